This design comes from an exercise in tuning for small area, a short achievable clock period and few clock cycles on the open sky130 flow, not from production work. Function was checked by simulation only, so behaviour that the tests miss may differ from the original. Runs are listed by start time; runs that overlapped did not see each other's results, and the first one shown may already differ from the original design. Not every run is shown, and edits may drop behaviour that the tests do not exercise. Power figures rest on the tool's default switching activity, not on a simulated workload.

### flow/design.v
module pe #(parameter DATAWIDTH = 16) (
    input wire clk,
    input wire rst_n,
    input wire valid_in,
    input wire [DATAWIDTH-1:0] a_in,
    input wire [DATAWIDTH-1:0] b_in,
    output reg valid_out,
    output reg [DATAWIDTH-1:0] a_out,
    output reg [DATAWIDTH-1:0] b_out,
    output reg [2*DATAWIDTH-1:0] c_out
);
    always @(posedge clk or negedge rst_n) begin
        if (!rst_n) begin
            a_out <= 0;
            b_out <= 0;
            c_out <= 0;
            valid_out <=0;
        end 
        else if (valid_in) begin
            a_out <= a_in;
            b_out <= b_in;
            c_out <= c_out + a_in*b_in;
            valid_out <= 1;
        end
        else if(!valid_in) valid_out <=0;  
    end
endmodule
module pipe_reg #(parameter DATAWIDTH = 16) (
    input wire clk,
    input wire rst_n,
    input wire valid_in,
    input wire [DATAWIDTH-1:0] in,
    output reg [DATAWIDTH-1:0] out
);
    always_ff @(posedge clk or negedge rst_n) begin
        if (!rst_n)
            out <= 0;
        else if (valid_in)
            out <= in;
    end
endmodule 
module counter #(
    parameter N_SIZE = 5  
)(
    input  wire clk,
    input  wire rst_n,
    input wire valid_out_enable,  
    output wire [$clog2(N_SIZE)-1:0] count
);
    reg [$clog2(N_SIZE)-1:0] count_reg;
    always @(posedge clk or negedge rst_n ) begin
        if (!rst_n)
            count_reg <= '0;
        else if (!(valid_out_enable))
            count_reg <= '0;
        else if (valid_out_enable) begin
            if (count_reg == N_SIZE - 1)
                count_reg <= '0;   
            else
                count_reg <= count_reg + 1;
        end
    end
    assign count = count_reg;
endmodule
module mux #(
    parameter DATAWIDTH = 16,  
    parameter N_INPUTS = 8,       
    parameter SELWIDTH = 3        
) (
    input wire [N_INPUTS*DATAWIDTH - 1 : 0 ] in_array,  
    input wire [SELWIDTH-1:0] sel,                                
    output wire [DATAWIDTH - 1 : 0 ] out 
);
    assign out = in_array[sel*DATAWIDTH +: DATAWIDTH];
endmodule
module systolic_array #(
    parameter DATAWIDTH = 16,
    parameter N_SIZE = 5
)(
    input wire clk,
    input wire rst_n,
    input wire valid_in,
    input wire [N_SIZE*DATAWIDTH-1:0] matrix_a_in,
    input wire [N_SIZE*DATAWIDTH-1:0] matrix_b_in,
    output wire valid_out,
    output wire [N_SIZE*2*DATAWIDTH-1:0] matrix_c_out
);
    wire [DATAWIDTH-1:0] a_pipelined_data [N_SIZE*(N_SIZE+1)-1:0];
    wire [DATAWIDTH-1:0] b_pipelined_data [(N_SIZE+1)*N_SIZE-1:0];
    genvar i, j;
    generate
        for (i = 0; i < N_SIZE; i++) begin : input_pipeline_gen
            for (j = 0; j < i; j++) begin : a_pipe_reg_inst
                pipe_reg #(DATAWIDTH) pipe_reg_a_inst (
                    .clk(clk),
                    .rst_n(rst_n),
                    .valid_in(1'b1),
                    .in(a_pipelined_data[i*(N_SIZE+1)+j]),
                    .out(a_pipelined_data[i*(N_SIZE+1)+j+1])
                );
            end
            for (j = 0; j < i; j++) begin : b_pipe_reg_inst
                pipe_reg #(DATAWIDTH) pipe_reg_b_inst (
                    .clk(clk),
                    .rst_n(rst_n),
                    .valid_in(1'b1),
                    .in(b_pipelined_data[j*N_SIZE+i]),
                    .out(b_pipelined_data[(j+1)*N_SIZE+i])
                );
            end
        end
    endgenerate
    genvar idx;
    generate
        for (idx = 0; idx < N_SIZE; idx++) begin : connect_inputs_to_pipeline_start
            assign a_pipelined_data[idx*(N_SIZE+1)] = matrix_a_in[idx*DATAWIDTH +: DATAWIDTH];
            assign b_pipelined_data[idx] = matrix_b_in[idx*DATAWIDTH +: DATAWIDTH];
        end
    endgenerate
    wire [DATAWIDTH-1:0] a_in_pe [N_SIZE*N_SIZE-1:0];
    wire [DATAWIDTH-1:0] b_in_pe [N_SIZE*N_SIZE-1:0];
    wire valid_in_pe [N_SIZE*N_SIZE-1:0];
    wire [DATAWIDTH-1:0] a_out_pe [N_SIZE*N_SIZE-1:0];
    wire [DATAWIDTH-1:0] b_out_pe [N_SIZE*N_SIZE-1:0];
    wire [2*DATAWIDTH-1:0] c_out_pe [N_SIZE*N_SIZE-1:0];
    wire valid_out_pe [N_SIZE*N_SIZE-1:0];
    genvar raw, col; 
    generate
        for (raw = 0; raw < N_SIZE; raw++) begin : pe_row_gen
            for (col = 0; col < N_SIZE; col++) begin : pe_col_gen
                pe #(DATAWIDTH) pe_inst (
                    .clk(clk),
                    .rst_n(rst_n),
                    .valid_in(valid_in_pe[raw*N_SIZE+col]),
                    .a_in(a_in_pe[raw*N_SIZE+col]),
                    .b_in(b_in_pe[raw*N_SIZE+col]),
                    .valid_out(valid_out_pe[raw*N_SIZE+col]),
                    .a_out(a_out_pe[raw*N_SIZE+col]),
                    .b_out(b_out_pe[raw*N_SIZE+col]),
                    .c_out(c_out_pe[raw*N_SIZE+col])
                );
            end
        end
    endgenerate
    genvar row_idx, col_idx;
    generate
        for (row_idx = 0; row_idx < N_SIZE; row_idx++) begin : pe_input_connections_row
            for (col_idx = 0; col_idx < N_SIZE; col_idx++) begin : pe_input_connections_col
                if (col_idx == 0) begin : a_from_pipe
                    assign a_in_pe[row_idx*N_SIZE+col_idx] = a_pipelined_data[row_idx*(N_SIZE+1)+row_idx];
                end else begin : a_from_left
                    assign a_in_pe[row_idx*N_SIZE+col_idx] = a_out_pe[row_idx*N_SIZE+col_idx-1];
                end
                if (row_idx == 0) begin : b_from_pipe
                    assign b_in_pe[row_idx*N_SIZE+col_idx] = b_pipelined_data[col_idx*N_SIZE+col_idx];
                end else begin : b_from_above
                    assign b_in_pe[row_idx*N_SIZE+col_idx] = b_out_pe[(row_idx-1)*N_SIZE+col_idx];
                end
                if (row_idx == 0 && col_idx == 0) begin : v_first
                    assign valid_in_pe[row_idx*N_SIZE+col_idx] = valid_in;
                end else if (row_idx == 0) begin : v_row0
                    assign valid_in_pe[row_idx*N_SIZE+col_idx] = valid_out_pe[row_idx*N_SIZE+col_idx-1];
                end else if (col_idx == 0) begin : v_col0
                    assign valid_in_pe[row_idx*N_SIZE+col_idx] = valid_out_pe[(row_idx-1)*N_SIZE+col_idx];
                end else begin : v_inner
                    assign valid_in_pe[row_idx*N_SIZE+col_idx] =
                        valid_out_pe[(row_idx-1)*N_SIZE+col_idx] && valid_out_pe[row_idx*N_SIZE+col_idx-1];
                end
            end
        end
    endgenerate
    wire [N_SIZE*2*DATAWIDTH-1:0] c_pe_column_data [N_SIZE-1:0];
    genvar r_reorder, c_reorder;
    generate
        for (c_reorder = 0; c_reorder < N_SIZE; c_reorder++) begin : reorder_col
            for (r_reorder = 0; r_reorder < N_SIZE; r_reorder++) begin : reorder_row
                assign c_pe_column_data[c_reorder][r_reorder*2*DATAWIDTH +: 2*DATAWIDTH] = c_out_pe[r_reorder*N_SIZE+c_reorder];
            end
        end
    endgenerate
    wire [$clog2(N_SIZE) - 1 : 0] output_row_select;
    counter #(
        .N_SIZE(N_SIZE)
    ) output_row_counter (
        .clk(clk),
        .rst_n(rst_n),
        .valid_out_enable(valid_out),
        .count(output_row_select)
    );
    genvar mux_col_idx;
    generate
        for (mux_col_idx = 0; mux_col_idx < N_SIZE; mux_col_idx++) begin : c_output_mux_gen
            mux #(
                .N_INPUTS(N_SIZE),
                .DATAWIDTH(2*DATAWIDTH),
                .SELWIDTH($clog2(N_SIZE))
            ) c_output_mux_col(
                .in_array(c_pe_column_data[mux_col_idx]),
                .sel(output_row_select),
                .out(matrix_c_out[mux_col_idx*2*DATAWIDTH +: 2*DATAWIDTH])
            );
        end
    endgenerate
    assign valid_out = valid_out_pe[N_SIZE*N_SIZE - 1];
endmodule
### flow/run.sh
#!/bin/bash
# synth_recipe.tcl (not shown) runs the flow's synth.tcl, then flattens the netlist and writes it again
# the make line also repeats each setting of config.mk as NAME=value (left out here)
make -C /OpenROAD-flow-scripts/flow DESIGN_CONFIG=/design/flow/config.mk WORK_HOME=/design/flow/orfs CLKGATE_MAP_FILE= SYNTH_SCRIPT=/design/flow/synth_recipe.tcl finish
### flow/config.mk
export PLATFORM = sky130hd
export DESIGN_NAME = systolic_array
export DESIGN_NICKNAME = systolic_array
export VERILOG_FILES = /design/flow/design.v
export SDC_FILE = /design/flow/constraint.sdc
export NUM_CORES = 4
export LEC_CHECK = 0
export CAP_MARGIN = 20
export CORE_MARGIN = 2
export CORE_UTILIZATION = 40
export SLEW_MARGIN = 20
### flow/constraint.sdc
create_clock -name core_clock -period 10.0 [get_ports {clk}]
set_input_delay 2.0000 -clock core_clock [delete_from_list [all_inputs] [get_ports {clk}]]
set_output_delay 2.0000 -clock core_clock [all_outputs]
set_load 0.01 [all_outputs]
==> results of run 1 <==
==> synth_stat cells, drive strengths merged, types with 24 or more instances <==
cell type,number
inv,8440
fa,5625
nand2,4090
and2,3018
ha,2477
dfrtp,1772
clkbuf,1208
mux2,920
o21ai,889
a21oi,666
xnor2,460
nor2,453
a21o,326
mux2i,322
xor2,196
o22ai,175
nand3,137
nand2b,106
nor3,94
o21a,88
and3,73
nor2b,73
o21bai,68
a31oi,67
buf,56
a211oi,51
nand4,48
or3,45
o31ai,38
o211ai,33
or2,27
a31o,26
nand3b,24
o2111ai,24
==> worst max-delay path, cell delays in order <==
cell             delay, ps
clkdlybuf4s50_1       1070
buf_4                  320
nand2_1                 90
fa_1                   530
fa_1                   460
fa_1                   420
inv_1                   80
fa_1                   440
fa_1                   540
inv_1                   50
fa_1                   470
inv_1                   40
ha_1                   350
o2111ai_1              170
o211ai_1               490
a31oi_1                240
o21ai_0                350
o21ai_0                230
o21ai_0                220
a21oi_1                120
xor2_1                 150
mux2i_1                 90
==> metrics by stage <==
stage               cell area (µm²)  hold WS (ps)  worst slack [ps]  std cells  utilization [%]
finish                       322000           338              1880      42200             43.1
global placement             314000           332               955      41700             41.9
floorplan                    300000           331              2180      32400                -
global route                 322000           342              1490      42200             43.1
detailed placement           314000           335               993      41700             41.9
CTS                          322000           327              1990      42200             43.1
==> layout by cell type (no fill, tap or decap), types with 33 or more instances in the layout <==
| cell | n |
|---|---|
| inv_1 | 8439 |
| fa_1 | 5625 |
| nand2_1 | 4090 |
| and2_1 | 3018 |
| ha_1 | 2477 |
| dfrtp_1 | 1761 |
| mux2_2 | 920 |
| o21ai_0 | 868 |
| a21oi_1 | 665 |
| xnor2_1 | 460 |
| nor2_1 | 452 |
| buf_4 | 328 |
| a21o_1 | 326 |
| mux2i_1 | 321 |
| clkdlybuf4s50_1 | 321 |
| clkbuf_16 | 236 |
| xor2_1 | 196 |
| o22ai_1 | 173 |
| nand3_1 | 137 |
| nand2b_1 | 105 |
| nor3_1 | 94 |
| o21a_1 | 88 |
| and3_1 | 73 |
| nor2b_1 | 73 |
| o21bai_1 | 68 |
| a31oi_1 | 66 |
| a211oi_1 | 49 |
| nand4_1 | 48 |
| or3_1 | 45 |
| bufinv_16 | 40 |
| o31ai_1 | 38 |
| clkinv_2 | 34 |
| o211ai_1 | 33 |
==> logic make-up (layout without fill, tap and decap cells) <==
kind of cell / after synthesis / count (layout) / share of synthesized area [%]
DFF: 1772 / 1772 / 14.8
adders and majority gates: 8102 / 8102 / 47.8
and+or+nand+nor: 8263 / 8263 / 13.4
buffers and inverters: 9705 / 9544 / 12.1
muxes: 1242 / 1242 / 4.53
other: 0 / 8 / 0
xor gates and xnor gates: 656 / 656 / 1.91
AOI/OAI and AO/OA: 2652 / 2652 / 5.41
==> how the worst max path moves through the flow <==
| stage | to | depth (start not counted) |
|---|---|---|
| global route | pe_row_gen[0].pe_col_gen[0].pe_inst.c_out[30]$_DFFE_PN0P_ | 21 |
| finish | pe_row_gen[0].pe_col_gen[0].pe_inst.c_out[30]$_DFFE_PN0P_ | 22 |
| floorplan | pe_row_gen[0].pe_col_gen[0].pe_inst.c_out[28]$_DFFE_PN0P_ | 26 |
| CTS | pe_row_gen[0].pe_col_gen[0].pe_inst.c_out[30]$_DFFE_PN0P_ | 23 |
| global placement | pe_row_gen[0].pe_col_gen[0].pe_inst.c_out[30]$_DFFE_PN0P_ | 23 |
| detailed placement | pe_row_gen[0].pe_col_gen[0].pe_inst.c_out[30]$_DFFE_PN0P_ | 23 |
==> metal layers <==
layer	vias to the layer above	part of all wire (%)	track usage, %
met5	-	0.057	0.225
met4	18	6.9	12.9
met3	1762	6.9	4.79
met2	6085	48	40.1
met1	112000	38	28.1
li1	95300	-	-
==> area by class of cell <==
| cell class | instances | area (µm²) |
|---|---|---|
| clock inverter | 157 | 2130 |
| tap | 9920 | 12400 |
| clock buffer | 278 | 6320 |
| sequential | 1772 | 44400 |
| multi-input combinational | 20900 | 219000 |
| inverter | 8441 | 31700 |
| antenna | 8 | 20.0 |
| fill | 73200 | 426000 |
| timing repair buffer | 668 | 6050 |
==> implementation parameters, run 1 <==
Parameter                              Value

Yosys
  Most instantiated flip-flop cell in the synthesis netlist    dfrtp_1
  FFs w/ async S/R, synth    100%
  Post-synth net total    40700
  Cell taking the most area after synthesis    fa_1
  Area of the mapped netlist    300000 µm²
  Average instance area after synthesis    9.27 µm²
  Post-synthesis cell count    32400
  Flops & latches, synth    1772
  Sequential fraction of the synthesis area    14.8%
  Unique cell type count in the Yosys netlist    91
  Cell types with the largest area share after synthesis    fa_1 38%, dfrtp_1 15%, inv_1 11%
  Yosys top cell area share    37.5%
  Count of flip-flops with a built-in enable after synthesis    0
  YS warnings    4

Clock tree
  Setup Fix Bufs, Post-CTS    0
  Number of clock sinks    1772
  Clock tree from TritonCTS    done
  CTS H-tree depth    4
  CTS-repair resized insts    0
  Clock edge transition at the registers on the reported setup and hold paths    70 ps
  Buffer levels on the longest clock path    4
  Clk Tree Root Cell    clkbuf_16
  Insertion delay of the later-clocked pin in the worst-skew pair    1040 ps
  Cts bufs inserted    233
  Hold-fix buffer count after cts    0

Critical path
  Worst Path Class, Setup    in -> reg
  Critical Path RT    10820 ps
  Register-to-register path setup slack    2060 ps
  Max FO, Critical Path    9
  Critical path launch point    matrix_b_in[1]
  Capturing element type of the critical path    flip-flop
  Destination of the worst register-to-register timing path    pe_row_gen[4].pe_col_gen[3].pe_inst.c_out[31]$_DFFE_PN0P_
  Worst reg2reg path startpoint    pe_row_gen[4].pe_col_gen[2].pe_inst.a_out[10]$_DFFE_PN0P_
  Kind of start point of the critical path    input pin
  Data arrival, critical path    8940 ps
  R2R cell count    22

Die
  Initial cell density of the core    40.1%
  Height of the chip    870 µm
  Chip Width    870 µm
  Core ar.    749000 µm²
  Total number of placement rows    318
  Die ar.    757000 µm²
  IO Count    324

Global route
  Total congestion overflow    0
  Antenna violations before repair    45
  Global-route wire length before repair    1390000 µm
  Global-route usage over all layers    23.6%
  Number of global-route vias before repair    235000
  Maximum number of pins on one net before global-route repair    153

Route
  Total via count after detailed routing    215000
  Detailed Route WL    880000 µm
  Routed length per instance    20.9 µm
  Total DRC errors in the routed layout    0
  Number of vias per cell    5.09
  Count of nets left with antenna violations after detail routing    0
  Detailed-router iteration count before antenna repair    8
  Initial DRC Count    12300

Timing
  Worst relative slew slack    8.16%
  Post-route fraction of the period consumed by the critical path    81.2%
  Worst Max-Slew Pin Slew    1380 ps
  Post-layout minimum cycle time    8120 ps
  Final Hold Fails    0
  Peak Freq    123 MHz
  Sum Neg Setup Slack    0 ps
  Number of pins exceeding their max-slew limit in the final report    0
  Finish-stage setup viols    0
  RSZ-0062 raised after global routing    false
  Setup clock skew after layout    82.0 ps

Layout
  Register with the highest flop count    pe_row_gen.pe_col_gen.pe_inst.c_out
  Fraction of layout instances using a drive strength above 1    5.54%
  Area Growth Syn to Fin    7.42%
  Total number of nets in the final design    40300
  Largest registers in the final layout    pe_row_gen.pe_col_gen.pe_inst.c_out (800), pe_row_gen.pe_col_gen.pe_inst.a_out (320), pe_row_gen.pe_col_gen.pe_inst.b_out (320)
  Largest register FFs    800

Min path
  Path type of the worst min-delay path    reg -> reg
  Instance count along the most critical hold path    0

Flow run
  Number of max-capacitance violations reported    0

Place
  Count of buffers from port buffering    323
  Routability Congestion    0.948
  Estimated wirelength of the detail-placed design    700000 µm

Status
  Result of the run  no timing/DRC/antenna violations
Testbench counts, summed over its fixed seeds: cycles 1,460.
Power of run 1 is not shown: default switching activity piles up to over one toggle a cycle in this logic, so the estimate is an artifact.
==> run 2, diff against run 1 <==
==> flow/design.v (replaced) <==
module pe (
    input  wire        clk,
    input  wire        rst_n,
    input  wire [24:0] e_in,
    input  wire [15:0] b_in,
    output reg  [31:0] cs,
    output wire [31:0] cc
);
    reg [24:0] e;
    reg [15:0] b;
    always @(posedge clk) begin
        e <= e_in;
        b <= b_in;
    end
    reg  [31:0] cc_r;
    wire [31:0] cs_n, cc_n;
    wire t0 = e[2] ^ cs[0] ^ (((e[0] & b[0])) ^ e[2]);
    wire t1 = (e[2] & cs[0]) | ((((e[0] & b[0])) ^ e[2]) & (e[2] ^ cs[0]));
    wire t2 = cs[1] ^ cc[1] ^ (((e[0] & b[1]) | (e[1] & b[0])) ^ e[2]);
    wire t3 = (cs[1] & cc[1]) | ((((e[0] & b[1]) | (e[1] & b[0])) ^ e[2]) & (cs[1] ^ cc[1]));
    wire t4 = e[5] ^ cs[2] ^ cc[2];
    wire t5 = (e[5] & cs[2]) | (cc[2] & (e[5] ^ cs[2]));
    wire t6 = cs[3] ^ cc[3] ^ (((e[0] & b[3]) | (e[1] & b[2])) ^ e[2]);
    wire t7 = (cs[3] & cc[3]) | ((((e[0] & b[3]) | (e[1] & b[2])) ^ e[2]) & (cs[3] ^ cc[3]));
    wire t8 = e[8] ^ cs[4] ^ cc[4];
    wire t9 = (e[8] & cs[4]) | (cc[4] & (e[8] ^ cs[4]));
    wire t10 = (((e[0] & b[4]) | (e[1] & b[3])) ^ e[2]) ^ (((e[3] & b[2]) | (e[4] & b[1])) ^ e[5]) ^ (((e[6] & b[0])) ^ e[8]);
    wire t11 = ((((e[0] & b[4]) | (e[1] & b[3])) ^ e[2]) & (((e[3] & b[2]) | (e[4] & b[1])) ^ e[5])) | ((((e[6] & b[0])) ^ e[8]) & ((((e[0] & b[4]) | (e[1] & b[3])) ^ e[2]) ^ (((e[3] & b[2]) | (e[4] & b[1])) ^ e[5])));
    wire t12 = cs[5] ^ cc[5] ^ (((e[0] & b[5]) | (e[1] & b[4])) ^ e[2]);
    wire t13 = (cs[5] & cc[5]) | ((((e[0] & b[5]) | (e[1] & b[4])) ^ e[2]) & (cs[5] ^ cc[5]));
    wire t14 = e[11] ^ cs[6] ^ cc[6];
    wire t15 = (e[11] & cs[6]) | (cc[6] & (e[11] ^ cs[6]));
    wire t16 = (((e[0] & b[6]) | (e[1] & b[5])) ^ e[2]) ^ (((e[3] & b[4]) | (e[4] & b[3])) ^ e[5]) ^ (((e[6] & b[2]) | (e[7] & b[1])) ^ e[8]);
    wire t17 = ((((e[0] & b[6]) | (e[1] & b[5])) ^ e[2]) & (((e[3] & b[4]) | (e[4] & b[3])) ^ e[5])) | ((((e[6] & b[2]) | (e[7] & b[1])) ^ e[8]) & ((((e[0] & b[6]) | (e[1] & b[5])) ^ e[2]) ^ (((e[3] & b[4]) | (e[4] & b[3])) ^ e[5])));
    wire t18 = cs[7] ^ cc[7] ^ (((e[0] & b[7]) | (e[1] & b[6])) ^ e[2]);
    wire t19 = (cs[7] & cc[7]) | ((((e[0] & b[7]) | (e[1] & b[6])) ^ e[2]) & (cs[7] ^ cc[7]));
    wire t20 = (((e[3] & b[5]) | (e[4] & b[4])) ^ e[5]) ^ (((e[6] & b[3]) | (e[7] & b[2])) ^ e[8]) ^ (((e[9] & b[1]) | (e[10] & b[0])) ^ e[11]);
    wire t21 = ((((e[3] & b[5]) | (e[4] & b[4])) ^ e[5]) & (((e[6] & b[3]) | (e[7] & b[2])) ^ e[8])) | ((((e[9] & b[1]) | (e[10] & b[0])) ^ e[11]) & ((((e[3] & b[5]) | (e[4] & b[4])) ^ e[5]) ^ (((e[6] & b[3]) | (e[7] & b[2])) ^ e[8])));
    wire t22 = e[14] ^ cs[8] ^ cc[8];
    wire t23 = (e[14] & cs[8]) | (cc[8] & (e[14] ^ cs[8]));
    wire t24 = (((e[0] & b[8]) | (e[1] & b[7])) ^ e[2]) ^ (((e[3] & b[6]) | (e[4] & b[5])) ^ e[5]) ^ (((e[6] & b[4]) | (e[7] & b[3])) ^ e[8]);
    wire t25 = ((((e[0] & b[8]) | (e[1] & b[7])) ^ e[2]) & (((e[3] & b[6]) | (e[4] & b[5])) ^ e[5])) | ((((e[6] & b[4]) | (e[7] & b[3])) ^ e[8]) & ((((e[0] & b[8]) | (e[1] & b[7])) ^ e[2]) ^ (((e[3] & b[6]) | (e[4] & b[5])) ^ e[5])));
    wire t26 = cs[9] ^ cc[9] ^ (((e[0] & b[9]) | (e[1] & b[8])) ^ e[2]);
    wire t27 = (cs[9] & cc[9]) | ((((e[0] & b[9]) | (e[1] & b[8])) ^ e[2]) & (cs[9] ^ cc[9]));
    wire t28 = (((e[3] & b[7]) | (e[4] & b[6])) ^ e[5]) ^ (((e[6] & b[5]) | (e[7] & b[4])) ^ e[8]) ^ (((e[9] & b[3]) | (e[10] & b[2])) ^ e[11]);
    wire t29 = ((((e[3] & b[7]) | (e[4] & b[6])) ^ e[5]) & (((e[6] & b[5]) | (e[7] & b[4])) ^ e[8])) | ((((e[9] & b[3]) | (e[10] & b[2])) ^ e[11]) & ((((e[3] & b[7]) | (e[4] & b[6])) ^ e[5]) ^ (((e[6] & b[5]) | (e[7] & b[4])) ^ e[8])));
    wire t30 = e[17] ^ cs[10] ^ cc[10];
    wire t31 = (e[17] & cs[10]) | (cc[10] & (e[17] ^ cs[10]));
    wire t32 = (((e[0] & b[10]) | (e[1] & b[9])) ^ e[2]) ^ (((e[3] & b[8]) | (e[4] & b[7])) ^ e[5]) ^ (((e[6] & b[6]) | (e[7] & b[5])) ^ e[8]);
    wire t33 = ((((e[0] & b[10]) | (e[1] & b[9])) ^ e[2]) & (((e[3] & b[8]) | (e[4] & b[7])) ^ e[5])) | ((((e[6] & b[6]) | (e[7] & b[5])) ^ e[8]) & ((((e[0] & b[10]) | (e[1] & b[9])) ^ e[2]) ^ (((e[3] & b[8]) | (e[4] & b[7])) ^ e[5])));
    wire t34 = (((e[9] & b[4]) | (e[10] & b[3])) ^ e[11]) ^ (((e[12] & b[2]) | (e[13] & b[1])) ^ e[14]) ^ (((e[15] & b[0])) ^ e[17]);
    wire t35 = ((((e[9] & b[4]) | (e[10] & b[3])) ^ e[11]) & (((e[12] & b[2]) | (e[13] & b[1])) ^ e[14])) | ((((e[15] & b[0])) ^ e[17]) & ((((e[9] & b[4]) | (e[10] & b[3])) ^ e[11]) ^ (((e[12] & b[2]) | (e[13] & b[1])) ^ e[14])));
    wire t36 = cs[11] ^ cc[11] ^ (((e[0] & b[11]) | (e[1] & b[10])) ^ e[2]);
    wire t37 = (cs[11] & cc[11]) | ((((e[0] & b[11]) | (e[1] & b[10])) ^ e[2]) & (cs[11] ^ cc[11]));
    wire t38 = (((e[3] & b[9]) | (e[4] & b[8])) ^ e[5]) ^ (((e[6] & b[7]) | (e[7] & b[6])) ^ e[8]) ^ (((e[9] & b[5]) | (e[10] & b[4])) ^ e[11]);
    wire t39 = ((((e[3] & b[9]) | (e[4] & b[8])) ^ e[5]) & (((e[6] & b[7]) | (e[7] & b[6])) ^ e[8])) | ((((e[9] & b[5]) | (e[10] & b[4])) ^ e[11]) & ((((e[3] & b[9]) | (e[4] & b[8])) ^ e[5]) ^ (((e[6] & b[7]) | (e[7] & b[6])) ^ e[8])));
    wire t40 = e[20] ^ cs[12] ^ cc[12];
    wire t41 = (e[20] & cs[12]) | (cc[12] & (e[20] ^ cs[12]));
    wire t42 = (((e[0] & b[12]) | (e[1] & b[11])) ^ e[2]) ^ (((e[3] & b[10]) | (e[4] & b[9])) ^ e[5]) ^ (((e[6] & b[8]) | (e[7] & b[7])) ^ e[8]);
    wire t43 = ((((e[0] & b[12]) | (e[1] & b[11])) ^ e[2]) & (((e[3] & b[10]) | (e[4] & b[9])) ^ e[5])) | ((((e[6] & b[8]) | (e[7] & b[7])) ^ e[8]) & ((((e[0] & b[12]) | (e[1] & b[11])) ^ e[2]) ^ (((e[3] & b[10]) | (e[4] & b[9])) ^ e[5])));
    wire t44 = (((e[9] & b[6]) | (e[10] & b[5])) ^ e[11]) ^ (((e[12] & b[4]) | (e[13] & b[3])) ^ e[14]) ^ (((e[15] & b[2]) | (e[16] & b[1])) ^ e[17]);
    wire t45 = ((((e[9] & b[6]) | (e[10] & b[5])) ^ e[11]) & (((e[12] & b[4]) | (e[13] & b[3])) ^ e[14])) | ((((e[15] & b[2]) | (e[16] & b[1])) ^ e[17]) & ((((e[9] & b[6]) | (e[10] & b[5])) ^ e[11]) ^ (((e[12] & b[4]) | (e[13] & b[3])) ^ e[14])));
    wire t46 = cs[13] ^ cc[13] ^ (((e[0] & b[13]) | (e[1] & b[12])) ^ e[2]);
    wire t47 = (cs[13] & cc[13]) | ((((e[0] & b[13]) | (e[1] & b[12])) ^ e[2]) & (cs[13] ^ cc[13]));
    wire t48 = (((e[3] & b[11]) | (e[4] & b[10])) ^ e[5]) ^ (((e[6] & b[9]) | (e[7] & b[8])) ^ e[8]) ^ (((e[9] & b[7]) | (e[10] & b[6])) ^ e[11]);
    wire t49 = ((((e[3] & b[11]) | (e[4] & b[10])) ^ e[5]) & (((e[6] & b[9]) | (e[7] & b[8])) ^ e[8])) | ((((e[9] & b[7]) | (e[10] & b[6])) ^ e[11]) & ((((e[3] & b[11]) | (e[4] & b[10])) ^ e[5]) ^ (((e[6] & b[9]) | (e[7] & b[8])) ^ e[8])));
    wire t50 = (((e[12] & b[5]) | (e[13] & b[4])) ^ e[14]) ^ (((e[15] & b[3]) | (e[16] & b[2])) ^ e[17]) ^ (((e[18] & b[1]) | (e[19] & b[0])) ^ e[20]);
    wire t51 = ((((e[12] & b[5]) | (e[13] & b[4])) ^ e[14]) & (((e[15] & b[3]) | (e[16] & b[2])) ^ e[17])) | ((((e[18] & b[1]) | (e[19] & b[0])) ^ e[20]) & ((((e[12] & b[5]) | (e[13] & b[4])) ^ e[14]) ^ (((e[15] & b[3]) | (e[16] & b[2])) ^ e[17])));
    wire t52 = e[23] ^ cs[14] ^ cc[14];
    wire t53 = (e[23] & cs[14]) | (cc[14] & (e[23] ^ cs[14]));
    wire t54 = (((e[0] & b[14]) | (e[1] & b[13])) ^ e[2]) ^ (((e[3] & b[12]) | (e[4] & b[11])) ^ e[5]) ^ (((e[6] & b[10]) | (e[7] & b[9])) ^ e[8]);
    wire t55 = ((((e[0] & b[14]) | (e[1] & b[13])) ^ e[2]) & (((e[3] & b[12]) | (e[4] & b[11])) ^ e[5])) | ((((e[6] & b[10]) | (e[7] & b[9])) ^ e[8]) & ((((e[0] & b[14]) | (e[1] & b[13])) ^ e[2]) ^ (((e[3] & b[12]) | (e[4] & b[11])) ^ e[5])));
    wire t56 = (((e[9] & b[8]) | (e[10] & b[7])) ^ e[11]) ^ (((e[12] & b[6]) | (e[13] & b[5])) ^ e[14]) ^ (((e[15] & b[4]) | (e[16] & b[3])) ^ e[17]);
    wire t57 = ((((e[9] & b[8]) | (e[10] & b[7])) ^ e[11]) & (((e[12] & b[6]) | (e[13] & b[5])) ^ e[14])) | ((((e[15] & b[4]) | (e[16] & b[3])) ^ e[17]) & ((((e[9] & b[8]) | (e[10] & b[7])) ^ e[11]) ^ (((e[12] & b[6]) | (e[13] & b[5])) ^ e[14])));
    wire t58 = cs[15] ^ cc[15] ^ (((e[0] & b[15]) | (e[1] & b[14])) ^ e[2]);
    wire t59 = (cs[15] & cc[15]) | ((((e[0] & b[15]) | (e[1] & b[14])) ^ e[2]) & (cs[15] ^ cc[15]));
    wire t60 = (((e[3] & b[13]) | (e[4] & b[12])) ^ e[5]) ^ (((e[6] & b[11]) | (e[7] & b[10])) ^ e[8]) ^ (((e[9] & b[9]) | (e[10] & b[8])) ^ e[11]);
    wire t61 = ((((e[3] & b[13]) | (e[4] & b[12])) ^ e[5]) & (((e[6] & b[11]) | (e[7] & b[10])) ^ e[8])) | ((((e[9] & b[9]) | (e[10] & b[8])) ^ e[11]) & ((((e[3] & b[13]) | (e[4] & b[12])) ^ e[5]) ^ (((e[6] & b[11]) | (e[7] & b[10])) ^ e[8])));
    wire t62 = (((e[12] & b[7]) | (e[13] & b[6])) ^ e[14]) ^ (((e[15] & b[5]) | (e[16] & b[4])) ^ e[17]) ^ (((e[18] & b[3]) | (e[19] & b[2])) ^ e[20]);
    wire t63 = ((((e[12] & b[7]) | (e[13] & b[6])) ^ e[14]) & (((e[15] & b[5]) | (e[16] & b[4])) ^ e[17])) | ((((e[18] & b[3]) | (e[19] & b[2])) ^ e[20]) & ((((e[12] & b[7]) | (e[13] & b[6])) ^ e[14]) ^ (((e[15] & b[5]) | (e[16] & b[4])) ^ e[17])));
    wire t64 = cs[16] ^ cc[16] ^ (e[24] & b[0]);
    wire t65 = (cs[16] & cc[16]) | ((e[24] & b[0]) & (cs[16] ^ cc[16]));
    wire t66 = (((e[1] & b[15])) ^ e[2]) ^ (((e[3] & b[14]) | (e[4] & b[13])) ^ e[5]) ^ (((e[6] & b[12]) | (e[7] & b[11])) ^ e[8]);
    wire t67 = ((((e[1] & b[15])) ^ e[2]) & (((e[3] & b[14]) | (e[4] & b[13])) ^ e[5])) | ((((e[6] & b[12]) | (e[7] & b[11])) ^ e[8]) & ((((e[1] & b[15])) ^ e[2]) ^ (((e[3] & b[14]) | (e[4] & b[13])) ^ e[5])));
    wire t68 = (((e[9] & b[10]) | (e[10] & b[9])) ^ e[11]) ^ (((e[12] & b[8]) | (e[13] & b[7])) ^ e[14]) ^ (((e[15] & b[6]) | (e[16] & b[5])) ^ e[17]);
    wire t69 = ((((e[9] & b[10]) | (e[10] & b[9])) ^ e[11]) & (((e[12] & b[8]) | (e[13] & b[7])) ^ e[14])) | ((((e[15] & b[6]) | (e[16] & b[5])) ^ e[17]) & ((((e[9] & b[10]) | (e[10] & b[9])) ^ e[11]) ^ (((e[12] & b[8]) | (e[13] & b[7])) ^ e[14])));
    wire t70 = ~(cs[17] ^ cc[17]);
    wire t71 = cs[17] | cc[17];
    wire t72 = ~e[2] ^ (e[24] & b[1]) ^ (((e[3] & b[15]) | (e[4] & b[14])) ^ e[5]);
    wire t73 = (~e[2] & (e[24] & b[1])) | ((((e[3] & b[15]) | (e[4] & b[14])) ^ e[5]) & (~e[2] ^ (e[24] & b[1])));
    wire t74 = (((e[6] & b[13]) | (e[7] & b[12])) ^ e[8]) ^ (((e[9] & b[11]) | (e[10] & b[10])) ^ e[11]) ^ (((e[12] & b[9]) | (e[13] & b[8])) ^ e[14]);
    wire t75 = ((((e[6] & b[13]) | (e[7] & b[12])) ^ e[8]) & (((e[9] & b[11]) | (e[10] & b[10])) ^ e[11])) | ((((e[12] & b[9]) | (e[13] & b[8])) ^ e[14]) & ((((e[6] & b[13]) | (e[7] & b[12])) ^ e[8]) ^ (((e[9] & b[11]) | (e[10] & b[10])) ^ e[11])));
    wire t76 = (((e[15] & b[7]) | (e[16] & b[6])) ^ e[17]) ^ (((e[18] & b[5]) | (e[19] & b[4])) ^ e[20]) ^ (((e[21] & b[3]) | (e[22] & b[2])) ^ e[23]);
    wire t77 = ((((e[15] & b[7]) | (e[16] & b[6])) ^ e[17]) & (((e[18] & b[5]) | (e[19] & b[4])) ^ e[20])) | ((((e[21] & b[3]) | (e[22] & b[2])) ^ e[23]) & ((((e[15] & b[7]) | (e[16] & b[6])) ^ e[17]) ^ (((e[18] & b[5]) | (e[19] & b[4])) ^ e[20])));
    wire t78 = ~(cs[18] ^ cc[18]);
    wire t79 = cs[18] | cc[18];
    wire t80 = (e[24] & b[2]) ^ (((e[4] & b[15])) ^ e[5]) ^ (((e[6] & b[14]) | (e[7] & b[13])) ^ e[8]);
    wire t81 = ((e[24] & b[2]) & (((e[4] & b[15])) ^ e[5])) | ((((e[6] & b[14]) | (e[7] & b[13])) ^ e[8]) & ((e[24] & b[2]) ^ (((e[4] & b[15])) ^ e[5])));
    wire t82 = (((e[9] & b[12]) | (e[10] & b[11])) ^ e[11]) ^ (((e[12] & b[10]) | (e[13] & b[9])) ^ e[14]) ^ (((e[15] & b[8]) | (e[16] & b[7])) ^ e[17]);
    wire t83 = ((((e[9] & b[12]) | (e[10] & b[11])) ^ e[11]) & (((e[12] & b[10]) | (e[13] & b[9])) ^ e[14])) | ((((e[15] & b[8]) | (e[16] & b[7])) ^ e[17]) & ((((e[9] & b[12]) | (e[10] & b[11])) ^ e[11]) ^ (((e[12] & b[10]) | (e[13] & b[9])) ^ e[14])));
    wire t84 = cs[19] ^ cc[19] ^ ~e[5];
    wire t85 = (cs[19] & cc[19]) | (~e[5] & (cs[19] ^ cc[19]));
    wire t86 = (e[24] & b[3]) ^ (((e[6] & b[15]) | (e[7] & b[14])) ^ e[8]) ^ (((e[9] & b[13]) | (e[10] & b[12])) ^ e[11]);
    wire t87 = ((e[24] & b[3]) & (((e[6] & b[15]) | (e[7] & b[14])) ^ e[8])) | ((((e[9] & b[13]) | (e[10] & b[12])) ^ e[11]) & ((e[24] & b[3]) ^ (((e[6] & b[15]) | (e[7] & b[14])) ^ e[8])));
    wire t88 = (((e[12] & b[11]) | (e[13] & b[10])) ^ e[14]) ^ (((e[15] & b[9]) | (e[16] & b[8])) ^ e[17]) ^ (((e[18] & b[7]) | (e[19] & b[6])) ^ e[20]);
    wire t89 = ((((e[12] & b[11]) | (e[13] & b[10])) ^ e[14]) & (((e[15] & b[9]) | (e[16] & b[8])) ^ e[17])) | ((((e[18] & b[7]) | (e[19] & b[6])) ^ e[20]) & ((((e[12] & b[11]) | (e[13] & b[10])) ^ e[14]) ^ (((e[15] & b[9]) | (e[16] & b[8])) ^ e[17])));
    wire t90 = ~(cs[20] ^ cc[20]);
    wire t91 = cs[20] | cc[20];
    wire t92 = (e[24] & b[4]) ^ (((e[7] & b[15])) ^ e[8]) ^ (((e[9] & b[14]) | (e[10] & b[13])) ^ e[11]);
    wire t93 = ((e[24] & b[4]) & (((e[7] & b[15])) ^ e[8])) | ((((e[9] & b[14]) | (e[10] & b[13])) ^ e[11]) & ((e[24] & b[4]) ^ (((e[7] & b[15])) ^ e[8])));
    wire t94 = (((e[12] & b[12]) | (e[13] & b[11])) ^ e[14]) ^ (((e[15] & b[10]) | (e[16] & b[9])) ^ e[17]) ^ (((e[18] & b[8]) | (e[19] & b[7])) ^ e[20]);
    wire t95 = ((((e[12] & b[12]) | (e[13] & b[11])) ^ e[14]) & (((e[15] & b[10]) | (e[16] & b[9])) ^ e[17])) | ((((e[18] & b[8]) | (e[19] & b[7])) ^ e[20]) & ((((e[12] & b[12]) | (e[13] & b[11])) ^ e[14]) ^ (((e[15] & b[10]) | (e[16] & b[9])) ^ e[17])));
    wire t96 = cs[21] ^ cc[21] ^ ~e[8];
    wire t97 = (cs[21] & cc[21]) | (~e[8] & (cs[21] ^ cc[21]));
    wire t98 = (e[24] & b[5]) ^ (((e[9] & b[15]) | (e[10] & b[14])) ^ e[11]) ^ (((e[12] & b[13]) | (e[13] & b[12])) ^ e[14]);
    wire t99 = ((e[24] & b[5]) & (((e[9] & b[15]) | (e[10] & b[14])) ^ e[11])) | ((((e[12] & b[13]) | (e[13] & b[12])) ^ e[14]) & ((e[24] & b[5]) ^ (((e[9] & b[15]) | (e[10] & b[14])) ^ e[11])));
    wire t100 = (((e[15] & b[11]) | (e[16] & b[10])) ^ e[17]) ^ (((e[18] & b[9]) | (e[19] & b[8])) ^ e[20]) ^ (((e[21] & b[7]) | (e[22] & b[6])) ^ e[23]);
    wire t101 = ((((e[15] & b[11]) | (e[16] & b[10])) ^ e[17]) & (((e[18] & b[9]) | (e[19] & b[8])) ^ e[20])) | ((((e[21] & b[7]) | (e[22] & b[6])) ^ e[23]) & ((((e[15] & b[11]) | (e[16] & b[10])) ^ e[17]) ^ (((e[18] & b[9]) | (e[19] & b[8])) ^ e[20])));
    wire t102 = ~(cs[22] ^ cc[22]);
    wire t103 = cs[22] | cc[22];
    wire t104 = (e[24] & b[6]) ^ (((e[10] & b[15])) ^ e[11]) ^ (((e[12] & b[14]) | (e[13] & b[13])) ^ e[14]);
    wire t105 = ((e[24] & b[6]) & (((e[10] & b[15])) ^ e[11])) | ((((e[12] & b[14]) | (e[13] & b[13])) ^ e[14]) & ((e[24] & b[6]) ^ (((e[10] & b[15])) ^ e[11])));
    wire t106 = (((e[15] & b[12]) | (e[16] & b[11])) ^ e[17]) ^ (((e[18] & b[10]) | (e[19] & b[9])) ^ e[20]) ^ (((e[21] & b[8]) | (e[22] & b[7])) ^ e[23]);
    wire t107 = ((((e[15] & b[12]) | (e[16] & b[11])) ^ e[17]) & (((e[18] & b[10]) | (e[19] & b[9])) ^ e[20])) | ((((e[21] & b[8]) | (e[22] & b[7])) ^ e[23]) & ((((e[15] & b[12]) | (e[16] & b[11])) ^ e[17]) ^ (((e[18] & b[10]) | (e[19] & b[9])) ^ e[20])));
    wire t108 = cs[23] ^ cc[23] ^ ~e[11];
    wire t109 = (cs[23] & cc[23]) | (~e[11] & (cs[23] ^ cc[23]));
    wire t110 = (e[24] & b[7]) ^ (((e[12] & b[15]) | (e[13] & b[14])) ^ e[14]) ^ (((e[15] & b[13]) | (e[16] & b[12])) ^ e[17]);
    wire t111 = ((e[24] & b[7]) & (((e[12] & b[15]) | (e[13] & b[14])) ^ e[14])) | ((((e[15] & b[13]) | (e[16] & b[12])) ^ e[17]) & ((e[24] & b[7]) ^ (((e[12] & b[15]) | (e[13] & b[14])) ^ e[14])));
    wire t112 = ~(cs[24] ^ cc[24]);
    wire t113 = cs[24] | cc[24];
    wire t114 = (e[24] & b[8]) ^ (((e[13] & b[15])) ^ e[14]) ^ (((e[15] & b[14]) | (e[16] & b[13])) ^ e[17]);
    wire t115 = ((e[24] & b[8]) & (((e[13] & b[15])) ^ e[14])) | ((((e[15] & b[14]) | (e[16] & b[13])) ^ e[17]) & ((e[24] & b[8]) ^ (((e[13] & b[15])) ^ e[14])));
    wire t116 = cs[25] ^ cc[25] ^ ~e[14];
    wire t117 = (cs[25] & cc[25]) | (~e[14] & (cs[25] ^ cc[25]));
    wire t118 = (e[24] & b[9]) ^ (((e[15] & b[15]) | (e[16] & b[14])) ^ e[17]) ^ (((e[18] & b[13]) | (e[19] & b[12])) ^ e[20]);
    wire t119 = ((e[24] & b[9]) & (((e[15] & b[15]) | (e[16] & b[14])) ^ e[17])) | ((((e[18] & b[13]) | (e[19] & b[12])) ^ e[20]) & ((e[24] & b[9]) ^ (((e[15] & b[15]) | (e[16] & b[14])) ^ e[17])));
    wire t120 = ~(cs[26] ^ cc[26]);
    wire t121 = cs[26] | cc[26];
    wire t122 = (e[24] & b[10]) ^ (((e[16] & b[15])) ^ e[17]) ^ (((e[18] & b[14]) | (e[19] & b[13])) ^ e[20]);
    wire t123 = ((e[24] & b[10]) & (((e[16] & b[15])) ^ e[17])) | ((((e[18] & b[14]) | (e[19] & b[13])) ^ e[20]) & ((e[24] & b[10]) ^ (((e[16] & b[15])) ^ e[17])));
    wire t124 = cs[27] ^ cc[27] ^ ~e[17];
    wire t125 = (cs[27] & cc[27]) | (~e[17] & (cs[27] ^ cc[27]));
    wire t126 = (e[24] & b[11]) ^ (((e[18] & b[15]) | (e[19] & b[14])) ^ e[20]) ^ (((e[21] & b[13]) | (e[22] & b[12])) ^ e[23]);
    wire t127 = ((e[24] & b[11]) & (((e[18] & b[15]) | (e[19] & b[14])) ^ e[20])) | ((((e[21] & b[13]) | (e[22] & b[12])) ^ e[23]) & ((e[24] & b[11]) ^ (((e[18] & b[15]) | (e[19] & b[14])) ^ e[20])));
    wire t128 = ~(cs[28] ^ cc[28]);
    wire t129 = cs[28] | cc[28];
    wire t130 = (e[24] & b[12]) ^ (((e[19] & b[15])) ^ e[20]) ^ (((e[21] & b[14]) | (e[22] & b[13])) ^ e[23]);
    wire t131 = ((e[24] & b[12]) & (((e[19] & b[15])) ^ e[20])) | ((((e[21] & b[14]) | (e[22] & b[13])) ^ e[23]) & ((e[24] & b[12]) ^ (((e[19] & b[15])) ^ e[20])));
    wire t132 = cs[29] ^ cc[29] ^ ~e[20];
    wire t133 = (cs[29] & cc[29]) | (~e[20] & (cs[29] ^ cc[29]));
    wire t134 = ~(cs[30] ^ cc[30]);
    wire t135 = cs[30] | cc[30];
    wire t136 = cs[31] ^ cc[31] ^ ~e[23];
    wire t137 = (((e[0] & b[2]) | (e[1] & b[1])) ^ e[2]) ^ (((e[3] & b[0])) ^ e[5]) ^ t4;
    wire t138 = ((((e[0] & b[2]) | (e[1] & b[1])) ^ e[2]) & (((e[3] & b[0])) ^ e[5])) | (t4 & ((((e[0] & b[2]) | (e[1] & b[1])) ^ e[2]) ^ (((e[3] & b[0])) ^ e[5])));
    wire t139 = (((e[3] & b[1]) | (e[4] & b[0])) ^ e[5]) ^ t5 ^ t6;
    wire t140 = ((((e[3] & b[1]) | (e[4] & b[0])) ^ e[5]) & t5) | (t6 & ((((e[3] & b[1]) | (e[4] & b[0])) ^ e[5]) ^ t5));
    wire t141 = t8 ^ t7 ^ t10;
    wire t142 = (t8 & t7) | (t10 & (t8 ^ t7));
    wire t143 = (((e[3] & b[3]) | (e[4] & b[2])) ^ e[5]) ^ (((e[6] & b[1]) | (e[7] & b[0])) ^ e[8]) ^ t9;
    wire t144 = ((((e[3] & b[3]) | (e[4] & b[2])) ^ e[5]) & (((e[6] & b[1]) | (e[7] & b[0])) ^ e[8])) | (t9 & ((((e[3] & b[3]) | (e[4] & b[2])) ^ e[5]) ^ (((e[6] & b[1]) | (e[7] & b[0])) ^ e[8])));
    wire t145 = (((e[9] & b[0])) ^ e[11]) ^ t14 ^ t13;
    wire t146 = ((((e[9] & b[0])) ^ e[11]) & t14) | (t13 & ((((e[9] & b[0])) ^ e[11]) ^ t14));
    wire t147 = t15 ^ t17 ^ t18;
    wire t148 = (t15 & t17) | (t18 & (t15 ^ t17));
    wire t149 = (((e[9] & b[2]) | (e[10] & b[1])) ^ e[11]) ^ (((e[12] & b[0])) ^ e[14]) ^ t22;
    wire t150 = ((((e[9] & b[2]) | (e[10] & b[1])) ^ e[11]) & (((e[12] & b[0])) ^ e[14])) | (t22 & ((((e[9] & b[2]) | (e[10] & b[1])) ^ e[11]) ^ (((e[12] & b[0])) ^ e[14])));
    wire t151 = t19 ^ t21 ^ t24;
    wire t152 = (t19 & t21) | (t24 & (t19 ^ t21));
    wire t153 = (((e[12] & b[1]) | (e[13] & b[0])) ^ e[14]) ^ t23 ^ t25;
    wire t154 = ((((e[12] & b[1]) | (e[13] & b[0])) ^ e[14]) & t23) | (t25 & ((((e[12] & b[1]) | (e[13] & b[0])) ^ e[14]) ^ t23));
    wire t155 = t30 ^ t27 ^ t29;
    wire t156 = (t30 & t27) | (t29 & (t30 ^ t27));
    wire t157 = (((e[12] & b[3]) | (e[13] & b[2])) ^ e[14]) ^ (((e[15] & b[1]) | (e[16] & b[0])) ^ e[17]) ^ t31;
    wire t158 = ((((e[12] & b[3]) | (e[13] & b[2])) ^ e[14]) & (((e[15] & b[1]) | (e[16] & b[0])) ^ e[17])) | (t31 & ((((e[12] & b[3]) | (e[13] & b[2])) ^ e[14]) ^ (((e[15] & b[1]) | (e[16] & b[0])) ^ e[17])));
    wire t159 = t33 ^ t35 ^ t36;
    wire t160 = (t33 & t35) | (t36 & (t33 ^ t35));
    wire t161 = (((e[18] & b[0])) ^ e[20]) ^ t40 ^ t37;
    wire t162 = ((((e[18] & b[0])) ^ e[20]) & t40) | (t37 & ((((e[18] & b[0])) ^ e[20]) ^ t40));
    wire t163 = t39 ^ t42 ^ t44;
    wire t164 = (t39 & t42) | (t44 & (t39 ^ t42));
    wire t165 = t41 ^ t43 ^ t45;
    wire t166 = (t41 & t43) | (t45 & (t41 ^ t43));
    wire t167 = t46 ^ t48 ^ t50;
    wire t168 = (t46 & t48) | (t50 & (t46 ^ t48));
    wire t169 = (((e[18] & b[2]) | (e[19] & b[1])) ^ e[20]) ^ (((e[21] & b[0])) ^ e[23]) ^ t52;
    wire t170 = ((((e[18] & b[2]) | (e[19] & b[1])) ^ e[20]) & (((e[21] & b[0])) ^ e[23])) | (t52 & ((((e[18] & b[2]) | (e[19] & b[1])) ^ e[20]) ^ (((e[21] & b[0])) ^ e[23])));
    wire t171 = t47 ^ t49 ^ t51;
    wire t172 = (t47 & t49) | (t51 & (t47 ^ t49));
    wire t173 = (((e[21] & b[1]) | (e[22] & b[0])) ^ e[23]) ^ t53 ^ t55;
    wire t174 = ((((e[21] & b[1]) | (e[22] & b[0])) ^ e[23]) & t53) | (t55 & ((((e[21] & b[1]) | (e[22] & b[0])) ^ e[23]) ^ t53));
    wire t175 = t57 ^ t58 ^ t60;
    wire t176 = (t57 & t58) | (t60 & (t57 ^ t58));
    wire t177 = (((e[18] & b[4]) | (e[19] & b[3])) ^ e[20]) ^ (((e[21] & b[2]) | (e[22] & b[1])) ^ e[23]) ^ t64;
    wire t178 = ((((e[18] & b[4]) | (e[19] & b[3])) ^ e[20]) & (((e[21] & b[2]) | (e[22] & b[1])) ^ e[23])) | (t64 & ((((e[18] & b[4]) | (e[19] & b[3])) ^ e[20]) ^ (((e[21] & b[2]) | (e[22] & b[1])) ^ e[23])));
    wire t179 = t59 ^ t61 ^ t63;
    wire t180 = (t59 & t61) | (t63 & (t59 ^ t61));
    wire t181 = t70 ^ t65 ^ t67;
    wire t182 = (t70 & t65) | (t67 & (t70 ^ t65));
    wire t183 = t69 ^ t72 ^ t74;
    wire t184 = (t69 & t72) | (t74 & (t69 ^ t72));
    wire t185 = t71 ^ t78 ^ (((e[18] & b[6]) | (e[19] & b[5])) ^ e[20]);
    wire t186 = (t71 & t78) | ((((e[18] & b[6]) | (e[19] & b[5])) ^ e[20]) & (t71 ^ t78));
    wire t187 = (((e[21] & b[4]) | (e[22] & b[3])) ^ e[23]) ^ t73 ^ t75;
    wire t188 = ((((e[21] & b[4]) | (e[22] & b[3])) ^ e[23]) & t73) | (t75 & ((((e[21] & b[4]) | (e[22] & b[3])) ^ e[23]) ^ t73));
    wire t189 = t77 ^ t80 ^ t82;
    wire t190 = (t77 & t80) | (t82 & (t77 ^ t80));
    wire t191 = t79 ^ (((e[21] & b[5]) | (e[22] & b[4])) ^ e[23]) ^ t84;
    wire t192 = (t79 & (((e[21] & b[5]) | (e[22] & b[4])) ^ e[23])) | (t84 & (t79 ^ (((e[21] & b[5]) | (e[22] & b[4])) ^ e[23])));
    wire t193 = t81 ^ t83 ^ t86;
    wire t194 = (t81 & t83) | (t86 & (t81 ^ t83));
    wire t195 = t90 ^ (((e[21] & b[6]) | (e[22] & b[5])) ^ e[23]) ^ t85;
    wire t196 = (t90 & (((e[21] & b[6]) | (e[22] & b[5])) ^ e[23])) | (t85 & (t90 ^ (((e[21] & b[6]) | (e[22] & b[5])) ^ e[23])));
    wire t197 = t87 ^ t89 ^ t92;
    wire t198 = (t87 & t89) | (t92 & (t87 ^ t89));
    wire t199 = t91 ^ t96 ^ t93;
    wire t200 = (t91 & t96) | (t93 & (t91 ^ t96));
    wire t201 = t95 ^ t98 ^ t100;
    wire t202 = (t95 & t98) | (t100 & (t95 ^ t98));
    wire t203 = t102 ^ t97 ^ t99;
    wire t204 = (t102 & t97) | (t99 & (t102 ^ t97));
    wire t205 = t101 ^ t104 ^ t106;
    wire t206 = (t101 & t104) | (t106 & (t101 ^ t104));
    wire t207 = t103 ^ (((e[18] & b[11]) | (e[19] & b[10])) ^ e[20]) ^ (((e[21] & b[9]) | (e[22] & b[8])) ^ e[23]);
    wire t208 = (t103 & (((e[18] & b[11]) | (e[19] & b[10])) ^ e[20])) | ((((e[21] & b[9]) | (e[22] & b[8])) ^ e[23]) & (t103 ^ (((e[18] & b[11]) | (e[19] & b[10])) ^ e[20])));
    wire t209 = t108 ^ t105 ^ t107;
    wire t210 = (t108 & t105) | (t107 & (t108 ^ t105));
    wire t211 = t112 ^ (((e[18] & b[12]) | (e[19] & b[11])) ^ e[20]) ^ (((e[21] & b[10]) | (e[22] & b[9])) ^ e[23]);
    wire t212 = (t112 & (((e[18] & b[12]) | (e[19] & b[11])) ^ e[20])) | ((((e[21] & b[10]) | (e[22] & b[9])) ^ e[23]) & (t112 ^ (((e[18] & b[12]) | (e[19] & b[11])) ^ e[20])));
    wire t213 = t109 ^ t111 ^ t114;
    wire t214 = (t109 & t111) | (t114 & (t109 ^ t111));
    wire t215 = t113 ^ (((e[21] & b[11]) | (e[22] & b[10])) ^ e[23]) ^ t116;
    wire t216 = (t113 & (((e[21] & b[11]) | (e[22] & b[10])) ^ e[23])) | (t116 & (t113 ^ (((e[21] & b[11]) | (e[22] & b[10])) ^ e[23])));
    wire t217 = t120 ^ (((e[21] & b[12]) | (e[22] & b[11])) ^ e[23]) ^ t117;
    wire t218 = (t120 & (((e[21] & b[12]) | (e[22] & b[11])) ^ e[23])) | (t117 & (t120 ^ (((e[21] & b[12]) | (e[22] & b[11])) ^ e[23])));
    wire t219 = t121 ^ t124 ^ t123;
    wire t220 = (t121 & t124) | (t123 & (t121 ^ t124));
    wire t221 = t128 ^ t125 ^ t127;
    wire t222 = (t128 & t125) | (t127 & (t128 ^ t125));
    wire t223 = (e[24] & b[13]) ^ t129 ^ (((e[21] & b[15]) | (e[22] & b[14])) ^ e[23]);
    wire t224 = ((e[24] & b[13]) & t129) | ((((e[21] & b[15]) | (e[22] & b[14])) ^ e[23]) & ((e[24] & b[13]) ^ t129));
    wire t225 = (e[24] & b[14]) ^ t134 ^ (((e[22] & b[15])) ^ e[23]);
    wire t226 = ((e[24] & b[14]) & t134) | ((((e[22] & b[15])) ^ e[23]) & ((e[24] & b[14]) ^ t134));
    wire t227 = (e[24] & b[15]) ^ t135 ^ t136;
    wire t228 = t11 ^ t12 ^ t143;
    wire t229 = (t11 & t12) | (t143 & (t11 ^ t12));
    wire t230 = t144 ^ t16 ^ t145;
    wire t231 = (t144 & t16) | (t145 & (t144 ^ t16));
    wire t232 = t20 ^ t146 ^ t147;
    wire t233 = (t20 & t146) | (t147 & (t20 ^ t146));
    wire t234 = t149 ^ t148 ^ t151;
    wire t235 = (t149 & t148) | (t151 & (t149 ^ t148));
    wire t236 = t26 ^ t28 ^ t150;
    wire t237 = (t26 & t28) | (t150 & (t26 ^ t28));
    wire t238 = t32 ^ t34 ^ t154;
    wire t239 = (t32 & t34) | (t154 & (t32 ^ t34));
    wire t240 = t38 ^ t157 ^ t156;
    wire t241 = (t38 & t157) | (t156 & (t38 ^ t157));
    wire t242 = t158 ^ t161 ^ t160;
    wire t243 = (t158 & t161) | (t160 & (t158 ^ t161));
    wire t244 = t162 ^ t165 ^ t164;
    wire t245 = (t162 & t165) | (t164 & (t162 ^ t165));
    wire t246 = t54 ^ t56 ^ t169;
    wire t247 = (t54 & t56) | (t169 & (t54 ^ t56));
    wire t248 = t166 ^ t171 ^ t168;
    wire t249 = (t166 & t171) | (t168 & (t166 ^ t171));
    wire t250 = t62 ^ t170 ^ t172;
    wire t251 = (t62 & t170) | (t172 & (t62 ^ t170));
    wire t252 = t173 ^ t175;
    wire t253 = t173 & t175;
    wire t254 = t66 ^ t68 ^ t177;
    wire t255 = (t66 & t68) | (t177 & (t66 ^ t68));
    wire t256 = t174 ^ t179 ^ t176;
    wire t257 = (t174 & t179) | (t176 & (t174 ^ t179));
    wire t258 = t76 ^ t178 ^ t180;
    wire t259 = (t76 & t178) | (t180 & (t76 ^ t178));
    wire t260 = t181 ^ t183;
    wire t261 = t181 & t183;
    wire t262 = t185 ^ t182 ^ t187;
    wire t263 = (t185 & t182) | (t187 & (t185 ^ t182));
    wire t264 = t184 ^ t189;
    wire t265 = t184 & t189;
    wire t266 = t186 ^ t88 ^ t191;
    wire t267 = (t186 & t88) | (t191 & (t186 ^ t88));
    wire t268 = t188 ^ t190 ^ t193;
    wire t269 = (t188 & t190) | (t193 & (t188 ^ t190));
    wire t270 = t94 ^ t192 ^ t195;
    wire t271 = (t94 & t192) | (t195 & (t94 ^ t192));
    wire t272 = t194 ^ t197;
    wire t273 = t194 & t197;
    wire t274 = t196 ^ t199 ^ t198;
    wire t275 = (t196 & t199) | (t198 & (t196 ^ t199));
    wire t276 = t200 ^ t203 ^ t202;
    wire t277 = (t200 & t203) | (t202 & (t200 ^ t203));
    wire t278 = t207 ^ t110 ^ t204;
    wire t279 = (t207 & t110) | (t204 & (t207 ^ t110));
    wire t280 = t208 ^ t211 ^ t210;
    wire t281 = (t208 & t211) | (t210 & (t208 ^ t211));
    wire t282 = t212 ^ t115 ^ t118;
    wire t283 = (t212 & t115) | (t118 & (t212 ^ t115));
    wire t284 = t119 ^ t122 ^ t216;
    wire t285 = (t119 & t122) | (t216 & (t119 ^ t122));
    wire t286 = t126 ^ t218 ^ t219;
    wire t287 = (t126 & t218) | (t219 & (t126 ^ t218));
    wire t288 = t130 ^ t220 ^ t221;
    wire t289 = (t130 & t220) | (t221 & (t130 ^ t220));
    wire t290 = t132 ^ t131 ^ t223;
    wire t291 = (t132 & t131) | (t223 & (t132 ^ t131));
    wire t292 = t133 ^ t224 ^ t225;
    wire t293 = (t133 & t224) | (t225 & (t133 ^ t224));
    wire t294 = t153 ^ t152 ^ t236;
    wire t295 = (t153 & t152) | (t236 & (t153 ^ t152));
    wire t296 = t155 ^ t237 ^ t238;
    wire t297 = (t155 & t237) | (t238 & (t155 ^ t237));
    wire t298 = t159 ^ t239 ^ t240;
    wire t299 = (t159 & t239) | (t240 & (t159 ^ t239));
    wire t300 = t163 ^ t241 ^ t242;
    wire t301 = (t163 & t241) | (t242 & (t163 ^ t241));
    wire t302 = t167 ^ t243 ^ t244;
    wire t303 = (t167 & t243) | (t244 & (t167 ^ t243));
    wire t304 = t246 ^ t245 ^ t248;
    wire t305 = (t246 & t245) | (t248 & (t246 ^ t245));
    wire t306 = t247 ^ t252 ^ t250;
    wire t307 = (t247 & t252) | (t250 & (t247 ^ t252));
    wire t308 = t254 ^ t251 ^ t253;
    wire t309 = (t254 & t251) | (t253 & (t254 ^ t251));
    wire t310 = t255 ^ t260 ^ t258;
    wire t311 = (t255 & t260) | (t258 & (t255 ^ t260));
    wire t312 = t259 ^ t261 ^ t264;
    wire t313 = (t259 & t261) | (t264 & (t259 ^ t261));
    wire t314 = t266 ^ t265 ^ t263;
    wire t315 = (t266 & t265) | (t263 & (t266 ^ t265));
    wire t316 = t267 ^ t270 ^ t272;
    wire t317 = (t267 & t270) | (t272 & (t267 ^ t270));
    wire t318 = t201 ^ t271 ^ t273;
    wire t319 = (t201 & t271) | (t273 & (t201 ^ t271));
    wire t320 = t205 ^ t275 ^ t276;
    wire t321 = (t205 & t275) | (t276 & (t205 ^ t275));
    wire t322 = t209 ^ t206 ^ t278;
    wire t323 = (t209 & t206) | (t278 & (t209 ^ t206));
    wire t324 = t213 ^ t279 ^ t280;
    wire t325 = (t213 & t279) | (t280 & (t213 ^ t279));
    wire t326 = t215 ^ t214 ^ t282;
    wire t327 = (t215 & t214) | (t282 & (t215 ^ t214));
    wire t328 = t217 ^ t283 ^ t284;
    wire t329 = (t217 & t283) | (t284 & (t217 ^ t283));
    wire t330 = t222 ^ t290 ^ t289;
    wire t331 = (t222 & t290) | (t289 & (t222 ^ t290));
    wire t332 = t226 ^ t227 ^ t293;
    wire t333 = t249 ^ t306 ^ t305;
    wire t334 = (t249 & t306) | (t305 & (t249 ^ t306));
    wire t335 = t256 ^ t307 ^ t308;
    wire t336 = (t256 & t307) | (t308 & (t256 ^ t307));
    wire t337 = t257 ^ t309 ^ t310;
    wire t338 = (t257 & t309) | (t310 & (t257 ^ t309));
    wire t339 = t262 ^ t311 ^ t312;
    wire t340 = (t262 & t311) | (t312 & (t262 ^ t311));
    wire t341 = t268 ^ t313 ^ t314;
    wire t342 = (t268 & t313) | (t314 & (t268 ^ t313));
    wire t343 = t269 ^ t315 ^ t316;
    wire t344 = (t269 & t315) | (t316 & (t269 ^ t315));
    wire t345 = t274 ^ t317 ^ t318;
    wire t346 = (t274 & t317) | (t318 & (t274 ^ t317));
    wire t347 = t319 ^ t320;
    wire t348 = t319 & t320;
    wire t349 = t277 ^ t322 ^ t321;
    wire t350 = (t277 & t322) | (t321 & (t277 ^ t322));
    wire t351 = t323 ^ t324;
    wire t352 = t323 & t324;
    wire t353 = t281 ^ t326 ^ t325;
    wire t354 = (t281 & t326) | (t325 & (t281 ^ t326));
    wire t355 = t327 ^ t328;
    wire t356 = t327 & t328;
    wire t357 = t285 ^ t286 ^ t329;
    wire t358 = (t285 & t286) | (t329 & (t285 ^ t286));
    wire t359 = t287 ^ t288;
    wire t360 = t287 & t288;
    wire t361 = t291 ^ t292 ^ t331;
    wire t362 = (t291 & t292) | (t331 & (t291 ^ t292));
    assign cs_n[0] = t0;
    assign cs_n[1] = t1;
    assign cs_n[2] = t3;
    assign cs_n[3] = t138;
    assign cs_n[4] = t140;
    assign cs_n[5] = t142;
    assign cs_n[6] = t229;
    assign cs_n[7] = t231;
    assign cs_n[8] = t233;
    assign cs_n[9] = t235;
    assign cs_n[10] = t295;
    assign cs_n[11] = t297;
    assign cs_n[12] = t299;
    assign cs_n[13] = t301;
    assign cs_n[14] = t303;
    assign cs_n[15] = t333;
    assign cs_n[16] = t334;
    assign cs_n[17] = t336;
    assign cs_n[18] = t338;
    assign cs_n[19] = t340;
    assign cs_n[20] = t342;
    assign cs_n[21] = t344;
    assign cs_n[22] = t346;
    assign cs_n[23] = t348;
    assign cs_n[24] = t350;
    assign cs_n[25] = t352;
    assign cs_n[26] = t354;
    assign cs_n[27] = t356;
    assign cs_n[28] = t358;
    assign cs_n[29] = t360;
    assign cs_n[30] = t361;
    assign cs_n[31] = t362;
    assign cc_n[0] = 1'b0;
    assign cc_n[1] = t2;
    assign cc_n[2] = t137;
    assign cc_n[3] = t139;
    assign cc_n[4] = t141;
    assign cc_n[5] = t228;
    assign cc_n[6] = t230;
    assign cc_n[7] = t232;
    assign cc_n[8] = t234;
    assign cc_n[9] = t294;
    assign cc_n[10] = t296;
    assign cc_n[11] = t298;
    assign cc_n[12] = t300;
    assign cc_n[13] = t302;
    assign cc_n[14] = t304;
    assign cc_n[15] = 1'b0;
    assign cc_n[16] = t335;
    assign cc_n[17] = t337;
    assign cc_n[18] = t339;
    assign cc_n[19] = t341;
    assign cc_n[20] = t343;
    assign cc_n[21] = t345;
    assign cc_n[22] = t347;
    assign cc_n[23] = t349;
    assign cc_n[24] = t351;
    assign cc_n[25] = t353;
    assign cc_n[26] = t355;
    assign cc_n[27] = t357;
    assign cc_n[28] = t359;
    assign cc_n[29] = t330;
    assign cc_n[30] = 1'b0;
    assign cc_n[31] = t332;
    always @(posedge clk or negedge rst_n) begin
        if (!rst_n) begin
            cs <= 32'd0;
            cc_r[1] <= 1'b0;
            cc_r[2] <= 1'b0;
            cc_r[3] <= 1'b0;
            cc_r[4] <= 1'b0;
            cc_r[5] <= 1'b0;
            cc_r[6] <= 1'b0;
            cc_r[7] <= 1'b0;
            cc_r[8] <= 1'b0;
            cc_r[9] <= 1'b0;
            cc_r[10] <= 1'b0;
            cc_r[11] <= 1'b0;
            cc_r[12] <= 1'b0;
            cc_r[13] <= 1'b0;
            cc_r[14] <= 1'b0;
            cc_r[16] <= 1'b0;
            cc_r[17] <= 1'b0;
            cc_r[18] <= 1'b0;
            cc_r[19] <= 1'b0;
            cc_r[20] <= 1'b0;
            cc_r[21] <= 1'b0;
            cc_r[22] <= 1'b0;
            cc_r[23] <= 1'b0;
            cc_r[24] <= 1'b0;
            cc_r[25] <= 1'b0;
            cc_r[26] <= 1'b0;
            cc_r[27] <= 1'b0;
            cc_r[28] <= 1'b0;
            cc_r[29] <= 1'b0;
            cc_r[31] <= 1'b0;
        end else begin
            cs <= cs_n;
            cc_r[1] <= cc_n[1];
            cc_r[2] <= cc_n[2];
            cc_r[3] <= cc_n[3];
            cc_r[4] <= cc_n[4];
            cc_r[5] <= cc_n[5];
            cc_r[6] <= cc_n[6];
            cc_r[7] <= cc_n[7];
            cc_r[8] <= cc_n[8];
            cc_r[9] <= cc_n[9];
            cc_r[10] <= cc_n[10];
            cc_r[11] <= cc_n[11];
            cc_r[12] <= cc_n[12];
            cc_r[13] <= cc_n[13];
            cc_r[14] <= cc_n[14];
            cc_r[16] <= cc_n[16];
            cc_r[17] <= cc_n[17];
            cc_r[18] <= cc_n[18];
            cc_r[19] <= cc_n[19];
            cc_r[20] <= cc_n[20];
            cc_r[21] <= cc_n[21];
            cc_r[22] <= cc_n[22];
            cc_r[23] <= cc_n[23];
            cc_r[24] <= cc_n[24];
            cc_r[25] <= cc_n[25];
            cc_r[26] <= cc_n[26];
            cc_r[27] <= cc_n[27];
            cc_r[28] <= cc_n[28];
            cc_r[29] <= cc_n[29];
            cc_r[31] <= cc_n[31];
        end
    end
    assign cc[1] = cc_r[1];
    assign cc[2] = cc_r[2];
    assign cc[3] = cc_r[3];
    assign cc[4] = cc_r[4];
    assign cc[5] = cc_r[5];
    assign cc[6] = cc_r[6];
    assign cc[7] = cc_r[7];
    assign cc[8] = cc_r[8];
    assign cc[9] = cc_r[9];
    assign cc[10] = cc_r[10];
    assign cc[11] = cc_r[11];
    assign cc[12] = cc_r[12];
    assign cc[13] = cc_r[13];
    assign cc[14] = cc_r[14];
    assign cc[16] = cc_r[16];
    assign cc[17] = cc_r[17];
    assign cc[18] = cc_r[18];
    assign cc[19] = cc_r[19];
    assign cc[20] = cc_r[20];
    assign cc[21] = cc_r[21];
    assign cc[22] = cc_r[22];
    assign cc[23] = cc_r[23];
    assign cc[24] = cc_r[24];
    assign cc[25] = cc_r[25];
    assign cc[26] = cc_r[26];
    assign cc[27] = cc_r[27];
    assign cc[28] = cc_r[28];
    assign cc[29] = cc_r[29];
    assign cc[31] = cc_r[31];
    assign cc[0] = 1'b0;
    assign cc[15] = 1'b0;
    assign cc[30] = 1'b0;
endmodule
module counter (
    input  wire clk,
    input  wire rst_n,
    input  wire valid_in,
    output reg  [4:0] sel
);
    reg [2:0] kcnt;
    reg       d1;
    always @(posedge clk or negedge rst_n) begin
        if (!rst_n) begin
            kcnt <= 3'd0;
            d1   <= 1'b0;
            sel  <= 5'd0;
        end else begin
            if (valid_in)
                kcnt <= (kcnt == 3'd4) ? 3'd0 : kcnt + 3'd1;
            d1  <= valid_in && (kcnt == 3'd4);
            sel <= {sel[3:0], d1};
        end
    end
endmodule
module mux (
    input  wire [159:0] in_array,
    input  wire [4:0]   sel,
    output wire [31:0]  out
);
    assign out = ({32{sel[0]}} & in_array[0 +: 32])
               | ({32{sel[1]}} & in_array[32 +: 32])
               | ({32{sel[2]}} & in_array[64 +: 32])
               | ({32{sel[3]}} & in_array[96 +: 32])
               | ({32{sel[4]}} & in_array[128 +: 32]);
endmodule
module systolic_array #(
    parameter DATAWIDTH = 16,
    parameter N_SIZE = 5
)(
    input  wire clk,
    input  wire rst_n,
    input  wire valid_in,
    input  wire [N_SIZE*DATAWIDTH-1:0] matrix_a_in,
    input  wire [N_SIZE*DATAWIDTH-1:0] matrix_b_in,
    output reg  valid_out,
    output reg  [N_SIZE*2*DATAWIDTH-1:0] matrix_c_out
);
    localparam EW = 25;
    wire [N_SIZE*EW-1:0] a_enc;
    genvar i, j;
    generate
        for (i = 0; i < N_SIZE; i = i + 1) begin : enc
            wire [15:0] x = matrix_a_in[i*DATAWIDTH +: DATAWIDTH];
            wire [16:0] xp = {x, 1'b0};
            for (j = 0; j < 8; j = j + 1) begin : g
                wire b2 = xp[2*j+2], b1 = xp[2*j+1], b0 = xp[2*j];
                assign a_enc[i*EW + 3*j + 0] = valid_in & (b1 ^ b0);
                assign a_enc[i*EW + 3*j + 1] = valid_in & ((b2 & ~b1 & ~b0) | (~b2 & b1 & b0));
                assign a_enc[i*EW + 3*j + 2] = valid_in & b2 & ~(b1 & b0);
            end
            assign a_enc[i*EW + 24] = valid_in & x[15];
        end
    endgenerate
    reg [EW-1:0] a3_d1, a4_d1, a4_d2;
    always @(posedge clk or negedge rst_n) begin
        if (!rst_n) begin
            a3_d1 <= '0;
            a4_d1 <= '0;
            a4_d2 <= '0;
        end else begin
            a3_d1 <= a_enc[3*EW +: EW];
            a4_d1 <= a_enc[4*EW +: EW];
            a4_d2 <= a4_d1;
        end
    end
    reg [N_SIZE*DATAWIDTH-1:0] b_d1, b_d2;
    always @(posedge clk) begin
        b_d1 <= matrix_b_in;
        b_d2 <= b_d1;
    end
    wire [31:0] cs [0:N_SIZE*N_SIZE-1];
    wire [31:0] cc [0:N_SIZE*N_SIZE-1];
    generate
        for (i = 0; i < N_SIZE; i = i + 1) begin : row
            wire [EW-1:0] ar = (i == 4) ? a4_d2 : (i == 3) ? a3_d1 : a_enc[i*EW +: EW];
            wire [N_SIZE*DATAWIDTH-1:0] br = (i == 4) ? b_d2 : (i == 3) ? b_d1 : matrix_b_in;
            for (j = 0; j < N_SIZE; j = j + 1) begin : col
                pe u_pe (
                    .clk(clk), .rst_n(rst_n),
                    .e_in(ar), .b_in(br[j*DATAWIDTH +: DATAWIDTH]),
                    .cs(cs[i*N_SIZE+j]), .cc(cc[i*N_SIZE+j])
                );
            end
        end
    endgenerate
    wire [N_SIZE-1:0] sel;
    counter u_ctl (
        .clk(clk), .rst_n(rst_n), .valid_in(valid_in),
        .sel(sel)
    );
    generate
        for (j = 0; j < N_SIZE; j = j + 1) begin : ocol
            wire [31:0] s_sel, c_sel;
            mux u_ms (
                .in_array({cs[4*N_SIZE+j], cs[3*N_SIZE+j], cs[2*N_SIZE+j], cs[1*N_SIZE+j], cs[j]}),
                .sel(sel), .out(s_sel)
            );
            mux u_mc (
                .in_array({cc[4*N_SIZE+j], cc[3*N_SIZE+j], cc[2*N_SIZE+j], cc[1*N_SIZE+j], cc[j]}),
                .sel(sel), .out(c_sel)
            );
            always @(posedge clk)
                matrix_c_out[j*32 +: 32] <= s_sel + c_sel;
        end
    endgenerate
    always @(posedge clk or negedge rst_n) begin
        if (!rst_n)
            valid_out <= 1'b0;
        else
            valid_out <= |sel;
    end
endmodule
==> flow/flow/run.sh (new file) <==
#!/bin/bash
set -euo pipefail
bash standard.sh SETUP_SLACK_MARGIN=6.5 finish > standard_flow.log 2>&1
==> flow/standard.sh (new file) <==
#!/bin/bash
# synth_recipe.tcl (not shown) runs the flow's synth.tcl, then flattens the netlist and writes it again
# the make line also repeats each setting of config.mk as NAME=value (left out here)
make -C /OpenROAD-flow-scripts/flow DESIGN_CONFIG=/design/flow/config.mk WORK_HOME=/design/flow/orfs CLKGATE_MAP_FILE= SYNTH_SCRIPT=/design/flow/synth_recipe.tcl "${@:-finish}"
--- a/flow/config.mk
+++ b/flow/config.mk
@@ -7,5 +7,7 @@
 export LEC_CHECK = 0
+export ABC_CLOCK_PERIOD_IN_PS = 3000
 export CAP_MARGIN = 20
 export CORE_MARGIN = 2
-export CORE_UTILIZATION = 40
+export CORE_UTILIZATION = 50
 export SLEW_MARGIN = 20
+export TNS_END_PERCENT = 0
removed: flow/run.sh
==> run 2 against run 1 <==
  * Utilization rose by 12 points
  * Global-route usage rose by 21 points
  * Largest cell class unchanged
  * Clock skew rose by 20 ps
  * Sequential share of layout area rose by 6.1 points
==> implementation parameters, run 2 <==
Parameter                              Value

Layout
  Total number of nets in the final design    27000 (-33%)
  Filler cell count    41000 (-44%)
  Area Growth Syn to Fin    10.3%
  Multi-input combinational cell area    159000 µm² (-28%)
  Largest register FFs    800 (unchanged)
  Sequential cell area in the final layout    51400 µm² (+16%)
  Largest registers in the final layout    row.col.u_pe.cs (800), row.col.u_pe.cc_r (725), row.col.u_pe.b (232)
  Fraction of layout instances using a drive strength above 1    7.17% (+1.6 points)
  Leading cell types in the layout, fill and taps excluded    4735 x inv_1, 4052 x fa_1, 3398 x xnor2_1
  Leading cell type in the layout, fill and taps excluded    inv_1
  Register with the highest flop count    row.col.u_pe.cs

Global route
  Antenna violations before repair    123 (+170%)
  Global-route usage over all layers    44.2% (+21 points)
  Global-route wire length before repair    1470000 µm (+5.8%)
  Number of global-route vias before repair    191000 (-19%)
  Maximum number of pins on one net before global-route repair    164 (+7.2%)
  Total congestion overflow    0 (unchanged)

Route
  Total DRC errors in the routed layout    0 (unchanged)
  Detailed-router iteration count before antenna repair    12 (+4)
  Routed length per instance    36.5 µm (+75%)
  Detailed Route WL    1050000 µm (+20%)
  Initial DRC Count    26900 (+120%)
  Number of vias per cell    6.43 (+26%)
  Total via count after detailed routing    186000 (-14%)
  Count of nets left with antenna violations after detail routing    0 (unchanged)

Clock tree
  Cts bufs inserted    287 (+23%)
  CTS H-tree depth    5 (+1)
  Clock tree from TritonCTS    done
  Number of clock sinks    2135 (+20%)
  Insertion delay of the later-clocked pin in the worst-skew pair    1070 ps (+30 ps)
  Buffer levels on the longest clock path    4 (unchanged)
  Clk Tree Root Cell    clkbuf_16
  Clock edge transition at the registers on the reported setup and hold paths    60 ps (about the same)
  Hold-fix buffer count after cts    0 (unchanged)

Critical path
  Register-to-register path setup slack    5640 ps (+3580 ps)
  Data arrival, critical path    5260 ps (-3680 ps)
  Capturing element type of the critical path    flip-flop
  Kind of start point of the critical path    flip-flop
  Max FO, Critical Path    7 (-2)
  Critical Path RT    10910 ps (+90 ps)
  Worst Path Class, Setup    reg -> reg

Yosys
  Count of flip-flops with a built-in enable after synthesis    0 (unchanged)
  Ranking of synthesized cells by instance count    4740 x inv_1, 4055 x fa_1, 3400 x xnor2_1, 3305 x a22oi_1, 1844 x clkbuf_1
  Post-synthesis cell count    22900 (-29%)
  Post-synthesis simple-gate area fraction    2.95% (-10 points)
  FFs w/ async S/R, synth    75.4% (-25 points)
  Most instantiated flip-flop cell in the synthesis netlist    dfrtp_1
  Cell taking the most area after synthesis    fa_1
  Dominant combinational cell family by area after synthesis    adder cells
  Share of the synthesized area in compound gates (AO/OA/AOI/OAI)    13.0% (+7.6 points)
  Post-synth net total    27700 (-32%)
  Yosys top cell area share    34.5% (-3.0 points)
  Share of the synthesized netlist area taken by xor and xnor gates    13.7% (+12 points)
  Sequential fraction of the synthesis area    21.6% (+6.8 points)
  Flops & latches, synth    2135 (+20%)
  Most repeated cell in the gate-level netlist after synthesis    inv_1
  Arithmetic-cell share of the synthesized area counting full adders, half adders and majority gates    37.6% (-10 points)
  Post-synthesis mux area share    0.124% (-4.4 points)
  Cell types with the largest area share after synthesis    fa_1 35%, dfrtp_1 17%, xnor2_1 13%
  Average instance area after synthesis    10.3 µm² (+11%)
  Area of the mapped netlist    235000 µm² (-22%)
  Unique cell type count in the Yosys netlist    66 (-27%)
  YS warnings    3 (-1)

Flow run
  Number of max-capacitance violations reported    0 (unchanged)

Power and ir drop
  Total power after layout    90.2 mW
  Clock power frac    12.4%
  Switching power    44.4 mW
  Sequential group share of total power    20.2%
  Worst IR Drop VDD    265 µV
  Logic pwr share    67.4%
  Switching fraction of total power    49.2%
  Internal power component    45.9 mW
  P per Cell Area    348 nW/µm²
  Static Leakage    114 nW

Place
  Routability Congestion    0.977 (+3.1%)
  Estimated wirelength of the detail-placed design    677000 µm (-3.3%)
  Count of buffers from port buffering    323 (unchanged)

Die
  Height of the chip    690 µm (-21%)
  Die ar.    476000 µm² (-37%)
  IO Count    324 (unchanged)
  Core ar.    468000 µm² (-38%)
  Initial cell density of the core    50.3% (+10 points)
  Total number of placement rows    251 (-21%)
  Chip Width    690 µm (-21%)

Timing
  Worst relative slew slack    7.89% (-0.28 points)
  RSZ-0062 raised after global routing    true
  Worst hold slack    334 ps (-4.08 ps)
  Post-layout minimum cycle time    4360 ps (-3760 ps)
  Number of pins exceeding their max-slew limit in the final report    0 (unchanged)
  Worst Max-Slew Pin Slew    1380 ps (+4.13 ps)
  Setup clock skew after layout    102 ps (+20.3 ps)
  Peak Freq    229 MHz (+86%)
  Finish-stage setup viols    0 (unchanged)
  Post-route fraction of the period consumed by the critical path    43.6% (-38 points)
  Final Hold Fails    0 (unchanged)
  Sum Neg Setup Slack    0 ps (unchanged)

Min path
  Path type of the worst min-delay path    reg -> reg

Status
  Result of the run  no timing/DRC/antenna violations
run 2: path summary, 6_finish.rpt:
check                           cells after the start                   start                                  end
worst max-delay path                               12  u_ctl.sel[4]$_DFF_PN0_             matrix_c_out[57]$_DFF_P_
worst min-delay path                                0     a4_d2[20]$_DFF_PN0_     row[4].col[0].u_pe.e[20]$_DFF_P_
worst max register to register                     12  u_ctl.sel[4]$_DFF_PN0_             matrix_c_out[57]$_DFF_P_
worst min register to register                      0     a4_d2[20]$_DFF_PN0_     row[4].col[0].u_pe.e[20]$_DFF_P_
max in group asynchronous                           4                   rst_n  row[3].col[2].u_pe.cs[18]$_DFF_PN0_
min in group asynchronous                           1                   rst_n                  a4_d1[16]$_DFF_PN0_
run 2: final cells by class:
type	instances	area share (%)
diodes	265	0.256
clock buffers	405	3.20
clock inverters	117	0.569
inverters	4770	7.03
multi-input cells	13900	61.3
flip-flops and latches	2135	19.8
well taps	6198	2.99
repair buffers	1067	4.80
run 2: worst max-delay path, stage by stage, from the launching register on:
cell and delay (ps):
dfrtp_4 520, buf_4 200, buf_4 220, a222oi_1 1100
nand2_1 260, ha_1 370, or3_4 420, o21a_1 210
a21oi_4 210, o31ai_1 130, a21oi_1 280, buf_4 170
xnor2_1 140
run 2: logic make-up (layout without fill, tap and decap cells):
kind of cell | count (synthesis) | count (layout)
xor+xnor | 3691 | 3691
compound gates | 4032 | 4032
simple gates | 1519 | 1519
mux | 26 | 26
flops | 2135 | 2135
fa+ha+maj | 4632 | 4632
other cells | 0 | 265
buf+inv | 6903 | 6359
run 2: power by group through the flow:
stage | sequential (mW) | clock [mW] | combinational [mW]
global route | 18.4 | 11.5 | 70.4
global placement | 18.4 | 0 | 56.8
floorplan | 15.8 | 0 | 42.5
CTS | 18.1 | 11.2 | 60.4
finish | 18.2 | 11.2 | 60.8
detailed placement | 18.3 | 0 | 58.8
run 2: routing by layer:
layer  vias to the layer above  routed length (µm)  global-route usage, %
met5                         -                1040                   1.53
met3                      4083              172000                   21.4
met2                     15600              424000                   60.2
met1                     95400              358000                   53.4
met4                        82               97200                   33.7
li1                      70400                   -                      -
run 2: per-stage QoR:
stage / cell area, µm² / instances / util [%] / setup WS (ps)
2_1_floorplan: 236000 / 22900 / - / 6210
3_3_place_gp: 243000 / 27800 / 51.9 / 4820
3_5_place_dp: 243000 / 27800 / 51.9 / 4770
4_1_cts: 258000 / 28500 / 55.1 / 5840
5_1_grt: 259000 / 28700 / 55.4 / 5700
6_report: 259000 / 28900 / 55.4 / 5640
run 2: what timing repair did:
action	CTS	global route
setup buffers	188	60
gates resized for setup	423	102
cloned	16	1
pin swaps	66	54
setup endpoints to repair	1428	1245
endpoints found under the hold margin	0	0
Testbench counts for the RTL of run 2, summed over its fixed seeds: cycles 1,140.
==> run 3, diff against run 2 <==
==> flow/flow/run.sh (replaced) <==
#!/bin/bash
set -euo pipefail
WORK=$(cd "$(dirname "$0")/.." && pwd)
cd "$WORK"
RES="$WORK/orfs/results/${FLOW_PLATFORM:-sky130hd}/systolic_array/base"
bash standard.sh "$RES/1_2_yosys.v" > synth_flow.log 2>&1
cp "$RES/1_2_yosys.v" "$WORK/1_2_yosys.standard.v"
python3 flow/polarity.py "$WORK/1_2_yosys.standard.v" "$RES/1_2_yosys.v" > polarity.log 2>&1
bash standard.sh SETUP_SLACK_MARGIN=6.5 finish > standard_flow.log 2>&1
==> flow/flow/polarity.py (new file) <==
#!/usr/bin/env python3
"""Remove inverters from a flat Yosys gate netlist by choosing the polarity of
self-dual and complementary cells.

A full adder is self-dual: FA(~a, ~b, ~c) = (~sum, ~cout). So an FA may be
"flipped": its inputs take the complements of their signals and its outputs
then carry complemented values. An xnor2 may likewise become an xor2 (same
area) to complement its output. This script picks flips greedily so as to
need as few inverters as possible, then writes the netlist back with one
inverter per signal whose complement is still needed.

Registers and ports are untouched (same instance names, cells and nets).

usage: polarity.py IN.v OUT.v
"""
import re
import sys
from collections import defaultdict

OUT_PINS = {"X", "Y", "Q", "Q_N", "SUM", "COUT", "HI", "LO", "GCLK"}
INV = {"sky130_fd_sc_hd__inv_1", "sky130_fd_sc_hd__inv_2", "sky130_fd_sc_hd__clkinv_1"}
FA = {"sky130_fd_sc_hd__fa_1"}
SWAP = {"sky130_fd_sc_hd__xnor2_1": "sky130_fd_sc_hd__xor2_1",
        "sky130_fd_sc_hd__xor2_1": "sky130_fd_sc_hd__xnor2_1"}

USE_SWAP = True
ANNEAL = 300
cell_re = re.compile(r"^\s*(sky130_fd_sc_hd__\w+)\s+(\S+)\s*\((.*?)\);", re.S | re.M)
pin_re = re.compile(r"\.(\w+)\(([^()]*)\)")


def esc(net):
    return net + " " if net.startswith("\\") else net


def main():
    src, dst = sys.argv[1], sys.argv[2]
    text = open(src).read()
    mstart = text.index("module ")
    mend = text.rindex("endmodule")
    body = text[mstart:mend]

    cells = []      # [type, name, {pin: net}, span]
    for m in cell_re.finditer(body):
        pins = {p: n.strip() for p, n in pin_re.findall(m.group(3))}
        cells.append([m.group(1), m.group(2), pins, m.span()])

    # port nets (never renamed, drivers fixed)
    hdr = body[: body.index(";")]
    ports = set()
    for m in re.finditer(r"^\s*(input|output)\s+(\[\d+:\d+\]\s*)?(\S+);", body, re.M):
        ports.add(m.group(3))

    def base(net):
        return net.split("[")[0].strip()

    # assigns would complicate the net model: refuse them
    assigns = re.findall(r"^\s*assign\s+(.*?);", body, re.M)

    driver = {}     # net -> cell index
    for i, (t, n, pins, _) in enumerate(cells):
        for p, net in pins.items():
            if p in OUT_PINS:
                driver[net] = i

    inv_cells = [i for i, c in enumerate(cells) if c[0] in INV]
    inv_in = {cells[i][2]["Y"]: cells[i][2]["A"] for i in inv_cells}

    def root(net):
        par = 0
        seen = 0
        while net in inv_in:
            net = inv_in[net]
            par ^= 1
            seen += 1
            if seen > 50:
                raise SystemExit("inverter loop")
        return net, par

    # sinks: (cell index or None for port/assign, pin, root, parity)
    sinks = defaultdict(list)   # root -> list of [cell, pin, parity]
    for i, (t, n, pins, _) in enumerate(cells):
        if t in INV:
            continue
        for p, net in pins.items():
            if p in OUT_PINS:
                continue
            if net.startswith("1'b") or net == "":
                continue
            r, par = root(net)
            sinks[r].append([i, p, par])
    # nets used by assigns or ports are fixed-polarity sinks
    fixed_sink_nets = []
    for a in assigns:
        for net in re.findall(r"[\\\w$.\[\]]+(?:\s*\[\d+\])?", a):
            pass
    for m in re.finditer(r"^\s*assign\s+(.*?)\s*=\s*(.*?);", body, re.M):
        rhs = m.group(2).strip()
        if rhs.startswith("{") or "'" in rhs:
            continue
        r, par = root(rhs)
        sinks[r].append([None, rhs, par])
    for net in list(inv_in.keys()) + [c[2].get(p) for c in cells for p in c[2] if p in OUT_PINS]:
        if net is None:
            continue
        if base(net) in ports:
            r, par = root(net)
            if (r, par) != (net, 0):
                sinks[r].append([None, net, par])

    flippable = {}  # cell index -> kind
    for i, c in enumerate(cells):
        if any(base(c[2][p]) in ports for p in c[2] if p in OUT_PINS):
            continue
        if c[0] in FA:
            flippable[i] = "fa"
        elif c[0] in SWAP and USE_SWAP:
            flippable[i] = "swap"
    flip = defaultdict(int)

    # for each cell, the roots of its outputs and of its inputs
    out_roots = defaultdict(list)
    in_roots = defaultdict(set)
    for r, lst in sinks.items():
        for s in lst:
            if s[0] is not None:
                in_roots[s[0]].add(r)
    for i, c in enumerate(cells):
        for p, net in c[2].items():
            if p in OUT_PINS and c[0] not in INV:
                out_roots[i].append(net)

    def drv_flip(r):
        d = driver.get(r)
        return flip[d] if d is not None else 0

    def need(r):
        fd = drv_flip(r)
        for ci, p, par in sinks.get(r, ()):
            fs = flip[ci] if (ci is not None and flippable.get(ci) == "fa") else 0
            if par ^ fs ^ fd:
                return 1
        return 0

    def local_cost(i):
        rs = set(out_roots[i]) | (in_roots[i] if flippable[i] == "fa" else set())
        return sum(need(r) for r in rs)

    before = sum(need(r) for r in sinks)
    for it in range(20):
        changed = 0
        for i in flippable:
            c0 = local_cost(i)
            flip[i] ^= 1
            c1 = local_cost(i)
            if c1 < c0:
                changed += 1
            else:
                flip[i] ^= 1
        if not changed:
            break
    # simulated annealing on top of the greedy result
    import random, math
    rng = random.Random(1)
    fl = list(flippable)
    cur = sum(need(r) for r in sinks)
    best = cur
    best_flip = {i: flip[i] for i in fl}
    n_iter = ANNEAL * len(fl)
    for step in range(n_iter):
        T = 0.6 * (1 - step / n_iter) + 0.01
        i = fl[rng.randrange(len(fl))]
        c0 = local_cost(i)
        flip[i] ^= 1
        c1 = local_cost(i)
        d = c1 - c0
        if d <= 0 or rng.random() < math.exp(-d / T):
            cur += d
            if cur < best:
                best = cur
                best_flip = {j: flip[j] for j in fl}
        else:
            flip[i] ^= 1
    for j in fl:
        flip[j] = best_flip[j]
    after = sum(need(r) for r in sinks)
    print(f"inverters: {len(inv_cells)} cells, {before} needed before flips, {after} after;"
          f" flipped {sum(flip[i] for i in flippable)} of {len(flippable)}", file=sys.stderr)

    # rewrite
    newnet = {}
    extra = []
    k = 0
    for r in sinks:
        if need(r):
            nm = f"_pinv{k}_"
            k += 1
            newnet[r] = nm
            fd = drv_flip(r)
            phys = r
            extra.append(f"  wire {nm};\n  sky130_fd_sc_hd__inv_1 pinv{k}_ (\n    .A({esc(phys)}),\n    .Y({nm})\n  );\n")
    # new connections per cell pin
    conn = defaultdict(dict)
    for r, lst in sinks.items():
        fd = drv_flip(r)
        for ci, p, par in lst:
            fs = flip[ci] if (ci is not None and flippable.get(ci) == "fa") else 0
            net = newnet[r] if (par ^ fs ^ fd) else r
            if ci is None:
                conn[None][p] = net
            else:
                conn[ci][p] = net
    out = []
    pos = 0
    for i, (t, n, pins, span) in enumerate(cells):
        out.append(body[pos:span[0]])
        pos = span[1]
        if t in INV:
            continue
        swapped = flippable.get(i) == "swap" and flip[i]
        tt = SWAP[t] if swapped else t
        pl = []
        for p, net in pins.items():
            if p not in OUT_PINS and i in conn and p in conn[i]:
                net = conn[i][p]
            if swapped and p in ("X", "Y"):
                p = "X" if p == "Y" else "Y"
            pl.append(f"    .{p}({esc(net)})")
        out.append(f"{tt} {n} (\n" + ",\n".join(pl) + "\n  );")
    out.append(body[pos:])
    nb = "".join(out)
    # ports / assigns that read a complemented signal
    tail = []
    for key, net in conn[None].items():
        if net != key and not key.startswith("assign"):
            r = root(key)[0]
            # key is a port net or assign rhs that used to be an inverter output;
            # drive it from a fresh inverter of the root's physical net
            pass
    # port nets that were inverter outputs: keep an inverter driving them
    for y, a in inv_in.items():
        if base(y) in ports:
            r, par = root(y)
            fd = drv_flip(r)
            if par ^ fd:
                tail.append(f"  sky130_fd_sc_hd__inv_1 pport{len(tail)}_ (\n    .A({esc(r)}),\n    .Y({esc(y)})\n  );\n")
            else:
                tail.append(f"  sky130_fd_sc_hd__buf_1 pport{len(tail)}_ (\n    .A({esc(r)}),\n    .X({esc(y)})\n  );\n")
    # assign rhs that were inverter outputs
    def fix_assign(m):
        lhs, rhs = m.group(1), m.group(2).strip()
        if rhs in inv_in:
            r, par = root(rhs)
            fd = drv_flip(r)
            if par ^ fd:
                return f"assign {lhs} = {newnet[r]};"
            return f"assign {lhs} = {r};"
        return m.group(0)
    nb = re.sub(r"assign\s+(.*?)\s*=\s*(.*?);", fix_assign, nb)
    nb = nb + "".join(extra) + "".join(tail)
    open(dst, "w").write(text[:mstart] + nb + text[mend:])


if __name__ == "__main__":
    main()
==> run 3 against run 2 <==
  * Wire length down 5.7%
  * Register-to-register slack improved by 80 ps
  * Synthesized cell count down 16%
  * Die area shrank 6.0%
  * Combinational power decreased by 9.0%
  * Sequential power hardly changed
  * Final cell count is 14% lower
  * Setup slack better by 78 ps
  * Count of clock-buffer cells in the layout down 20
  * Global-route usage is 0.29 points higher
  * Design area is 6.0% lower
  * Synthesized area down 6.0%
  * Critical endpoint is now matrix_c_out[127]$_DFF_P_
==> implementation parameters, run 3 <==
Parameter                              Value

Status
  Result of the run  no timing/DRC/antenna violations

Die
  Die ar.    448000 µm² (-6.0%)
  IO Count    324 (unchanged)
  Core ar.    441000 µm² (-5.7%)
  Height of the chip    669 µm (-3.0%)
  Initial cell density of the core    50.1% (-0.15 points)
  Total number of placement rows    244 (-2.8%)
  Chip Width    669 µm (-3.0%)

Critical path
  Crit-path max cell delay    1130 ps (+30 ps)
  Register-to-register path setup slack    5720 ps (+80 ps)
  R2R cell count    11 (-1)
  Capturing element type of the critical path    flip-flop
  Cell with the largest stage delay on the worst path    a222oi_1
  Kind of start point of the critical path    flip-flop
  Data arrival, critical path    5130 ps (-130 ps)
  Critical Path RT    10850 ps (-60 ps)
  Max FO, Critical Path    54 (+47)
  Worst Path Class, Setup    reg -> reg
  Chain of cells forming the critical path    buf_16 > buf_12 > a222oi_1 > nand2_1 > ha_1 > and3_1 > a221o_2 > a41oi_4 > o21ai_2 > nor4_1 > nor4bb_1

Timing
  Peak Freq    234 MHz (+1.8%)
  Final setup margin    5720 ps (+77.8 ps)
  Finish-stage setup viols    0 (unchanged)
  Post-route fraction of the period consumed by the critical path    42.8% (-0.78 points)
  Number of pins exceeding their max-slew limit in the final report    0 (unchanged)
  Worst relative slew slack    3.18% (-4.7 points)
  Worst Max-Slew Pin Slew    1450 ps (+65.7 ps)
  RSZ-0062 raised after global routing    true
  Setup clock skew after layout    47.2 ps (-55.1 ps)
  Post-layout minimum cycle time    4280 ps (-77.8 ps)
  Final Hold Fails    0 (unchanged)
  Sum Neg Setup Slack    0 ps (unchanged)
  Worst hold slack    324 ps (-9.36 ps)

Place
  Pre-CTS setup slack    4560 ps (-217 ps)
  Count of buffers from port buffering    323 (unchanged)
  Routability Congestion    0.991 (+1.4%)
  Total placed cells including tap cells    23800 (-14%)
  Estimated wirelength of the detail-placed design    635000 µm (-6.2%)
  Post-placement cell area    229000 µm² (-5.9%)

Route
  Total via count after detailed routing    170000 (-8.3%)
  Initial DRC Count    24700 (-8.1%)
  Routed length per instance    40.2 µm (+10%)
  Total DRC errors in the routed layout    0 (unchanged)
  Detailed-router iteration count before antenna repair    13 (+1)
  Detailed Route WL    992000 µm (-5.7%)
  Number of vias per cell    6.90 (+7.2%)
  Count of nets left with antenna violations after detail routing    0 (unchanged)

Layout
  Leading cell types in the layout, fill and taps excluded    4053 x fa_1, 3303 x a22oi_1, 2254 x xor2_1
  Core Util, Final    55.3% (-0.16 points)
  Leading cell type in the layout, fill and taps excluded    fa_1
  Number of non-filler instances in the completed layout    24700 (-14%)
  Largest registers in the final layout    row.col.u_pe.cs (800), row.col.u_pe.cc_r (725), row.col.u_pe.b (232)
  Final design instance area without fill    244000 µm² (-6.0%)
  Largest register FFs    800 (unchanged)
  Fraction of layout instances using a drive strength above 1    8.54% (+1.4 points)
  Area Growth Syn to Fin    10.3% (about the same)
  Total number of nets in the final design    23200 (-14%)
  Register with the highest flop count    row.col.u_pe.cs

Clock tree
  Cts bufs inserted    280 (-2.4%)
  Clock edge transition at the registers on the reported setup and hold paths    60 ps (about the same)
  Number of clock sinks    2135 (unchanged)
  Clk Tree Root Cell    clkbuf_16
  Insertion delay of the later-clocked pin in the worst-skew pair    1010 ps (-60 ps)
  Buffer levels on the longest clock path    4 (unchanged)
  Clock tree from TritonCTS    done
  CTS H-tree depth    5 (unchanged)

Power and ir drop
  Static Leakage    98.6 nW (-13%)
  P per Cell Area    346 nW/µm² (-0.68%)
  Total power after layout    84.2 mW (-6.6%)
  Worst IR Drop VDD    226 µV (-15%)

Yosys
  Post-synth net total    24000 (-14%)
  Area of the mapped netlist    221000 µm² (-6.0%)
  YS warnings    3 (unchanged)
  Post-synthesis cell count    19200 (-16%)
  Average instance area after synthesis    11.5 µm² (+12%)

Min path
  Path type of the worst min-delay path    reg -> reg
  Instance count along the most critical hold path    0 (unchanged)

Global route
  Maximum number of pins on one net before global-route repair    133 (-19%)
  Global-route usage over all layers    44.5% (+0.29 points)
  Antenna violations before repair    107 (-13%)
  Total congestion overflow    0 (unchanged)
  Global-route wire length before repair    1400000 µm (-4.9%)
  Number of global-route vias before repair    181000 (-5.4%)

Flow run
  Number of max-capacitance violations reported    0 (unchanged)
## run 3: cell types whose count changed in the layout (fill, tap and decap cells not counted), moves of 10 or more
cell,previous run,this run
xnor2_1,3398,1429
dfxtp_4,147,131
xor2_1,290,2254
buf_16,32,21
buf_8,48,58
clkdlybuf4s50_1,319,293
buf_12,143,128
dfxtp_2,64,87
inv_1,4735,969
dlygate4sd2_1,2,28
diode_2,265,200
clkbuf_1,61,48
buf_6,124,107
## run 3: timing repair
| action | in CTS | in global routing |
|---|---|---|
| buffers inserted | 152 | 36 |
| endpoints found under the setup margin | 1540 | 1390 |
| endpoints found under the hold margin | 0 | 0 |
| pin swaps | 65 | 48 |
| gates resized for setup | 470 | 76 |
| hold buffers | 0 | 0 |
| cloned | 6 | 4 |
## run 3: area by class of cell
| class | count | area [µm²] |
|---|---|---|
| clock buffer | 385 | 8080 |
| multi-input combinational | 13900 | 159000 |
| timing repair buffer | 1038 | 11600 |
| tap | 5904 | 7390 |
| inverter | 1004 | 4000 |
| fill | 37600 | 197000 |
| sequential | 2135 | 51400 |
| clock inverter | 126 | 1680 |
| antenna | 200 | 500 |
## run 3: power breakdown
part,internal [mW],leakage (nW),switching (mW)
combinational,25.2,69.9,30.1
clock,6.50,4.79,4.57
sequential,13.9,23.9,4.00
## run 3: worst paths after layout
path,from,endpoint
min reg2reg,a4_d1[8]$_DFF_PN0_,a4_d2[8]$_DFF_PN0_
min,a4_d1[8]$_DFF_PN0_,a4_d2[8]$_DFF_PN0_
max reg2reg,u_ctl.sel[1]$_DFF_PN0_,matrix_c_out[127]$_DFF_P_
min in group asynchronous,rst_n,row[4].col[2].u_pe.cs[28]$_DFF_PN0_
max in group asynchronous,rst_n,row[2].col[1].u_pe.cc_r[4]$_DFF_PN0_
max,u_ctl.sel[1]$_DFF_PN0_,matrix_c_out[127]$_DFF_P_
## run 3: critical path: cells and delay by family (launching register included)
family	cells	cell delay, ps
AO/OA/AOI/OAI	4	1930
adder cells (fa/ha/maj)	1	410
buffers and inverters	2	430
AND/OR/NAND/NOR	4	670
flip-flops	1	610
## run 3: metal layers
layer | global-route usage, % | wire, µm | part of all wire (%)
met2 | 62.6 | 409000 | 41
met5 | 0.451 | 992 | 0.10
met1 | 52.0 | 326000 | 33
met4 | 39.0 | 111000 | 11
met3 | 18.8 | 145000 | 15
==> run 4, diff against run 3 <==
--- a/flow/design.v
+++ b/flow/design.v
@@ -3,4 +3,4 @@
     input  wire        rst_n,
-    input  wire [24:0] e_in,
-    input  wire [15:0] b_in,
+    input  wire [24:0] e,
+    input  wire [15:0] b,
     output reg  [31:0] cs,
@@ -8,8 +8,2 @@
 );
-    reg [24:0] e;
-    reg [15:0] b;
-    always @(posedge clk) begin
-        e <= e_in;
-        b <= b_in;
-    end
     reg  [31:0] cc_r;
@@ -541,2 +535,18 @@
 endmodule
+module booth_enc (
+    input  wire [15:0] x,
+    output wire [24:0] e
+);
+    wire [16:0] xp = {x, 1'b0};
+    genvar g;
+    generate
+        for (g = 0; g < 8; g = g + 1) begin : d
+            wire b2 = xp[2*g+2], b1 = xp[2*g+1], b0 = xp[2*g];
+            assign e[3*g + 0] = b1 ^ b0;
+            assign e[3*g + 1] = (b2 & ~b1 & ~b0) | (~b2 & b1 & b0);
+            assign e[3*g + 2] = b2 & ~(b1 & b0);
+        end
+    endgenerate
+    assign e[24] = x[15];
+endmodule
 module counter (
@@ -563,4 +573,4 @@
 module mux (
-    input  wire [159:0] in_array,
-    input  wire [4:0]   sel,
+    input  wire [127:0] in_array,
+    input  wire [3:0]   sel,
     output wire [31:0]  out
@@ -570,4 +580,3 @@
                | ({32{sel[2]}} & in_array[64 +: 32])
-               | ({32{sel[3]}} & in_array[96 +: 32])
-               | ({32{sel[4]}} & in_array[128 +: 32]);
+               | ({32{sel[3]}} & in_array[96 +: 32]);
 endmodule
@@ -586,33 +595,35 @@
     localparam EW = 25;
-    wire [N_SIZE*EW-1:0] a_enc;
     genvar i, j;
+    wire [N_SIZE*DATAWIDTH-1:0] a_g = valid_in ? matrix_a_in : '0;
+    wire [N_SIZE*EW-1:0] a_e, b_e;
     generate
         for (i = 0; i < N_SIZE; i = i + 1) begin : enc
-            wire [15:0] x = matrix_a_in[i*DATAWIDTH +: DATAWIDTH];
-            wire [16:0] xp = {x, 1'b0};
-            for (j = 0; j < 8; j = j + 1) begin : g
-                wire b2 = xp[2*j+2], b1 = xp[2*j+1], b0 = xp[2*j];
-                assign a_enc[i*EW + 3*j + 0] = valid_in & (b1 ^ b0);
-                assign a_enc[i*EW + 3*j + 1] = valid_in & ((b2 & ~b1 & ~b0) | (~b2 & b1 & b0));
-                assign a_enc[i*EW + 3*j + 2] = valid_in & b2 & ~(b1 & b0);
-            end
-            assign a_enc[i*EW + 24] = valid_in & x[15];
+            booth_enc u_ea (.x(a_g[i*DATAWIDTH +: DATAWIDTH]), .e(a_e[i*EW +: EW]));
+            booth_enc u_eb (.x(matrix_b_in[i*DATAWIDTH +: DATAWIDTH]), .e(b_e[i*EW +: EW]));
         end
     endgenerate
-    reg [EW-1:0] a3_d1, a4_d1, a4_d2;
+    reg [N_SIZE*DATAWIDTH-1:0] a_r, b_r;
+    reg [N_SIZE*EW-1:0]        a_er, b_er;
+    always @(posedge clk) begin
+        a_r  <= a_g;
+        a_er <= a_e;
+        b_r  <= matrix_b_in;
+        b_er <= b_e;
+    end
+    reg [DATAWIDTH-1:0]        a4_r;
+    reg [EW-1:0]               a4_er;
+    reg [N_SIZE*DATAWIDTH-1:0] b4_r;
+    reg [N_SIZE*EW-1:0]        b4_er;
     always @(posedge clk or negedge rst_n) begin
         if (!rst_n) begin
-            a3_d1 <= '0;
-            a4_d1 <= '0;
-            a4_d2 <= '0;
+            a4_r  <= '0;
+            a4_er <= '0;
         end else begin
-            a3_d1 <= a_enc[3*EW +: EW];
-            a4_d1 <= a_enc[4*EW +: EW];
-            a4_d2 <= a4_d1;
+            a4_r  <= a_r[4*DATAWIDTH +: DATAWIDTH];
+            a4_er <= a_er[4*EW +: EW];
         end
     end
-    reg [N_SIZE*DATAWIDTH-1:0] b_d1, b_d2;
     always @(posedge clk) begin
-        b_d1 <= matrix_b_in;
-        b_d2 <= b_d1;
+        b4_r  <= b_r;
+        b4_er <= b_er;
     end
@@ -622,10 +633,20 @@
         for (i = 0; i < N_SIZE; i = i + 1) begin : row
-            wire [EW-1:0] ar = (i == 4) ? a4_d2 : (i == 3) ? a3_d1 : a_enc[i*EW +: EW];
-            wire [N_SIZE*DATAWIDTH-1:0] br = (i == 4) ? b_d2 : (i == 3) ? b_d1 : matrix_b_in;
+            wire [DATAWIDTH-1:0]        ar  = (i == 4) ? a4_r  : a_r[i*DATAWIDTH +: DATAWIDTH];
+            wire [EW-1:0]               aer = (i == 4) ? a4_er : a_er[i*EW +: EW];
+            wire [N_SIZE*DATAWIDTH-1:0] br  = (i == 4) ? b4_r  : b_r;
+            wire [N_SIZE*EW-1:0]        ber = (i == 4) ? b4_er : b_er;
             for (j = 0; j < N_SIZE; j = j + 1) begin : col
-                pe u_pe (
-                    .clk(clk), .rst_n(rst_n),
-                    .e_in(ar), .b_in(br[j*DATAWIDTH +: DATAWIDTH]),
-                    .cs(cs[i*N_SIZE+j]), .cc(cc[i*N_SIZE+j])
-                );
+                if ((i + j) % 2 == 0) begin : ea
+                    pe u_pe (
+                        .clk(clk), .rst_n(rst_n),
+                        .e(aer), .b(br[j*DATAWIDTH +: DATAWIDTH]),
+                        .cs(cs[i*N_SIZE+j]), .cc(cc[i*N_SIZE+j])
+                    );
+                end else begin : eb
+                    pe u_pe (
+                        .clk(clk), .rst_n(rst_n),
+                        .e(ber[j*EW +: EW]), .b(ar),
+                        .cs(cs[i*N_SIZE+j]), .cc(cc[i*N_SIZE+j])
+                    );
+                end
             end
@@ -640,13 +661,20 @@
         for (j = 0; j < N_SIZE; j = j + 1) begin : ocol
-            wire [31:0] s_sel, c_sel;
+            wire [31:0] s_nxt, c_nxt;
             mux u_ms (
-                .in_array({cs[4*N_SIZE+j], cs[3*N_SIZE+j], cs[2*N_SIZE+j], cs[1*N_SIZE+j], cs[j]}),
-                .sel(sel), .out(s_sel)
+                .in_array({cs[4*N_SIZE+j], cs[3*N_SIZE+j], cs[2*N_SIZE+j], cs[1*N_SIZE+j]}),
+                .sel(sel[3:0]), .out(s_nxt)
             );
             mux u_mc (
-                .in_array({cc[4*N_SIZE+j], cc[3*N_SIZE+j], cc[2*N_SIZE+j], cc[1*N_SIZE+j], cc[j]}),
-                .sel(sel), .out(c_sel)
+                .in_array({cc[4*N_SIZE+j], cc[3*N_SIZE+j], cc[2*N_SIZE+j], cc[1*N_SIZE+j]}),
+                .sel(sel[3:0]), .out(c_nxt)
             );
+            reg [31:0] hs, hc;
+            always @(posedge clk) begin
+                hs <= s_nxt;
+                hc <= c_nxt;
+            end
+            wire [31:0] s_o = sel[0] ? cs[j] : hs;
+            wire [31:0] c_o = sel[0] ? cc[j] : hc;
             always @(posedge clk)
-                matrix_c_out[j*32 +: 32] <= s_sel + c_sel;
+                matrix_c_out[j*32 +: 32] <= s_o + c_o;
         end
--- a/flow/flow/run.sh
+++ b/flow/flow/run.sh
@@ -8,2 +8,2 @@
 python3 flow/polarity.py "$WORK/1_2_yosys.standard.v" "$RES/1_2_yosys.v" > polarity.log 2>&1
-bash standard.sh SETUP_SLACK_MARGIN=6.5 finish > standard_flow.log 2>&1
+bash standard.sh SETUP_SLACK_MARGIN=6.5 "BUFFER_PORTS_ARGS=-buffer_cell sky130_fd_sc_hd__buf_4" finish > standard_flow.log 2>&1
==> run 4 against run 3 <==
  * The layout now fails its checks (slew limit)
  * Combinational power increased by 9.0%
  * First-iteration DRC count fell by 7.3%
  * Register-to-register slack gained 580 ps
  * Hold slack got worse by 3.2 ps
  * Synthesized area increased by 5.3%
  * Largest cell class unchanged
==> implementation parameters, run 4 <==
Parameter                              Value

Route
  Routed length per instance    35.1 µm (-13%)
  Detailed-router iteration count before antenna repair    9 (-4)
  Count of nets left with antenna violations after detail routing    0 (unchanged)
  Number of vias per cell    6.45 (-6.4%)
  Total DRC errors in the routed layout    0 (unchanged)
  Detailed Route WL    920000 µm (-7.2%)
  Initial DRC Count    22900 (-7.3%)
  Total via count after detailed routing    169000 (-0.76%)

Clock tree
  Clock edge transition at the registers on the reported setup and hold paths    60 ps (about the same)
  CTS H-tree depth    5 (unchanged)
  Clock tree from TritonCTS    done
  Insertion delay of the later-clocked pin in the worst-skew pair    1060 ps (+50 ps)
  Clk Tree Root Cell    clkbuf_16
  Cts bufs inserted    312 (+11%)
  Buffer levels on the longest clock path    4 (unchanged)
  Number of clock sinks    2516 (+18%)
  Hold-fix buffer count after cts    0 (unchanged)

Global route
  Maximum number of pins on one net before global-route repair    157 (+18%)
  Global-route usage over all layers    38.6% (-5.9 points)
  Global-route wire length before repair    1310000 µm (-6.5%)
  Antenna violations before repair    134 (+25%)
  Total congestion overflow    0 (unchanged)
  Number of global-route vias before repair    176000 (-2.5%)

Timing
  Sum Neg Setup Slack    0 ps (unchanged)
  Worst Max-Slew Pin Slew    1500 ps (+57.1 ps)
  Finish-stage setup viols    0 (unchanged)
  Post-route fraction of the period consumed by the critical path    37.0% (-5.8 points)
  Final Hold Fails    0 (unchanged)
  Setup clock skew after layout    82.4 ps (+35.2 ps)
  Worst relative slew slack    -0.300% (-3.5 points)
  Peak Freq    270 MHz (+16%)
  Number of pins exceeding their max-slew limit in the final report    1 (+1)
  Post-layout minimum cycle time    3700 ps (-579 ps)
  RSZ-0062 raised after global routing    true

Yosys
  Post-synthesis cell count    20200 (+5.3%)
  YS warnings    3 (unchanged)
  Average instance area after synthesis    11.5 µm² (about the same)
  Post-synth net total    25000 (+4.4%)
  Area of the mapped netlist    233000 µm² (+5.3%)

Power and ir drop
  Switching fraction of total power    45.3% (-0.59 points)
  Internal power component    51.1 mW (+12%)
  Switching power    42.3 mW (+9.4%)
  Clock power frac    13.3% (+0.2 points)
  Static Leakage    105 nW (+6.8%)
  Sequential group share of total power    22.1% (+0.8 points)
  Worst IR Drop VDD    220 µV (-2.3%)
  Logic pwr share    64.6% (-1.0 points)
  P per Cell Area    360 nW/µm² (+4.1%)

Layout
  Leading cell type in the layout, fill and taps excluded    fa_1
  Register with the highest flop count    row.col.ea.u_pe.cs
  Leading cell types in the layout, fill and taps excluded    4050 x fa_1, 3601 x a22oi_1, 2237 x xor2_1
  Filler cell count    38800 (+3.2%)
  Area Growth Syn to Fin    11.5%
  Fraction of layout instances using a drive strength above 1    12.4% (+3.9 points)
  Core Util, Final    56.0% (+0.72 points)
  Total number of nets in the final design    24500 (+5.9%)
  Largest register FFs    416 (-48%)
  Largest registers in the final layout    row.col.ea.u_pe.cs (416), row.col.eb.u_pe.cs (384), row.col.ea.u_pe.cc_r (377)

Die
  Die ar.    471000 µm² (+5.2%)
  Chip Width    686 µm (+2.6%)
  IO Count    324 (unchanged)
  Initial cell density of the core    50.2% (+0.080 points)
  Core ar.    464000 µm² (+5.1%)
  Total number of placement rows    250 (+2.5%)
  Height of the chip    686 µm (+2.6%)

Critical path
  Cell with the largest stage delay on the worst path    fa_1
  Capturing element type of the critical path    flip-flop
  Buffers & Inverters on Critical Path    1 (-1)
  Worst reg2reg path startpoint    b_r[55]$_DFF_P_
  R2R cell count    8 (-3)
  Kind of start point of the critical path    flip-flop
  Chain of cells forming the critical path    buf_4 > a22oi_1 > xor2_1 > fa_1 > fa_1 > fa_1 > fa_1 > fa_1
  Worst Path Class, Setup    reg -> reg
  Most frequent cell on the critical path    fa_1
  Crit-path max cell delay    570 ps (-560 ps)
  Data arrival, critical path    4590 ps (-540 ps)
  Critical Path RT    10890 ps (+40 ps)
  Max FO, Critical Path    34 (-37%)
  Register-to-register path setup slack    6300 ps (+580 ps)
  Destination of the worst register-to-register timing path    row[1].col[3].ea.u_pe.cc_r[18]$_DFF_PN0_
  Dominant delay contributor by cell family on the critical path    adder cells

Place
  Routability Congestion    0.991 (about the same)
  Count of buffers from port buffering    323 (unchanged)
  Estimated wirelength of the detail-placed design    611000 µm (-3.7%)

Status
  Result of the run    finished with violations
  Layout check failures    slew limit

Min path
  Path type of the worst min-delay path    reg -> reg
  Worst hold path endpoint    a4_r[15]$_DFF_PN0_
  Hold path startpoint    a_r[79]$_DFF_P_
  Instance count along the most critical hold path    0 (unchanged)

Flow run
  Number of max-capacitance violations reported    0 (unchanged)
-- run 4: worst max-delay path by stage --
stage               depth (start not counted)              startpoint                                       end  slack (ps)
detailed placement                         13  u_ctl.sel[0]$_DFF_PN0_                  matrix_c_out[61]$_DFF_P_        4910
floorplan                                  10        a_er[86]$_DFF_P_  row[3].col[3].ea.u_pe.cc_r[23]$_DFF_PN0_        6420
global placement                           13  u_ctl.sel[0]$_DFF_PN0_                  matrix_c_out[61]$_DFF_P_        4910
CTS                                         7        b4_r[71]$_DFF_P_  row[4].col[4].ea.u_pe.cc_r[18]$_DFF_PN0_        6350
finish                                      8         b_r[55]$_DFF_P_  row[1].col[3].ea.u_pe.cc_r[18]$_DFF_PN0_        6300
global route                                8        b_er[55]$_DFF_P_  row[3].col[2].eb.u_pe.cc_r[19]$_DFF_PN0_        6250
-- run 4: repair_timing --
item,CTS,global route
buffers inserted,193,105
endpoints found under the setup margin,1395,748
resized for setup,812,364
cloned,33,32
pin swaps,14,28
-- run 4: final cells by class --
type / count / area, µm² / area share [%]
antenna: 66 / 165 / 0.0636
timing repair inverter: 7 / 52.6 / 0.0202
sequential: 2516 / 58900 / 22.7
timing repair buffer: 1197 / 14100 / 5.41
tap: 6174 / 7720 / 2.98
clock buffer: 446 / 9230 / 3.56
multi-input combinational: 14600 / 163000 / 62.9
inverter: 1092 / 4360 / 1.68
clock inverter: 131 / 1730 / 0.665
-- run 4: stage by stage --
step | instance area [µm²] | cells | setup slack (ps) | total power [mW] | hold WS (ps)
floorplan | 233000 | 20200 | 6420 | 60.5 | 314
global placement | 239000 | 25100 | 4910 | 77.2 | 314
detailed placement | 239000 | 25100 | 4910 | 79.3 | 316
CTS | 256000 | 26000 | 6350 | 92.8 | 325
global route | 259000 | 26200 | 6250 | 103 | 325
finish | 260000 | 26200 | 6300 | 93.4 | 321
-- run 4: power groups by stage --
stage | combinational [mW] | clock [mW] | sequential [mW]
finish | 60.3 | 12.4 | 20.6
global route | 69.0 | 12.9 | 21.0
CTS | 59.9 | 12.5 | 20.4
detailed placement | 58.7 | 0 | 20.6
global placement | 56.6 | 0 | 20.6
floorplan | 42.1 | 0 | 18.4
-- run 4: metal layers --
metal,vias up,routed length (µm),GRT usage (%)
met2,12600,355000,49.2
met3,2150,176000,25.1
li1,66100,-,-
met4,88,39500,14.0
met5,-,2080,1.52
met1,88000,348000,51.7
Testbench counts for the RTL of run 4, summed over its fixed seeds: cycles 1,140.
==> run 5, diff against run 4 <==
==> flow/design.v (replaced) <==
module pe (
    input  wire        clk,
    input  wire        rst_n,
    input  wire [26:0] e,
    input  wire [17:0] t,
    input  wire [15:0] b,
    output reg  [31:0] cs,
    output wire [31:0] cc
);
    reg  [31:0] cc_r;
    wire [31:0] cs_n, cc_n;
    wire t0 = e[4] ^ cs[0] ^ (((e[0] & b[0]) | (e[2] & t[0])) ^ e[4]);
    wire t1 = (e[4] & cs[0]) | ((((e[0] & b[0]) | (e[2] & t[0])) ^ e[4]) & (e[4] ^ cs[0]));
    wire t2 = cs[1] ^ cc[1] ^ (((e[0] & b[1]) | (e[1] & b[0]) | (e[2] & t[1])) ^ e[4]);
    wire t3 = (cs[1] & cc[1]) | ((((e[0] & b[1]) | (e[1] & b[0]) | (e[2] & t[1])) ^ e[4]) & (cs[1] ^ cc[1]));
    wire t4 = cs[2] ^ cc[2] ^ (((e[0] & b[2]) | (e[1] & b[1]) | (e[2] & t[2]) | (e[3] & b[0])) ^ e[4]);
    wire t5 = (cs[2] & cc[2]) | ((((e[0] & b[2]) | (e[1] & b[1]) | (e[2] & t[2]) | (e[3] & b[0])) ^ e[4]) & (cs[2] ^ cc[2]));
    wire t6 = e[9] ^ cs[3] ^ cc[3];
    wire t7 = (e[9] & cs[3]) | (cc[3] & (e[9] ^ cs[3]));
    wire t8 = cs[4] ^ cc[4] ^ (((e[0] & b[4]) | (e[1] & b[3]) | (e[2] & t[4]) | (e[3] & b[2])) ^ e[4]);
    wire t9 = (cs[4] & cc[4]) | ((((e[0] & b[4]) | (e[1] & b[3]) | (e[2] & t[4]) | (e[3] & b[2])) ^ e[4]) & (cs[4] ^ cc[4]));
    wire t10 = cs[5] ^ cc[5] ^ (((e[0] & b[5]) | (e[1] & b[4]) | (e[2] & t[5]) | (e[3] & b[3])) ^ e[4]);
    wire t11 = (cs[5] & cc[5]) | ((((e[0] & b[5]) | (e[1] & b[4]) | (e[2] & t[5]) | (e[3] & b[3])) ^ e[4]) & (cs[5] ^ cc[5]));
    wire t12 = e[14] ^ cs[6] ^ cc[6];
    wire t13 = (e[14] & cs[6]) | (cc[6] & (e[14] ^ cs[6]));
    wire t14 = (((e[0] & b[6]) | (e[1] & b[5]) | (e[2] & t[6]) | (e[3] & b[4])) ^ e[4]) ^ (((e[5] & b[3]) | (e[6] & b[2]) | (e[7] & t[3]) | (e[8] & b[1])) ^ e[9]) ^ (((e[10] & b[0]) | (e[12] & t[0])) ^ e[14]);
    wire t15 = ((((e[0] & b[6]) | (e[1] & b[5]) | (e[2] & t[6]) | (e[3] & b[4])) ^ e[4]) & (((e[5] & b[3]) | (e[6] & b[2]) | (e[7] & t[3]) | (e[8] & b[1])) ^ e[9])) | ((((e[10] & b[0]) | (e[12] & t[0])) ^ e[14]) & ((((e[0] & b[6]) | (e[1] & b[5]) | (e[2] & t[6]) | (e[3] & b[4])) ^ e[4]) ^ (((e[5] & b[3]) | (e[6] & b[2]) | (e[7] & t[3]) | (e[8] & b[1])) ^ e[9])));
    wire t16 = cs[7] ^ cc[7] ^ (((e[0] & b[7]) | (e[1] & b[6]) | (e[2] & t[7]) | (e[3] & b[5])) ^ e[4]);
    wire t17 = (cs[7] & cc[7]) | ((((e[0] & b[7]) | (e[1] & b[6]) | (e[2] & t[7]) | (e[3] & b[5])) ^ e[4]) & (cs[7] ^ cc[7]));
    wire t18 = cs[8] ^ cc[8] ^ (((e[0] & b[8]) | (e[1] & b[7]) | (e[2] & t[8]) | (e[3] & b[6])) ^ e[4]);
    wire t19 = (cs[8] & cc[8]) | ((((e[0] & b[8]) | (e[1] & b[7]) | (e[2] & t[8]) | (e[3] & b[6])) ^ e[4]) & (cs[8] ^ cc[8]));
    wire t20 = e[19] ^ cs[9] ^ cc[9];
    wire t21 = (e[19] & cs[9]) | (cc[9] & (e[19] ^ cs[9]));
    wire t22 = (((e[0] & b[9]) | (e[1] & b[8]) | (e[2] & t[9]) | (e[3] & b[7])) ^ e[4]) ^ (((e[5] & b[6]) | (e[6] & b[5]) | (e[7] & t[6]) | (e[8] & b[4])) ^ e[9]) ^ (((e[10] & b[3]) | (e[11] & b[2]) | (e[12] & t[3]) | (e[13] & b[1])) ^ e[14]);
    wire t23 = ((((e[0] & b[9]) | (e[1] & b[8]) | (e[2] & t[9]) | (e[3] & b[7])) ^ e[4]) & (((e[5] & b[6]) | (e[6] & b[5]) | (e[7] & t[6]) | (e[8] & b[4])) ^ e[9])) | ((((e[10] & b[3]) | (e[11] & b[2]) | (e[12] & t[3]) | (e[13] & b[1])) ^ e[14]) & ((((e[0] & b[9]) | (e[1] & b[8]) | (e[2] & t[9]) | (e[3] & b[7])) ^ e[4]) ^ (((e[5] & b[6]) | (e[6] & b[5]) | (e[7] & t[6]) | (e[8] & b[4])) ^ e[9])));
    wire t24 = cs[10] ^ cc[10] ^ (((e[0] & b[10]) | (e[1] & b[9]) | (e[2] & t[10]) | (e[3] & b[8])) ^ e[4]);
    wire t25 = (cs[10] & cc[10]) | ((((e[0] & b[10]) | (e[1] & b[9]) | (e[2] & t[10]) | (e[3] & b[8])) ^ e[4]) & (cs[10] ^ cc[10]));
    wire t26 = (((e[5] & b[7]) | (e[6] & b[6]) | (e[7] & t[7]) | (e[8] & b[5])) ^ e[9]) ^ (((e[10] & b[4]) | (e[11] & b[3]) | (e[12] & t[4]) | (e[13] & b[2])) ^ e[14]) ^ (((e[15] & b[1]) | (e[16] & b[0]) | (e[17] & t[1])) ^ e[19]);
    wire t27 = ((((e[5] & b[7]) | (e[6] & b[6]) | (e[7] & t[7]) | (e[8] & b[5])) ^ e[9]) & (((e[10] & b[4]) | (e[11] & b[3]) | (e[12] & t[4]) | (e[13] & b[2])) ^ e[14])) | ((((e[15] & b[1]) | (e[16] & b[0]) | (e[17] & t[1])) ^ e[19]) & ((((e[5] & b[7]) | (e[6] & b[6]) | (e[7] & t[7]) | (e[8] & b[5])) ^ e[9]) ^ (((e[10] & b[4]) | (e[11] & b[3]) | (e[12] & t[4]) | (e[13] & b[2])) ^ e[14])));
    wire t28 = cs[11] ^ cc[11] ^ (((e[0] & b[11]) | (e[1] & b[10]) | (e[2] & t[11]) | (e[3] & b[9])) ^ e[4]);
    wire t29 = (cs[11] & cc[11]) | ((((e[0] & b[11]) | (e[1] & b[10]) | (e[2] & t[11]) | (e[3] & b[9])) ^ e[4]) & (cs[11] ^ cc[11]));
    wire t30 = (((e[5] & b[8]) | (e[6] & b[7]) | (e[7] & t[8]) | (e[8] & b[6])) ^ e[9]) ^ (((e[10] & b[5]) | (e[11] & b[4]) | (e[12] & t[5]) | (e[13] & b[3])) ^ e[14]) ^ (((e[15] & b[2]) | (e[16] & b[1]) | (e[17] & t[2]) | (e[18] & b[0])) ^ e[19]);
    wire t31 = ((((e[5] & b[8]) | (e[6] & b[7]) | (e[7] & t[8]) | (e[8] & b[6])) ^ e[9]) & (((e[10] & b[5]) | (e[11] & b[4]) | (e[12] & t[5]) | (e[13] & b[3])) ^ e[14])) | ((((e[15] & b[2]) | (e[16] & b[1]) | (e[17] & t[2]) | (e[18] & b[0])) ^ e[19]) & ((((e[5] & b[8]) | (e[6] & b[7]) | (e[7] & t[8]) | (e[8] & b[6])) ^ e[9]) ^ (((e[10] & b[5]) | (e[11] & b[4]) | (e[12] & t[5]) | (e[13] & b[3])) ^ e[14])));
    wire t32 = e[24] ^ cs[12] ^ cc[12];
    wire t33 = (e[24] & cs[12]) | (cc[12] & (e[24] ^ cs[12]));
    wire t34 = (((e[0] & b[12]) | (e[1] & b[11]) | (e[2] & t[12]) | (e[3] & b[10])) ^ e[4]) ^ (((e[5] & b[9]) | (e[6] & b[8]) | (e[7] & t[9]) | (e[8] & b[7])) ^ e[9]) ^ (((e[10] & b[6]) | (e[11] & b[5]) | (e[12] & t[6]) | (e[13] & b[4])) ^ e[14]);
    wire t35 = ((((e[0] & b[12]) | (e[1] & b[11]) | (e[2] & t[12]) | (e[3] & b[10])) ^ e[4]) & (((e[5] & b[9]) | (e[6] & b[8]) | (e[7] & t[9]) | (e[8] & b[7])) ^ e[9])) | ((((e[10] & b[6]) | (e[11] & b[5]) | (e[12] & t[6]) | (e[13] & b[4])) ^ e[14]) & ((((e[0] & b[12]) | (e[1] & b[11]) | (e[2] & t[12]) | (e[3] & b[10])) ^ e[4]) ^ (((e[5] & b[9]) | (e[6] & b[8]) | (e[7] & t[9]) | (e[8] & b[7])) ^ e[9])));
    wire t36 = cs[13] ^ cc[13] ^ (((e[0] & b[13]) | (e[1] & b[12]) | (e[2] & t[13]) | (e[3] & b[11])) ^ e[4]);
    wire t37 = (cs[13] & cc[13]) | ((((e[0] & b[13]) | (e[1] & b[12]) | (e[2] & t[13]) | (e[3] & b[11])) ^ e[4]) & (cs[13] ^ cc[13]));
    wire t38 = (((e[5] & b[10]) | (e[6] & b[9]) | (e[7] & t[10]) | (e[8] & b[8])) ^ e[9]) ^ (((e[10] & b[7]) | (e[11] & b[6]) | (e[12] & t[7]) | (e[13] & b[5])) ^ e[14]) ^ (((e[15] & b[4]) | (e[16] & b[3]) | (e[17] & t[4]) | (e[18] & b[2])) ^ e[19]);
    wire t39 = ((((e[5] & b[10]) | (e[6] & b[9]) | (e[7] & t[10]) | (e[8] & b[8])) ^ e[9]) & (((e[10] & b[7]) | (e[11] & b[6]) | (e[12] & t[7]) | (e[13] & b[5])) ^ e[14])) | ((((e[15] & b[4]) | (e[16] & b[3]) | (e[17] & t[4]) | (e[18] & b[2])) ^ e[19]) & ((((e[5] & b[10]) | (e[6] & b[9]) | (e[7] & t[10]) | (e[8] & b[8])) ^ e[9]) ^ (((e[10] & b[7]) | (e[11] & b[6]) | (e[12] & t[7]) | (e[13] & b[5])) ^ e[14])));
    wire t40 = cs[14] ^ cc[14] ^ (((e[0] & b[14]) | (e[1] & b[13]) | (e[2] & t[14]) | (e[3] & b[12])) ^ e[4]);
    wire t41 = (cs[14] & cc[14]) | ((((e[0] & b[14]) | (e[1] & b[13]) | (e[2] & t[14]) | (e[3] & b[12])) ^ e[4]) & (cs[14] ^ cc[14]));
    wire t42 = (((e[5] & b[11]) | (e[6] & b[10]) | (e[7] & t[11]) | (e[8] & b[9])) ^ e[9]) ^ (((e[10] & b[8]) | (e[11] & b[7]) | (e[12] & t[8]) | (e[13] & b[6])) ^ e[14]) ^ (((e[15] & b[5]) | (e[16] & b[4]) | (e[17] & t[5]) | (e[18] & b[3])) ^ e[19]);
    wire t43 = ((((e[5] & b[11]) | (e[6] & b[10]) | (e[7] & t[11]) | (e[8] & b[9])) ^ e[9]) & (((e[10] & b[8]) | (e[11] & b[7]) | (e[12] & t[8]) | (e[13] & b[6])) ^ e[14])) | ((((e[15] & b[5]) | (e[16] & b[4]) | (e[17] & t[5]) | (e[18] & b[3])) ^ e[19]) & ((((e[5] & b[11]) | (e[6] & b[10]) | (e[7] & t[11]) | (e[8] & b[9])) ^ e[9]) ^ (((e[10] & b[8]) | (e[11] & b[7]) | (e[12] & t[8]) | (e[13] & b[6])) ^ e[14])));
    wire t44 = cs[15] ^ cc[15] ^ ((e[25] & b[0]));
    wire t45 = (cs[15] & cc[15]) | (((e[25] & b[0])) & (cs[15] ^ cc[15]));
    wire t46 = (((e[0] & b[15]) | (e[1] & b[14]) | (e[2] & t[15]) | (e[3] & b[13])) ^ e[4]) ^ (((e[5] & b[12]) | (e[6] & b[11]) | (e[7] & t[12]) | (e[8] & b[10])) ^ e[9]) ^ (((e[10] & b[9]) | (e[11] & b[8]) | (e[12] & t[9]) | (e[13] & b[7])) ^ e[14]);
    wire t47 = ((((e[0] & b[15]) | (e[1] & b[14]) | (e[2] & t[15]) | (e[3] & b[13])) ^ e[4]) & (((e[5] & b[12]) | (e[6] & b[11]) | (e[7] & t[12]) | (e[8] & b[10])) ^ e[9])) | ((((e[10] & b[9]) | (e[11] & b[8]) | (e[12] & t[9]) | (e[13] & b[7])) ^ e[14]) & ((((e[0] & b[15]) | (e[1] & b[14]) | (e[2] & t[15]) | (e[3] & b[13])) ^ e[4]) ^ (((e[5] & b[12]) | (e[6] & b[11]) | (e[7] & t[12]) | (e[8] & b[10])) ^ e[9])));
    wire t48 = cs[16] ^ cc[16] ^ ((e[25] & b[1]) | (e[26] & b[0]));
    wire t49 = (cs[16] & cc[16]) | (((e[25] & b[1]) | (e[26] & b[0])) & (cs[16] ^ cc[16]));
    wire t50 = (((e[1] & b[15]) | (e[2] & t[16]) | (e[3] & b[14])) ^ e[4]) ^ (((e[5] & b[13]) | (e[6] & b[12]) | (e[7] & t[13]) | (e[8] & b[11])) ^ e[9]) ^ (((e[10] & b[10]) | (e[11] & b[9]) | (e[12] & t[10]) | (e[13] & b[8])) ^ e[14]);
    wire t51 = ((((e[1] & b[15]) | (e[2] & t[16]) | (e[3] & b[14])) ^ e[4]) & (((e[5] & b[13]) | (e[6] & b[12]) | (e[7] & t[13]) | (e[8] & b[11])) ^ e[9])) | ((((e[10] & b[10]) | (e[11] & b[9]) | (e[12] & t[10]) | (e[13] & b[8])) ^ e[14]) & ((((e[1] & b[15]) | (e[2] & t[16]) | (e[3] & b[14])) ^ e[4]) ^ (((e[5] & b[13]) | (e[6] & b[12]) | (e[7] & t[13]) | (e[8] & b[11])) ^ e[9])));
    wire t52 = cs[17] ^ cc[17] ^ ((e[25] & b[2]) | (e[26] & b[1]));
    wire t53 = (cs[17] & cc[17]) | (((e[25] & b[2]) | (e[26] & b[1])) & (cs[17] ^ cc[17]));
    wire t54 = (((e[2] & t[17]) | (e[3] & b[15])) ^ e[4]) ^ (((e[5] & b[14]) | (e[6] & b[13]) | (e[7] & t[14]) | (e[8] & b[12])) ^ e[9]) ^ (((e[10] & b[11]) | (e[11] & b[10]) | (e[12] & t[11]) | (e[13] & b[9])) ^ e[14]);
    wire t55 = ((((e[2] & t[17]) | (e[3] & b[15])) ^ e[4]) & (((e[5] & b[14]) | (e[6] & b[13]) | (e[7] & t[14]) | (e[8] & b[12])) ^ e[9])) | ((((e[10] & b[11]) | (e[11] & b[10]) | (e[12] & t[11]) | (e[13] & b[9])) ^ e[14]) & ((((e[2] & t[17]) | (e[3] & b[15])) ^ e[4]) ^ (((e[5] & b[14]) | (e[6] & b[13]) | (e[7] & t[14]) | (e[8] & b[12])) ^ e[9])));
    wire t56 = ~(cs[18] ^ cc[18]);
    wire t57 = cs[18] | cc[18];
    wire t58 = ~e[4] ^ ((e[25] & b[3]) | (e[26] & b[2])) ^ (((e[5] & b[15]) | (e[6] & b[14]) | (e[7] & t[15]) | (e[8] & b[13])) ^ e[9]);
    wire t59 = (~e[4] & ((e[25] & b[3]) | (e[26] & b[2]))) | ((((e[5] & b[15]) | (e[6] & b[14]) | (e[7] & t[15]) | (e[8] & b[13])) ^ e[9]) & (~e[4] ^ ((e[25] & b[3]) | (e[26] & b[2]))));
    wire t60 = (((e[10] & b[12]) | (e[11] & b[11]) | (e[12] & t[12]) | (e[13] & b[10])) ^ e[14]) ^ (((e[15] & b[9]) | (e[16] & b[8]) | (e[17] & t[9]) | (e[18] & b[7])) ^ e[19]) ^ (((e[20] & b[6]) | (e[21] & b[5]) | (e[22] & t[6]) | (e[23] & b[4])) ^ e[24]);
    wire t61 = ((((e[10] & b[12]) | (e[11] & b[11]) | (e[12] & t[12]) | (e[13] & b[10])) ^ e[14]) & (((e[15] & b[9]) | (e[16] & b[8]) | (e[17] & t[9]) | (e[18] & b[7])) ^ e[19])) | ((((e[20] & b[6]) | (e[21] & b[5]) | (e[22] & t[6]) | (e[23] & b[4])) ^ e[24]) & ((((e[10] & b[12]) | (e[11] & b[11]) | (e[12] & t[12]) | (e[13] & b[10])) ^ e[14]) ^ (((e[15] & b[9]) | (e[16] & b[8]) | (e[17] & t[9]) | (e[18] & b[7])) ^ e[19])));
    wire t62 = ~(cs[19] ^ cc[19]);
    wire t63 = cs[19] | cc[19];
    wire t64 = ((e[25] & b[4]) | (e[26] & b[3])) ^ (((e[6] & b[15]) | (e[7] & t[16]) | (e[8] & b[14])) ^ e[9]) ^ (((e[10] & b[13]) | (e[11] & b[12]) | (e[12] & t[13]) | (e[13] & b[11])) ^ e[14]);
    wire t65 = (((e[25] & b[4]) | (e[26] & b[3])) & (((e[6] & b[15]) | (e[7] & t[16]) | (e[8] & b[14])) ^ e[9])) | ((((e[10] & b[13]) | (e[11] & b[12]) | (e[12] & t[13]) | (e[13] & b[11])) ^ e[14]) & (((e[25] & b[4]) | (e[26] & b[3])) ^ (((e[6] & b[15]) | (e[7] & t[16]) | (e[8] & b[14])) ^ e[9])));
    wire t66 = (((e[15] & b[10]) | (e[16] & b[9]) | (e[17] & t[10]) | (e[18] & b[8])) ^ e[19]) ^ (((e[20] & b[7]) | (e[21] & b[6]) | (e[22] & t[7]) | (e[23] & b[5])) ^ e[24]);
    wire t67 = (((e[15] & b[10]) | (e[16] & b[9]) | (e[17] & t[10]) | (e[18] & b[8])) ^ e[19]) & (((e[20] & b[7]) | (e[21] & b[6]) | (e[22] & t[7]) | (e[23] & b[5])) ^ e[24]);
    wire t68 = ~(cs[20] ^ cc[20]);
    wire t69 = cs[20] | cc[20];
    wire t70 = ((e[25] & b[5]) | (e[26] & b[4])) ^ (((e[7] & t[17]) | (e[8] & b[15])) ^ e[9]) ^ (((e[10] & b[14]) | (e[11] & b[13]) | (e[12] & t[14]) | (e[13] & b[12])) ^ e[14]);
    wire t71 = (((e[25] & b[5]) | (e[26] & b[4])) & (((e[7] & t[17]) | (e[8] & b[15])) ^ e[9])) | ((((e[10] & b[14]) | (e[11] & b[13]) | (e[12] & t[14]) | (e[13] & b[12])) ^ e[14]) & (((e[25] & b[5]) | (e[26] & b[4])) ^ (((e[7] & t[17]) | (e[8] & b[15])) ^ e[9])));
    wire t72 = (((e[15] & b[11]) | (e[16] & b[10]) | (e[17] & t[11]) | (e[18] & b[9])) ^ e[19]) ^ (((e[20] & b[8]) | (e[21] & b[7]) | (e[22] & t[8]) | (e[23] & b[6])) ^ e[24]);
    wire t73 = (((e[15] & b[11]) | (e[16] & b[10]) | (e[17] & t[11]) | (e[18] & b[9])) ^ e[19]) & (((e[20] & b[8]) | (e[21] & b[7]) | (e[22] & t[8]) | (e[23] & b[6])) ^ e[24]);
    wire t74 = cs[21] ^ cc[21] ^ ~e[9];
    wire t75 = (cs[21] & cc[21]) | (~e[9] & (cs[21] ^ cc[21]));
    wire t76 = ((e[25] & b[6]) | (e[26] & b[5])) ^ (((e[10] & b[15]) | (e[11] & b[14]) | (e[12] & t[15]) | (e[13] & b[13])) ^ e[14]) ^ (((e[15] & b[12]) | (e[16] & b[11]) | (e[17] & t[12]) | (e[18] & b[10])) ^ e[19]);
    wire t77 = (((e[25] & b[6]) | (e[26] & b[5])) & (((e[10] & b[15]) | (e[11] & b[14]) | (e[12] & t[15]) | (e[13] & b[13])) ^ e[14])) | ((((e[15] & b[12]) | (e[16] & b[11]) | (e[17] & t[12]) | (e[18] & b[10])) ^ e[19]) & (((e[25] & b[6]) | (e[26] & b[5])) ^ (((e[10] & b[15]) | (e[11] & b[14]) | (e[12] & t[15]) | (e[13] & b[13])) ^ e[14])));
    wire t78 = ~(cs[22] ^ cc[22]);
    wire t79 = cs[22] | cc[22];
    wire t80 = ((e[25] & b[7]) | (e[26] & b[6])) ^ (((e[11] & b[15]) | (e[12] & t[16]) | (e[13] & b[14])) ^ e[14]) ^ (((e[15] & b[13]) | (e[16] & b[12]) | (e[17] & t[13]) | (e[18] & b[11])) ^ e[19]);
    wire t81 = (((e[25] & b[7]) | (e[26] & b[6])) & (((e[11] & b[15]) | (e[12] & t[16]) | (e[13] & b[14])) ^ e[14])) | ((((e[15] & b[13]) | (e[16] & b[12]) | (e[17] & t[13]) | (e[18] & b[11])) ^ e[19]) & (((e[25] & b[7]) | (e[26] & b[6])) ^ (((e[11] & b[15]) | (e[12] & t[16]) | (e[13] & b[14])) ^ e[14])));
    wire t82 = ~(cs[23] ^ cc[23]);
    wire t83 = cs[23] | cc[23];
    wire t84 = ((e[25] & b[8]) | (e[26] & b[7])) ^ (((e[12] & t[17]) | (e[13] & b[15])) ^ e[14]) ^ (((e[15] & b[14]) | (e[16] & b[13]) | (e[17] & t[14]) | (e[18] & b[12])) ^ e[19]);
    wire t85 = (((e[25] & b[8]) | (e[26] & b[7])) & (((e[12] & t[17]) | (e[13] & b[15])) ^ e[14])) | ((((e[15] & b[14]) | (e[16] & b[13]) | (e[17] & t[14]) | (e[18] & b[12])) ^ e[19]) & (((e[25] & b[8]) | (e[26] & b[7])) ^ (((e[12] & t[17]) | (e[13] & b[15])) ^ e[14])));
    wire t86 = cs[24] ^ cc[24] ^ ~e[14];
    wire t87 = (cs[24] & cc[24]) | (~e[14] & (cs[24] ^ cc[24]));
    wire t88 = ((e[25] & b[9]) | (e[26] & b[8])) ^ (((e[15] & b[15]) | (e[16] & b[14]) | (e[17] & t[15]) | (e[18] & b[13])) ^ e[19]) ^ (((e[20] & b[12]) | (e[21] & b[11]) | (e[22] & t[12]) | (e[23] & b[10])) ^ e[24]);
    wire t89 = (((e[25] & b[9]) | (e[26] & b[8])) & (((e[15] & b[15]) | (e[16] & b[14]) | (e[17] & t[15]) | (e[18] & b[13])) ^ e[19])) | ((((e[20] & b[12]) | (e[21] & b[11]) | (e[22] & t[12]) | (e[23] & b[10])) ^ e[24]) & (((e[25] & b[9]) | (e[26] & b[8])) ^ (((e[15] & b[15]) | (e[16] & b[14]) | (e[17] & t[15]) | (e[18] & b[13])) ^ e[19])));
    wire t90 = ~(cs[25] ^ cc[25]);
    wire t91 = cs[25] | cc[25];
    wire t92 = ((e[25] & b[10]) | (e[26] & b[9])) ^ (((e[16] & b[15]) | (e[17] & t[16]) | (e[18] & b[14])) ^ e[19]) ^ (((e[20] & b[13]) | (e[21] & b[12]) | (e[22] & t[13]) | (e[23] & b[11])) ^ e[24]);
    wire t93 = (((e[25] & b[10]) | (e[26] & b[9])) & (((e[16] & b[15]) | (e[17] & t[16]) | (e[18] & b[14])) ^ e[19])) | ((((e[20] & b[13]) | (e[21] & b[12]) | (e[22] & t[13]) | (e[23] & b[11])) ^ e[24]) & (((e[25] & b[10]) | (e[26] & b[9])) ^ (((e[16] & b[15]) | (e[17] & t[16]) | (e[18] & b[14])) ^ e[19])));
    wire t94 = ~(cs[26] ^ cc[26]);
    wire t95 = cs[26] | cc[26];
    wire t96 = ((e[25] & b[11]) | (e[26] & b[10])) ^ (((e[17] & t[17]) | (e[18] & b[15])) ^ e[19]) ^ (((e[20] & b[14]) | (e[21] & b[13]) | (e[22] & t[14]) | (e[23] & b[12])) ^ e[24]);
    wire t97 = (((e[25] & b[11]) | (e[26] & b[10])) & (((e[17] & t[17]) | (e[18] & b[15])) ^ e[19])) | ((((e[20] & b[14]) | (e[21] & b[13]) | (e[22] & t[14]) | (e[23] & b[12])) ^ e[24]) & (((e[25] & b[11]) | (e[26] & b[10])) ^ (((e[17] & t[17]) | (e[18] & b[15])) ^ e[19])));
    wire t98 = cs[27] ^ cc[27] ^ ~e[19];
    wire t99 = (cs[27] & cc[27]) | (~e[19] & (cs[27] ^ cc[27]));
    wire t100 = ~(cs[28] ^ cc[28]);
    wire t101 = cs[28] | cc[28];
    wire t102 = ~(cs[29] ^ cc[29]);
    wire t103 = cs[29] | cc[29];
    wire t104 = cs[30] ^ cc[30] ^ ~e[24];
    wire t105 = (cs[30] & cc[30]) | (~e[24] & (cs[30] ^ cc[30]));
    wire t106 = ~(cs[31] ^ cc[31]);
    wire t107 = t6 ^ (((e[0] & b[3]) | (e[1] & b[2]) | (e[2] & t[3]) | (e[3] & b[1])) ^ e[4]) ^ (((e[5] & b[0]) | (e[7] & t[0])) ^ e[9]);
    wire t108 = (t6 & (((e[0] & b[3]) | (e[1] & b[2]) | (e[2] & t[3]) | (e[3] & b[1])) ^ e[4])) | ((((e[5] & b[0]) | (e[7] & t[0])) ^ e[9]) & (t6 ^ (((e[0] & b[3]) | (e[1] & b[2]) | (e[2] & t[3]) | (e[3] & b[1])) ^ e[4])));
    wire t109 = t7 ^ (((e[5] & b[1]) | (e[6] & b[0]) | (e[7] & t[1])) ^ e[9]) ^ t8;
    wire t110 = (t7 & (((e[5] & b[1]) | (e[6] & b[0]) | (e[7] & t[1])) ^ e[9])) | (t8 & (t7 ^ (((e[5] & b[1]) | (e[6] & b[0]) | (e[7] & t[1])) ^ e[9])));
    wire t111 = (((e[5] & b[2]) | (e[6] & b[1]) | (e[7] & t[2]) | (e[8] & b[0])) ^ e[9]) ^ t9 ^ t10;
    wire t112 = ((((e[5] & b[2]) | (e[6] & b[1]) | (e[7] & t[2]) | (e[8] & b[0])) ^ e[9]) & t9) | (t10 & ((((e[5] & b[2]) | (e[6] & b[1]) | (e[7] & t[2]) | (e[8] & b[0])) ^ e[9]) ^ t9));
    wire t113 = t12 ^ t11 ^ t14;
    wire t114 = (t12 & t11) | (t14 & (t12 ^ t11));
    wire t115 = t13 ^ (((e[5] & b[4]) | (e[6] & b[3]) | (e[7] & t[4]) | (e[8] & b[2])) ^ e[9]) ^ (((e[10] & b[1]) | (e[11] & b[0]) | (e[12] & t[1])) ^ e[14]);
    wire t116 = (t13 & (((e[5] & b[4]) | (e[6] & b[3]) | (e[7] & t[4]) | (e[8] & b[2])) ^ e[9])) | ((((e[10] & b[1]) | (e[11] & b[0]) | (e[12] & t[1])) ^ e[14]) & (t13 ^ (((e[5] & b[4]) | (e[6] & b[3]) | (e[7] & t[4]) | (e[8] & b[2])) ^ e[9])));
    wire t117 = (((e[5] & b[5]) | (e[6] & b[4]) | (e[7] & t[5]) | (e[8] & b[3])) ^ e[9]) ^ (((e[10] & b[2]) | (e[11] & b[1]) | (e[12] & t[2]) | (e[13] & b[0])) ^ e[14]) ^ t17;
    wire t118 = ((((e[5] & b[5]) | (e[6] & b[4]) | (e[7] & t[5]) | (e[8] & b[3])) ^ e[9]) & (((e[10] & b[2]) | (e[11] & b[1]) | (e[12] & t[2]) | (e[13] & b[0])) ^ e[14])) | (t17 & ((((e[5] & b[5]) | (e[6] & b[4]) | (e[7] & t[5]) | (e[8] & b[3])) ^ e[9]) ^ (((e[10] & b[2]) | (e[11] & b[1]) | (e[12] & t[2]) | (e[13] & b[0])) ^ e[14])));
    wire t119 = t20 ^ (((e[15] & b[0]) | (e[17] & t[0])) ^ e[19]) ^ t19;
    wire t120 = (t20 & (((e[15] & b[0]) | (e[17] & t[0])) ^ e[19])) | (t19 & (t20 ^ (((e[15] & b[0]) | (e[17] & t[0])) ^ e[19])));
    wire t121 = t21 ^ t23 ^ t24;
    wire t122 = (t21 & t23) | (t24 & (t21 ^ t23));
    wire t123 = t25 ^ t27 ^ t28;
    wire t124 = (t25 & t27) | (t28 & (t25 ^ t27));
    wire t125 = t32 ^ (((e[15] & b[3]) | (e[16] & b[2]) | (e[17] & t[3]) | (e[18] & b[1])) ^ e[19]) ^ (((e[20] & b[0]) | (e[22] & t[0])) ^ e[24]);
    wire t126 = (t32 & (((e[15] & b[3]) | (e[16] & b[2]) | (e[17] & t[3]) | (e[18] & b[1])) ^ e[19])) | ((((e[20] & b[0]) | (e[22] & t[0])) ^ e[24]) & (t32 ^ (((e[15] & b[3]) | (e[16] & b[2]) | (e[17] & t[3]) | (e[18] & b[1])) ^ e[19])));
    wire t127 = t29 ^ t31 ^ t34;
    wire t128 = (t29 & t31) | (t34 & (t29 ^ t31));
    wire t129 = t33 ^ (((e[20] & b[1]) | (e[21] & b[0]) | (e[22] & t[1])) ^ e[24]) ^ t35;
    wire t130 = (t33 & (((e[20] & b[1]) | (e[21] & b[0]) | (e[22] & t[1])) ^ e[24])) | (t35 & (t33 ^ (((e[20] & b[1]) | (e[21] & b[0]) | (e[22] & t[1])) ^ e[24])));
    wire t131 = t36 ^ t38;
    wire t132 = t36 & t38;
    wire t133 = (((e[20] & b[2]) | (e[21] & b[1]) | (e[22] & t[2]) | (e[23] & b[0])) ^ e[24]) ^ t37 ^ t39;
    wire t134 = ((((e[20] & b[2]) | (e[21] & b[1]) | (e[22] & t[2]) | (e[23] & b[0])) ^ e[24]) & t37) | (t39 & ((((e[20] & b[2]) | (e[21] & b[1]) | (e[22] & t[2]) | (e[23] & b[0])) ^ e[24]) ^ t37));
    wire t135 = t40 ^ t42;
    wire t136 = t40 & t42;
    wire t137 = (((e[15] & b[6]) | (e[16] & b[5]) | (e[17] & t[6]) | (e[18] & b[4])) ^ e[19]) ^ (((e[20] & b[3]) | (e[21] & b[2]) | (e[22] & t[3]) | (e[23] & b[1])) ^ e[24]) ^ t44;
    wire t138 = ((((e[15] & b[6]) | (e[16] & b[5]) | (e[17] & t[6]) | (e[18] & b[4])) ^ e[19]) & (((e[20] & b[3]) | (e[21] & b[2]) | (e[22] & t[3]) | (e[23] & b[1])) ^ e[24])) | (t44 & ((((e[15] & b[6]) | (e[16] & b[5]) | (e[17] & t[6]) | (e[18] & b[4])) ^ e[19]) ^ (((e[20] & b[3]) | (e[21] & b[2]) | (e[22] & t[3]) | (e[23] & b[1])) ^ e[24])));
    wire t139 = t41 ^ t43 ^ t46;
    wire t140 = (t41 & t43) | (t46 & (t41 ^ t43));
    wire t141 = (((e[15] & b[7]) | (e[16] & b[6]) | (e[17] & t[7]) | (e[18] & b[5])) ^ e[19]) ^ (((e[20] & b[4]) | (e[21] & b[3]) | (e[22] & t[4]) | (e[23] & b[2])) ^ e[24]) ^ t45;
    wire t142 = ((((e[15] & b[7]) | (e[16] & b[6]) | (e[17] & t[7]) | (e[18] & b[5])) ^ e[19]) & (((e[20] & b[4]) | (e[21] & b[3]) | (e[22] & t[4]) | (e[23] & b[2])) ^ e[24])) | (t45 & ((((e[15] & b[7]) | (e[16] & b[6]) | (e[17] & t[7]) | (e[18] & b[5])) ^ e[19]) ^ (((e[20] & b[4]) | (e[21] & b[3]) | (e[22] & t[4]) | (e[23] & b[2])) ^ e[24])));
    wire t143 = t48 ^ t47 ^ t50;
    wire t144 = (t48 & t47) | (t50 & (t48 ^ t47));
    wire t145 = (((e[15] & b[8]) | (e[16] & b[7]) | (e[17] & t[8]) | (e[18] & b[6])) ^ e[19]) ^ (((e[20] & b[5]) | (e[21] & b[4]) | (e[22] & t[5]) | (e[23] & b[3])) ^ e[24]) ^ t49;
    wire t146 = ((((e[15] & b[8]) | (e[16] & b[7]) | (e[17] & t[8]) | (e[18] & b[6])) ^ e[19]) & (((e[20] & b[5]) | (e[21] & b[4]) | (e[22] & t[5]) | (e[23] & b[3])) ^ e[24])) | (t49 & ((((e[15] & b[8]) | (e[16] & b[7]) | (e[17] & t[8]) | (e[18] & b[6])) ^ e[19]) ^ (((e[20] & b[5]) | (e[21] & b[4]) | (e[22] & t[5]) | (e[23] & b[3])) ^ e[24])));
    wire t147 = t52 ^ t51 ^ t54;
    wire t148 = (t52 & t51) | (t54 & (t52 ^ t51));
    wire t149 = t56 ^ t53 ^ t55;
    wire t150 = (t56 & t53) | (t55 & (t56 ^ t53));
    wire t151 = t58 ^ t60;
    wire t152 = t58 & t60;
    wire t153 = t57 ^ t62 ^ t66;
    wire t154 = (t57 & t62) | (t66 & (t57 ^ t62));
    wire t155 = t59 ^ t61 ^ t64;
    wire t156 = (t59 & t61) | (t64 & (t59 ^ t61));
    wire t157 = t63 ^ t68 ^ t67;
    wire t158 = (t63 & t68) | (t67 & (t63 ^ t68));
    wire t159 = t72 ^ t65 ^ t70;
    wire t160 = (t72 & t65) | (t70 & (t72 ^ t65));
    wire t161 = t69 ^ (((e[20] & b[9]) | (e[21] & b[8]) | (e[22] & t[9]) | (e[23] & b[7])) ^ e[24]) ^ t74;
    wire t162 = (t69 & (((e[20] & b[9]) | (e[21] & b[8]) | (e[22] & t[9]) | (e[23] & b[7])) ^ e[24])) | (t74 & (t69 ^ (((e[20] & b[9]) | (e[21] & b[8]) | (e[22] & t[9]) | (e[23] & b[7])) ^ e[24])));
    wire t163 = t73 ^ t71 ^ t76;
    wire t164 = (t73 & t71) | (t76 & (t73 ^ t71));
    wire t165 = t78 ^ t75 ^ (((e[20] & b[10]) | (e[21] & b[9]) | (e[22] & t[10]) | (e[23] & b[8])) ^ e[24]);
    wire t166 = (t78 & t75) | ((((e[20] & b[10]) | (e[21] & b[9]) | (e[22] & t[10]) | (e[23] & b[8])) ^ e[24]) & (t78 ^ t75));
    wire t167 = t77 ^ t80;
    wire t168 = t77 & t80;
    wire t169 = t79 ^ t82 ^ (((e[20] & b[11]) | (e[21] & b[10]) | (e[22] & t[11]) | (e[23] & b[9])) ^ e[24]);
    wire t170 = (t79 & t82) | ((((e[20] & b[11]) | (e[21] & b[10]) | (e[22] & t[11]) | (e[23] & b[9])) ^ e[24]) & (t79 ^ t82));
    wire t171 = t81 ^ t84;
    wire t172 = t81 & t84;
    wire t173 = t83 ^ t86 ^ t85;
    wire t174 = (t83 & t86) | (t85 & (t83 ^ t86));
    wire t175 = t90 ^ t87 ^ t89;
    wire t176 = (t90 & t87) | (t89 & (t90 ^ t87));
    wire t177 = t91 ^ t94 ^ t93;
    wire t178 = (t91 & t94) | (t93 & (t91 ^ t94));
    wire t179 = t95 ^ ((e[25] & b[12]) | (e[26] & b[11])) ^ (((e[20] & b[15]) | (e[21] & b[14]) | (e[22] & t[15]) | (e[23] & b[13])) ^ e[24]);
    wire t180 = (t95 & ((e[25] & b[12]) | (e[26] & b[11]))) | ((((e[20] & b[15]) | (e[21] & b[14]) | (e[22] & t[15]) | (e[23] & b[13])) ^ e[24]) & (t95 ^ ((e[25] & b[12]) | (e[26] & b[11]))));
    wire t181 = t100 ^ ((e[25] & b[13]) | (e[26] & b[12])) ^ t99;
    wire t182 = (t100 & ((e[25] & b[13]) | (e[26] & b[12]))) | (t99 & (t100 ^ ((e[25] & b[13]) | (e[26] & b[12]))));
    wire t183 = t101 ^ t102 ^ ((e[25] & b[14]) | (e[26] & b[13]));
    wire t184 = (t101 & t102) | (((e[25] & b[14]) | (e[26] & b[13])) & (t101 ^ t102));
    wire t185 = t103 ^ ((e[25] & b[15]) | (e[26] & b[14])) ^ t104;
    wire t186 = (t103 & ((e[25] & b[15]) | (e[26] & b[14]))) | (t104 & (t103 ^ ((e[25] & b[15]) | (e[26] & b[14]))));
    wire t187 = t106 ^ ((e[26] & b[15])) ^ t105;
    wire t188 = t15 ^ t115 ^ t16;
    wire t189 = (t15 & t115) | (t16 & (t15 ^ t115));
    wire t190 = t116 ^ t18 ^ t117;
    wire t191 = (t116 & t18) | (t117 & (t116 ^ t18));
    wire t192 = t22 ^ t118 ^ t119;
    wire t193 = (t22 & t118) | (t119 & (t22 ^ t118));
    wire t194 = t26 ^ t120 ^ t121;
    wire t195 = (t26 & t120) | (t121 & (t26 ^ t120));
    wire t196 = t30 ^ t122 ^ t123;
    wire t197 = (t30 & t122) | (t123 & (t30 ^ t122));
    wire t198 = t125 ^ t124 ^ t127;
    wire t199 = (t125 & t124) | (t127 & (t125 ^ t124));
    wire t200 = t126 ^ t131 ^ t128;
    wire t201 = (t126 & t131) | (t128 & (t126 ^ t131));
    wire t202 = t132 ^ t135 ^ t130;
    wire t203 = (t132 & t135) | (t130 & (t132 ^ t135));
    wire t204 = t136 ^ t137 ^ t134;
    wire t205 = (t136 & t137) | (t134 & (t136 ^ t137));
    wire t206 = t138 ^ t141 ^ t140;
    wire t207 = (t138 & t141) | (t140 & (t138 ^ t141));
    wire t208 = t142 ^ t145 ^ t144;
    wire t209 = (t142 & t145) | (t144 & (t142 ^ t145));
    wire t210 = t146 ^ t151 ^ t148;
    wire t211 = (t146 & t151) | (t148 & (t146 ^ t151));
    wire t212 = t152 ^ t153 ^ t150;
    wire t213 = (t152 & t153) | (t150 & (t152 ^ t153));
    wire t214 = t154 ^ t157 ^ t156;
    wire t215 = (t154 & t157) | (t156 & (t154 ^ t157));
    wire t216 = t161 ^ t158 ^ t160;
    wire t217 = (t161 & t158) | (t160 & (t161 ^ t158));
    wire t218 = t162 ^ t165 ^ t167;
    wire t219 = (t162 & t165) | (t167 & (t162 ^ t165));
    wire t220 = t166 ^ t169 ^ t168;
    wire t221 = (t166 & t169) | (t168 & (t166 ^ t169));
    wire t222 = t170 ^ t88 ^ t172;
    wire t223 = (t170 & t88) | (t172 & (t170 ^ t88));
    wire t224 = t92 ^ t174 ^ t175;
    wire t225 = (t92 & t174) | (t175 & (t92 ^ t174));
    wire t226 = t96 ^ t176 ^ t177;
    wire t227 = (t96 & t176) | (t177 & (t96 ^ t176));
    wire t228 = t98 ^ t97 ^ t179;
    wire t229 = (t98 & t97) | (t179 & (t98 ^ t97));
    wire t230 = (((e[21] & b[15]) | (e[22] & t[16]) | (e[23] & b[14])) ^ e[24]) ^ t180 ^ t181;
    wire t231 = ((((e[21] & b[15]) | (e[22] & t[16]) | (e[23] & b[14])) ^ e[24]) & t180) | (t181 & ((((e[21] & b[15]) | (e[22] & t[16]) | (e[23] & b[14])) ^ e[24]) ^ t180));
    wire t232 = (((e[22] & t[17]) | (e[23] & b[15])) ^ e[24]) ^ t183 ^ t182;
    wire t233 = ((((e[22] & t[17]) | (e[23] & b[15])) ^ e[24]) & t183) | (t182 & ((((e[22] & t[17]) | (e[23] & b[15])) ^ e[24]) ^ t183));
    wire t234 = t129 ^ t199 ^ t200;
    wire t235 = (t129 & t199) | (t200 & (t129 ^ t199));
    wire t236 = t133 ^ t202 ^ t201;
    wire t237 = (t133 & t202) | (t201 & (t133 ^ t202));
    wire t238 = t139 ^ t203 ^ t204;
    wire t239 = (t139 & t203) | (t204 & (t139 ^ t203));
    wire t240 = t143 ^ t205 ^ t206;
    wire t241 = (t143 & t205) | (t206 & (t143 ^ t205));
    wire t242 = t147 ^ t207 ^ t208;
    wire t243 = (t147 & t207) | (t208 & (t147 ^ t207));
    wire t244 = t149 ^ t209 ^ t210;
    wire t245 = (t149 & t209) | (t210 & (t149 ^ t209));
    wire t246 = t155 ^ t212 ^ t211;
    wire t247 = (t155 & t212) | (t211 & (t155 ^ t212));
    wire t248 = t159 ^ t213 ^ t214;
    wire t249 = (t159 & t213) | (t214 & (t159 ^ t213));
    wire t250 = t163 ^ t215 ^ t216;
    wire t251 = (t163 & t215) | (t216 & (t163 ^ t215));
    wire t252 = t164 ^ t218 ^ t217;
    wire t253 = (t164 & t218) | (t217 & (t164 ^ t218));
    wire t254 = t171 ^ t219 ^ t220;
    wire t255 = (t171 & t219) | (t220 & (t171 ^ t219));
    wire t256 = t173 ^ t221 ^ t222;
    wire t257 = (t173 & t221) | (t222 & (t173 ^ t221));
    wire t258 = t223 ^ t224;
    wire t259 = t223 & t224;
    wire t260 = t225 ^ t226;
    wire t261 = t225 & t226;
    wire t262 = t178 ^ t228 ^ t227;
    wire t263 = (t178 & t228) | (t227 & (t178 ^ t228));
    wire t264 = t229 ^ t230;
    wire t265 = t229 & t230;
    wire t266 = t231 ^ t232;
    wire t267 = t231 & t232;
    wire t268 = t184 ^ t185 ^ t233;
    wire t269 = (t184 & t185) | (t233 & (t184 ^ t185));
    wire t270 = t186 ^ t187;
    assign cs_n[0] = t0;
    assign cs_n[1] = t1;
    assign cs_n[2] = t3;
    assign cs_n[3] = t5;
    assign cs_n[4] = t108;
    assign cs_n[5] = t110;
    assign cs_n[6] = t112;
    assign cs_n[7] = t114;
    assign cs_n[8] = t189;
    assign cs_n[9] = t191;
    assign cs_n[10] = t193;
    assign cs_n[11] = t195;
    assign cs_n[12] = t197;
    assign cs_n[13] = t234;
    assign cs_n[14] = t235;
    assign cs_n[15] = t237;
    assign cs_n[16] = t239;
    assign cs_n[17] = t241;
    assign cs_n[18] = t243;
    assign cs_n[19] = t245;
    assign cs_n[20] = t247;
    assign cs_n[21] = t249;
    assign cs_n[22] = t251;
    assign cs_n[23] = t253;
    assign cs_n[24] = t255;
    assign cs_n[25] = t257;
    assign cs_n[26] = t259;
    assign cs_n[27] = t261;
    assign cs_n[28] = t263;
    assign cs_n[29] = t265;
    assign cs_n[30] = t267;
    assign cs_n[31] = t269;
    assign cc_n[0] = 1'b0;
    assign cc_n[1] = t2;
    assign cc_n[2] = t4;
    assign cc_n[3] = t107;
    assign cc_n[4] = t109;
    assign cc_n[5] = t111;
    assign cc_n[6] = t113;
    assign cc_n[7] = t188;
    assign cc_n[8] = t190;
    assign cc_n[9] = t192;
    assign cc_n[10] = t194;
    assign cc_n[11] = t196;
    assign cc_n[12] = t198;
    assign cc_n[13] = 1'b0;
    assign cc_n[14] = t236;
    assign cc_n[15] = t238;
    assign cc_n[16] = t240;
    assign cc_n[17] = t242;
    assign cc_n[18] = t244;
    assign cc_n[19] = t246;
    assign cc_n[20] = t248;
    assign cc_n[21] = t250;
    assign cc_n[22] = t252;
    assign cc_n[23] = t254;
    assign cc_n[24] = t256;
    assign cc_n[25] = t258;
    assign cc_n[26] = t260;
    assign cc_n[27] = t262;
    assign cc_n[28] = t264;
    assign cc_n[29] = t266;
    assign cc_n[30] = t268;
    assign cc_n[31] = t270;
    always @(posedge clk or negedge rst_n) begin
        if (!rst_n) begin
            cs <= 32'd0;
            cc_r[1] <= 1'b0;
            cc_r[2] <= 1'b0;
            cc_r[3] <= 1'b0;
            cc_r[4] <= 1'b0;
            cc_r[5] <= 1'b0;
            cc_r[6] <= 1'b0;
            cc_r[7] <= 1'b0;
            cc_r[8] <= 1'b0;
            cc_r[9] <= 1'b0;
            cc_r[10] <= 1'b0;
            cc_r[11] <= 1'b0;
            cc_r[12] <= 1'b0;
            cc_r[14] <= 1'b0;
            cc_r[15] <= 1'b0;
            cc_r[16] <= 1'b0;
            cc_r[17] <= 1'b0;
            cc_r[18] <= 1'b0;
            cc_r[19] <= 1'b0;
            cc_r[20] <= 1'b0;
            cc_r[21] <= 1'b0;
            cc_r[22] <= 1'b0;
            cc_r[23] <= 1'b0;
            cc_r[24] <= 1'b0;
            cc_r[25] <= 1'b0;
            cc_r[26] <= 1'b0;
            cc_r[27] <= 1'b0;
            cc_r[28] <= 1'b0;
            cc_r[29] <= 1'b0;
            cc_r[30] <= 1'b0;
            cc_r[31] <= 1'b0;
        end else begin
            cs <= cs_n;
            cc_r[1] <= cc_n[1];
            cc_r[2] <= cc_n[2];
            cc_r[3] <= cc_n[3];
            cc_r[4] <= cc_n[4];
            cc_r[5] <= cc_n[5];
            cc_r[6] <= cc_n[6];
            cc_r[7] <= cc_n[7];
            cc_r[8] <= cc_n[8];
            cc_r[9] <= cc_n[9];
            cc_r[10] <= cc_n[10];
            cc_r[11] <= cc_n[11];
            cc_r[12] <= cc_n[12];
            cc_r[14] <= cc_n[14];
            cc_r[15] <= cc_n[15];
            cc_r[16] <= cc_n[16];
            cc_r[17] <= cc_n[17];
            cc_r[18] <= cc_n[18];
            cc_r[19] <= cc_n[19];
            cc_r[20] <= cc_n[20];
            cc_r[21] <= cc_n[21];
            cc_r[22] <= cc_n[22];
            cc_r[23] <= cc_n[23];
            cc_r[24] <= cc_n[24];
            cc_r[25] <= cc_n[25];
            cc_r[26] <= cc_n[26];
            cc_r[27] <= cc_n[27];
            cc_r[28] <= cc_n[28];
            cc_r[29] <= cc_n[29];
            cc_r[30] <= cc_n[30];
            cc_r[31] <= cc_n[31];
        end
    end
    assign cc[1] = cc_r[1];
    assign cc[2] = cc_r[2];
    assign cc[3] = cc_r[3];
    assign cc[4] = cc_r[4];
    assign cc[5] = cc_r[5];
    assign cc[6] = cc_r[6];
    assign cc[7] = cc_r[7];
    assign cc[8] = cc_r[8];
    assign cc[9] = cc_r[9];
    assign cc[10] = cc_r[10];
    assign cc[11] = cc_r[11];
    assign cc[12] = cc_r[12];
    assign cc[14] = cc_r[14];
    assign cc[15] = cc_r[15];
    assign cc[16] = cc_r[16];
    assign cc[17] = cc_r[17];
    assign cc[18] = cc_r[18];
    assign cc[19] = cc_r[19];
    assign cc[20] = cc_r[20];
    assign cc[21] = cc_r[21];
    assign cc[22] = cc_r[22];
    assign cc[23] = cc_r[23];
    assign cc[24] = cc_r[24];
    assign cc[25] = cc_r[25];
    assign cc[26] = cc_r[26];
    assign cc[27] = cc_r[27];
    assign cc[28] = cc_r[28];
    assign cc[29] = cc_r[29];
    assign cc[30] = cc_r[30];
    assign cc[31] = cc_r[31];
    assign cc[0] = 1'b0;
    assign cc[13] = 1'b0;
endmodule
module booth_enc (
    input  wire [15:0] x,
    output wire [26:0] e,
    output wire [17:0] t
);
    wire [18:0] xp = {2'b00, x, 1'b0};
    genvar g;
    generate
        for (g = 0; g < 5; g = g + 1) begin : d
            wire       h = xp[3*g+3];
            wire [2:0] u = {1'b0, xp[3*g+2], 1'b0} + {2'b00, xp[3*g+1]} + {2'b00, xp[3*g]};
            wire [2:0] m = h ? (3'd4 - u) : u;
            assign e[5*g + 0] = (m == 3'd1);
            assign e[5*g + 1] = (m == 3'd2);
            assign e[5*g + 2] = (m == 3'd3);
            assign e[5*g + 3] = (m == 3'd4);
            assign e[5*g + 4] = h & (u != 3'd4);
        end
    endgenerate
    assign e[25] = x[15] ^ x[14];
    assign e[26] = x[15] & x[14];
    assign t = {2'b00, x} + {1'b0, x, 1'b0};
endmodule
module counter (
    input  wire clk,
    input  wire rst_n,
    input  wire valid_in,
    output reg  [4:0] sel
);
    reg [2:0] kcnt;
    reg       d1;
    always @(posedge clk or negedge rst_n) begin
        if (!rst_n) begin
            kcnt <= 3'd0;
            d1   <= 1'b0;
            sel  <= 5'd0;
        end else begin
            if (valid_in)
                kcnt <= (kcnt == 3'd4) ? 3'd0 : kcnt + 3'd1;
            d1  <= valid_in && (kcnt == 3'd4);
            sel <= {sel[3:0], d1};
        end
    end
endmodule
module mux (
    input  wire [127:0] in_array,
    input  wire [3:0]   sel,
    output wire [31:0]  out
);
    assign out = ({32{sel[0]}} & in_array[0 +: 32])
               | ({32{sel[1]}} & in_array[32 +: 32])
               | ({32{sel[2]}} & in_array[64 +: 32])
               | ({32{sel[3]}} & in_array[96 +: 32]);
endmodule
module systolic_array #(
    parameter DATAWIDTH = 16,
    parameter N_SIZE = 5
)(
    input  wire clk,
    input  wire rst_n,
    input  wire valid_in,
    input  wire [N_SIZE*DATAWIDTH-1:0] matrix_a_in,
    input  wire [N_SIZE*DATAWIDTH-1:0] matrix_b_in,
    output reg  valid_out,
    output reg  [N_SIZE*2*DATAWIDTH-1:0] matrix_c_out
);
    localparam EW = 27;    
    localparam TW = 18;    
    genvar i, j;
    wire [N_SIZE*DATAWIDTH-1:0] a_g = valid_in ? matrix_a_in : '0;
    wire [N_SIZE*EW-1:0] a_e, b_e, a_eu;
    wire [N_SIZE*TW-1:0] a_t, b_t, a_tu;
    generate
        for (i = 0; i < N_SIZE; i = i + 1) begin : enc
            booth_enc u_ea (.x(matrix_a_in[i*DATAWIDTH +: DATAWIDTH]), .e(a_eu[i*EW +: EW]), .t(a_tu[i*TW +: TW]));
            booth_enc u_eb (.x(matrix_b_in[i*DATAWIDTH +: DATAWIDTH]), .e(b_e[i*EW +: EW]), .t(b_t[i*TW +: TW]));
        end
    endgenerate
    assign a_e = valid_in ? a_eu : '0;
    assign a_t = valid_in ? a_tu : '0;
    reg [N_SIZE*DATAWIDTH-1:0] a_r, b_r;
    reg [N_SIZE*EW-1:0]        a_er, b_er;
    reg [N_SIZE*TW-1:0]        a_tr, b_tr;
    always @(posedge clk) begin
        a_r  <= a_g;
        a_er <= a_e;
        a_tr <= a_t;
        b_r  <= matrix_b_in;
        b_er <= b_e;
        b_tr <= b_t;
    end
    reg [DATAWIDTH-1:0]        a4_r;
    reg [EW-1:0]               a4_er;
    reg [TW-1:0]               a4_tr;
    reg [N_SIZE*DATAWIDTH-1:0] b4_r;
    reg [N_SIZE*EW-1:0]        b4_er;
    reg [N_SIZE*TW-1:0]        b4_tr;
    always @(posedge clk or negedge rst_n) begin
        if (!rst_n) begin
            a4_r  <= '0;
            a4_er <= '0;
            a4_tr <= '0;
        end else begin
            a4_r  <= a_r[4*DATAWIDTH +: DATAWIDTH];
            a4_er <= a_er[4*EW +: EW];
            a4_tr <= a_tr[4*TW +: TW];
        end
    end
    always @(posedge clk) begin
        b4_r  <= b_r;
        b4_er <= b_er;
        b4_tr <= b_tr;
    end
    wire [31:0] cs [0:N_SIZE*N_SIZE-1];
    wire [31:0] cc [0:N_SIZE*N_SIZE-1];
    generate
        for (i = 0; i < N_SIZE; i = i + 1) begin : row
            wire [DATAWIDTH-1:0]        ar  = (i == 4) ? a4_r  : a_r[i*DATAWIDTH +: DATAWIDTH];
            wire [EW-1:0]               aer = (i == 4) ? a4_er : a_er[i*EW +: EW];
            wire [N_SIZE*DATAWIDTH-1:0] br  = (i == 4) ? b4_r  : b_r;
            wire [N_SIZE*EW-1:0]        ber = (i == 4) ? b4_er : b_er;
            wire [TW-1:0]               atr = (i == 4) ? a4_tr : a_tr[i*TW +: TW];
            wire [N_SIZE*TW-1:0]        btr = (i == 4) ? b4_tr : b_tr;
            for (j = 0; j < N_SIZE; j = j + 1) begin : col
                if ((i + j) % 2 == 0) begin : ea
                    pe u_pe (
                        .clk(clk), .rst_n(rst_n),
                        .e(aer), .b(br[j*DATAWIDTH +: DATAWIDTH]), .t(btr[j*TW +: TW]),
                        .cs(cs[i*N_SIZE+j]), .cc(cc[i*N_SIZE+j])
                    );
                end else begin : eb
                    pe u_pe (
                        .clk(clk), .rst_n(rst_n),
                        .e(ber[j*EW +: EW]), .b(ar), .t(atr),
                        .cs(cs[i*N_SIZE+j]), .cc(cc[i*N_SIZE+j])
                    );
                end
            end
        end
    endgenerate
    wire [N_SIZE-1:0] sel;
    counter u_ctl (
        .clk(clk), .rst_n(rst_n), .valid_in(valid_in),
        .sel(sel)
    );
    generate
        for (j = 0; j < N_SIZE; j = j + 1) begin : ocol
            wire [31:0] s_nxt, c_nxt;
            mux u_ms (
                .in_array({cs[4*N_SIZE+j], cs[3*N_SIZE+j], cs[2*N_SIZE+j], cs[1*N_SIZE+j]}),
                .sel(sel[3:0]), .out(s_nxt)
            );
            mux u_mc (
                .in_array({cc[4*N_SIZE+j], cc[3*N_SIZE+j], cc[2*N_SIZE+j], cc[1*N_SIZE+j]}),
                .sel(sel[3:0]), .out(c_nxt)
            );
            reg [31:0] hs, hc;
            always @(posedge clk) begin
                hs <= s_nxt;
                hc <= c_nxt;
            end
            wire [31:0] sum0 = cs[j] + cc[j];
            wire [31:0] sumh = hs + hc;
            always @(posedge clk)
                matrix_c_out[j*32 +: 32] <= sel[0] ? sum0 : sumh;
        end
    endgenerate
    always @(posedge clk or negedge rst_n) begin
        if (!rst_n)
            valid_out <= 1'b0;
        else
            valid_out <= |sel;
    end
endmodule
==> run 5 against run 4 <==
  * Now clean on timing, DRC and antenna
  * Hold slack gained 2.7 ps
  * Sequential power grew 7%
  * Flip-flop and latch count grew 316
  * Synthesized cell count grew 5.9%
  * Global-route usage grew 5.4 points
  * Utilization shrank 1.4 points
  * Critical path depth grew 4
  * Register-to-register slack lost 180 ps
  * Power shrank 7.1%
  * Clock power grew 11%
  * Synthesized area is essentially flat
  * Critical endpoint is now matrix_c_out[85]$_DFF_P_
  * Highest routed layer unchanged
==> implementation parameters, run 5 <==
Parameter                              Value

Status
  Result of the run  no timing/DRC/antenna violations

Place
  Pre-CTS setup slack    4860 ps (-47.9 ps)
  Post-placement cell area    239000 µm² (-0.16%)
  Estimated wirelength of the detail-placed design    719000 µm (+18%)
  Routability Congestion    1.04 (+5.1%)
  Total placed cells including tap cells    26100 (+3.8%)
  Count of buffers from port buffering    323 (unchanged)

Yosys
  Post-synthesis cell count    21400 (+5.9%)
  Average instance area after synthesis    10.9 µm² (-5.6%)
  YS warnings    3 (unchanged)
  Area of the mapped netlist    233000 µm² (about the same)
  Post-synth net total    25500 (+1.8%)

Global route
  Global-route usage over all layers    44.0% (+5.4 points)
  Antenna violations before repair    134 (unchanged)
  Total congestion overflow    0 (unchanged)
  Number of global-route vias before repair    192000 (+8.7%)
  Maximum number of pins on one net before global-route repair    183 (+17%)
  Global-route wire length before repair    1480000 µm (+13%)

Layout
  Number of non-filler instances in the completed layout    26900 (+2.8%)
  Leading cell types in the layout, fill and taps excluded    2820 x fa_1, 1876 x a22o_1, 1751 x a221oi_1
  Total number of nets in the final design    24400 (-0.35%)
  Largest register FFs    416 (unchanged)
  Fraction of layout instances using a drive strength above 1    9.79% (-2.6 points)
  Leading cell type in the layout, fill and taps excluded    fa_1
  Largest registers in the final layout    row.col.ea.u_pe.cs (416), row.col.ea.u_pe.cc_r (390), row.col.eb.u_pe.cs (384)
  Core Util, Final    54.6% (-1.4 points)
  Final design instance area without fill    253000 µm² (-2.5%)
  Area Growth Syn to Fin    8.78%
  Register with the highest flop count    row.col.ea.u_pe.cs

Timing
  Number of pins exceeding their max-slew limit in the final report    0 (-1)
  Post-route fraction of the period consumed by the critical path    38.8% (+1.8 points)
  Worst hold slack    324 ps (+2.66 ps)
  Final Hold Fails    0 (unchanged)
  Peak Freq    257 MHz (-4.7%)
  Worst relative slew slack    5.63% (+5.9 points)
  Post-layout minimum cycle time    3880 ps (+183 ps)
  Worst Max-Slew Pin Slew    1410 ps (-93.7 ps)
  Finish-stage setup viols    0 (unchanged)
  RSZ-0062 raised after global routing    true
  Final setup margin    6120 ps (-183 ps)
  Sum Neg Setup Slack    0 ps (unchanged)
  Setup clock skew after layout    77.0 ps (-5.43 ps)

Power and ir drop
  Sequential group share of total power    25.5% (+3.4 points)
  Worst IR Drop VDD    200 µV (-9.2%)
  Internal power component    46.9 mW (-8.2%)
  Switching fraction of total power    45.9% (+0.64 points)
  Clock power frac    15.9% (+2.6 points)
  Total power after layout    86.7 mW (-7.1%)
  P per Cell Area    343 nW/µm² (-4.7%)
  Static Leakage    105 nW (-0.22%)
  Logic pwr share    58.6% (-6.0 points)
  Switching power    39.8 mW (-5.8%)

Route
  Total DRC errors in the routed layout    0 (unchanged)
  Detailed-router iteration count before antenna repair    11 (+2)
  Detailed Route WL    1050000 µm (+15%)
  Total via count after detailed routing    193000 (+14%)
  Number of vias per cell    7.15 (+11%)
  Initial DRC Count    28900 (+26%)
  Routed length per instance    39.2 µm (+11%)
  Count of nets left with antenna violations after detail routing    0 (unchanged)

Min path
  Path type of the worst min-delay path    reg -> reg

Flow run
  Number of max-capacitance violations reported    0 (unchanged)

Clock tree
  CTS H-tree depth    5 (unchanged)
  Number of clock sinks    2832 (+13%)
  Cts bufs inserted    346 (+11%)
  Buffer levels on the longest clock path    4 (unchanged)
  Clock tree from TritonCTS    done
  Insertion delay of the later-clocked pin in the worst-skew pair    1040 ps (-20 ps)
  Clk Tree Root Cell    clkbuf_16
  Clock edge transition at the registers on the reported setup and hold paths    60 ps (about the same)

Critical path
  Capturing element type of the critical path    flip-flop
  Kind of start point of the critical path    flip-flop
  Max FO, Critical Path    4 (-88%)
  Worst Path Class, Setup    reg -> reg
  Register-to-register path setup slack    6120 ps (-180 ps)
  Data arrival, critical path    4670 ps (+80 ps)
  Critical Path RT    10780 ps (-110 ps)

Die
  Chip Width    686 µm (about the same)
  Core ar.    464000 µm² (unchanged)
  Height of the chip    686 µm (about the same)
  IO Count    324 (unchanged)
  Total number of placement rows    250 (unchanged)
  Initial cell density of the core    50.2% (about the same)
  Die ar.    471000 µm² (about the same)
==> run 5: cell types whose count changed in the layout (fill, tap and decap cells not counted), sizes merged, moves of 497 or more <==
cell	before	now
xor2	2243	1022
a22o	0	1876
nand2	1167	621
a221oi	3	1758
ha	612	1109
a22oi	3610	1007
fa	4055	2820
==> run 5: power by group through the flow <==
stage | Combinational [mW] | Clock (mW) | Sequential [mW]
global route | 56.9 | 14.3 | 22.4
CTS | 50.0 | 13.8 | 21.8
floorplan | 34.4 | 0 | 19.4
global placement | 47.5 | 0 | 21.9
finish | 50.8 | 13.8 | 22.1
detailed placement | 49.1 | 0 | 22.0
==> run 5: path summary, 6_finish.rpt <==
check	depth (start not counted)	from	end
hold reg to reg	0	a_r[73]$_SDFF_PN0_	a4_r[9]$_DFF_PN0_
max in group asynchronous	3	rst_n	a4_er[12]$_DFF_PN0_
setup / recovery	12	ocol[2].hs[1]$_DFF_P_	matrix_c_out[85]$_DFF_P_
setup reg to reg	12	ocol[2].hs[1]$_DFF_P_	matrix_c_out[85]$_DFF_P_
hold / removal	0	a_r[73]$_SDFF_PN0_	a4_r[9]$_DFF_PN0_
min in group asynchronous	1	rst_n	a4_er[4]$_DFF_PN0_
==> run 5: what timing repair did <==
action	4_1_cts	5_1_grt
setup endpoints to repair	875	834
pin swaps	26	32
setup buffers	34	20
hold buffers	0	0
resized for setup	196	58
==> run 5: per-layer routing <==
| layer | global-route usage, % | up-vias | wire, µm |
|---|---|---|---|
| li1 | - | 74400 | - |
| met1 | 52.8 | 97000 | 364000 |
| met2 | 60.8 | 16300 | 426000 |
| met3 | 18.2 | 4791 | 150000 |
| met4 | 37.9 | 72 | 113000 |
| met5 | 1.35 | - | 1280 |
==> run 5: area by class of cell <==
cell class	count	area (µm²)
tap	6174	7720
multi-input combinational	14700	154000
sequential	2832	65200
antenna	117	293
inverter	1512	5720
timing repair buffer	965	7770
fill	40600	211000
clock buffer	477	10200
clock inverter	171	2040
==> run 5: critical path: stages, from the launching register on <==
cell,delay (ps)
dfxtp_1,300
ha_1,220
fa_1,380
inv_1,100
nor2b_1,50
o21a_1,180
o21ai_1,240
a21oi_1,160
a31o_2,340
a221o_1,420
a21oi_1,210
xor2_1,640
o21ai_0,370
Testbench counts for the RTL of run 5, summed over its fixed seeds: cycles 1,140.
==> run 6, diff against run 5 <==
==> flow/design.v: back to that of run 4 <==
--- a/flow/config.mk
+++ b/flow/config.mk
@@ -8,6 +8,6 @@
 export ABC_CLOCK_PERIOD_IN_PS = 3000
-export CAP_MARGIN = 20
+export CAP_MARGIN = 30
 export CORE_MARGIN = 2
 export CORE_UTILIZATION = 50
-export SLEW_MARGIN = 20
+export SLEW_MARGIN = 40
 export TNS_END_PERCENT = 0
==> run 6 against run 5 <==
  * Still clean on timing, DRC and antenna
  * Global-route usage down 5.1 points
  * Design area increased by 2.3%
  * Count of clock-buffer cells in the layout shrank 42
  * Via count is 12% lower
  * Sequential power decreased by 6%
  * Setup slack gained 170 ps
  * Synthesized cell count shrank 5.6%
  * Final cell count is 2.8% lower
  * Fmax rose by 4.5%
  * Sequential share of layout area down 3.0 points
  * Critical path type unchanged
  * Highest routed layer unchanged
==> implementation parameters, run 6 <==
Parameter                              Value

Critical path
  Max FO, Critical Path    33 (+29)
  Critical path launch point    b_er[82]$_DFF_P_
  Most frequent cell on the critical path    fa_1
  Critical Path RT    10900 ps (+120 ps)
  Capturing element type of the critical path    flip-flop
  Crit-path max cell delay    580 ps (-60 ps)
  Dominant delay contributor by cell family on the critical path    adder cells
  Kind of start point of the critical path    flip-flop
  Worst Path Class, Setup    reg -> reg
  Buffers & Inverters on Critical Path    1 (unchanged)
  Data arrival, critical path    4620 ps (-50 ps)
  Worst reg2reg path startpoint    b_er[82]$_DFF_P_
  Cell with the largest stage delay on the worst path    fa_1
  Chain of cells forming the critical path    buf_4 > a22oi_1 > xor2_1 > fa_1 > fa_1 > ha_1 > fa_1 > fa_1

Clock tree
  Clock tree from TritonCTS    done
  CTS H-tree depth    5 (unchanged)
  Hold-fix buffer count after cts    0 (unchanged)
  Cts bufs inserted    314 (-9.2%)
  Insertion delay of the later-clocked pin in the worst-skew pair    1050 ps (about the same)
  Number of clock sinks    2516 (-11%)
  Clock edge transition at the registers on the reported setup and hold paths    70 ps (about the same)
  Buffer levels on the longest clock path    4 (unchanged)
  Clk Tree Root Cell    clkbuf_16

Route
  Total via count after detailed routing    169000 (-12%)
  Number of vias per cell    6.46 (-9.7%)
  Count of nets left with antenna violations after detail routing    0 (unchanged)
  Total DRC errors in the routed layout    0 (unchanged)
  Detailed Route WL    915000 µm (-13%)
  Routed length per instance    34.9 µm (-11%)
  Initial DRC Count    22000 (-24%)
  Detailed-router iteration count before antenna repair    10 (-1)

Min path
  Path type of the worst min-delay path    reg -> reg
  Hold path startpoint    a_er[123]$_DFF_P_

Power and ir drop
  Clock power frac    13.1% (-2.8 points)
  Logic pwr share    64.7% (+6.1 points)
  Worst IR Drop VDD    181 µV (-9.8%)
  Internal power component    50.7 mW (+8.3%)
  Sequential group share of total power    22.2% (-3.3 points)
  Total power after layout    93.0 mW (+7.3%)
  Static Leakage    105 nW (about the same)
  P per Cell Area    359 nW/µm² (+4.9%)
  Switching power    42.3 mW (+6.1%)
  Switching fraction of total power    45.5% (-0.49 points)

Place
  Routability Congestion    0.991 (-4.9%)
  Estimated wirelength of the detail-placed design    612000 µm (-15%)
  Count of buffers from port buffering    323 (unchanged)
  Total placed cells including tap cells    25200 (-3.4%)

Die
  Chip Width    686 µm (about the same)
  Total number of placement rows    250 (unchanged)
  Height of the chip    686 µm (about the same)
  Initial cell density of the core    50.2% (about the same)
  IO Count    324 (unchanged)
  Die ar.    471000 µm² (about the same)
  Core ar.    464000 µm² (unchanged)

Global route
  Global-route usage over all layers    39.0% (-5.1 points)
  Maximum number of pins on one net before global-route repair    134 (-27%)
  Number of global-route vias before repair    177000 (-7.8%)
  Global-route wire length before repair    1320000 µm (-11%)
  Total congestion overflow    0 (unchanged)
  Antenna violations before repair    131 (-2.2%)

Timing
  Peak Freq    269 MHz (+4.5%)
  Sum Neg Setup Slack    0 ps (unchanged)
  Post-route fraction of the period consumed by the critical path    37.2% (-1.7 points)
  Worst relative slew slack    28.6% (+23 points)
  Final Hold Fails    0 (unchanged)
  Setup clock skew after layout    66.4 ps (-10.6 ps)
  RSZ-0062 raised after global routing    true
  Post-layout minimum cycle time    3720 ps (-168 ps)
  Number of pins exceeding their max-slew limit in the final report    0 (unchanged)
  Worst Max-Slew Pin Slew    1070 ps (-340 ps)
  Finish-stage setup viols    0 (unchanged)

Layout
  Area Growth Syn to Fin    11.2%
  Largest register FFs    416 (unchanged)
  Total number of nets in the final design    24500 (+0.29%)
  Register with the highest flop count    row.col.ea.u_pe.cs
  Number of non-filler instances in the completed layout    26200 (-2.8%)
  Fraction of layout instances using a drive strength above 1    12.3% (+2.5 points)
  Leading cell type in the layout, fill and taps excluded    fa_1
  Largest registers in the final layout    row.col.ea.u_pe.cs (416), row.col.eb.u_pe.cs (384), row.col.ea.u_pe.cc_r (377)
  Leading cell types in the layout, fill and taps excluded    4050 x fa_1, 3591 x a22oi_1, 2241 x xor2_1

Yosys
  Average instance area after synthesis    11.5 µm² (+6.0%)
  Post-synth net total    25000 (-1.8%)
  Post-synthesis cell count    20200 (-5.6%)
  Area of the mapped netlist    233000 µm² (about the same)
  YS warnings    3 (unchanged)

Status
  Result of the run  no timing/DRC/antenna violations

Flow run
  Number of max-capacitance violations reported    0 (unchanged)
-- run 6: stage by stage --
stage	worst slack [ps]	hold slack (ps)	instance area (µm²)	utilization, %
global placement	4910	314	239000	51.6
CTS	6390	325	258000	55.6
finish	6280	322	259000	55.8
floorplan	6420	314	233000	-
detailed placement	5090	317	240000	51.8
global route	6200	325	259000	55.8
-- run 6: metal layers --
layer	vias up	wire length, µm	part of all wire, %	track usage [%]
li1	66100	-	-	-
met5	-	920	0.10	0.755
met4	78	42400	4.6	15.1
met2	12800	350000	38	49.6
met1	88000	349000	38	52.4
met3	2236	173000	19	24.7
-- run 6: final timing paths --
| kind | endpoint | slack, ps | cells after the start |
|---|---|---|---|
| setup / recovery | row[2].col[3].eb.u_pe.cc_r[17]$_DFF_PN0_ | 6280 | 8 |
| hold / removal | a4_er[23]$_DFF_PN0_ | 320 | 0 |
| setup reg to reg | row[2].col[3].eb.u_pe.cc_r[17]$_DFF_PN0_ | 6280 | 8 |
| hold reg to reg | a4_er[23]$_DFF_PN0_ | 320 | 0 |
| max in group asynchronous | row[0].col[2].ea.u_pe.cc_r[13]$_DFF_PN0_ | 6870 | 4 |
| min in group asynchronous | row[4].col[3].eb.u_pe.cs[28]$_DFF_PN0_ | 940 | 1 |
-- run 6: area by class of cell --
type | instances | area [µm²]
fillers | 38800 | 205000
inverters | 1092 | 4330
repair inverters | 7 | 52.6
repair buffers | 1180 | 13700
diodes | 76 | 190
well taps | 6174 | 7720
multi-input cells | 14600 | 163000
flip-flops and latches | 2516 | 58900
clock buffers | 435 | 9040
clock inverters | 147 | 1660
-- run 6: power by group through the flow --
stage	Sequential, mW	Clock [mW]	Combinational [mW]
final	20.7	12.2	60.2
after global placement	20.6	0	56.6
after global routing	21.0	12.7	68.9
after detailed placement	20.6	0	58.7
after CTS	20.4	12.3	60.0
after floorplan	18.4	0	42.1
-- run 6: what timing repair did --
item	4_1_cts	5_1_grt
cloned	56	1
pin swaps	17	4
setup buffers	206	6
gates resized for setup	926	12
endpoints found under the setup margin	1420	629
Testbench counts for the RTL of run 6, summed over its fixed seeds: cycles 1,140.

-- port drivers added, routing unchanged --
Ports are ideal in the flow. The routed layouts listed here were re-timed in OpenROAD.
Step 1, drivers: a clkbuf_16 drives clk and a buf_2 each remaining input, both assumed.
Step 2 also shifts input and output timing later by t, the mid clock arrival at the registers, as if the neighbouring blocks saw the same clock.
Slacks: ideal ports / drivers / drivers and shift; pairs: ideal ports / drivers.
run | t, ns | setup slack, ns | worst data-port slew with drivers (ns) | cell pins on the clock port's net
run 1 | 1.139 | 1.881 / 1.997 / 0.858 | 0.11 | 1
run 2 | 1.149 | 5.642 / 5.642 / 5.622 | 0.19 | 1
run 3 | 1.110 | 5.720 / 5.720 / 5.564 | 0.21 | 1
run 4 | 1.135 | 6.298 / 6.258 / 5.683 | 0.30 | 1
run 5 | 1.145 | 6.115 / 6.115 / 5.005 | 0.46 | 1
run 6 | 1.132 | 6.283 / 6.283 / 5.674 | 0.30 | 1
For run 5, which loses most, drivers alone change the setup slack by 0.000 ns; drivers and shift together by -1.110 ns. Setup slack includes reset recovery checks.
